From an optimization exercise on the open Yosys and OpenROAD flow, aimed at small area and a short achievable clock period; shortcuts taken in it are not production practice.
RTL that was checked went through simulation tests only; none was proved equivalent to the original.
Runs are listed by start time; runs that overlapped did not see each other's results, and the first one shown may already differ from the original design.
Not every run is shown, and edits may drop behaviour that the tests do not exercise.
Function not checked in runs 2 and 3: the RTL went through the layout flow alone.
Power is estimated from default activity; no workload was simulated.

[flow/design.v]
module SPI (tx_valid,tx_data,rx_valid,rx_data,rst_n,clk,SS_n,MISO,MOSI);
parameter IDLE = 3'b000;
parameter CHK_CMD = 3'b001;
parameter READ_ADD = 3'b010;
parameter READ_DATA = 3'b011;
parameter WRITE = 3'b100;
input MOSI,SS_n,rst_n,clk,tx_valid;
input [7:0] tx_data;
output rx_valid,MISO;
output [9:0] rx_data;
reg rx_valid_tmp,MISO_tmp;
reg [9:0] rx_data_tmp;
reg [2:0] cs,ns;
reg [3:0] shift_counter;
reg read_state;
reg state;
always @(posedge clk or negedge rst_n) begin
    if(!rst_n) begin
        cs<=IDLE;
    end
    else begin
        cs<=ns;
    end
end 
always @(cs or MOSI or SS_n or tx_valid or tx_data or state or read_state) begin
    case (cs)
    IDLE:begin
        if(!SS_n) begin
            ns=CHK_CMD;
        end
        else begin
            ns=IDLE;
        end
    end
     CHK_CMD:begin
        if(SS_n) begin
            ns=IDLE;
        end
        else begin
            if(!({SS_n,MOSI}))begin
                ns=WRITE;
            end
            else if((!(SS_n))&&(MOSI)&&(!(state))) begin
                ns=READ_ADD;
            end
            else begin
                ns=READ_DATA;
            end
        end
     end
     READ_ADD:begin
        if(~SS_n) begin
            ns=READ_ADD;
        end
        else begin
            ns=IDLE;
        end
     end   
     READ_DATA:begin
           if(~SS_n) begin
            ns=READ_DATA;
        end
        else begin
            ns=IDLE;
        end
     end
     WRITE:begin
           if(~SS_n) begin
            ns=WRITE;
        end
        else begin
            ns=IDLE;
        end
     end
     default:begin
        ns=IDLE;
     end
    endcase
end
always @(posedge clk ) begin
case(cs)
IDLE:begin
    shift_counter<=10;  
    MISO_tmp<=0;
    rx_data_tmp<=0;
    rx_valid_tmp<=0;
    end
READ_ADD:begin
      if(shift_counter==0) begin
        rx_valid_tmp<=1;
        shift_counter<=10;
    end
    else begin
        rx_data_tmp<={MOSI,rx_data_tmp[9:1]};
        shift_counter<=shift_counter-1;
    end
end
READ_DATA:begin
    if((shift_counter==0)&&(!(read_state))) begin
        shift_counter<=8;
        rx_valid_tmp<=1;
    end
    else if ((shift_counter>0)&&(!(read_state))) begin
         rx_data_tmp<={MOSI,rx_data_tmp[9:1]};
         shift_counter<=shift_counter-1;  rx_valid_tmp<=0;
    end
    else if ((shift_counter==0)&&(read_state)) begin
        shift_counter<=10;
        rx_valid_tmp<=0;
    end
    else if (tx_valid) begin
        MISO_tmp<=tx_data[shift_counter-1];
        shift_counter<=shift_counter-1; rx_valid_tmp<=0;
    end
    end
WRITE:begin
    if(shift_counter==0) begin
        rx_valid_tmp<=1;
    end
    else begin
        rx_data_tmp<={MOSI,rx_data_tmp[9:1]};
        shift_counter<=shift_counter-1;
    end
end
endcase    
end
always @(posedge clk or negedge rst_n) begin
  if(~rst_n) begin
        state<=0;
        read_state<=0;
    end
    else begin
        case (cs)
        IDLE:begin
            read_state<=0;
        end
            READ_ADD:begin
                if(shift_counter==0) begin
                    state<=1;
                end
            end
           READ_DATA:begin
             if((shift_counter==0)&&(!(read_state))) begin
                read_state<=1;
             end
             else if ((shift_counter==0)&&(read_state)) begin
                read_state<=0;
                state<=0;
             end
           end
        endcase
    end   
end
assign MISO=MISO_tmp;
assign rx_data=rx_data_tmp;
assign rx_valid=rx_valid_tmp;
endmodule 
module rram (din,clk,rst_n,rx_valid,dout,tx_valid);
parameter MEM_DEPTH=256;
parameter ADDR_SIZE = 8;
input [9:0] din;
input clk,rst_n,rx_valid;
output [7:0] dout;
output tx_valid;
reg [7:0] dout_tmp;
reg tx_valid_tmp;
reg [ADDR_SIZE-1:0] address_holder;
reg [7:0] mem [MEM_DEPTH-1:0];
always @(posedge clk or negedge rst_n) begin
    if(!rst_n) begin
        dout_tmp<=0;
        tx_valid_tmp<=0;
    end
    else begin if(rx_valid) begin case (din[9:8])
        2'b11:begin
            dout_tmp<=mem[address_holder];
            tx_valid_tmp<=1;
        end
        default:begin
        end
    endcase
    end
end  
end
always @(posedge clk) begin
    if(rst_n && rx_valid) begin case (din[9:8])
        2'b00:begin
            address_holder<=din[7:0];
        end
        2'b01:begin
          mem [address_holder]<=din[7:0];  
        end
        2'b10:begin
            address_holder<=din [7:0];
        end
        default:begin
        end
    endcase
    end
end
assign dout=dout_tmp;
assign tx_valid=tx_valid_tmp;
endmodule 
module topmod (rst_n,clk,SS_n,MISO,MOSI);
input  MOSI,SS_n,rst_n,clk ;
output MISO;
wire rx_valid,tx_valid;
wire [9:0] rx_data;
wire [7:0] tx_data;
rram RAM_INTERFACE(.din(rx_data),.clk(clk),.rst_n(rst_n),.rx_valid(rx_valid),.dout(tx_data),.tx_valid(tx_valid));
SPI SPI_INTERFACE(.tx_valid(tx_valid),.tx_data(tx_data),.rx_valid(rx_valid),.rx_data(rx_data),.rst_n(rst_n),.clk(clk),.SS_n(SS_n),.MISO(MISO),.MOSI(MOSI));
endmodule 
[flow/run.sh]
#!/bin/bash
# synth_recipe.tcl (not shown) runs the flow's synth.tcl, then flattens the netlist and writes it again
# the make line also repeats each setting of config.mk as NAME=value (left out here)
make -C /OpenROAD-flow-scripts/flow DESIGN_CONFIG=/design/flow/config.mk WORK_HOME=/design/flow/orfs CLKGATE_MAP_FILE= SYNTH_SCRIPT=/design/flow/synth_recipe.tcl finish
[flow/config.mk]
export PLATFORM = sky130hd
export DESIGN_NAME = topmod
export DESIGN_NICKNAME = topmod
export VERILOG_FILES = /design/flow/design.v
export SDC_FILE = /design/flow/constraint.sdc
export NUM_CORES = 4
export LEC_CHECK = 0
export CAP_MARGIN = 20
export CORE_MARGIN = 2
export CORE_UTILIZATION = 40
export SLEW_MARGIN = 20
[flow/constraint.sdc]
create_clock -name core_clock -period 4.2 [get_ports {clk}]
set_input_delay 0.8400 -clock core_clock [delete_from_list [all_inputs] [get_ports {clk}]]
set_output_delay 0.8400 -clock core_clock [all_outputs]
set_load 0.01 [all_outputs]
==> out/results.txt, run 1 <==
Run status - timing/DRC/antenna clean
Root Driver - clkbuf_16
Met1 Track Usage GR - 28.7%
Share of flip-flops with an asynchronous set or reset - 0.671%
Number of warning messages in the yosys log - 2
Critical Path Sink Type - flop
Cell variety after synth - 70
Mapped Nets - 3,875
Final period util - 93.0%
DP Area - 87,000 µm²
Placed wire-length estimate - 128,000 µm
Measured slew at the worst slew-check pin - 1180 ps
Clock latency on the worst-skew pair - 860 ps
Final setup margin - 292 ps
GRT overflow - 0
DRC violation count after routing - 0
Final Util - 46.3%
Placeable Area - 202,000 µm²
Number of fill cells - 16,600
Fin area - 93,700 µm²
Commonest non-fill, non-tap cell in the layout - edfxtp_1
Hold Crit Class - in2async
Share of cells above drive strength 1 - 27.6%
Number of synthesized register bits - 2,086
Primary FF master, synth - edfxtp_1
Clock buffer depth - 3
H-tree depth - 4
Post-Route WL - 209,000 µm
CTS Buf Count - 208
Tot Pwr - 47.0 mW
Max_cap viols - 0
Worst slack, placed - 430 ps
CP Data Required Time - 5000 ps
Setup TNS - 0 ps
Post-Synthesis Cells - 3,870
Die Ht - 455 µm
Mapped cell area - 81,300 µm²
R2r setup slk - 290 ps
RSZ-0062 raised after global routing - no
Vias in the first global route - 40,800
Setup violations, final - 0
Final GP Congestion - 0.856
Peak supply drop - 0.342 mV
Hold WS - 397 ps
CTS resizes - 0
DR WL/cell - 29.4 µm
Initial Utilization - 40.2%
Largest net degree at the start of global routing - 187
Routed Antenna Nets - 0
Critical path arrival - 4710 ps
Count of final hold-check violations - 0
Mean post-synth cell area - 21.0 µm²
Initial antenna violation count - 4
Number of port buffers - 4
First-pass DRT Iterations - 5
CTS tree - built
Max-slew violations - 0
Met3 GRT Util - 3.81%
Nets@finish - 4,269
Fin crit period - 3910 ps
Area growth syn-to-layout - 15.2%
P_leak - 29.9 nW
Total I/O pin count - 5
Grt met2 use - 31.2%
GRT busiest layer - met2
Sequential fraction of the synthesis area - 76.9%
Footprint of the multi-input gates - 17,400 µm²
Critical path class - reg2reg
CP startpoint kind - flop
Vias per cell - 5.75
DR vias - 40,900
Pwr/cell area - 502 nW/µm²
CP max FO - 15
First-pass GRT wire length - 301,000 µm
Post-synth EDFFs - 2,072
Std-Cell Rows - 165
Peak Freq - 256 MHz
Iteration-0 DRC Markers - 4,962
GR Util All Layers - 20.2%
Post-CTS Setup Inserts - 0
Sequential cell area - 62,600 µm²
Clk sinks - 2,086
Most frequent cells in the layout - edfxtp_1 (2,072), mux4_2 (494), buf_4 (374)
Layout Cells excl Fill - 7,116
Die W - 455 µm
Die Footprint - 207,000 µm²
Hold buffers post-CTS - 0
Cells after DPL - 6,726
Clock Skew - 55.7 ps
Reg clk slew, reported paths - 70 ps
Slew margin rel. - 21.6%
## worst paths after layout
check	from	end	cells past startpoint
worst min register to register	RAM_INTERFACE.tx_valid_tmp$_DFFE_PN0P_	RAM_INTERFACE.tx_valid_tmp$_DFFE_PN0P_	1
min in group core_clock	RAM_INTERFACE.tx_valid_tmp$_DFFE_PN0P_	RAM_INTERFACE.tx_valid_tmp$_DFFE_PN0P_	1
worst max-delay path	RAM_INTERFACE.address_holder[5]$_DFFE_PP_	RAM_INTERFACE.dout_tmp[6]$_DFFE_PN0P_	9
max in group asynchronous	rst_n	RAM_INTERFACE.dout_tmp[7]$_DFFE_PN0P_	2
worst max register to register	RAM_INTERFACE.address_holder[5]$_DFFE_PP_	RAM_INTERFACE.dout_tmp[6]$_DFFE_PN0P_	9
worst min-delay path	rst_n	RAM_INTERFACE.dout_tmp[6]$_DFFE_PN0P_	2
## routing by layer
layer  share of wire [%]  up-vias
met2                  47     1787
li1                    -    16900
met1                  42    21900
met5              0.0053        -
met4                 3.4        2
met3                 7.8      340
## state kept, by name, indices dropped and copies added, names as in the netlist
signal / flops
SPI_INTERFACE.read_state: 1
RAM_INTERFACE.tx_valid_tmp: 1
SPI_INTERFACE.cs: 3
RAM_INTERFACE.address_holder: 8
SPI_INTERFACE.MISO_tmp: 1
SPI_INTERFACE.state: 1
SPI_INTERFACE.shift_counter: 4
SPI_INTERFACE.rx_data_tmp: 10
RAM_INTERFACE.mem: 2048
SPI_INTERFACE.rx_valid_tmp: 1
RAM_INTERFACE.dout_tmp: 8
## report_power, final
part | switching (mW) | internal, mW | total (mW)
clock | 7.97 | 10.3 | 18.2
sequential | 0.121 | 23.9 | 24.1
combinational | 3.23 | 1.49 | 4.72
## layout make-up
cell class / count / area share [%]
diodes: 4 / 0.0107
repair buffers: 417 / 3.87
clock buffers: 247 / 5.78
clock inverters: 139 / 1.36
well taps: 2672 / 3.57
multi-input cells: 1543 / 18.6
inverters: 8 / 0.0374
flip-flops and latches: 2086 / 66.8
## synth_stat cells, drive strengths merged (9+ instances only)
master,number,area [µm²]
a211oi,13,97.6
a21oi,24,120
a22oi,47,353
a31oi,12,75.1
a32oi,14,123
buf,159,1120
clkbuf,74,278
dfrtp,14,350
edfxtp,2072,62200
mux2i,143,1430
mux4,495,11200
nand2,156,586
nand2b,12,75.1
nand3,60,300
nand4,14,87.6
nor2,296,1110
nor2b,26,163
nor3,23,115
nor4,10,62.6
o211ai,9,67.6
o21ai,22,110
o22ai,57,357
## worst max-delay path, cell delays in order (launching register included)
cell	delay (ps)
edfxtp_1	800
buf_4	390
nand2b_1	680
buf_4	420
nor4_1	400
a22oi_1	180
a21oi_1	180
nor4_1	70
a31oi_1	570
a21o_1	140
## logic make-up (layout without fill, tap and decap cells)
family          count (synthesis)  after routing  share of synthesized area (%)
fa+ha+maj                       1              1                         0.0154
flops                        2086           2086                           76.9
xor+xnor                        2              2                         0.0215
buf+inv                       241            811                           1.76
other cells                     0              4                              0
simple gates                  621            621                           3.28
mux                           645            645                           15.6
compound gates                274            274                           2.42
==> run 2, diff against run 1 <==
--- a/flow/design.v
+++ b/flow/design.v
@@ -160,2 +160,4 @@
 parameter ADDR_SIZE = 8;
+localparam GROUP = 32;
+localparam NGRP = MEM_DEPTH/GROUP;
 input [9:0] din;
@@ -167,33 +169,62 @@
 reg [ADDR_SIZE-1:0] address_holder;
-reg [7:0] mem [MEM_DEPTH-1:0];
+reg [8*MEM_DEPTH-1:0] cells;
+reg phase, phase_d;
+reg wr_prev, rd_prev;
+reg [7:0] wdata;
+reg [8*NGRP-1:0] grp;
+wire wr_now = rx_valid & ~din[9] & din[8];
+wire rd_now = rx_valid & din[9] & din[8];
+wire [7:0] col = wr_prev ? (wdata ^ {8{phase}}) :
+                 (wr_now & rst_n) ? (din[7:0] ^ {8{phase}}) : 8'd0;
+reg [MEM_DEPTH-1:0] sel;
+integer i;
+always @* begin
+    for (i = 0; i < MEM_DEPTH; i = i + 1)
+        sel[i] = (address_holder == i);
+end
+genvar w, g, b;
+generate
+for (w = 0; w < MEM_DEPTH; w = w + 1) begin : row
+    always @(posedge clk)
+        cells[w*8 +: 8] <= ~(({8{sel[w]}} & col) | cells[w*8 +: 8]);
+end
+for (g = 0; g < NGRP; g = g + 1) begin : stage1
+    reg [7:0] acc;
+    integer k;
+    always @* begin
+        acc = 8'd0;
+        for (k = 0; k < GROUP; k = k + 1)
+            acc = acc | ({8{sel[g*GROUP+k]}} & cells[(g*GROUP+k)*8 +: 8]);
+    end
+    always @(posedge clk)
+        grp[g*8 +: 8] <= acc;
+end
+endgenerate
+reg [7:0] rdv;
+integer j;
+always @* begin
+    rdv = 8'd0;
+    for (j = 0; j < NGRP; j = j + 1)
+        rdv = rdv | grp[j*8 +: 8];
+    rdv = rdv ^ {8{phase_d}};
+end
+always @(posedge clk) begin
+    phase <= ~phase;
+    phase_d <= phase;
+    wr_prev <= wr_now & rst_n;
+    wdata <= din[7:0];
+    if (rst_n && rx_valid && !din[8])
+        address_holder <= din[7:0];
+end
 always @(posedge clk or negedge rst_n) begin
-    if(!rst_n) begin
-        dout_tmp<=0;
-        tx_valid_tmp<=0;
-    end
-    else begin if(rx_valid) begin case (din[9:8])
-        2'b11:begin
-            dout_tmp<=mem[address_holder];
-            tx_valid_tmp<=1;
-        end
-        default:begin
-        end
-    endcase
-    end
-end  
-end
-always @(posedge clk) begin
-    if(rst_n && rx_valid) begin case (din[9:8])
-        2'b00:begin
-            address_holder<=din[7:0];
-        end
-        2'b01:begin
-          mem [address_holder]<=din[7:0];  
-        end
-        2'b10:begin
-            address_holder<=din [7:0];
-        end
-        default:begin
-        end
-    endcase
+    if (!rst_n) begin
+        dout_tmp <= 0;
+        tx_valid_tmp <= 0;
+        rd_prev <= 0;
+    end else begin
+        rd_prev <= rd_now;
+        if (rd_now | rd_prev)
+            dout_tmp <= rdv;
+        if (rd_now)
+            tx_valid_tmp <= 1;
     end
@@ -202,3 +233,3 @@
 assign tx_valid=tx_valid_tmp;
-endmodule 
+endmodule
 module topmod (rst_n,clk,SS_n,MISO,MOSI);
==> run 2 against run 1 <==
  * Largest cell class unchanged
  * Routed wire length up 9.7%
  * Worst setup slack better by 370 ps
  * Largest power group unchanged
  * Critical path depth down 2
  * Clock-buffer cell count up 50
  * Critical endpoint is now RAM_INTERFACE.grp[30]$_DFF_P_
  * Critical path type unchanged
  * Utilization down 0.77 points
  * Clock power up 5%
  * Highest routed layer unchanged
  * Final area down 12%
==> out/results.txt, run 2 <==
CTS Buf Count - 211
Die W - 430 µm
Critical Path Sink Type - flop
Pwr/cell area - 520 nW/µm²
Synth top area share - 58.5%
Footprint of the multi-input gates - 26,600 µm²
Peak Freq - 283 MHz
Count of final hold-check violations - 0
Die Ht - 430 µm
Measured slew at the worst slew-check pin - 1190 ps
Clock buffer depth - 3
Vias in the first global route - 52,700
Slew margin rel. - 20.5%
CP max FO - 30
Area growth syn-to-layout - 13.3%
Die Footprint - 185,000 µm²
Clk sinks - 2,162
Std-Cell Rows - 156
Crit Reg-Reg Startpoint - RAM_INTERFACE.address_holder[1]$_DFFE_PP_
Run status - timing/DRC/antenna clean
Setup violations, final - 0
Largest net degree at the start of global routing - 104
Critical path arrival - 4310 ps
Post-CTS Setup Inserts - 0
Final period util - 84.1%
Number of warning messages in the yosys log - 2
Max-slew violations - 0
Worst-path cell chain - buf_4 -> and4b_4 -> buf_4 -> buf_4 -> a22oi_1 -> a31oi_1 -> a2111o_1
H-tree depth - 4
Placed wire-length estimate - 145,000 µm
Cell taking the most area after synthesis - dfxtp_1
R2R depth - 7
Post-Route WL - 229,000 µm
Number of port buffers - 4
Biggest regs - RAM_INTERFACE.cells x2048, RAM_INTERFACE.grp x64, SPI_INTERFACE.rx_data_tmp x10
DR vias - 55,800
Hold buffers post-CTS - 0
Most frequent cells in the layout - dfxtp_1 (2,123), a21oi_1 (2,120), mux2i_1 (449)
First-pass GRT wire length - 342,000 µm
Post-synth EDFFs - 24
Hold Crit Class - in2async
Initial antenna violation count - 7
Cell variety after synth - 67
DR WL/cell - 24.6 µm
Number of flip-flops under the largest register name - 2,048
R2r setup slk - 670 ps
Reg clk slew, reported paths - 60 ps
CP startpoint kind - flop
Final setup margin - 666 ps
Sequential fraction of the synthesis area - 60.1%
Vias per cell - 5.98
Max_cap viols - 0
Primary FF master, synth - dfxtp_1
Most flop-heavy register - RAM_INTERFACE.cells
GRT overflow - 0
CTS resizes - 0
Nets@finish - 6,802
Critical path class - reg2reg
Peak supply drop - 0.428 mV
Most common cell in the netlist - a21oi_1
Root Driver - clkbuf_16
Fin crit period - 3530 ps
Share of cells above drive strength 1 - 9.08%
Area contributors post-synth - dfxtp_1 (59%), a21oi_1 (15%), mux2i_1 (6.2%), a22oi_1 (3.6%), buf_2 (2.3%)
Total I/O pin count - 5
DRC violation count after routing - 0
Sequential cell area - 43,600 µm²
Critical path's slowest cell - edfxtp_1
Mapped cell area - 72,600 µm²
Initial Utilization - 40.2%
Most common cell on crit path - buf_4
Placeable Area - 181,000 µm²
Post-synth top cells - a21oi_1 (2,128), dfxtp_1 (2,123), mux2i_1 (449)
Setup TNS - 0 ps
Number of fill cells - 16,400
Worst slack, placed - 759 ps
P_leak - 29.6 nW
CP Data Required Time - 4980 ps
Iteration-0 DRC Markers - 6,543
Clock latency on the worst-skew pair - 860 ps
Mean post-synth cell area - 10.5 µm²
Mapped Nets - 6,946
Worst Setup EP - RAM_INTERFACE.grp[30]$_DFF_P_
Commonest non-fill, non-tap cell in the layout - dfxtp_1
CP peak stage delay - 870 ps
GR Util All Layers - 23.9%
RR Endpoint - RAM_INTERFACE.grp[30]$_DFF_P_
Final GP Congestion - 0.889
Post-Synthesis Cells - 6,941
Share of flip-flops with an asynchronous set or reset - 0.694%
Clock Skew - 72.3 ps
First-pass DRT Iterations - 7
CTS tree - built
Routed Antenna Nets - 0
RSZ-0062 raised after global routing - no
Number of synthesized register bits - 2,162
Crit path from - RAM_INTERFACE.address_holder[1]$_DFFE_PP_
-- run 2: cell count changes after synthesis, sizes merged, moves of 49 or more --
cell    before   now
a222oi       0    80
buf        159   394
nor2       296   376
mux4       495     2
edfxtp    2072    24
clkbuf      74   154
nand2      156    72
dfxtp        0  2123
a22oi       47   352
a21oi       24  2128
o22ai       57   177
a22o         7    56
mux2i      143   449
-- run 2: area by class of cell --
class	count	share of cell area (%)
diodes	2	0.00608
clock buffers	297	7.36
clock inverters	83	1.21
inverters	13	0.0593
multi-input cells	4218	32.3
flip-flops and latches	2162	53.0
well taps	2370	3.60
repair buffers	191	2.49
-- run 2: worst min path at each step --
stage	cells past startpoint	to	from	slack, ps
floorplan	0	RAM_INTERFACE.phase_d$_DFF_P_	RAM_INTERFACE.phase$_DFF_P_	330
global placement	1	RAM_INTERFACE.cells[1530]$_DFF_P_	RAM_INTERFACE.cells[1530]$_DFF_P_	390
detailed placement	1	RAM_INTERFACE.cells[1534]$_DFF_P_	RAM_INTERFACE.cells[1534]$_DFF_P_	390
CTS	2	SPI_INTERFACE.read_state$_DFFE_PN0P_	rst_n	380
global route	1	RAM_INTERFACE.cells[1018]$_DFF_P_	RAM_INTERFACE.cells[1018]$_DFF_P_	410
finish	2	RAM_INTERFACE.dout_tmp[1]$_DFFE_PN0P_	rst_n	400
-- run 2: routing by layer --
metal  up-vias  routed length [µm]  GRT usage (%)
met5         -                  52              0
met4         8                7390           8.19
met3       437               17300           4.16
met2      2256              102000           36.6
met1     27600              103000           33.9
li1      25500                   -              -
-- run 2: critical path: cells and delay by family (launching register included) --
family	cells	cell delay, ps
AO/OA/AOI/OAI	3	780
buffers and inverters	3	1000
flip-flops	1	870
AND/OR/NAND/NOR	1	760
-- run 2: cells by family after synthesis --
kind of cell | Yosys count | synth area share, %
xor+xnor | 11 | 0.133
fa+ha+maj | 2 | 0.0310
compound gates | 3111 | 25.4
simple gates | 595 | 3.71
flops | 2162 | 60.1
buf+inv | 561 | 3.71
mux | 499 | 7.00
-- run 2: metrics by stage --
step | utilization, % | hold slack (ps) | total power [mW] | cell area, µm² | std cells
2_1_floorplan | - | 329 | 22.9 | 72600 | 6941
3_3_place_gp | 41.7 | 392 | 23.9 | 75200 | 8953
3_5_place_dp | 41.7 | 393 | 23.9 | 75200 | 8953
4_1_cts | 45.6 | 378 | 42.9 | 82300 | 9333
5_1_grt | 45.6 | 410 | 43.9 | 82300 | 9334
6_report | 45.6 | 399 | 42.8 | 82300 | 9336
-- run 2: power breakdown --
| part | internal (mW) | total (mW) | switching (mW) |
|---|---|---|---|
| clock network | 11.0 | 19.2 | 8.22 |
| registers | 20.8 | 21.1 | 0.304 |
| logic | 0.677 | 2.42 | 1.75 |
==> run 3, diff against run 2 <==
--- a/flow/config.mk
+++ b/flow/config.mk
@@ -9,3 +9,4 @@
 export CORE_MARGIN = 2
-export CORE_UTILIZATION = 40
+export CORE_UTILIZATION = 55
+export SETUP_SLACK_MARGIN = 1.8
 export SLEW_MARGIN = 20
==> run 3 against run 2 <==
  * Die area is 27% lower
  * Clock power fell by 3%
  * Sequential cell count is the same
  * Clock-buffer cell count rose by 26
  * Sequential share of layout area is 3.9 points lower
  * Combinational power rose by 56%
  * Critical path type unchanged
==> out/results.txt, run 3 <==
Run status - timing/DRC/antenna clean
CP max FO - 28
Post-Synthesis Cells - 6,941
Vias in the first global route - 54,500
CTS tree - built
GRT overflow - 0
Final period util - 66.8%
Critical path's slowest cell - a222oi_1
WP buf/inv - 4
DR WL/cell - 29.6 µm
DRC violation count after routing - 0
Commonest non-fill, non-tap cell in the layout - dfxtp_1
Post-Route WL - 266,000 µm
Hold endpoint - RAM_INTERFACE.cells[1015]$_DFF_P_
Critical Path Sink Type - flop
Number of fill cells - 9,821
Clock buffer depth - 3
CTS Buf Count - 210
Compound-Gate Fraction of Synth Area - 25.4%
Primary FF master, synth - dfxtp_1
Setup violations, final - 0
Reg clk slew, reported paths - 60 ps
Crit Reg-Reg Startpoint - RAM_INTERFACE.address_holder[0]$_DFFE_PP_
Max-slew violations - 0
Worst-path cell chain - buf_6 -> buf_12 -> buf_4 -> nor4_4 -> buf_12 -> a222oi_1 -> a21oi_1 -> a2111o_1
Largest family of logic cells by synthesized area - compound AO/OA/AOI/OAI gates
Slew margin rel. - 14.8%
CP startpoint kind - flop
Std-Cell Rows - 133
Biggest regs - RAM_INTERFACE.cells x2048, RAM_INTERFACE.grp x64, SPI_INTERFACE.rx_data_tmp x10
Mapped Nets - 6,946
Post-synth EDFFs - 24
Xor/xnor share of the synthesized area - 0.133%
Most common cell on crit path - buf_12
Hold path depth - 1
Largest net degree at the start of global routing - 113
Cell taking the most area after synthesis - dfxtp_1
GR Util All Layers - 35.5%
Peak supply drop - 0.417 mV
Nets@finish - 7,079
Most flop-heavy register - RAM_INTERFACE.cells
Worst hold start - RAM_INTERFACE.cells[1015]$_DFF_P_
R2r setup slk - 1400 ps
Number of port buffers - 4
First-pass DRT Iterations - 9
Peak Freq - 357 MHz
Adder-cell share of the synthesized area - 0.0310%
Area contributors post-synth - dfxtp_1 (59%), a21oi_1 (15%), mux2i_1 (6.2%), a22oi_1 (3.6%), buf_2 (2.3%)
CP top delay family - compound AO/OA/AOI/OAI gates
Initial antenna violation count - 6
Mapped cell area - 72,600 µm²
Number of flip-flops under the largest register name - 2,048
Sequential fraction of the synthesis area - 60.1%
RR Endpoint - RAM_INTERFACE.grp[35]$_DFF_P_
Area growth syn-to-layout - 22.4%
Clock Skew - 30.4 ps
Mean post-synth cell area - 10.5 µm²
CP Data Required Time - 4930 ps
Die W - 367 µm
Placed wire-length estimate - 144,000 µm
Synth top area share - 58.5%
Post-synthesis simple-gate area fraction - 3.71%
H-tree depth - 4
CP peak stage delay - 940 ps
DR vias - 59,200
Number of synthesized register bits - 2,162
Hold Crit Class - reg2reg
Most frequent cells in the layout - dfxtp_1 (2,121), a21oi_1 (2,085), mux2i_1 (436)
Root Driver - clkbuf_16
Final GP Congestion - 0.870
Initial Utilization - 55.3%
Hold buffers post-CTS - 0
Measured slew at the worst slew-check pin - 1270 ps
Count of final hold-check violations - 0
Final Util - 67.7%
Post-synth top cells - a21oi_1 (2,128), dfxtp_1 (2,123), mux2i_1 (449)
Share of flip-flops with an asynchronous set or reset - 0.694%
Setup TNS - 0 ps
Clock latency on the worst-skew pair - 840 ps
Critical path arrival - 3530 ps
Max_cap viols - 0
Pwr/cell area - 491 nW/µm²
Routed Antenna Nets - 0
Die Footprint - 135,000 µm²
Cell variety after synth - 67
Number of warning messages in the yosys log - 2
Placeable Area - 131,000 µm²
Share of cells above drive strength 1 - 19.1%
Fin crit period - 2800 ps
Die Ht - 367 µm
First-pass GRT wire length - 362,000 µm
Most common cell in the netlist - a21oi_1
Vias per cell - 6.58
Iteration-0 DRC Markers - 7,324
RSZ-0062 raised after global routing - yes
R2R depth - 8
Mux share of post-synthesis cell area - 7.00%
P_leak - 32.1 nW
Total I/O pin count - 5
Clk sinks - 2,162
Critical path class - reg2reg
-- run 3: cell types whose count changed in the layout (fill, tap and decap cells not counted), moves of 58 or more --
cell and delta:
a22oi_2 +87, buf_6 +58, buf_4 +63, a22oi_1 -87, nor2_2 +131, nor2_4 +103, nor2_1 -234
-- run 3: timing repair --
item	CTS	global route
endpoints found under the setup margin	2069	1551
resized for setup	461	440
gates cloned	42	50
hold endpoints to repair	0	0
buffers inserted	96	76
pin swaps	65	150
-- run 3: final cells by class --
class                      count  area [µm²]  area share [%]
antenna                        3        7.51         0.00845
clock buffer                 323        6270            7.05
clock inverter                53         523           0.589
inverter                      13        48.8          0.0549
multi-input combinational   4226       29500            33.2
sequential                  2162       43600            49.1
tap                         1755        2200            2.47
timing repair buffer         461        6750            7.59
-- run 3: cells by family (layout without fill, tap and decap cells) --
family / Yosys count / in the layout
DFF: 2162 / 2162
and+or+nand+nor: 595 / 603
muxes: 499 / 499
other: 0 / 3
buffers and inverters: 561 / 850
AOI/OAI and AO/OA: 3111 / 3111
adders and majority gates: 2 / 2
xor gates and xnor gates: 11 / 11
-- run 3: power breakdown --
part           internal, mW  switching, mW
Clock                  10.7           7.98
Sequential             20.8          0.284
Combinational          1.29           2.48
Total                  32.8           10.8
-- run 3: worst max-delay path by stage --
stage / startpoint / end / slack (ps) / depth (start not counted)
after floorplan: rst_n / RAM_INTERFACE.cells[135]$_DFF_P_ / 1910 / 8
after global placement: RAM_INTERFACE.address_holder[1]$_DFFE_PP_ / RAM_INTERFACE.grp[29]$_DFF_P_ / 740 / 7
after detailed placement: RAM_INTERFACE.address_holder[1]$_DFFE_PP_ / RAM_INTERFACE.grp[29]$_DFF_P_ / 710 / 7
after CTS: RAM_INTERFACE.address_holder[3]$_DFFE_PP_ / RAM_INTERFACE.grp[35]$_DFF_P_ / 1610 / 7
final: RAM_INTERFACE.address_holder[0]$_DFFE_PP_ / RAM_INTERFACE.grp[35]$_DFF_P_ / 1400 / 8
after global routing: RAM_INTERFACE.address_holder[0]$_DFFE_PP_ / RAM_INTERFACE.grp[38]$_DFF_P_ / 1510 / 8
-- run 3: stage by stage --
| stage | hold WS [ps] | area (µm²) | power (mW) | worst slack [ps] | cells |
|---|---|---|---|---|---|
| 3_3_place_gp | 392 | 74600 | 24.0 | 740 | 8353 |
| 2_1_floorplan | 329 | 72600 | 22.9 | 1910 | 6941 |
| 3_5_place_dp | 393 | 74600 | 24.0 | 715 | 8353 |
| 5_1_grt | 413 | 88800 | 44.6 | 1510 | 8993 |
| 4_1_cts | 390 | 85100 | 43.0 | 1610 | 8867 |
| 6_report | 401 | 88800 | 43.6 | 1400 | 8996 |
-- run 3: metal layers --
layer / global-route usage, % / routed length, µm / part of all wire [%] / vias to the layer above
li1: - / - / - / 26100
met1: 49.3 / 107000 / 40 / 29200
met2: 53.7 / 117000 / 44 / 3106
met3: 6.34 / 26800 / 10 / 709
met4: 16.4 / 15900 / 6.0 / 2
met5: 0 / 15 / 0.0056 / -
==> run 4, diff against run 3 <==
--- a/flow/design.v
+++ b/flow/design.v
@@ -168,3 +168,3 @@
 reg tx_valid_tmp;
-reg [ADDR_SIZE-1:0] address_holder;
+reg [15:0] addr_hi_n, addr_lo_n;
 reg [8*MEM_DEPTH-1:0] cells;
@@ -182,3 +182,3 @@
     for (i = 0; i < MEM_DEPTH; i = i + 1)
-        sel[i] = (address_holder == i);
+        sel[i] = ~(addr_hi_n[i/16] | addr_lo_n[i%16]);
 end
@@ -215,4 +215,8 @@
     wdata <= din[7:0];
-    if (rst_n && rx_valid && !din[8])
-        address_holder <= din[7:0];
+    if (rst_n && rx_valid && !din[8]) begin
+        for (i = 0; i < 16; i = i + 1) begin
+            addr_hi_n[i] <= (din[7:4] != i);
+            addr_lo_n[i] <= (din[3:0] != i);
+        end
+    end
 end
==> run 4 against run 3 <==
  * Critical endpoint is now RAM_INTERFACE.grp[61]$_DFF_P_
  * Global-route usage fell by 2.1 points
  * Die area is 2.4% lower
  * Final area decreased by 6.9%
  * Clock-buffer cell count is 2 lower
  * Non-clock buffer count is 217 lower
  * First-iteration DRC count decreased by 12%
  * Utilization is 2.9 points lower
  * Power grew 0.76%
==> out/results.txt, run 4 <==
Clock buffer depth - 3
CTS tree - built
Cell taking the most area after synthesis - dfxtp_1
Grt met2 use - 50.9%
Measured slew at the worst slew-check pin - 1110 ps
Routed Antenna Nets - 0
Reg clk slew, reported paths - 70 ps
Placed wire-length estimate - 124,000 µm
Area growth syn-to-layout - 16.9%
Worst slack, placed - 428 ps
Final period util - 60.2%
DP Area - 72,000 µm²
Hold buffers post-CTS - 0
Number of warning messages in the yosys log - 2
CP max FO - 52
Setup TNS - 0 ps
Root Driver - clkbuf_16
Iteration-0 DRC Markers - 6,460
Clk sinks - 2,186
Switch share - 23.6%
Synth top area share - 60.0%
Die W - 363 µm
Critical path arrival - 3220 ps
Die Footprint - 132,000 µm²
DRC violation count after routing - 0
Cell variety after synth - 46
Total I/O pin count - 5
Run status - timing/DRC/antenna clean
Number of port buffers - 4
Most common cell in the netlist - dfxtp_1
Number of synthesized register bits - 2,186
Final setup margin - 1670 ps
Met1 Track Usage GR - 48.1%
DR vias - 56,200
Count of final hold-check violations - 0
GRT busiest layer - met2
Hold Crit Class - reg2reg
Most frequent cells in the layout - dfxtp_1 (2,121), a21oi_1 (2,057), nor2_1 (266)
GRT overflow - 0
Nets@finish - 6,674
Mapped Nets - 6,752
Share of flip-flops with an asynchronous set or reset - 0.686%
Int Pwr - 33.6 mW
Fin area - 82,700 µm²
CP Data Required Time - 4890 ps
Vias per cell - 6.60
Clock latency on the worst-skew pair - 840 ps
Peak Freq - 395 MHz
Most flop-heavy register - RAM_INTERFACE.cells
H-tree depth - 4
Mean post-synth cell area - 10.5 µm²
Placeable Area - 128,000 µm²
Power share of the combinational group - 6.2%
Slew margin rel. - 25.7%
Fin crit period - 2530 ps
Clock Skew - 31.6 ps
CTS Buf Count - 210
GR Util All Layers - 33.3%
Number of fill cells - 10,100
Pwr/cell area - 531 nW/µm²
Biggest regs - RAM_INTERFACE.cells x2048, RAM_INTERFACE.grp x64
Std-Cell Rows - 131
Commonest non-fill, non-tap cell in the layout - dfxtp_1
Initial antenna violation count - 7
Number of flip-flops under the largest register name - 2,048
Final GP Congestion - 0.807
Largest net degree at the start of global routing - 117
Setup violations, final - 0
P_leak - 30.0 nW
Vias in the first global route - 52,100
Max_cap viols - 0
Mapped cell area - 70,800 µm²
Switching power - 10.4 mW
Post-Synthesis Cells - 6,747
CP startpoint kind - flop
DR WL/cell - 28.4 µm
Initial Utilization - 55.4%
Post-synth top cells - dfxtp_1 (2,123), a21oi_1 (2,058), a221oi_1 (316)
Die Ht - 363 µm
Max-slew violations - 0
Peak supply drop - 0.447 mV
RSZ-0062 raised after global routing - yes
Post-synth EDFFs - 48
Met3 GRT Util - 5.44%
Critical Path Sink Type - flop
Flop pwr share - 50.7%
Sequential fraction of the synthesis area - 62.6%
First-pass GRT wire length - 336,000 µm
Final Util - 64.8%
Tot Pwr - 43.9 mW
Area contributors post-synth - dfxtp_1 (60%), a21oi_1 (15%), a221oi_1 (3.9%), a22o_1 (3.1%), edfxtp_1 (2.0%)
Clock power share - 43.2%
Critical path class - reg2reg
Primary FF master, synth - dfxtp_1
Share of cells above drive strength 1 - 11.9%
First-pass DRT Iterations - 8
Post-Route WL - 241,000 µm
## run 4: changes by cell type after synthesis, sizes merged, moves of 113 or more
cell,delta
nor2b,+205
a22oi,-167
a22o,+193
mux2i,-449
o22ai,-113
a221oi,+319
## run 4: logic make-up after synthesis
| family | count (synthesis) | share of synthesized area (%) |
|---|---|---|
| compound gates | 3242 | 28.3 |
| xor+xnor | 10 | 0.124 |
| fa+ha+maj | 1 | 0.0177 |
| buf+inv | 587 | 3.77 |
| flops | 2186 | 62.6 |
| mux | 2 | 0.0636 |
| simple gates | 719 | 5.14 |
## run 4: critical path, stage by stage, from the launching register on
cell      delay (ps)
edfxtp_1         370
bufinv_8         280
buf_6            330
a222oi_1         490
a31oi_4          200
or4_4            560
## run 4: metrics by stage
stage                     hold slack (ps)  instances
final                                 397       8503
after global routing                  404       8503
after CTS                             399       8421
after detailed placement              391       7983
after global placement                389       7982
after floorplan                       329       6747
## run 4: worst paths after layout
| kind | slack, ps | cells past startpoint | endpoint | start |
|---|---|---|---|---|
| max in group asynchronous | 3480 | 2 | RAM_INTERFACE.dout_tmp[5]$_DFFE_PN0P_ | rst_n |
| hold / removal | 400 | 1 | RAM_INTERFACE.cells[669]$_DFF_P_ | RAM_INTERFACE.cells[669]$_DFF_P_ |
| setup reg to reg | 1670 | 5 | RAM_INTERFACE.grp[61]$_DFF_P_ | RAM_INTERFACE.addr_lo_n[11]$_DFFE_PP_ |
| setup / recovery | 1670 | 5 | RAM_INTERFACE.grp[61]$_DFF_P_ | RAM_INTERFACE.addr_lo_n[11]$_DFFE_PP_ |
| hold reg to reg | 400 | 1 | RAM_INTERFACE.cells[669]$_DFF_P_ | RAM_INTERFACE.cells[669]$_DFF_P_ |
| min in group asynchronous | 530 | 2 | SPI_INTERFACE.cs[1]$_DFF_PN0_ | rst_n |
## run 4: area by class of cell
cell class / instances / area [µm²] / area share [%]
repair inverters: 17 / 133 / 0.160
clock inverters: 62 / 598 / 0.723
flip-flops and latches: 2186 / 44300 / 53.6
well taps: 1662 / 2080 / 2.51
multi-input cells: 3974 / 25100 / 30.4
repair buffers: 244 / 3790 / 4.59
diodes: 1 / 2.50 / 0.00302
inverters: 36 / 384 / 0.464
clock buffers: 321 / 6300 / 7.61
## run 4: metal layers
metal	routed length, µm	up-vias
met3	21400	444
met2	106000	2621
met4	9010	4
met5	24	-
li1	-	25200
met1	105000	27900
## run 4: power by group through the flow
| stage | Combinational, mW | Clock (mW) | Sequential [mW] |
|---|---|---|---|
| floorplan | 1.42 | 0 | 22.5 |
| global placement | 2.11 | 0 | 22.7 |
| detailed placement | 2.15 | 0 | 22.7 |
| CTS | 2.37 | 19.0 | 22.2 |
| global route | 2.82 | 19.9 | 22.3 |
| finish | 2.70 | 19.0 | 22.3 |
## run 4: what timing repair did
item / CTS / global route
gates cloned: 21 / 43
setup buffers: 34 / 38
resized for setup: 156 / 213
endpoints found under the setup margin: 2124 / 1639
pin swaps: 5 / 21
hold endpoints to repair: 0 / 0
==> run 5, diff against run 4 <==
--- a/flow/config.mk
+++ b/flow/config.mk
@@ -9,4 +9,4 @@
 export CORE_MARGIN = 2
-export CORE_UTILIZATION = 55
-export SETUP_SLACK_MARGIN = 1.8
+export CORE_UTILIZATION = 65
+export SETUP_SLACK_MARGIN = 2.2
 export SLEW_MARGIN = 20
==> run 5 against run 4 <==
  * The run now fails in global routing
  * Area after synthesis is the same
  * Synthesized cell count is the same
==> out/results.txt, run 5 <==
Post-Synthesis Cells - 6,747
Cell variety after synth - 46
Number of port buffers - 4
Area contributors post-synth - dfxtp_1 (60%), a21oi_1 (15%), a221oi_1 (3.9%), a22o_1 (3.1%), edfxtp_1 (2.0%)
Post-synth top cells - dfxtp_1 (2,123), a21oi_1 (2,058), a221oi_1 (316)
Run Error - [ERROR DPL-0038] Utilization greater than 100%, impossible to legalize
Share of flip-flops with an asynchronous set or reset - 0.686%
Root Driver - clkbuf_16
Cell taking the most area after synthesis - dfxtp_1
CTS Buf Count - 202
Total I/O pin count - 5
Number of warning messages in the yosys log - 2
Initial Utilization - 65.3%
Post-synth EDFFs - 48
Number of synthesized register bits - 2,186
Last stage - global routing
Placed wire-length estimate - 120,000 µm
Synth top area share - 60.0%
Clk sinks - 2,186
Std-Cell Rows - 121
Sequential fraction of the synthesis area - 62.6%
Worst_ep kind - register input
Primary FF master, synth - dfxtp_1
Largest net degree at the start of global routing - 81
Cells after DPL - 7,737
Die W - 334 µm
Clock buffer depth - 3
Final GP Congestion - 0.845
Mapped cell area - 70,800 µm²
Most common cell in the netlist - dfxtp_1
Crit. endpoint post-GRT repair - RAM_INTERFACE.cells[158]$_DFF_P_/D
Die Ht - 334 µm
Mean post-synth cell area - 10.5 µm²
Run status - stopped before the end
Mapped Nets - 6,752
H-tree depth - 4
==> run 5: what timing repair did <==
action                     4_1_cts
setup buffers                  362
gates resized for setup       2059
setup endpoints to repair     2141
hold buffers                     0
gates cloned                   331
pin swaps                      223
==> run 5: cells by family after synthesis <==
kind of cell | synth area share, %
AOI/OAI and AO/OA | 28.3
xor gates and xnor gates | 0.124
adders and majority gates | 0.0177
buffers and inverters | 3.77
DFF | 62.6
muxes | 0.0636
and+or+nand+nor | 5.14
==> run 5: worst max path at each step <==
stage                     slack [ps]                           endpoint                                       start  cells after the start
after floorplan                 1950   RAM_INTERFACE.cells[247]$_DFF_P_                                       rst_n                      7
after global placement           420  RAM_INTERFACE.cells[1649]$_DFF_P_                                       rst_n                      8
after detailed placement         270  RAM_INTERFACE.cells[1481]$_DFF_P_                                       rst_n                      8
after CTS                       1740  RAM_INTERFACE.cells[2017]$_DFF_P_  SPI_INTERFACE.rx_data_tmp[9]$_SDFFCE_PN0P_                     14
==> run 5: through the flow <==
step	total power, mW	util (%)	setup WS [ps]	instance area (µm²)
floorplan	23.9	-	1950	70800
global placement	24.7	66.2	419	71700
detailed placement	24.8	66.2	267	71700
CTS	45.0	91.2	1740	98800
==> run 5: power by group through the flow <==
stage	Combinational (mW)	Clock, mW	Sequential (mW)
floorplan	1.42	0	22.5
global placement	2.06	0	22.7
detailed placement	2.12	0	22.7
CTS	4.20	18.4	22.3
==> run 6, diff against run 5 <==
--- a/flow/config.mk
+++ b/flow/config.mk
@@ -9,4 +9,6 @@
 export CORE_MARGIN = 2
-export CORE_UTILIZATION = 65
-export SETUP_SLACK_MARGIN = 2.2
+export CORE_UTILIZATION = 55
+export CTS_CLUSTER_DIAMETER = 80
+export CTS_CLUSTER_SIZE = 30
+export SETUP_SLACK_MARGIN = 1.8
 export SLEW_MARGIN = 20
==> run 6 against run 5 <==
  * Now clean on timing, DRC and antenna
  * Synthesized cell count unchanged
  * Area after synthesis unchanged
==> out/results.txt, run 6 <==
Max-slew violations - 0
Total I/O pin count - 5
Post-synth top cells - dfxtp_1 (2,123), a21oi_1 (2,058), a221oi_1 (316)
Primary FF master, synth - dfxtp_1
Nets@finish - 6,537
CP startpoint kind - flop
Clock Skew - 38.9 ps
Sequential fraction of the synthesis area - 62.6%
CTS Buf Count - 89
First-pass DRT Iterations - 8
Slew margin rel. - 21.3%
Die Footprint - 132,000 µm²
Run status - timing/DRC/antenna clean
Cell variety after synth - 46
Critical Path Sink Type - flop
Post-Synthesis Cells - 6,747
Vias in the first global route - 50,500
Biggest regs - RAM_INTERFACE.cells x2048, RAM_INTERFACE.grp x64
Placeable Area - 128,000 µm²
R2R depth - 8
Die W - 363 µm
Footprint of the multi-input gates - 25,300 µm²
Std-Cell Rows - 131
Commonest non-fill, non-tap cell in the layout - dfxtp_1
Most flop-heavy register - RAM_INTERFACE.cells
Cells after DPL - 7,983
CP Data Required Time - 4810 ps
DR vias - 54,900
Cell taking the most area after synthesis - dfxtp_1
Critical path arrival - 3100 ps
Fin crit period - 2490 ps
Mapped Nets - 6,752
RSZ-0062 raised after global routing - yes
Vias per cell - 6.67
Area contributors post-synth - dfxtp_1 (60%), a21oi_1 (15%), a221oi_1 (3.9%), a22o_1 (3.1%), edfxtp_1 (2.0%)
Initial antenna violation count - 9
Reg clk slew, reported paths - 120 ps
Iteration-0 DRC Markers - 6,692
Final GP Congestion - 0.807
Root Driver - clkbuf_16
Setup violations, final - 0
GR Util All Layers - 32.8%
Clk sinks - 2,186
Most frequent cells in the layout - dfxtp_1 (2,121), a21oi_1 (2,056), nor2_1 (266)
Clock buffer depth - 3
Peak supply drop - 0.338 mV
DRC violation count after routing - 0
CTS tree - built
DR WL/cell - 28.7 µm
Area growth syn-to-layout - 11.0%
H-tree depth - 3
Max_cap viols - 0
P_leak - 27.8 nW
Hold buffers post-CTS - 0
GRT overflow - 0
Worst slack, placed - 428 ps
Hold WS - 289 ps
Final period util - 59.3%
Number of port buffers - 4
Final setup margin - 1710 ps
Peak Freq - 401 MHz
Tot Pwr - 36.0 mW
Number of synthesized register bits - 2,186
Clock latency on the worst-skew pair - 770 ps
Most common cell in the netlist - dfxtp_1
Placed wire-length estimate - 124,000 µm
Mean post-synth cell area - 10.5 µm²
Count of final hold-check violations - 0
Initial Utilization - 55.4%
Largest net degree at the start of global routing - 117
Mapped cell area - 70,800 µm²
Critical path class - reg2reg
Setup TNS - 0 ps
Measured slew at the worst slew-check pin - 1170 ps
Number of flip-flops under the largest register name - 2,048
Number of fill cells - 10,500
First-pass GRT wire length - 330,000 µm
Post-Route WL - 236,000 µm
Share of cells above drive strength 1 - 9.54%
Hold Crit Class - in2async
Routed Antenna Nets - 0
Sequential cell area - 44,300 µm²
Die Ht - 363 µm
CP max FO - 6
Synth top area share - 60.0%
Post-synth EDFFs - 48
Share of flip-flops with an asynchronous set or reset - 0.686%
Layout Cells excl Fill - 8,242
Number of warning messages in the yosys log - 2
Pwr/cell area - 458 nW/µm²
## run 6: cell counts after synthesis
No cell type changed its count.
## run 6: kinds of logic after synthesis
| logic type | Yosys count | share of synthesized area (%) |
|---|---|---|
| AOI/OAI and AO/OA | 3242 | 28.3 |
| buffers and inverters | 587 | 3.77 |
| DFF | 2186 | 62.6 |
| adders and majority gates | 1 | 0.0177 |
| xor gates and xnor gates | 10 | 0.124 |
| and+or+nand+nor | 719 | 5.14 |
| muxes | 2 | 0.0636 |
## run 6: power breakdown
group          leakage, nW  switching (mW)  internal (mW)
Clock                 1.35            6.71           4.37
Combinational         6.54            1.79          0.927
Sequential            20.0           0.548           21.7
## run 6: area by class of cell
| type | instances | share of cell area, % |
|---|---|---|
| sequential | 2186 | 56.4 |
| clock buffer | 105 | 3.00 |
| clock inverter | 29 | 0.519 |
| tap | 1662 | 2.65 |
| antenna | 5 | 0.0159 |
| multi-input combinational | 3974 | 32.2 |
| timing repair inverter | 16 | 0.162 |
| inverter | 36 | 0.497 |
| timing repair buffer | 229 | 4.54 |
## run 6: worst max-delay path: stages, from the launching register on
cell      delay, ps
edfxtp_1        370
buf_4           120
buf_12          170
buf_16          190
nor2b_1          70
a2111o_1        400
a221oi_1        330
a31oi_1         160
or4_4           490
## run 6: path summary, 6_finish.rpt
kind,from,to,slack [ps]
min in group core_clock,RAM_INTERFACE.cells[669]$_DFF_P_,RAM_INTERFACE.cells[669]$_DFF_P_,400
hold reg to reg,RAM_INTERFACE.cells[669]$_DFF_P_,RAM_INTERFACE.cells[669]$_DFF_P_,400
setup reg to reg,RAM_INTERFACE.addr_lo_n[0]$_DFFE_PP_,RAM_INTERFACE.grp[31]$_DFF_P_,1710
setup / recovery,RAM_INTERFACE.addr_lo_n[0]$_DFFE_PP_,RAM_INTERFACE.grp[31]$_DFF_P_,1710
max in group asynchronous,rst_n,SPI_INTERFACE.state$_DFFE_PN0P_,3710
hold / removal,rst_n,RAM_INTERFACE.rd_prev$_DFF_PN0_,290
## run 6: per-layer routing
| metal | track usage [%] | wire length, µm |
|---|---|---|
| met4 | 10.4 | 7870 |
| met3 | 4.80 | 19900 |
| met1 | 48.0 | 104000 |
| met2 | 50.0 | 104000 |
| met5 | 0 | 13 |
## run 6: timing repair
action | CTS | global route
cloned | 27 | 30
resized for setup | 192 | 214
endpoints found under the setup margin | 2127 | 1608
pin swaps | 7 | 26
setup buffers | 33 | 30
## run 6: through the flow
step | cell area [µm²] | utilization, %
6_report | 78600 | 61.6
3_3_place_gp | 72000 | 56.4
3_5_place_dp | 72000 | 56.4
4_1_cts | 76600 | 60.0
5_1_grt | 78600 | 61.6
2_1_floorplan | 70800 | -
==> run 7, diff against run 6 <==
--- a/flow/design.v
+++ b/flow/design.v
@@ -171,9 +171,9 @@
 reg phase, phase_d;
-reg wr_prev, rd_prev;
-reg [7:0] wdata;
-reg [8*NGRP-1:0] grp;
-wire wr_now = rx_valid & ~din[9] & din[8];
+reg [7:0] din_d, din_dd;
+reg aset_d, wr_d, wr_dd;
+reg rd_d, rd_dd;
+reg [8*NGRP-1:0] grp_n;
 wire rd_now = rx_valid & din[9] & din[8];
-wire [7:0] col = wr_prev ? (wdata ^ {8{phase}}) :
-                 (wr_now & rst_n) ? (din[7:0] ^ {8{phase}}) : 8'd0;
+wire [7:0] col = wr_dd ? (din_dd ^ {8{phase}}) :
+                 wr_d ? (din_d ^ {8{phase}}) : 8'd0;
 reg [MEM_DEPTH-1:0] sel;
@@ -184,3 +184,3 @@
 end
-genvar w, g, b;
+genvar w, g;
 generate
@@ -199,3 +199,3 @@
     always @(posedge clk)
-        grp[g*8 +: 8] <= acc;
+        grp_n[g*8 +: 8] <= ~acc;
 end
@@ -205,6 +205,6 @@
 always @* begin
-    rdv = 8'd0;
+    rdv = 8'hff;
     for (j = 0; j < NGRP; j = j + 1)
-        rdv = rdv | grp[j*8 +: 8];
-    rdv = rdv ^ {8{phase_d}};
+        rdv = rdv & grp_n[j*8 +: 8];
+    rdv = ~rdv ^ {8{phase_d}};
 end
@@ -213,8 +213,11 @@
     phase_d <= phase;
-    wr_prev <= wr_now & rst_n;
-    wdata <= din[7:0];
-    if (rst_n && rx_valid && !din[8]) begin
+    din_d <= din[7:0];
+    din_dd <= din_d;
+    aset_d <= rst_n & rx_valid & ~din[8];
+    wr_d <= rst_n & rx_valid & ~din[9] & din[8];
+    wr_dd <= wr_d;
+    if (aset_d) begin
         for (i = 0; i < 16; i = i + 1) begin
-            addr_hi_n[i] <= (din[7:4] != i);
-            addr_lo_n[i] <= (din[3:0] != i);
+            addr_hi_n[i] <= (din_d[7:4] != i);
+            addr_lo_n[i] <= (din_d[3:0] != i);
         end
@@ -226,6 +229,8 @@
         tx_valid_tmp <= 0;
-        rd_prev <= 0;
+        rd_d <= 0;
+        rd_dd <= 0;
     end else begin
-        rd_prev <= rd_now;
-        if (rd_now | rd_prev)
+        rd_d <= rd_now;
+        rd_dd <= rd_d;
+        if (rd_now | rd_d | rd_dd)
             dout_tmp <= rdv;
==> run 7 against run 6 <==
  * Routed wire length shrank 9.7%
  * Global-route usage shrank 1.7 points
  * Worst hold slack gained 61 ps
  * Via count shrank 4.7%
  * First-iteration DRC count shrank 22%
  * Utilization shrank 2.7 points
  * Final area shrank 4.3%
==> out/results.txt, run 7 <==
Primary FF master, synth - dfxtp_1
Run status - timing/DRC/antenna clean
Setup TNS - 0 ps
Peak supply drop - 0.351 mV
Critical path arrival - 3040 ps
First-pass GRT wire length - 315,000 µm
RSZ-0062 raised after global routing - no
Largest net degree at the start of global routing - 137
Placeable Area - 128,000 µm²
Mapped cell area - 70,900 µm²
Critical path class - reg2reg
Final period util - 57.5%
Adder-cell share of the synthesized area - 0.0176%
GR Util All Layers - 31.2%
Post-synthesis simple-gate area fraction - 5.35%
Mux share of post-synthesis cell area - 0.0635%
Critical Path Sink Type - flop
Hold buffers post-CTS - 0
CP startpoint kind - flop
Initial Utilization - 55.5%
Worst-path cell chain - buf_4 -> nor2b_1 -> a2111oi_0 -> a31oi_1 -> nor3_1
First-pass DRT Iterations - 8
Biggest regs - RAM_INTERFACE.cells x2048, RAM_INTERFACE.grp_n x64
Die W - 363 µm
Compound-Gate Fraction of Synth Area - 28.1%
Slew margin rel. - 24.0%
Total I/O pin count - 5
Nets@finish - 6,425
CTS Buf Count - 90
Commonest non-fill, non-tap cell in the layout - dfxtp_1
Hold Crit Class - reg2reg
Number of flip-flops under the largest register name - 2,048
P_leak - 31.5 nW
Post-synth top cells - dfxtp_1 (2,133), a21oi_1 (2,074), a22o_1 (386)
H-tree depth - 3
DR vias - 52,400
Share of flip-flops with an asynchronous set or reset - 0.728%
CP max FO - 17
Cell taking the most area after synthesis - dfxtp_1
GRT overflow - 0
Area contributors post-synth - dfxtp_1 (60%), a21oi_1 (15%), a22o_1 (4.8%), a221oi_1 (3.8%), nor2b_1 (2.3%)
Most common cell in the netlist - dfxtp_1
DRC violation count after routing - 0
Clock latency on the worst-skew pair - 740 ps
Max_cap viols - 0
Critical path's slowest cell - buf_4
Peak Freq - 414 MHz
Placed wire-length estimate - 123,000 µm
Most frequent cells in the layout - dfxtp_1 (2,130), a21oi_1 (2,066), a22o_1 (386)
CTS tree - built
Clock Skew - 31.3 ps
Routed Antenna Nets - 0
Post-Synthesis Cells - 6,733
Fin crit period - 2410 ps
Clock buffer depth - 3
Iteration-0 DRC Markers - 5,187
Cells after DPL - 7,973
Post-synth EDFFs - 48
Std-Cell Rows - 131
Number of warning messages in the yosys log - 2
Number of port buffers - 4
Largest family of logic cells by synthesized area - compound AO/OA/AOI/OAI gates
Reg clk slew, reported paths - 110 ps
Number of fill cells - 10,900
Vias in the first global route - 49,100
Measured slew at the worst slew-check pin - 1140 ps
Count of final hold-check violations - 0
Max-slew violations - 0
CP Data Required Time - 4820 ps
Die Ht - 363 µm
Vias per cell - 6.44
Final GP Congestion - 0.837
Die Footprint - 132,000 µm²
Layout Cells excl Fill - 8,125
Mean post-synth cell area - 10.5 µm²
DR WL/cell - 26.3 µm
Most flop-heavy register - RAM_INTERFACE.cells
Synth top area share - 60.2%
CP peak stage delay - 630 ps
Cell variety after synth - 44
Share of cells above drive strength 1 - 5.12%
Number of synthesized register bits - 2,197
Setup violations, final - 0
Root Driver - clkbuf_16
Post-Route WL - 213,000 µm
Area growth syn-to-layout - 6.03%
Xor/xnor share of the synthesized area - 0.123%
Clk sinks - 2,197
Sequential fraction of the synthesis area - 62.8%
Initial antenna violation count - 8
Mapped Nets - 6,738
Pwr/cell area - 481 nW/µm²
run 7: changes by cell type after synthesis, sizes merged, moves of 16 or more:
cell	previous run	this run
a22o	249	386
a2111oi	1	66
nor3	6	71
a222oi	64	0
o22ai	64	1
a22oi	185	129
o21ai	69	13
or4	56	0
nor2b	230	259
a2111o	80	63
a21oi	2058	2074
nand4	2	18
nor4	16	0
run 7: worst max-delay path, delay by kind of cell, from the launching register on:
kind / cells / cell delay (ps)
buffers and inverters: 1 / 630
flip-flops: 1 / 460
AND/OR/NAND/NOR: 2 / 360
AO/OA/AOI/OAI: 2 / 850
run 7: final timing paths:
check | endpoint | start | slack [ps] | cells after the start
max | RAM_INTERFACE.grp_n[63]$_DFF_P_ | RAM_INTERFACE.addr_lo_n[5]$_DFFE_PP_ | 1790 | 5
min | RAM_INTERFACE.din_d[0]$_DFF_P_ | SPI_INTERFACE.rx_data_tmp[0]$_SDFFCE_PN0P_ | 350 | 0
max reg2reg | RAM_INTERFACE.grp_n[63]$_DFF_P_ | RAM_INTERFACE.addr_lo_n[5]$_DFFE_PP_ | 1790 | 5
min reg2reg | RAM_INTERFACE.din_d[0]$_DFF_P_ | SPI_INTERFACE.rx_data_tmp[0]$_SDFFCE_PN0P_ | 350 | 0
max in group asynchronous | RAM_INTERFACE.dout_tmp[0]$_DFFE_PN0P_ | rst_n | 3550 | 2
min in group asynchronous | SPI_INTERFACE.cs[0]$_DFF_PN0_ | rst_n | 440 | 2
run 7: final cells by class:
type                            count  area (µm²)  area share, %
Sequential cell                  2197       44500           59.2
Multi-Input combinational cell   3974       24100           32.0
Clock buffer                      104        2430           3.23
Tap cell                         1662        2080           2.76
Timing Repair Buffer              126        1510           2.00
Clock inverter                     27         352          0.467
Inverter                           31         210          0.279
Antenna cell                        4        10.0         0.0133
run 7: where the power goes:
| group | total (mW) | switching [mW] | leakage (nW) | internal, mW |
|---|---|---|---|---|
| sequential | 22.4 | 0.585 | 18.6 | 21.8 |
| combinational | 2.75 | 1.75 | 11.6 | 1.01 |
| clock | 11.1 | 6.64 | 1.36 | 4.42 |
run 7: cell families (layout without fill, tap and decap cells):
family,after synthesis,in the layout
and+or+nand+nor,766,766
muxes,2,2
AOI/OAI and AO/OA,3195,3195
xor gates and xnor gates,10,10
other,0,4
adders and majority gates,1,1
buffers and inverters,562,288
DFF,2197,2197
run 7: timing repair:
item,CTS,global route
gates cloned,2,3
setup endpoints to repair,1275,1175
pin swaps,1,0
setup buffers,8,3
resized for setup,33,41
run 7: stage by stage:
stage	utilization, %	setup WS [ps]	hold slack, ps	area [µm²]	power [mW]
finish	58.8	1790	350	75200	36.2
global route	58.8	1800	373	75200	37.3
CTS	58.7	1700	359	75000	36.3
detailed placement	56.3	1500	329	72000	25.5
global placement	56.3	1610	327	72000	25.5
floorplan	-	2010	323	70900	24.4
run 7: per-layer routing:
metal / vias up / global-route usage (%) / part of all wire, %
met4: 4 / 8.06 / 2.8
li1: 24400 / - / -
met3: 287 / 4.18 / 6.7
met1: 26000 / 45.6 / 46
met2: 1682 / 48.5 / 45
met5: - / 0 / 0.013
==> run 8, diff against run 7 <==
--- a/flow/config.mk
+++ b/flow/config.mk
@@ -12,3 +12,3 @@
 export CTS_CLUSTER_SIZE = 30
-export SETUP_SLACK_MARGIN = 1.8
+export SETUP_SLACK_MARGIN = 2.0
 export SLEW_MARGIN = 20
==> run 8 against run 7 <==
  * Still clean
  * Combinational power grew 8.0%
  * Worst hold slack gained 9.0 ps
  * Sequential share of layout area shrank 0.96 points
  * Power up 0.76%
  * Critical path depth is 4 lower
  * Maximum frequency grew 5.1%
  * Cell count increased by 0.54%
  * Critical path type is now reg2out
  * Critical endpoint is now MISO
  * Largest cell class unchanged
==> out/results.txt, run 8 <==
Most common cell in the netlist - dfxtp_1
Slew margin rel. - 29.6%
Number of warning messages in the yosys log - 2
CTS tree - built
Post-synth EDFFs - 48
CP startpoint kind - flop
Measured slew at the worst slew-check pin - 1060 ps
Area contributors post-synth - dfxtp_1 (60%), a21oi_1 (15%), a22o_1 (4.8%), a221oi_1 (3.8%), nor2b_1 (2.3%)
Crit Reg-Reg Startpoint - RAM_INTERFACE.addr_lo_n[13]$_DFFE_PP_
First-pass GRT wire length - 322,000 µm
Max-slew violations - 0
WP buf/inv - 1
Hold endpoint - RAM_INTERFACE.din_d[0]$_DFF_P_
Cell taking the most area after synthesis - dfxtp_1
Vias per cell - 6.55
Peak supply drop - 0.350 mV
CP Data Required Time - 3360 ps
RSZ-0062 raised after global routing - yes
Hold Crit Class - reg2reg
Biggest regs - RAM_INTERFACE.cells x2048, RAM_INTERFACE.grp_n x64
Initial Utilization - 55.5%
Final period util - 54.7%
Largest net degree at the start of global routing - 137
Final GP Congestion - 0.837
Mapped Nets - 6,738
Placeable Area - 128,000 µm²
Total I/O pin count - 5
CP top delay family - flip-flops
Fin crit period - 2300 ps
Vias in the first global route - 49,300
Clock latency on the worst-skew pair - 740 ps
Iteration-0 DRC Markers - 5,982
DRC violation count after routing - 0
Layout Cells excl Fill - 8,169
Worst hold start - SPI_INTERFACE.rx_data_tmp[0]$_SDFFCE_PN0P_
Critical path arrival - 1460 ps
Cell variety after synth - 44
Std-Cell Rows - 131
Setup violations, final - 0
CP peak stage delay - 520 ps
Most flop-heavy register - RAM_INTERFACE.cells
Sequential fraction of the synthesis area - 62.8%
Worst-path cell chain - buf_2
Number of flip-flops under the largest register name - 2,048
Count of final hold-check violations - 0
R2r setup slk - 1960 ps
Nets@finish - 6,463
H-tree depth - 3
CP max FO - 1
Number of synthesized register bits - 2,197
CTS Buf Count - 90
Post-synthesis simple-gate area fraction - 5.35%
Mux share of post-synthesis cell area - 0.0635%
Initial antenna violation count - 12
RR Endpoint - RAM_INTERFACE.grp_n[30]$_DFF_P_
Mean post-synth cell area - 10.5 µm²
Critical path's slowest cell - edfxtp_1
Clock buffer depth - 3
Share of flip-flops with an asynchronous set or reset - 0.728%
Hold path depth - 0
Share of cells above drive strength 1 - 7.02%
Adder-cell share of the synthesized area - 0.0176%
Most frequent cells in the layout - dfxtp_1 (2,130), a21oi_1 (2,066), a22o_1 (386)
Die Ht - 363 µm
Compound-Gate Fraction of Synth Area - 28.1%
Die W - 363 µm
Critical Path Sink Type - output port
Post-Synthesis Cells - 6,733
Placed wire-length estimate - 123,000 µm
Footprint of the multi-input gates - 24,600 µm²
Post-Route WL - 228,000 µm
R2R depth - 7
Pwr/cell area - 477 nW/µm²
DR WL/cell - 27.9 µm
Xor/xnor share of the synthesized area - 0.123%
Peak Freq - 435 MHz
Largest family of logic cells by synthesized area - compound AO/OA/AOI/OAI gates
Reg clk slew, reported paths - 110 ps
Primary FF master, synth - dfxtp_1
Number of port buffers - 4
Number of fill cells - 10,800
Commonest non-fill, non-tap cell in the layout - dfxtp_1
GR Util All Layers - 32.0%
Clock Skew - 29.4 ps
Setup TNS - 0 ps
DR vias - 53,500
Cells after DPL - 7,973
Hold buffers post-CTS - 0
Sequential cell area - 44,500 µm²
Critical path class - reg2out
Max_cap viols - 0
Die Footprint - 132,000 µm²
Root Driver - clkbuf_16
Mapped cell area - 70,900 µm²
Synth top area share - 60.2%
Run status - timing/DRC/antenna clean
First-pass DRT Iterations - 6
GRT overflow - 0
P_leak - 31.9 nW
Routed Antenna Nets - 0
Clk sinks - 2,197
Post-synth top cells - dfxtp_1 (2,133), a21oi_1 (2,074), a22o_1 (386)
Area growth syn-to-layout - 7.79%
## run 8: cell count changes in the layout (fill, tap and decap cells not counted), sizes merged
cell / change
inv: +1
clkbuf: +7
diode: +6
bufinv: +2
buf: +28
## run 8: final cells by class
type                       count  area share (%)
timing repair buffer         161            2.76
sequential                  2197            58.3
timing repair inverter         3          0.0344
multi-input combinational   3974            32.2
clock buffer                 104            3.18
clock inverter                27           0.460
inverter                      31           0.381
tap                         1662            2.72
antenna                       10          0.0327
## run 8: what timing repair did
| item | 4_1_cts | 5_1_grt |
|---|---|---|
| buffers inserted | 19 | 14 |
| gates cloned | 8 | 14 |
| gates resized for setup | 130 | 127 |
| pin swaps | 1 | 12 |
| endpoints found under the setup margin | 2062 | 1328 |
## run 8: cells by family after synthesis
group,count (synthesis)
XOR/XNOR,10
flip-flops,2197
adder cells (fa/ha/maj),1
multiplexers,2
buffers and inverters,562
AO/OA/AOI/OAI,3195
AND/OR/NAND/NOR,766
## run 8: how the worst max path moves through the flow
stage	slack, ps	cells after the start	startpoint	end
5_1_grt	1880	7	RAM_INTERFACE.addr_lo_n[13]$_DFFE_PP_	RAM_INTERFACE.grp_n[30]$_DFF_P_
4_1_cts	1870	1	SPI_INTERFACE.MISO_tmp$_DFFE_PP_	MISO
3_3_place_gp	1610	5	RAM_INTERFACE.wr_dd$_DFF_P_	RAM_INTERFACE.cells[1748]$_DFF_P_
3_5_place_dp	1500	5	RAM_INTERFACE.wr_dd$_DFF_P_	RAM_INTERFACE.cells[458]$_DFF_P_
6_report	1900	1	SPI_INTERFACE.MISO_tmp$_DFFE_PP_	MISO
2_1_floorplan	2010	5	SPI_INTERFACE.shift_counter[0]$_DFFE_PP_	SPI_INTERFACE.rx_data_tmp[0]$_SDFFCE_PN0P_
## run 8: where the power goes
part	internal [mW]	switching, mW	total [mW]	leakage [nW]
Clock	4.42	6.69	11.1	1.36
Combinational	1.09	1.88	2.97	12.0
Sequential	21.8	0.592	22.4	18.6
Total	27.3	9.16	36.5	31.9
## run 8: per-layer routing
metal	part of all wire [%]	wire length [µm]	track usage, %
met1	44	101000	46.6
met3	8.1	18400	4.83
met2	44	101000	49.7
met5	0.0057	13	0
met4	3.4	7720	8.75
## run 8: per-stage QoR
step	hold WS, ps	util (%)	total power [mW]	setup WS (ps)	cell area, µm²
3_3_place_gp	327	56.3	25.5	1610	72000
6_report	359	59.8	36.5	1900	76500
3_5_place_dp	329	56.3	25.5	1500	72000
5_1_grt	373	59.8	37.5	1880	76400
2_1_floorplan	323	-	24.4	2010	70900
4_1_cts	359	59.1	36.4	1870	75600
==> run 9, diff against run 8 <==
==> flow/flow/run.sh (new file) <==
#!/bin/bash
# The standard layout (standard.sh, unchanged synthesis), except that
# the port buffers that global placement inserts are buf_4 cells instead of
# the default pick. The make output goes to flow_make.log here; ORFS keeps
# each step's own log under orfs/logs/.
set -euo pipefail
bash standard.sh "BUFFER_PORTS_ARGS=-buffer_cell sky130_fd_sc_hd__buf_4" finish > flow_make.log 2>&1
==> flow/standard.sh (new file) <==
#!/bin/bash
# synth_recipe.tcl (not shown) runs the flow's synth.tcl, then flattens the netlist and writes it again
# the make line also repeats each setting of config.mk as NAME=value (left out here)
make -C /OpenROAD-flow-scripts/flow DESIGN_CONFIG=/design/flow/config.mk WORK_HOME=/design/flow/orfs CLKGATE_MAP_FILE= SYNTH_SCRIPT=/design/flow/synth_recipe.tcl "${@:-finish}"
removed: flow/run.sh
==> run 9 against run 8 <==
  * Still clean on timing, DRC and antenna
  * Sequential cell count unchanged
  * Cell count grew 0.21%
  * Utilization up 0.12 points
  * Maximum frequency decreased by 1.9%
  * Worst setup slack got worse by 44 ps
  * Critical path depth grew 6
  * Combinational power hardly changed
  * Die area did not move
  * Global-route usage shrank 0.084 points
  * Non-clock buffer count is 13 higher
  * Synthesized cell count did not move
  * Power grew 0.66%
  * Critical endpoint is now RAM_INTERFACE.grp_n[1]$_DFF_P_
  * Highest routed layer unchanged
==> out/results.txt, run 9 <==
Run status - timing/DRC/antenna clean
CTS Buf Count - 93
GRT overflow - 0
Peak supply drop - 0.362 mV
Critical path class - reg2reg
CTS tree - built
Commonest non-fill, non-tap cell in the layout - dfxtp_1
Critical path arrival - 3010 ps
Biggest regs - RAM_INTERFACE.cells x2048, RAM_INTERFACE.grp_n x64
CP Data Required Time - 4870 ps
Die Ht - 363 µm
Post-synth top cells - dfxtp_1 (2,133), a21oi_1 (2,074), a22o_1 (386)
Vias per cell - 6.53
GR Util All Layers - 32.0%
Number of warning messages in the yosys log - 2
Cell variety after synth - 44
Mapped Nets - 6,738
Setup violations, final - 0
CP max FO - 24
Pwr/cell area - 479 nW/µm²
Clk sinks - 2,197
Root Driver - clkbuf_16
Critical path's slowest cell - edfxtp_1
Initial antenna violation count - 8
RSZ-0062 raised after global routing - yes
Vias in the first global route - 49,400
DR vias - 53,400
P_leak - 32.0 nW
Mapped cell area - 70,900 µm²
Primary FF master, synth - dfxtp_1
Share of cells above drive strength 1 - 6.92%
Post-Route WL - 225,000 µm
Number of port buffers - 4
DRC violation count after routing - 0
Placeable Area - 128,000 µm²
Hold Crit Class - in2reg
Total I/O pin count - 5
Initial Utilization - 55.5%
CP peak stage delay - 460 ps
Placed wire-length estimate - 126,000 µm
Mean post-synth cell area - 10.5 µm²
Number of synthesized register bits - 2,197
DR WL/cell - 27.4 µm
Nets@finish - 6,477
Hold WS - 273 ps
First-pass DRT Iterations - 5
Share of flip-flops with an asynchronous set or reset - 0.728%
Cell taking the most area after synthesis - dfxtp_1
Std-Cell Rows - 131
Post-synth EDFFs - 48
Sequential fraction of the synthesis area - 62.8%
Measured slew at the worst slew-check pin - 989 ps
Worst-path cell chain - buf_12 -> buf_16 -> nor2b_1 -> a2111o_1 -> a221oi_1 -> a31oi_1 -> nor3_2
Count of final hold-check violations - 0
Fin crit period - 2340 ps
Clock Skew - 32.1 ps
Most common cell in the netlist - dfxtp_1
Largest net degree at the start of global routing - 137
Post-Synthesis Cells - 6,733
Max-slew violations - 0
Number of fill cells - 10,700
Most frequent cells in the layout - dfxtp_1 (2,130), a21oi_1 (2,064), a22o_1 (386)
Clock buffer depth - 3
Critical Path Sink Type - flop
Most flop-heavy register - RAM_INTERFACE.cells
H-tree depth - 3
Die W - 363 µm
Reg clk slew, reported paths - 120 ps
Slew margin rel. - 34.1%
Routed Antenna Nets - 0
First-pass GRT wire length - 322,000 µm
Area contributors post-synth - dfxtp_1 (60%), a21oi_1 (15%), a22o_1 (4.8%), a221oi_1 (3.8%), nor2b_1 (2.3%)
Max_cap viols - 0
Final period util - 55.7%
Area growth syn-to-layout - 8.00%
Iteration-0 DRC Markers - 5,923
Clock latency on the worst-skew pair - 760 ps
Final GP Congestion - 0.813
Number of flip-flops under the largest register name - 2,048
Setup TNS - 0 ps
Synth top area share - 60.2%
Die Footprint - 132,000 µm²
Peak Freq - 427 MHz
CP startpoint kind - flop
run 9: kinds of logic (layout without fill, tap and decap cells):
logic type / after synthesis / after routing / share of synthesized area (%)
fa+ha+maj: 1 / 1 / 0.0176
mux: 2 / 2 / 0.0635
compound gates: 3195 / 3195 / 28.1
xor+xnor: 10 / 10 / 0.123
flops: 2197 / 2197 / 62.8
simple gates: 766 / 766 / 5.35
other cells: 0 / 5 / 0
buf+inv: 562 / 348 / 3.55
run 9: layout make-up:
| class | count | area (µm²) | area share (%) |
|---|---|---|---|
| diodes | 5 | 12.5 | 0.0163 |
| clock buffers | 110 | 2500 | 3.26 |
| clock inverters | 32 | 395 | 0.516 |
| inverters | 31 | 337 | 0.439 |
| multi-input cells | 3974 | 24500 | 32.0 |
| flip-flops and latches | 2197 | 44500 | 58.1 |
| well taps | 1662 | 2080 | 2.71 |
| repair buffers | 174 | 2200 | 2.88 |
| repair inverters | 1 | 8.76 | 0.0114 |
run 9: final timing paths:
kind | startpoint | endpoint | slack, ps | cells past startpoint
worst min-delay path | SS_n | SPI_INTERFACE.cs[1]$_DFF_PN0_ | 270 | 2
worst max-delay path | RAM_INTERFACE.addr_lo_n[4]$_DFFE_PP_ | RAM_INTERFACE.grp_n[1]$_DFF_P_ | 1860 | 7
max in group asynchronous | rst_n | SPI_INTERFACE.read_state$_DFFE_PN0P_ | 3430 | 2
worst min register to register | SPI_INTERFACE.rx_data_tmp[0]$_SDFFCE_PN0P_ | RAM_INTERFACE.din_d[0]$_DFF_P_ | 360 | 0
min in group asynchronous | rst_n | RAM_INTERFACE.tx_valid_tmp$_DFFE_PN0P_ | 550 | 2
worst max register to register | RAM_INTERFACE.addr_lo_n[4]$_DFFE_PP_ | RAM_INTERFACE.grp_n[1]$_DFF_P_ | 1860 | 7
run 9: stage by stage:
step	util (%)	setup WS (ps)	std cells	total power, mW	cell area (µm²)
after floorplan	-	2010	6733	24.4	70900
after global placement	56.4	1390	7994	25.5	72000
after detailed placement	56.4	1420	7995	25.5	72100
after CTS	59.2	1830	8158	36.6	75700
after global routing	59.9	1870	8181	37.8	76600
final	59.9	1860	8186	36.7	76600
run 9: layer usage:
| layer | wire length [µm] | global-route usage (%) | vias up |
|---|---|---|---|
| met5 | 13 | 0 | - |
| met3 | 16600 | 4.43 | 316 |
| met2 | 101000 | 49.8 | 2015 |
| met1 | 100000 | 46.2 | 26600 |
| met4 | 6720 | 9.54 | 2 |
| li1 | - | - | 24500 |
run 9: power breakdown:
group | total (mW) | internal [mW] | switching, mW | leakage [nW]
sequential | 22.4 | 21.8 | 0.592 | 18.6
clock | 11.3 | 4.46 | 6.88 | 1.40
combinational | 2.97 | 1.10 | 1.87 | 12.1
run 9: critical path: cells and delay by family, from the launching register on:
family / cells / cell delay (ps)
AOI/OAI and AO/OA: 3 / 1040
buffers and inverters: 2 / 380
DFF: 1 / 460
and+or+nand+nor: 2 / 350
run 9: timing repair:
item,4_1_cts,5_1_grt
endpoints found under the setup margin,2105,1385
cloned,5,11
hold buffers,1,0
pin swaps,1,12
gates resized for setup,129,138
setup buffers,15,12
hold endpoints to repair,16,0
==> run 10, diff against run 9 <==
--- a/flow/design.v
+++ b/flow/design.v
@@ -83,3 +83,2 @@
     shift_counter<=10;  
-    MISO_tmp<=0;
     rx_data_tmp<=0;
@@ -111,3 +110,2 @@
     else if (tx_valid) begin
-        MISO_tmp<=tx_data[shift_counter-1];
         shift_counter<=shift_counter-1; rx_valid_tmp<=0;
@@ -153,2 +151,7 @@
 end
+wire miso_clr = (cs == IDLE);
+wire miso_load = (cs == READ_DATA) && read_state && (shift_counter != 0) && tx_valid;
+wire miso_bit = tx_data[shift_counter-1];
+always @(posedge clk)
+    MISO_tmp <= (~miso_clr & miso_load & miso_bit) | (~miso_clr & ~miso_load & MISO_tmp);
 assign MISO=MISO_tmp;
@@ -218,7 +221,5 @@
     wr_dd <= wr_d;
-    if (aset_d) begin
-        for (i = 0; i < 16; i = i + 1) begin
-            addr_hi_n[i] <= (din_d[7:4] != i);
-            addr_lo_n[i] <= (din_d[3:0] != i);
-        end
+    for (i = 0; i < 16; i = i + 1) begin
+        addr_hi_n[i] <= (aset_d & (din_d[7:4] != i)) | (~aset_d & addr_hi_n[i]);
+        addr_lo_n[i] <= (aset_d & (din_d[3:0] != i)) | (~aset_d & addr_lo_n[i]);
     end
==> flow/run.sh (new file) <==
#!/bin/bash
# synth_recipe.tcl (not shown) runs the flow's synth.tcl, then flattens the netlist and writes it again
# the make line also repeats each setting of config.mk as NAME=value (left out here)
make -C /OpenROAD-flow-scripts/flow DESIGN_CONFIG=/design/flow/config.mk WORK_HOME=/design/flow/orfs CLKGATE_MAP_FILE= SYNTH_SCRIPT=/design/flow/synth_recipe.tcl finish
removed: flow/flow/run.sh
removed: flow/standard.sh
==> run 10 against run 9 <==
  * Sequential power hardly changed
  * First-iteration DRC count is 33% higher
  * Die area shrank 0.35%
  * Largest power group unchanged
  * Routed wire length increased by 19%
  * Cell count up 2.2%
  * Final area rose by 2.8%
  * Power increased by 1.8%
  * Utilization is 1.8 points higher
  * Critical path type unchanged
  * Critical path depth down 1
  * Sequential share of layout area shrank 1.6 points
  * Still clean
  * Clock power about the same
  * Global-route usage increased by 5.9 points
==> out/results.txt, run 10 <==
Die Ht - 363 µm
CTS tree - built
Critical Path Sink Type - flop
Placeable Area - 128,000 µm²
DR vias - 57,000
Number of port buffers - 4
Final period util - 56.7%
Clock latency on the worst-skew pair - 770 ps
RSZ-0062 raised after global routing - yes
Vias in the first global route - 52,300
R2r setup slk - 1820 ps
Mapped Nets - 6,729
Most common cell in the netlist - dfxtp_1
H-tree depth - 3
Clock Skew - 35.9 ps
Count of final hold-check violations - 0
Final GP Congestion - 0.863
Total I/O pin count - 5
Setup violations, final - 0
Critical path class - reg2reg
CP peak stage delay - 840 ps
First-pass DRT Iterations - 8
Reg clk slew, reported paths - 120 ps
Clk sinks - 2,197
Iteration-0 DRC Markers - 7,871
DRC violation count after routing - 0
Post-Synthesis Cells - 6,724
Root Driver - clkbuf_16
Worst hold start - SPI_INTERFACE.rx_data_tmp[0]$_SDFFCE_PN0P_
Sequential fraction of the synthesis area - 63.0%
Number of flip-flops under the largest register name - 2,048
Synth top area share - 60.4%
Post-synth top cells - dfxtp_1 (2,134), a21oi_1 (2,072), a22oi_1 (346)
Hold path depth - 0
CP startpoint kind - flop
Pwr/cell area - 475 nW/µm²
Std-Cell Rows - 131
Nets@finish - 6,653
Post-Route WL - 267,000 µm
Share of flip-flops with an asynchronous set or reset - 0.728%
Number of fill cells - 10,400
Most frequent cells in the layout - dfxtp_1 (2,130), a21oi_1 (2,063), a22oi_1 (340)
RR Endpoint - RAM_INTERFACE.grp_n[22]$_DFF_P_
Commonest non-fill, non-tap cell in the layout - dfxtp_1
Placed wire-length estimate - 150,000 µm
Vias per cell - 6.81
Measured slew at the worst slew-check pin - 1160 ps
Cell variety after synth - 60
Area growth syn-to-layout - 11.4%
Cell taking the most area after synthesis - dfxtp_1
Die Footprint - 131,000 µm²
DR WL/cell - 31.9 µm
Routed Antenna Nets - 0
Mean post-synth cell area - 10.5 µm²
Hold endpoint - RAM_INTERFACE.din_d[0]$_DFF_P_
Max_cap viols - 0
Worst-path cell chain - buf_4 -> clkbuf_16 -> nor2_1 -> a22oi_1 -> nand2_1 -> nor3_1
Largest net degree at the start of global routing - 147
Number of synthesized register bits - 2,197
Share of cells above drive strength 1 - 10.0%
Critical path arrival - 3040 ps
Die W - 363 µm
GRT overflow - 0
Number of warning messages in the yosys log - 2
GR Util All Layers - 37.9%
Mapped cell area - 70,700 µm²
Slew margin rel. - 22.5%
Setup TNS - 0 ps
P_leak - 33.0 nW
Peak Freq - 420 MHz
Post-synth EDFFs - 47
Run status - timing/DRC/antenna clean
Biggest regs - RAM_INTERFACE.cells x2048, RAM_INTERFACE.grp_n x64, SPI_INTERFACE.rx_data_tmp x10
R2R depth - 6
Initial Utilization - 55.4%
First-pass GRT wire length - 370,000 µm
CP max FO - 13
Hold Crit Class - reg2reg
CTS Buf Count - 94
Peak supply drop - 0.368 mV
Most flop-heavy register - RAM_INTERFACE.cells
Clock buffer depth - 3
Critical path's slowest cell - nor2_1
CP Data Required Time - 4860 ps
Max-slew violations - 0
Initial antenna violation count - 8
Area contributors post-synth - dfxtp_1 (60%), a21oi_1 (15%), a22oi_1 (3.7%), a221oi_1 (3.3%), a22o_1 (2.7%)
Final setup margin - 1820 ps
Worst slack, placed - 1310 ps
Fin crit period - 2380 ps
Final Util - 61.7%
Primary FF master, synth - dfxtp_1
-- run 10: cell types whose count changed after synthesis, moves of 17 or more --
cell,change
a41oi_1,+25
nor2b_1,-58
nor3_1,-20
buf_1,+18
nand2_1,-33
a2111oi_0,-62
a22o_1,-165
o21ai_0,+17
a22oi_1,+217
o22ai_1,+20
a31oi_1,-32
clkbuf_1,-22
a221oi_1,-44
a222oi_1,+50
-- run 10: where the power goes --
part / total, mW / switching, mW / internal [mW]
combinational: 3.42 / 2.22 / 1.20
sequential: 22.4 / 0.601 / 21.8
clock: 11.6 / 7.03 / 4.54
total: 37.4 / 9.85 / 27.5
-- run 10: area by class of cell --
| type | instances | area [µm²] | share of cell area (%) |
|---|---|---|---|
| diodes | 1 | 2.50 | 0.00318 |
| clock buffers | 112 | 2490 | 3.17 |
| clock inverters | 42 | 500 | 0.636 |
| inverters | 45 | 462 | 0.586 |
| multi-input cells | 3963 | 24500 | 31.1 |
| flip-flops and latches | 2197 | 44500 | 56.6 |
| well taps | 1662 | 2080 | 2.64 |
| repair buffers | 340 | 4090 | 5.20 |
| repair inverters | 7 | 61.3 | 0.0779 |
-- run 10: worst max-delay path, delay by kind of cell (launching register included) --
kind,cells,cell delay (ps)
compound gates,1,210
buf+inv,2,440
flops,1,500
simple gates,3,1120
-- run 10: stage by stage --
step                      std cells  total power [mW]  hold WS (ps)  area (µm²)
after floorplan                6724              24.4           323       70700
after global placement         8075              25.7           326       72600
after CTS                      8304              37.0           360       77300
final                          8369              37.4           359       78700
after detailed placement       8076              25.8           334       72600
after global routing           8368              38.3           366       78700
-- run 10: what timing repair did --
action,4_1_cts,5_1_grt
gates resized for setup,179,160
buffers inserted,65,46
endpoints found under the setup margin,2112,562
pin swaps,22,37
cloned,9,18
hold buffers,0,0
-- run 10: metal layers --
metal / up-vias / part of all wire [%] / track usage [%]
met5: - / 0.032 / 0
met4: 14 / 4.6 / 14.0
met2: 3242 / 43 / 57.4
met1: 28100 / 41 / 54.2
li1: 25000 / - / -
met3: 602 / 11 / 6.69
-- run 10: cells by family after synthesis --
logic type / Yosys count / share of synthesized area, %
adders and majority gates: 2 / 0.0319
and+or+nand+nor: 717 / 5.02
xor gates and xnor gates: 9 / 0.112
AOI/OAI and AO/OA: 3231 / 28.2
muxes: 4 / 0.0920
DFF: 2197 / 63.0
buffers and inverters: 564 / 3.54
-- run 10: worst max-delay path by stage --
| stage | cells after the start | slack [ps] | from | end |
|---|---|---|---|---|
| 5_1_grt | 6 | 1790 | flop | RAM_INTERFACE.grp_n[22]$_DFF_P_ |
| 6_report | 6 | 1820 | flop | RAM_INTERFACE.grp_n[22]$_DFF_P_ |
| 4_1_cts | 5 | 1600 | flop | RAM_INTERFACE.grp_n[58]$_DFF_P_ |
| 3_3_place_gp | 5 | 1250 | flop | RAM_INTERFACE.grp_n[55]$_DFF_P_ |
| 3_5_place_dp | 3 | 1310 | rst_n | RAM_INTERFACE.wr_d$_DFF_P_ |
| 2_1_floorplan | 6 | 2180 | SPI_INTERFACE.shift_counter[0]$_DFFE_PP_ | SPI_INTERFACE.rx_data_tmp[0]$_SDFFCE_PN0P_ |
==> run 11, diff against run 10 <==
--- a/flow/design.v
+++ b/flow/design.v
@@ -179,4 +179,4 @@
 wire rd_now = rx_valid & din[9] & din[8];
-wire [7:0] col = wr_dd ? (din_dd ^ {8{phase}}) :
-                 wr_d ? (din_d ^ {8{phase}}) : 8'd0;
+reg [7:0] col;
+wire wr_now = rst_n & rx_valid & ~din[9] & din[8];
 reg [MEM_DEPTH-1:0] sel;
@@ -219,3 +219,5 @@
     aset_d <= rst_n & rx_valid & ~din[8];
-    wr_d <= rst_n & rx_valid & ~din[9] & din[8];
+    wr_d <= wr_now;
+    col <= wr_d ? (din_d ^ {8{~phase}}) :
+           wr_now ? (din[7:0] ^ {8{~phase}}) : 8'd0;
     wr_dd <= wr_d;
==> run 11 against run 10 <==
  * Still clean
  * Routed wire length shrank 0.25%
  * Area after synthesis shrank 0.19%
  * Combinational power grew 32%
  * Power grew 7.7%
  * Sequential share of layout area grew 0.81 points
  * Final area shrank 1.4%
  * Clock skew shrank 4.0 ps
  * Sequential power grew 8.9%
  * Largest power group unchanged
==> out/results.txt, run 11 <==
Post-synthesis simple-gate area fraction - 5.44%
Final period util - 55.1%
Commonest non-fill, non-tap cell in the layout - dfxtp_1
Std-Cell Rows - 131
Die Footprint - 131,000 µm²
Worst slack, placed - 1460 ps
Final Util - 61.0%
Cell taking the most area after synthesis - dfxtp_1
Biggest regs - RAM_INTERFACE.cells x2048, RAM_INTERFACE.grp_n x64, SPI_INTERFACE.rx_data_tmp x10
Grt met2 use - 58.7%
Root Driver - clkbuf_16
Most common cell in the netlist - dfxtp_1
Iteration-0 DRC Markers - 7,635
Met3 GRT Util - 7.80%
Clock buffer depth - 3
Sequential fraction of the synthesis area - 63.1%
Primary FF master, synth - dfxtp_1
Routed Antenna Nets - 0
Xor/xnor share of the synthesized area - 0.124%
Total I/O pin count - 5
Post-synth EDFFs - 47
Mapped cell area - 70,600 µm²
Worst hold start - RAM_INTERFACE.rd_d$_DFF_PN0_
Critical Path Sink Type - flop
Footprint of the multi-input gates - 24,200 µm²
Post-Route WL - 266,000 µm
GRT overflow - 0
ANT cells - 0
Peak supply drop - 0.369 mV
Most frequent cells in the layout - dfxtp_1 (2,123), a21oi_1 (2,059), a221oi_1 (291)
First-pass GRT wire length - 376,000 µm
Final GP Congestion - 0.855
Synth top area share - 60.5%
Count of final hold-check violations - 0
Cell variety after synth - 59
Share of flip-flops with an asynchronous set or reset - 0.729%
Hold path depth - 0
Clock Skew - 32.0 ps
Number of warning messages in the yosys log - 2
GR Util All Layers - 38.8%
Largest family of logic cells by synthesized area - compound AO/OA/AOI/OAI gates
Number of synthesized register bits - 2,196
Run status - timing/DRC/antenna clean
Hold buffers post-CTS - 0
Max-slew violations - 0
CP startpoint kind - flop
Final setup margin - 1890 ps
First-pass DRT Iterations - 6
Placeable Area - 127,000 µm²
DR WL/cell - 32.0 µm
Fin crit period - 2310 ps
Mux share of post-synthesis cell area - 0.0638%
Die Ht - 362 µm
P_leak - 32.5 nW
CTS Buf Count - 92
CTS tree - built
Slew margin rel. - 22.4%
Nets@finish - 6,610
Met1 Track Usage GR - 54.1%
Mean post-synth cell area - 10.5 µm²
Die W - 362 µm
Largest net degree at the start of global routing - 109
Setup violations, final - 0
Peak Freq - 432 MHz
Number of fill cells - 10,500
Share of cells above drive strength 1 - 8.63%
R2R depth - 6
Most flop-heavy register - RAM_INTERFACE.cells
RSZ-0062 raised after global routing - yes
Clk sinks - 2,196
Mapped Nets - 6,721
Number of port buffers - 4
Sequential cell area - 44,500 µm²
Compound-Gate Fraction of Synth Area - 28.0%
GRT busiest layer - met2
Vias in the first global route - 52,800
Worst Setup EP - RAM_INTERFACE.grp_n[7]$_DFF_P_
CP max FO - 18
Initial antenna violation count - 7
DRC violation count after routing - 0
Post-synth top cells - dfxtp_1 (2,133), a21oi_1 (2,060), clkbuf_1 (350)
H-tree depth - 3
CP Data Required Time - 4820 ps
RR Endpoint - RAM_INTERFACE.grp_n[7]$_DFF_P_
Setup TNS - 0 ps
Adder-cell share of the synthesized area - 0.0319%
DR vias - 56,800
Initial Utilization - 55.4%
Hold Crit Class - reg2reg
Fin area - 77,600 µm²
DP Area - 72,600 µm²
Max_cap viols - 0
Measured slew at the worst slew-check pin - 1160 ps
Area growth syn-to-layout - 10.0%
Clock latency on the worst-skew pair - 760 ps
Reg clk slew, reported paths - 100 ps
Critical path arrival - 2940 ps
Post-Synthesis Cells - 6,716
R2r setup slk - 1890 ps
Pwr/cell area - 519 nW/µm²
Number of flip-flops under the largest register name - 2,048
Placed wire-length estimate - 152,000 µm
Vias per cell - 6.83
Critical path class - reg2reg
Area contributors post-synth - dfxtp_1 (61%), a21oi_1 (15%), a221oi_1 (4.1%), a22o_1 (3.2%), nor2b_1 (2.3%)
-- run 11: per-stage QoR --
| stage | instances | power (mW) | hold slack [ps] |
|---|---|---|---|
| final | 8312 | 40.3 | 387 |
| after global routing | 8312 | 41.4 | 411 |
| after CTS | 8259 | 39.9 | 391 |
| after detailed placement | 8078 | 28.8 | 367 |
| after global placement | 8078 | 28.7 | 363 |
| after floorplan | 6716 | 26.9 | 329 |
-- run 11: cell type report --
cell class              count  share of cell area (%)
flip-flops and latches   2196                    57.4
multi-input cells        3961                    31.2
repair buffers            306                    4.48
clock buffers             106                    3.16
well taps                1662                    2.68
inverters                  45                   0.540
clock inverters            33                   0.490
repair inverters            3                  0.0371
-- run 11: worst min path at each step --
stage | to
floorplan | RAM_INTERFACE.phase_d$_DFF_P_
global placement | RAM_INTERFACE.rd_dd$_DFF_PN0_
detailed placement | RAM_INTERFACE.rd_dd$_DFF_PN0_
CTS | RAM_INTERFACE.rd_dd$_DFF_PN0_
global route | SPI_INTERFACE.cs[2]$_DFF_PN0_
finish | RAM_INTERFACE.rd_dd$_DFF_PN0_
-- run 11: kinds of logic after synthesis --
| group | Yosys count |
|---|---|
| buffers and inverters | 559 |
| multiplexers | 2 |
| flip-flops | 2196 |
| AND/OR/NAND/NOR | 763 |
| XOR/XNOR | 10 |
| adder cells (fa/ha/maj) | 2 |
| AO/OA/AOI/OAI | 3184 |
-- run 11: routing by layer --
| layer | vias to the layer above | share of wire [%] |
|---|---|---|
| li1 | 24800 | - |
| met1 | 28300 | 41 |
| met2 | 3108 | 44 |
| met3 | 547 | 10 |
| met4 | 10 | 4.4 |
| met5 | - | 0.035 |
-- run 11: worst max-delay path: stages, from the launching register on --
cell	delay, ps
edfxtp_1	510
buf_4	220
buf_6	240
nor2_1	770
a22oi_1	180
nand3_1	190
nor3_1	70
-- run 11: repair_timing --
action                                  4_1_cts  5_1_grt
pin swaps                                     5        9
cloned                                       11        8
endpoints found under the setup margin       81       90
hold endpoints to repair                      0        0
gates resized for setup                     123       95
setup buffers                                31       45
-- run 11: where the power goes --
group          leakage [nW]  internal (mW)  switching (mW)
Clock                  1.39           4.44            6.94
Sequential             18.5           22.9            1.51
Combinational          12.6           1.72            2.80
==> run 12, diff against run 11 <==
--- a/flow/design.v
+++ b/flow/design.v
@@ -163,4 +163,2 @@
 parameter ADDR_SIZE = 8;
-localparam GROUP = 32;
-localparam NGRP = MEM_DEPTH/GROUP;
 input [9:0] din;
@@ -177,3 +175,3 @@
 reg rd_d, rd_dd;
-reg [8*NGRP-1:0] grp_n;
+reg [8*16-1:0] grp_n;
 wire rd_now = rx_valid & din[9] & din[8];
@@ -193,3 +191,3 @@
 end
-for (g = 0; g < NGRP; g = g + 1) begin : stage1
+for (g = 0; g < 16; g = g + 1) begin : stage1
     reg [7:0] acc;
@@ -198,4 +196,4 @@
         acc = 8'd0;
-        for (k = 0; k < GROUP; k = k + 1)
-            acc = acc | ({8{sel[g*GROUP+k]}} & cells[(g*GROUP+k)*8 +: 8]);
+        for (k = 0; k < 16; k = k + 1)
+            acc = acc | ({8{~addr_lo_n[k]}} & cells[(g*16+k)*8 +: 8]);
     end
@@ -205,2 +203,3 @@
 endgenerate
+reg [15:0] hi_d;
 reg [7:0] rdv;
@@ -208,6 +207,6 @@
 always @* begin
-    rdv = 8'hff;
-    for (j = 0; j < NGRP; j = j + 1)
-        rdv = rdv & grp_n[j*8 +: 8];
-    rdv = ~rdv ^ {8{phase_d}};
+    rdv = 8'd0;
+    for (j = 0; j < 16; j = j + 1)
+        rdv = rdv | ({8{hi_d[j]}} & ~grp_n[j*8 +: 8]);
+    rdv = rdv ^ {8{phase_d}};
 end
@@ -216,2 +215,3 @@
     phase_d <= phase;
+    hi_d <= ~addr_hi_n;
     din_d <= din[7:0];
==> run 12 against run 11 <==
  * Still clean on timing, DRC and antenna
  * First-iteration DRC count decreased by 14%
  * Sequential power increased by 5%
  * Clock power increased by 4%
  * Combinational power decreased by 9.5%
  * Sequential share of layout area increased by 3.0 points
  * Routed wire length decreased by 8.4%
  * Non-clock buffer count decreased by 207
  * Worst setup slack improved by 120 ps
  * Clock skew about the same
  * Register-to-register slack improved by 120 ps
  * Maximum frequency increased by 5.4%
  * Critical path depth decreased by 1
  * Critical endpoint is now RAM_INTERFACE.grp_n[99]$_DFF_P_
==> out/results.txt, run 12 <==
Pwr/cell area - 543 nW/µm²
Initial Utilization - 55.2%
Synth top area share - 61.1%
P_leak - 31.7 nW
Number of port buffers - 4
Share of flip-flops with an asynchronous set or reset - 0.703%
Critical Path Sink Type - flop
Cell taking the most area after synthesis - dfxtp_1
Initial antenna violation count - 7
Fin area - 76,400 µm²
Layout Cells excl Fill - 8,133
Number of fill cells - 11,300
Hold buffers post-CTS - 0
Vias per cell - 6.70
Iteration-0 DRC Markers - 6,586
Number of synthesized register bits - 2,276
Sequential fraction of the synthesis area - 63.7%
Mapped Nets - 6,668
Setup TNS - 0 ps
Run status - timing/DRC/antenna clean
ANT cells - 0
Hold WS - 400 ps
Cell variety after synth - 46
CP peak stage delay - 660 ps
Commonest non-fill, non-tap cell in the layout - dfxtp_1
Std-Cell Rows - 133
Biggest regs - RAM_INTERFACE.cells x2048, RAM_INTERFACE.grp_n x128, RAM_INTERFACE.hi_d x16
Final GP Congestion - 0.902
Placed wire-length estimate - 143,000 µm
GRT overflow - 0
Area growth syn-to-layout - 5.44%
Nets@finish - 6,333
Largest net degree at the start of global routing - 129
Peak Freq - 456 MHz
Switch share - 27.4%
Fin crit period - 2200 ps
H-tree depth - 3
Mapped cell area - 72,400 µm²
Final Util - 58.3%
Clk sinks - 2,276
CP Data Required Time - 4870 ps
CP startpoint kind - flop
Die Ht - 367 µm
DR vias - 54,500
Clock Skew - 31.6 ps
Measured slew at the worst slew-check pin - 1200 ps
Worst-path cell chain - inv_6 -> buf_4 -> a22o_1 -> a221oi_1 -> and4_1
Clock latency on the worst-skew pair - 770 ps
Critical path class - reg2reg
Mean post-synth cell area - 10.9 µm²
Die Footprint - 135,000 µm²
CTS tree - built
Final period util - 52.3%
Max-slew violations - 0
Die W - 367 µm
Tot Pwr - 41.5 mW
CP max FO - 65
Area contributors post-synth - dfxtp_1 (61%), a21oi_1 (14%), a221oi_1 (6.3%), a22o_1 (6.2%), edfxtp_1 (1.9%)
Share of cells above drive strength 1 - 4.41%
Post-Route WL - 244,000 µm
Int Pwr - 30.1 mW
GR Util All Layers - 35.1%
Vias in the first global route - 51,100
First-pass DRT Iterations - 6
Post-synth top cells - dfxtp_1 (2,213), a21oi_1 (2,053), a221oi_1 (519)
First-pass GRT wire length - 356,000 µm
CTS Buf Count - 97
DRC violation count after routing - 0
Worst slack, placed - 1640 ps
Routed Antenna Nets - 0
Most frequent cells in the layout - dfxtp_1 (2,203), a21oi_1 (2,052), a221oi_1 (514)
Count of final hold-check violations - 0
Primary FF master, synth - dfxtp_1
Hold Crit Class - reg2reg
Post-Synthesis Cells - 6,663
Clock power share - 28.7%
Slew margin rel. - 19.5%
Critical path arrival - 2870 ps
Power share of the combinational group - 9.9%
Flop pwr share - 61.4%
DP Area - 73,100 µm²
RSZ-0062 raised after global routing - yes
Max_cap viols - 0
Total I/O pin count - 5
Reg clk slew, reported paths - 110 ps
DR WL/cell - 30.0 µm
Most flop-heavy register - RAM_INTERFACE.cells
Critical path's slowest cell - inv_6
Setup violations, final - 0
Number of flip-flops under the largest register name - 2,048
Clock buffer depth - 3
Final setup margin - 2000 ps
Root Driver - clkbuf_16
Most common cell in the netlist - dfxtp_1
Number of warning messages in the yosys log - 2
Post-synth EDFFs - 47
Cells after DPL - 7,981
Placeable Area - 131,000 µm²
Switching power - 11.4 mW
Peak supply drop - 0.343 mV
[run 12: changes by cell type after synthesis, sizes merged, moves of 44 or more]
cell / change
a2111o: -80
a221oi: +186
a222oi: -44
a22o: +256
a22oi: -203
a31oi: -122
and4: +118
dfxtp: +80
nor2b: -146
nor3: -47
[run 12: layout make-up]
type                    count  area, µm²  area share, %
inverters                  75        423          0.554
clock inverters            38        468          0.613
well taps                1755       2200           2.87
flip-flops and latches   2276      46100           60.4
multi-input cells        3779      23400           30.6
clock buffers             111       2610           3.41
repair buffers             99       1160           1.52
[run 12: layer usage]
| layer | vias up | GRT usage (%) | share of wire (%) |
|---|---|---|---|
| met2 | 2501 | 53.5 | 44 |
| met5 | - | 0 | 0.016 |
| met1 | 27200 | 50.2 | 43 |
| li1 | 24300 | - | - |
| met3 | 461 | 6.58 | 9.1 |
| met4 | 2 | 11.6 | 3.6 |
[run 12: critical path: cells and delay by family, from the launching register on]
kind                   cells  cell delay [ps]
AOI/OAI and AO/OA          2              260
buffers and inverters      2             1100
DFF                        1              470
and+or+nand+nor            1              210
[run 12: cell families (layout without fill, tap and decap cells)]
family          count (synthesis)  after routing  synth area share, %
buf+inv                       608            323                 4.18
xor+xnor                        9              9                0.109
fa+ha+maj                       2              2               0.0311
compound gates               3153           3153                 27.4
mux                             3              3               0.0760
flops                        2276           2276                 63.7
simple gates                  612            612                 4.61
[run 12: worst paths after layout]
path	startpoint	endpoint	slack, ps	cells after the start
setup / recovery	flop	RAM_INTERFACE.grp_n[99]$_DFF_P_	2000	5
setup reg to reg	flop	RAM_INTERFACE.grp_n[99]$_DFF_P_	2000	5
hold / removal	RAM_INTERFACE.rd_d$_DFF_PN0_	RAM_INTERFACE.rd_dd$_DFF_PN0_	400	0
max in group asynchronous	rst_n	RAM_INTERFACE.dout_tmp[4]$_DFFE_PN0P_	3360	2
hold reg to reg	RAM_INTERFACE.rd_d$_DFF_PN0_	RAM_INTERFACE.rd_dd$_DFF_PN0_	400	0
min in group asynchronous	rst_n	SPI_INTERFACE.read_state$_DFFE_PN0P_	630	2
[run 12: what timing repair did]
item,CTS,global route
resized for setup,22,23
setup endpoints to repair,83,58
setup buffers,0,3
pin swaps,0,1
[run 12: power by group through the flow]
| stage | clock network, mW | logic (mW) | registers [mW] |
|---|---|---|---|
| after floorplan | 0 | 2.93 | 25.0 |
| after global placement | 0 | 3.87 | 25.9 |
| after detailed placement | 0 | 3.97 | 25.9 |
| after CTS | 12.0 | 3.98 | 25.4 |
| after global routing | 12.7 | 4.37 | 25.7 |
| final | 11.9 | 4.09 | 25.5 |
==> run 13, diff against run 12 <==
--- a/flow/design.v
+++ b/flow/design.v
@@ -79,2 +79,4 @@
 end
+reg cnt_zero;
+wire cnt_one = (shift_counter == 1);
 always @(posedge clk ) begin
@@ -83,3 +85,3 @@
     shift_counter<=10;  
-    rx_data_tmp<=0;
+    cnt_zero<=0;
     rx_valid_tmp<=0;
@@ -87,5 +89,6 @@
 READ_ADD:begin
-      if(shift_counter==0) begin
+      if(cnt_zero) begin
         rx_valid_tmp<=1;
         shift_counter<=10;
+        cnt_zero<=0;
     end
@@ -94,2 +97,3 @@
         shift_counter<=shift_counter-1;
+        cnt_zero<=cnt_one;
     end
@@ -97,12 +101,15 @@
 READ_DATA:begin
-    if((shift_counter==0)&&(!(read_state))) begin
+    if(cnt_zero&&(!(read_state))) begin
         shift_counter<=8;
+        cnt_zero<=0;
         rx_valid_tmp<=1;
     end
-    else if ((shift_counter>0)&&(!(read_state))) begin
+    else if ((!cnt_zero)&&(!(read_state))) begin
          rx_data_tmp<={MOSI,rx_data_tmp[9:1]};
          shift_counter<=shift_counter-1;  rx_valid_tmp<=0;
-    end
-    else if ((shift_counter==0)&&(read_state)) begin
+         cnt_zero<=cnt_one;
+    end
+    else if (cnt_zero&&(read_state)) begin
         shift_counter<=10;
+        cnt_zero<=0;
         rx_valid_tmp<=0;
@@ -111,2 +118,3 @@
         shift_counter<=shift_counter-1; rx_valid_tmp<=0;
+        cnt_zero<=cnt_one;
     end
@@ -114,3 +122,3 @@
 WRITE:begin
-    if(shift_counter==0) begin
+    if(cnt_zero) begin
         rx_valid_tmp<=1;
@@ -120,2 +128,3 @@
         shift_counter<=shift_counter-1;
+        cnt_zero<=cnt_one;
     end
@@ -135,3 +144,3 @@
             READ_ADD:begin
-                if(shift_counter==0) begin
+                if(cnt_zero) begin
                     state<=1;
@@ -140,6 +149,6 @@
            READ_DATA:begin
-             if((shift_counter==0)&&(!(read_state))) begin
+             if(cnt_zero&&(!(read_state))) begin
                 read_state<=1;
              end
-             else if ((shift_counter==0)&&(read_state)) begin
+             else if (cnt_zero&&(read_state)) begin
                 read_state<=0;
@@ -152,3 +161,3 @@
 wire miso_clr = (cs == IDLE);
-wire miso_load = (cs == READ_DATA) && read_state && (shift_counter != 0) && tx_valid;
+wire miso_load = (cs == READ_DATA) && read_state && !cnt_zero && tx_valid;
 wire miso_bit = tx_data[shift_counter-1];
==> run 13 against run 12 <==
  * Still clean on timing, DRC and antenna
  * Worst hold slack worse by 19 ps
  * Clock skew is 7.0 ps higher
  * Die area is 0.16% higher
  * Synthesized cell count is 0.11% higher
  * Worst setup slack worse by 85 ps
  * Via count hardly changed
  * Area after synthesis is 0.16% higher
  * Sequential share of layout area hardly changed
  * Critical path type unchanged
  * Highest routed layer unchanged
==> out/results.txt, run 13 <==
Critical path's slowest cell - a221oi_1
Mapped cell area - 72,600 µm²
Vias per cell - 6.68
Run status - timing/DRC/antenna clean
Number of port buffers - 4
Primary FF master, synth - dfxtp_1
Std-Cell Rows - 133
Footprint of the multi-input gates - 23,400 µm²
GRT overflow - 0
Area contributors post-synth - dfxtp_1 (61%), a21oi_1 (14%), a221oi_1 (6.3%), a22o_1 (6.2%), edfxtp_1 (2.0%)
Most frequent cells in the layout - dfxtp_1 (2,203), a21oi_1 (2,061), a22o_1 (513)
P_leak - 32.0 nW
Number of warning messages in the yosys log - 2
Mapped Nets - 6,679
First-pass GRT wire length - 352,000 µm
Measured slew at the worst slew-check pin - 1200 ps
Critical path arrival - 2970 ps
Hold endpoint - RAM_INTERFACE.rd_dd$_DFF_PN0_
Tot Pwr - 42.3 mW
Post-synth top cells - dfxtp_1 (2,213), a21oi_1 (2,062), a221oi_1 (519)
Routed Antenna Nets - 0
Area growth syn-to-layout - 5.36%
Reg clk slew, reported paths - 120 ps
CP peak stage delay - 630 ps
DR vias - 54,500
Final period util - 54.3%
Setup violations, final - 0
Biggest regs - RAM_INTERFACE.cells x2048, RAM_INTERFACE.grp_n x128, RAM_INTERFACE.hi_d x16
CTS Buf Count - 94
Iteration-0 DRC Markers - 6,185
GR Util All Layers - 34.9%
Cell variety after synth - 42
R2R depth - 4
Pwr/cell area - 554 nW/µm²
Layout Cells excl Fill - 8,159
Clock buffer depth - 3
Vias in the first global route - 50,500
RR Endpoint - RAM_INTERFACE.grp_n[26]$_DFF_P_
Initial antenna violation count - 3
Post-synth EDFFs - 48
Hold Crit Class - reg2reg
CTS tree - built
Initial Utilization - 55.3%
Count of final hold-check violations - 0
Max-slew violations - 0
Worst-path cell chain - inv_8 -> a22o_1 -> a221oi_1 -> and4_1
DR WL/cell - 29.8 µm
Most common cell in the netlist - dfxtp_1
Post-Synthesis Cells - 6,670
Sequential fraction of the synthesis area - 63.6%
RSZ-0062 raised after global routing - yes
Clock latency on the worst-skew pair - 780 ps
Cell taking the most area after synthesis - dfxtp_1
Root Driver - clkbuf_16
CP startpoint kind - flop
Peak supply drop - 0.364 mV
Nets@finish - 6,360
Hold buffers post-CTS - 0
H-tree depth - 3
Mean post-synth cell area - 10.9 µm²
DRC violation count after routing - 0
Die Footprint - 135,000 µm²
Worst slack, placed - 1490 ps
Critical Path Sink Type - flop
Sequential cell area - 46,200 µm²
Synth top area share - 61.1%
Number of flip-flops under the largest register name - 2,048
Max_cap viols - 0
Hold path depth - 0
CP Data Required Time - 4890 ps
Cells after DPL - 8,009
Largest net degree at the start of global routing - 177
Commonest non-fill, non-tap cell in the layout - dfxtp_1
Total I/O pin count - 5
Clock Skew - 38.5 ps
R2r setup slk - 1920 ps
Post-Route WL - 243,000 µm
CP max FO - 73
Number of fill cells - 11,200
Placeable Area - 131,000 µm²
Final setup margin - 1920 ps
Number of synthesized register bits - 2,277
Share of cells above drive strength 1 - 4.64%
Placed wire-length estimate - 143,000 µm
Fin crit period - 2280 ps
Critical path class - reg2reg
Peak Freq - 439 MHz
Setup TNS - 0 ps
Most flop-heavy register - RAM_INTERFACE.cells
Clk sinks - 2,277
Die Ht - 367 µm
Worst hold start - RAM_INTERFACE.rd_d$_DFF_PN0_
Final GP Congestion - 0.882
First-pass DRT Iterations - 6
Share of flip-flops with an asynchronous set or reset - 0.703%
Slew margin rel. - 20.1%
Die W - 367 µm
## run 13: cell count changes in the layout (fill, tap and decap cells not counted), moves of 4 or more
cell and change:
a2111oi_0 -5, nor2b_1 -9, clkinv_8 -7, a21oi_1 +9, buf_4 +27, ha_1 +4, bufinv_16 +5, o21ai_0 -4
buf_12 -5, clkbuf_16 -4
## run 13: cell type report
class,instances,area share [%]
clock buffers,108,3.27
inverters,78,0.641
clock inverters,39,0.583
diodes,2,0.00655
flip-flops and latches,2277,60.4
multi-input cells,3782,30.6
repair buffers,118,1.59
well taps,1755,2.87
## run 13: per-layer routing
metal / global-route usage [%] / routed length [µm] / up-vias / share of wire [%]
met5: 0 / 11 / - / 0.0045
met4: 12.1 / 9430 / 2 / 3.9
met3: 4.83 / 19800 / 450 / 8.1
met2: 52.9 / 106000 / 2425 / 44
met1: 51.0 / 108000 / 27300 / 44
li1: - / - / 24300 / -
## run 13: metrics by stage
step	hold slack (ps)	instance area, µm²	util (%)
after floorplan	329	72600	-
after global placement	360	73300	55.9
after detailed placement	364	73300	55.9
after CTS	372	76300	58.2
after global routing	409	76500	58.3
final	381	76500	58.3
## run 13: how the worst max path moves through the flow
stage	startpoint	end	slack [ps]	depth (start not counted)
finish	flop	RAM_INTERFACE.grp_n[26]$_DFF_P_	1920	4
floorplan	SPI_INTERFACE.cnt_zero$_DFFE_PP_	SPI_INTERFACE.shift_counter[0]$_DFFE_PP_	2280	7
global route	flop	RAM_INTERFACE.grp_n[113]$_DFF_P_	1990	5
CTS	SPI_INTERFACE.MISO_tmp$_DFF_P_	MISO	1930	1
detailed placement	rst_n	RAM_INTERFACE.col[6]$_DFF_P_	1490	8
global placement	RAM_INTERFACE.grp_n[100]$_DFF_P_	RAM_INTERFACE.dout_tmp[4]$_DFFE_PN0P_	1320	5
## run 13: logic make-up (layout without fill, tap and decap cells)
logic type      after synthesis  count (layout)  share of synthesized area [%]
mux                           4               4                          0.102
fa+ha+maj                     5               5                         0.0862
buf+inv                     611             343                           4.26
simple gates                610             610                           4.56
xor+xnor                     10              10                          0.121
flops                      2277            2277                           63.6
other cells                   0               2                              0
compound gates             3153            3153                           27.3
## run 13: power by group
part	internal (mW)	switching, mW	leakage (nW)
Sequential	24.6	2.11	19.2
Combinational	1.57	2.38	11.3
Clock	4.64	7.08	1.45
Total	30.8	11.6	32.0
## run 13: timing repair
action / in CTS / in global routing
endpoints found under the setup margin: 95 / 46
gates cloned: 0 / 0
setup buffers: 0 / 0
gates resized for setup: 22 / 24
## run 13: worst max-delay path, delay by kind of cell, from the launching register on
family / cells / cell delay (ps)
AOI/OAI and AO/OA: 2 / 950
buffers and inverters: 1 / 270
DFF: 1 / 470
and+or+nand+nor: 1 / 430
==> run 14, diff against run 13 <==
--- a/flow/design.v
+++ b/flow/design.v
@@ -79,4 +79,2 @@
 end
-reg cnt_zero;
-wire cnt_one = (shift_counter == 1);
 always @(posedge clk ) begin
@@ -85,3 +83,3 @@
     shift_counter<=10;  
-    cnt_zero<=0;
+    rx_data_tmp<=0;
     rx_valid_tmp<=0;
@@ -89,6 +87,5 @@
 READ_ADD:begin
-      if(cnt_zero) begin
+      if(shift_counter==0) begin
         rx_valid_tmp<=1;
         shift_counter<=10;
-        cnt_zero<=0;
     end
@@ -97,3 +94,2 @@
         shift_counter<=shift_counter-1;
-        cnt_zero<=cnt_one;
     end
@@ -101,15 +97,12 @@
 READ_DATA:begin
-    if(cnt_zero&&(!(read_state))) begin
+    if((shift_counter==0)&&(!(read_state))) begin
         shift_counter<=8;
-        cnt_zero<=0;
         rx_valid_tmp<=1;
     end
-    else if ((!cnt_zero)&&(!(read_state))) begin
+    else if ((shift_counter>0)&&(!(read_state))) begin
          rx_data_tmp<={MOSI,rx_data_tmp[9:1]};
          shift_counter<=shift_counter-1;  rx_valid_tmp<=0;
-         cnt_zero<=cnt_one;
-    end
-    else if (cnt_zero&&(read_state)) begin
+    end
+    else if ((shift_counter==0)&&(read_state)) begin
         shift_counter<=10;
-        cnt_zero<=0;
         rx_valid_tmp<=0;
@@ -118,3 +111,2 @@
         shift_counter<=shift_counter-1; rx_valid_tmp<=0;
-        cnt_zero<=cnt_one;
     end
@@ -122,3 +114,3 @@
 WRITE:begin
-    if(cnt_zero) begin
+    if(shift_counter==0) begin
         rx_valid_tmp<=1;
@@ -128,3 +120,2 @@
         shift_counter<=shift_counter-1;
-        cnt_zero<=cnt_one;
     end
@@ -144,3 +135,3 @@
             READ_ADD:begin
-                if(cnt_zero) begin
+                if(shift_counter==0) begin
                     state<=1;
@@ -149,6 +140,6 @@
            READ_DATA:begin
-             if(cnt_zero&&(!(read_state))) begin
+             if((shift_counter==0)&&(!(read_state))) begin
                 read_state<=1;
              end
-             else if (cnt_zero&&(read_state)) begin
+             else if ((shift_counter==0)&&(read_state)) begin
                 read_state<=0;
@@ -161,3 +152,3 @@
 wire miso_clr = (cs == IDLE);
-wire miso_load = (cs == READ_DATA) && read_state && !cnt_zero && tx_valid;
+wire miso_load = (cs == READ_DATA) && read_state && (shift_counter != 0) && tx_valid;
 wire miso_bit = tx_data[shift_counter-1];
--- a/flow/config.mk
+++ b/flow/config.mk
@@ -9,3 +9,3 @@
 export CORE_MARGIN = 2
-export CORE_UTILIZATION = 55
+export CORE_UTILIZATION = 62
 export CTS_CLUSTER_DIAMETER = 80
==> run 14 against run 13 <==
  * Clock-buffer cell count fell by 6
  * Sequential cell count fell by 1
  * Cell count is 3.7% lower
  * Via count is 0.69% higher
  * Global-route usage grew 3.4 points
  * Worst hold slack gained 28 ps
  * Die area fell by 11%
  * Synthesized cell count decreased by 0.10%
  * Register-to-register slack gained 40 ps
  * Still clean on timing, DRC and antenna
  * Final area decreased by 1.3%
  * Critical path depth increased by 2
==> out/results.txt, run 14 <==
Footprint of the multi-input gates - 23,400 µm²
Final GP Congestion - 0.941
Post-synth EDFFs - 47
DRC violation count after routing - 0
CTS Buf Count - 87
CTS tree - built
Area growth syn-to-layout - 4.17%
Most common cell in the netlist - dfxtp_1
Critical path class - reg2reg
Area contributors post-synth - dfxtp_1 (61%), a21oi_1 (14%), a221oi_1 (6.3%), a22o_1 (6.2%), edfxtp_1 (1.9%)
Placed wire-length estimate - 135,000 µm
Primary FF master, synth - dfxtp_1
Tot Pwr - 40.2 mW
Pwr/cell area - 533 nW/µm²
R2R depth - 6
Vias in the first global route - 51,500
Post-Route WL - 236,000 µm
DR vias - 54,900
Post-Synthesis Cells - 6,663
Run status - timing/DRC/antenna clean
Number of flip-flops under the largest register name - 2,048
Critical Path Sink Type - flop
Commonest non-fill, non-tap cell in the layout - dfxtp_1
Layout Cells excl Fill - 7,858
CP startpoint kind - flop
R2r setup slk - 1960 ps
Hold Crit Class - reg2reg
Most frequent cells in the layout - dfxtp_1 (2,204), a21oi_1 (2,052), a221oi_1 (516)
Hold endpoint - RAM_INTERFACE.din_d[0]$_DFF_P_
Clk sinks - 2,276
Mapped Nets - 6,668
Mean post-synth cell area - 10.9 µm²
Clock latency on the worst-skew pair - 750 ps
Die W - 346 µm
Placeable Area - 116,000 µm²
Cells after DPL - 7,737
Count of final hold-check violations - 0
DP Area - 72,800 µm²
Sequential fraction of the synthesis area - 63.7%
RR Endpoint - RAM_INTERFACE.grp_n[101]$_DFF_P_
Number of port buffers - 4
Sequential cell area - 46,100 µm²
H-tree depth - 3
Cell taking the most area after synthesis - dfxtp_1
Number of fill cells - 9,182
Vias per cell - 6.98
Final Util - 65.0%
Max-slew violations - 0
Std-Cell Rows - 125
Share of cells above drive strength 1 - 3.67%
Routed Antenna Nets - 0
Nets@finish - 6,311
Setup violations, final - 0
Number of synthesized register bits - 2,276
RSZ-0062 raised after global routing - yes
CP max FO - 63
Final period util - 53.3%
Fin crit period - 2240 ps
Share of flip-flops with an asynchronous set or reset - 0.703%
Initial antenna violation count - 7
Largest net degree at the start of global routing - 129
DR WL/cell - 30.1 µm
Cell variety after synth - 46
Measured slew at the worst slew-check pin - 1160 ps
Initial Utilization - 62.4%
First-pass DRT Iterations - 6
Clock buffer depth - 3
Critical path arrival - 2930 ps
Peak supply drop - 0.406 mV
Fin area - 75,500 µm²
Biggest regs - RAM_INTERFACE.cells x2048, RAM_INTERFACE.grp_n x128, RAM_INTERFACE.hi_d x16
Final setup margin - 1960 ps
Die Footprint - 120,000 µm²
P_leak - 31.3 nW
CP Data Required Time - 4890 ps
Root Driver - clkbuf_16
Slew margin rel. - 22.6%
Total I/O pin count - 5
Most flop-heavy register - RAM_INTERFACE.cells
Mapped cell area - 72,400 µm²
Peak Freq - 446 MHz
Hold path depth - 0
Synth top area share - 61.1%
GRT overflow - 0
Die Ht - 346 µm
Max_cap viols - 0
Setup TNS - 0 ps
Reg clk slew, reported paths - 120 ps
Iteration-0 DRC Markers - 6,822
Number of warning messages in the yosys log - 2
Clock Skew - 34.9 ps
Worst slack, placed - 1550 ps
Hold WS - 410 ps
First-pass GRT wire length - 346,000 µm
Post-synth top cells - dfxtp_1 (2,213), a21oi_1 (2,053), a221oi_1 (519)
Worst hold start - SPI_INTERFACE.rx_data_tmp[0]$_SDFFCE_PN0P_
GR Util All Layers - 38.2%
## run 14: cell count changes in the layout (fill, tap and decap cells not counted), moves of 6 or more
cell     change
buf_12       +6
a21oi_1      -9
inv_6        -8
nor2b_1      +9
buf_4       -40
## run 14: logic make-up after synthesis
| logic type | after synthesis | share of synthesized area, % |
|---|---|---|
| AO/OA/AOI/OAI | 3153 | 27.4 |
| flip-flops | 2276 | 63.7 |
| AND/OR/NAND/NOR | 612 | 4.61 |
| buffers and inverters | 608 | 4.18 |
| XOR/XNOR | 9 | 0.109 |
| multiplexers | 3 | 0.0760 |
| adder cells (fa/ha/maj) | 2 | 0.0311 |
## run 14: area by class of cell
type | count | area share, %
multi-input cells | 3779 | 31.0
diodes | 4 | 0.0133
well taps | 1524 | 2.53
clock inverters | 11 | 0.131
flip-flops and latches | 2276 | 61.1
clock buffers | 102 | 3.15
inverters | 75 | 0.590
repair buffers | 87 | 1.44
## run 14: power breakdown
| part | leakage [nW] | internal, mW | switching (mW) |
|---|---|---|---|
| logic | 10.9 | 1.62 | 2.44 |
| registers | 19.2 | 23.8 | 1.66 |
| clock network | 1.22 | 4.10 | 6.61 |
## run 14: worst max path at each step
| stage | cells past startpoint | slack [ps] | endpoint | startpoint |
|---|---|---|---|---|
| 6_report | 6 | 1960 | RAM_INTERFACE.grp_n[101]$_DFF_P_ | flop |
| 5_1_grt | 5 | 1990 | RAM_INTERFACE.dout_tmp[4]$_DFFE_PN0P_ | RAM_INTERFACE.grp_n[84]$_DFF_P_ |
| 4_1_cts | 1 | 1970 | MISO | SPI_INTERFACE.MISO_tmp$_DFF_P_ |
| 3_5_place_dp | 8 | 1550 | RAM_INTERFACE.col[6]$_DFF_P_ | rst_n |
| 3_3_place_gp | 8 | 1500 | RAM_INTERFACE.col[6]$_DFF_P_ | rst_n |
| 2_1_floorplan | 5 | 2170 | SPI_INTERFACE.rx_data_tmp[0]$_SDFFCE_PN0P_ | SPI_INTERFACE.shift_counter[0]$_DFFE_PP_ |
## run 14: worst max-delay path, cell delays in order (launching register included)
cell and delay [ps]:
edfxtp_1 380, buf_8 380, inv_16 190, buf_12 350, a22o_1 240, a221oi_1 270
and4_1 230
## run 14: layer usage
metal,wire (µm),up-vias,GRT usage (%)
li1,-,24200,-
met1,98100,27000,53.8
met2,102000,3006,56.8
met3,24800,628,8.44
met4,11400,10,16.4
met5,69,-,0
## run 14: repair_timing
action | in CTS | in global routing
pin swaps | 0 | 1
setup buffers | 0 | 4
cloned | 0 | 0
resized for setup | 28 | 26
endpoints found under the setup margin | 126 | 92
hold buffers | 0 | 0
==> run 15, diff against run 14 <==
--- a/flow/config.mk
+++ b/flow/config.mk
@@ -12,3 +12,3 @@
 export CTS_CLUSTER_SIZE = 30
-export SETUP_SLACK_MARGIN = 2.0
+export SETUP_SLACK_MARGIN = 2.15
 export SLEW_MARGIN = 20
==> run 15 against run 14 <==
  * Clock skew decreased by 3.0 ps
  * Cell count is 0.11% higher
  * Via count is 0.53% higher
  * First-iteration DRC count increased by 1.9%
  * Critical path depth decreased by 4
  * Synthesized cell count did not move
  * Non-clock buffer count increased by 8
  * Area after synthesis unchanged
  * Clock-buffer cell count did not move
  * Power increased by 0.28%
  * Worst setup slack better by 36 ps
  * Routed wire length increased by 1.1%
==> out/results.txt, run 15 <==
Run status - timing/DRC/antenna clean
CP Data Required Time - 4790 ps
Cell variety after synth - 46
RSZ-0062 raised after global routing - yes
Std-Cell Rows - 125
Slew margin rel. - 19.1%
Placeable Area - 116,000 µm²
Sequential fraction of the synthesis area - 63.7%
CTS tree - built
Die Footprint - 120,000 µm²
RR Endpoint - RAM_INTERFACE.cells[764]$_DFF_P_
H-tree depth - 3
Pwr/cell area - 531 nW/µm²
Area contributors post-synth - dfxtp_1 (61%), a21oi_1 (14%), a221oi_1 (6.3%), a22o_1 (6.2%), edfxtp_1 (1.9%)
Worst hold start - SPI_INTERFACE.rx_data_tmp[0]$_SDFFCE_PN0P_
Hold endpoint - RAM_INTERFACE.din_d[0]$_DFF_P_
Vias per cell - 7.01
Critical path class - reg2reg
Count of final hold-check violations - 0
Max-slew violations - 0
Cell taking the most area after synthesis - dfxtp_1
Die W - 346 µm
CTS Buf Count - 87
Clock buffer depth - 3
P_leak - 31.5 nW
Layout Cells excl Fill - 7,867
Mapped cell area - 72,400 µm²
CP max FO - 17
First-pass GRT wire length - 348,000 µm
Share of flip-flops with an asynchronous set or reset - 0.703%
Initial antenna violation count - 7
First-pass DRT Iterations - 6
R2r setup slk - 2000 ps
Fin crit period - 2200 ps
Most common cell in the netlist - dfxtp_1
Primary FF master, synth - dfxtp_1
Post-Route WL - 239,000 µm
Final GP Congestion - 0.941
GRT overflow - 0
Clock Skew - 31.9 ps
Largest net degree at the start of global routing - 129
Routed Antenna Nets - 0
Nets@finish - 6,320
Worst slack, placed - 1550 ps
Share of cells above drive strength 1 - 4.51%
Clk sinks - 2,276
Max_cap viols - 0
R2R depth - 2
Post-Synthesis Cells - 6,663
Number of warning messages in the yosys log - 2
Number of fill cells - 9,128
Critical path arrival - 2790 ps
CP startpoint kind - flop
Reg clk slew, reported paths - 120 ps
Cells after DPL - 7,737
Post-synth EDFFs - 47
Clock latency on the worst-skew pair - 740 ps
Final period util - 52.5%
Placed wire-length estimate - 135,000 µm
Vias in the first global route - 51,600
Die Ht - 346 µm
Peak supply drop - 0.406 mV
Post-synth top cells - dfxtp_1 (2,213), a21oi_1 (2,053), a221oi_1 (519)
Number of flip-flops under the largest register name - 2,048
Setup TNS - 0 ps
Peak Freq - 454 MHz
Critical Path Sink Type - flop
Final setup margin - 2000 ps
Number of synthesized register bits - 2,276
DR WL/cell - 30.4 µm
Number of port buffers - 4
Most flop-heavy register - RAM_INTERFACE.cells
Total I/O pin count - 5
Synth top area share - 61.1%
Initial Utilization - 62.4%
Area growth syn-to-layout - 4.91%
DR vias - 55,100
Hold buffers post-CTS - 0
DRC violation count after routing - 0
Hold Crit Class - reg2reg
Biggest regs - RAM_INTERFACE.cells x2048, RAM_INTERFACE.grp_n x128, RAM_INTERFACE.hi_d x16
Most frequent cells in the layout - dfxtp_1 (2,203), a21oi_1 (2,052), a22o_1 (513)
Mean post-synth cell area - 10.9 µm²
Setup violations, final - 0
Measured slew at the worst slew-check pin - 1210 ps
Tot Pwr - 40.3 mW
Commonest non-fill, non-tap cell in the layout - dfxtp_1
Iteration-0 DRC Markers - 6,954
GR Util All Layers - 38.6%
Final Util - 65.5%
Mapped Nets - 6,668
Hold path depth - 0
Root Driver - clkbuf_16
## run 15: cell counts after synthesis
Identical to the previous run, type by type.
## run 15: final cells by class
class | instances | area, µm² | area share (%)
flip-flops and latches | 2276 | 46100 | 60.7
multi-input cells | 3779 | 23600 | 31.1
clock buffers | 102 | 2380 | 3.13
well taps | 1524 | 1910 | 2.51
repair buffers | 95 | 1270 | 1.67
inverters | 75 | 558 | 0.734
clock inverters | 11 | 98.8 | 0.130
diodes | 4 | 10.0 | 0.0132
repair inverters | 1 | 8.76 | 0.0115
## run 15: worst max-delay path by stage
| stage | end | slack, ps |
|---|---|---|
| after global placement | RAM_INTERFACE.col[6]$_DFF_P_ | 1500 |
| after floorplan | SPI_INTERFACE.rx_data_tmp[0]$_SDFFCE_PN0P_ | 2170 |
| after CTS | MISO | 2070 |
| after global routing | RAM_INTERFACE.cells[764]$_DFF_P_ | 2050 |
| after detailed placement | RAM_INTERFACE.col[6]$_DFF_P_ | 1550 |
| final | RAM_INTERFACE.cells[764]$_DFF_P_ | 2000 |
## run 15: per-layer routing
metal | GRT usage, % | share of wire (%) | up-vias | routed length [µm]
met3 | 8.63 | 11 | 633 | 26400
met2 | 57.1 | 43 | 3172 | 103000
met5 | 0 | 0.033 | - | 78
li1 | - | - | 24200 | -
met1 | 54.4 | 41 | 27100 | 98300
met4 | 16.7 | 4.8 | 10 | 11500
## run 15: worst max-delay path: stages (launching register included)
cell,delay [ps]
edfxtp_1,870
nor2_1,950
a21oi_1,190
## run 15: through the flow
stage / hold WS [ps] / area [µm²]
after floorplan: 329 / 72500
after global placement: 361 / 72700
after detailed placement: 381 / 72800
after CTS: 407 / 75600
after global routing: 420 / 76000
final: 412 / 76000
## run 15: logic make-up (layout without fill, tap and decap cells)
kind of cell | Yosys count | count (layout) | share of synthesized area (%)
AOI/OAI and AO/OA | 3153 | 3153 | 27.4
xor gates and xnor gates | 9 | 9 | 0.109
adders and majority gates | 2 | 2 | 0.0311
buffers and inverters | 608 | 284 | 4.18
DFF | 2276 | 2276 | 63.7
muxes | 3 | 3 | 0.0760
other | 0 | 4 | 0
and+or+nand+nor | 612 | 612 | 4.61
## run 15: where the power goes
group | internal, mW | switching, mW
logic | 1.67 | 2.51
clock network | 4.10 | 6.61
registers | 23.8 | 1.65
total | 29.6 | 10.8
## run 15: what timing repair did
action / in CTS / in global routing
setup endpoints to repair: 148 / 260
gates resized for setup: 76 / 63
gates cloned: 2 / 1
buffers inserted: 3 / 7
endpoints found under the hold margin: 0 / 0
pin swaps: 1 / 0
==> run 16, diff against run 15 <==
--- a/flow/config.mk
+++ b/flow/config.mk
@@ -10,5 +10,5 @@
 export CORE_UTILIZATION = 62
-export CTS_CLUSTER_DIAMETER = 80
-export CTS_CLUSTER_SIZE = 30
-export SETUP_SLACK_MARGIN = 2.15
+export CTS_CLUSTER_DIAMETER = 60
+export CTS_CLUSTER_SIZE = 25
+export SETUP_SLACK_MARGIN = 2.0
 export SLEW_MARGIN = 20
==> run 16 against run 15 <==
  * Still clean on timing, DRC and antenna
  * Clock-buffer cell count rose by 75
  * Sequential power barely moved
  * Routed wire length fell by 0.41%
  * Area after synthesis did not move
  * Worst setup slack got worse by 60 ps
  * Power rose by 11%
  * Combinational power fell by 3%
  * Sequential cell count did not move
  * Non-clock buffer count fell by 7
  * Critical endpoint is now RAM_INTERFACE.dout_tmp[4]$_DFFE_PN0P_
  * Largest cell class unchanged
  * Largest power group unchanged
==> out/results.txt, run 16 <==
Run status - timing/DRC/antenna clean
Most common cell in the netlist - dfxtp_1
CTS tree - built
Initial Utilization - 62.4%
Max Used Layer - met5
R2r setup slk - 1940 ps
Met2 wire length - 103,000 µm
Number of port buffers - 4
Max-slew violations - 0
Xor/xnor share of the synthesized area - 0.109%
CP top delay family - compound AO/OA/AOI/OAI gates
Vias per cell - 6.93
GR Util All Layers - 38.7%
Reg clk slew, reported paths - 80 ps
Slew margin rel. - 23.0%
Clock Skew - 36.8 ps
Metal3 WL - 27,000 µm
Number of flip-flops under the largest register name - 2,048
Clock latency on the worst-skew pair - 780 ps
DR vias - 55,400
Peak supply drop - 0.494 mV
R2R depth - 5
Crit path from - RAM_INTERFACE.hi_d[6]$_DFF_P_
Iteration-0 DRC Markers - 6,735
Cell taking the most area after synthesis - dfxtp_1
Cell variety after synth - 46
Final Util - 67.0%
WP buf/inv - 0
Critical path's slowest cell - a2111oi_0
Most flop-heavy register - RAM_INTERFACE.cells
CP Data Required Time - 4830 ps
Final period util - 53.9%
Mean post-synth cell area - 10.9 µm²
Worst slack, placed - 1550 ps
DR WL/cell - 29.8 µm
Most frequent cells in the layout - dfxtp_1 (2,204), a21oi_1 (2,052), a221oi_1 (517)
Post-synthesis simple-gate area fraction - 4.61%
Crit Reg-Reg Startpoint - RAM_INTERFACE.hi_d[6]$_DFF_P_
Routed Antenna Nets - 0
Mapped cell area - 72,400 µm²
Largest net degree at the start of global routing - 129
Peak Freq - 442 MHz
Compound-Gate Fraction of Synth Area - 27.4%
Mux share of post-synthesis cell area - 0.0760%
Number of synthesized register bits - 2,276
Pwr/cell area - 576 nW/µm²
CTS Buf Count - 142
Sequential fraction of the synthesis area - 63.7%
Setup violations, final - 0
Measured slew at the worst slew-check pin - 1150 ps
First-pass GRT wire length - 349,000 µm
Hold buffers post-CTS - 0
DRC violation count after routing - 0
RSZ-0062 raised after global routing - yes
Placeable Area - 116,000 µm²
CP max FO - 8
CP peak stage delay - 920 ps
Adder-cell share of the synthesized area - 0.0311%
Setup TNS - 0 ps
Max_cap viols - 0
Hold Crit Class - reg2reg
Met1 Wirelength - 96,800 µm
Std-Cell Rows - 125
Post-synth EDFFs - 47
Share of cells above drive strength 1 - 5.47%
RR Endpoint - RAM_INTERFACE.dout_tmp[4]$_DFFE_PN0P_
Synth top area share - 61.1%
Die Footprint - 120,000 µm²
Critical path class - reg2reg
Clk sinks - 2,276
Fin crit period - 2260 ps
Critical path arrival - 2890 ps
Area contributors post-synth - dfxtp_1 (61%), a21oi_1 (14%), a221oi_1 (6.3%), a22o_1 (6.2%), edfxtp_1 (1.9%)
Count of final hold-check violations - 0
Worst-path cell chain - nor2b_1 -> a2111oi_0 -> nand4_1 -> xnor2_1 -> o21ai_0
Number of warning messages in the yosys log - 2
H-tree depth - 4
Clock buffer depth - 3
Largest family of logic cells by synthesized area - compound AO/OA/AOI/OAI gates
Share of flip-flops with an asynchronous set or reset - 0.703%
Post-Synthesis Cells - 6,663
Root Driver - clkbuf_16
Mapped Nets - 6,668
Critical Path Sink Type - flop
Commonest non-fill, non-tap cell in the layout - dfxtp_1
Critical path depth - 5
CP startpoint kind - flop
First-pass DRT Iterations - 8
Biggest regs - RAM_INTERFACE.cells x2048, RAM_INTERFACE.grp_n x128, RAM_INTERFACE.hi_d x16
Primary FF master, synth - dfxtp_1
Total I/O pin count - 5
GRT overflow - 0
Area growth syn-to-layout - 7.38%
P_leak - 32.5 nW
Nets@finish - 6,367
Final setup margin - 1940 ps
Initial antenna violation count - 7
Worst Setup EP - RAM_INTERFACE.dout_tmp[4]$_DFFE_PN0P_
Die Ht - 346 µm
Placed wire-length estimate - 135,000 µm
Post-Route WL - 238,000 µm
Final GP Congestion - 0.941
Post-synth top cells - dfxtp_1 (2,213), a21oi_1 (2,053), a221oi_1 (519)
Die W - 346 µm
Vias in the first global route - 52,300
## run 16: cell count changes in the layout (fill, tap and decap cells not counted), sizes merged
cell	change
inv	+15
buf	-7
bufbuf	-1
diode	-1
bufinv	+13
clkinvlp	+6
clkbuf	+76
clkinv	+27
## run 16: worst min path at each step
stage                                                from                        endpoint  slack (ps)  depth (start not counted)
6_report       SPI_INTERFACE.rx_data_tmp[0]$_SDFFCE_PN0P_  RAM_INTERFACE.din_d[0]$_DFF_P_         390                          0
5_1_grt                      RAM_INTERFACE.rd_d$_DFF_PN0_   RAM_INTERFACE.rd_dd$_DFF_PN0_         390                          0
4_1_cts                      RAM_INTERFACE.rd_d$_DFF_PN0_   RAM_INTERFACE.rd_dd$_DFF_PN0_         390                          0
3_5_place_dp                 RAM_INTERFACE.rd_d$_DFF_PN0_   RAM_INTERFACE.rd_dd$_DFF_PN0_         380                          0
3_3_place_gp                 RAM_INTERFACE.rd_d$_DFF_PN0_   RAM_INTERFACE.rd_dd$_DFF_PN0_         360                          0
2_1_floorplan                 RAM_INTERFACE.phase$_DFF_P_   RAM_INTERFACE.phase_d$_DFF_P_         330                          0
## run 16: routing by layer
metal / GRT usage, % / vias up
met5: 0 / -
met2: 57.5 / 3213
li1: - / 24400
met1: 53.7 / 27100
met4: 17.2 / 10
met3: 9.21 / 650
## run 16: timing repair
item / CTS / global route
pin swaps: 0 / 1
endpoints found under the setup margin: 125 / 80
resized for setup: 30 / 21
buffers inserted: 0 / 4
## run 16: worst reg2reg max path, delay by kind of cell, from the launching register on
| kind | cells | cell delay (ps) |
|---|---|---|
| xor+xnor | 1 | 240 |
| flops | 1 | 390 |
| compound gates | 2 | 1020 |
| simple gates | 2 | 480 |
## run 16: per-stage QoR
step           hold slack [ps]  cells  power (mW)  instance area [µm²]
2_1_floorplan              329   6663        28.0                72500
3_3_place_gp               361   7736        29.6                72700
3_5_place_dp               381   7737        29.8                72800
4_1_cts                    390   7987        44.6                77700
5_1_grt                    394   7992        46.1                77800
6_report                   393   7995        44.8                77800
## run 16: kinds of logic (layout without fill, tap and decap cells)
logic type,count (synthesis),in the layout
compound gates,3153,3153
xor+xnor,9,9
fa+ha+maj,2,2
buf+inv,608,413
flops,2276,2276
mux,3,3
other cells,0,3
simple gates,612,612
## run 16: report_power, final
group          switching (mW)  total, mW  internal [mW]  leakage, nW
registers                1.66       25.5           23.8         19.2
logic                    2.45       4.07           1.62         10.9
clock network            7.56       15.3           7.70         2.33
## run 16: area by class of cell
class | count | area (µm²)
diodes | 3 | 7.51
clock inverters | 73 | 956
well taps | 1524 | 1910
multi-input cells | 3779 | 23400
fillers | 8968 | 38200
repair buffers | 88 | 1100
flip-flops and latches | 2276 | 46100
inverters | 75 | 443
clock buffers | 177 | 3840
==> run 17, diff against run 16 <==
--- a/flow/design.v
+++ b/flow/design.v
@@ -213,3 +213,6 @@
 always @(posedge clk) begin
-    phase <= ~phase;
+    if (phase)
+        phase <= 1'b0;
+    else
+        phase <= 1'b1;
     phase_d <= phase;
--- a/flow/config.mk
+++ b/flow/config.mk
@@ -10,4 +10,4 @@
 export CORE_UTILIZATION = 62
-export CTS_CLUSTER_DIAMETER = 60
-export CTS_CLUSTER_SIZE = 25
+export CTS_CLUSTER_DIAMETER = 80
+export CTS_CLUSTER_SIZE = 30
 export SETUP_SLACK_MARGIN = 2.0
==> run 17 against run 16 <==
  * Still clean
  * First-iteration DRC count increased by 1.3%
  * Power fell by 10%
  * Synthesized cell count unchanged
  * Maximum frequency rose by 1.1%
  * Final area is 3.0% lower
  * Worst setup slack better by 24 ps
  * Critical path depth is 1 higher
  * Cell count is 1.7% lower
  * Die area unchanged
  * Critical endpoint is now RAM_INTERFACE.grp_n[101]$_DFF_P_
==> out/results.txt, run 17 <==
Run status - timing/DRC/antenna clean
Nets@finish - 6,311
Placed wire-length estimate - 135,000 µm
CTS tree - built
DP Area - 72,800 µm²
CP Data Required Time - 4890 ps
Primary FF master, synth - dfxtp_1
Clock latency on the worst-skew pair - 750 ps
Critical Path Sink Type - flop
Final GP Congestion - 0.941
Max_cap viols - 0
Post-Synthesis Cells - 6,663
Root Driver - clkbuf_16
Number of warning messages in the yosys log - 2
Post-Route WL - 236,000 µm
Share of flip-flops with an asynchronous set or reset - 0.703%
P_leak - 31.3 nW
Measured slew at the worst slew-check pin - 1160 ps
Mean post-synth cell area - 10.9 µm²
Most flop-heavy register - RAM_INTERFACE.cells
Cell variety after synth - 46
Initial antenna violation count - 7
DR vias - 54,900
Switching power - 10.7 mW
Post-synth EDFFs - 47
Clock buffer depth - 3
Post-synth top cells - dfxtp_1 (2,213), a21oi_1 (2,053), a221oi_1 (519)
Sequential fraction of the synthesis area - 63.7%
Iteration-0 DRC Markers - 6,822
CTS Buf Count - 87
Reg clk slew, reported paths - 120 ps
Switch share - 26.6%
Routed Antenna Nets - 0
Number of port buffers - 4
Mapped cell area - 72,400 µm²
Power share of the combinational group - 10.1%
Synth top area share - 61.1%
Peak Freq - 446 MHz
RSZ-0062 raised after global routing - yes
Std-Cell Rows - 125
Commonest non-fill, non-tap cell in the layout - dfxtp_1
Pwr/cell area - 533 nW/µm²
Most frequent cells in the layout - dfxtp_1 (2,204), a21oi_1 (2,052), a221oi_1 (516)
GRT overflow - 0
Most common cell in the netlist - dfxtp_1
Total I/O pin count - 5
Die W - 346 µm
GR Util All Layers - 38.2%
CP startpoint kind - flop
Fin crit period - 2240 ps
Placeable Area - 116,000 µm²
First-pass DRT Iterations - 6
Hold buffers post-CTS - 0
Largest net degree at the start of global routing - 129
DR WL/cell - 30.1 µm
Critical path arrival - 2930 ps
Cell taking the most area after synthesis - dfxtp_1
Setup TNS - 0 ps
Max-slew violations - 0
Tot Pwr - 40.2 mW
Die Footprint - 120,000 µm²
DRC violation count after routing - 0
Count of final hold-check violations - 0
Clk sinks - 2,276
Vias in the first global route - 51,500
CP max FO - 63
Area growth syn-to-layout - 4.17%
Hold Crit Class - reg2reg
Initial Utilization - 62.4%
Final period util - 53.3%
H-tree depth - 3
Area contributors post-synth - dfxtp_1 (61%), a21oi_1 (14%), a221oi_1 (6.3%), a22o_1 (6.2%), edfxtp_1 (1.9%)
Biggest regs - RAM_INTERFACE.cells x2048, RAM_INTERFACE.grp_n x128, RAM_INTERFACE.hi_d x16
Clock Skew - 34.9 ps
Number of flip-flops under the largest register name - 2,048
Peak supply drop - 0.406 mV
Fin area - 75,500 µm²
Setup violations, final - 0
Vias per cell - 6.98
Critical path class - reg2reg
Number of fill cells - 9,182
Flop pwr share - 63.3%
Slew margin rel. - 22.6%
Die Ht - 346 µm
Int Pwr - 29.5 mW
First-pass GRT wire length - 346,000 µm
Mapped Nets - 6,668
Clock power share - 26.6%
Share of cells above drive strength 1 - 3.67%
Number of synthesized register bits - 2,276
## run 17: cell types whose count changed in the layout (fill, tap and decap cells not counted), moves of 6 or more
| cell | before | now |
|---|---|---|
| bufinv_16 | 18 | 1 |
| clkbuf_1 | 24 | 7 |
| clkbuf_16 | 146 | 93 |
| clkinv_2 | 15 | 3 |
| clkinv_4 | 15 | 1 |
| clkinvlp_4 | 7 | 1 |
| inv_6 | 19 | 6 |
## run 17: what timing repair did
action                                  in CTS  in global routing
pin swaps                                    0                  1
setup buffers                                0                  4
gates resized for setup                     28                 26
endpoints found under the setup margin     126                 92
## run 17: worst max-delay path: stages, from the launching register on
cell	delay (ps)
edfxtp_1	380
buf_8	380
inv_16	190
buf_12	350
a22o_1	240
a221oi_1	270
and4_1	230
## run 17: final timing paths
path / start / endpoint / slack [ps] / cells past startpoint
max: flop / RAM_INTERFACE.grp_n[101]$_DFF_P_ / 1960 / 6
min: SPI_INTERFACE.rx_data_tmp[0]$_SDFFCE_PN0P_ / RAM_INTERFACE.din_d[0]$_DFF_P_ / 410 / 0
max reg2reg: flop / RAM_INTERFACE.grp_n[101]$_DFF_P_ / 1960 / 6
min reg2reg: SPI_INTERFACE.rx_data_tmp[0]$_SDFFCE_PN0P_ / RAM_INTERFACE.din_d[0]$_DFF_P_ / 410 / 0
max in group asynchronous: rst_n / RAM_INTERFACE.dout_tmp[3]$_DFFE_PN0P_ / 3530 / 2
min in group asynchronous: rst_n / SPI_INTERFACE.cs[2]$_DFF_PN0_ / 430 / 2
## run 17: final cells by class
class | count | area [µm²] | share of cell area [%]
flip-flops and latches | 2276 | 46100 | 61.1
multi-input cells | 3779 | 23400 | 31.0
clock buffers | 102 | 2380 | 3.15
well taps | 1524 | 1910 | 2.53
repair buffers | 87 | 1080 | 1.44
inverters | 75 | 445 | 0.590
clock inverters | 11 | 98.8 | 0.131
diodes | 4 | 10.0 | 0.0133
## run 17: logic make-up (layout without fill, tap and decap cells)
group / count (synthesis) / count (layout) / synth area share, %
xor gates and xnor gates: 9 / 9 / 0.109
adders and majority gates: 2 / 2 / 0.0311
other: 0 / 4 / 0
DFF: 2276 / 2276 / 63.7
muxes: 3 / 3 / 0.0760
AOI/OAI and AO/OA: 3153 / 3153 / 27.4
buffers and inverters: 608 / 275 / 4.18
and+or+nand+nor: 612 / 612 / 4.61
## run 17: metrics by stage
stage	setup slack [ps]	hold slack (ps)	util (%)	instances
after floorplan	2170	329	-	6663
after global placement	1500	361	62.7	7736
after detailed placement	1550	381	62.7	7737
after CTS	1970	407	64.9	7850
after global routing	1990	420	65.0	7854
final	1960	410	65.0	7858
## run 17: routing by layer
layer | routed length, µm | part of all wire (%) | GRT usage [%]
met5 | 69 | 0.029 | 0
met4 | 11400 | 4.8 | 16.4
met3 | 24800 | 11 | 8.44
met2 | 102000 | 43 | 56.8
met1 | 98100 | 41 | 53.8
## run 17: power groups by stage
stage	combinational [mW]	clock, mW	sequential, mW
after floorplan	2.93	0	25.0
after global placement	3.79	0	25.9
after detailed placement	3.92	0	25.9
after CTS	3.92	10.7	25.4
after global routing	4.32	11.4	25.7
final	4.06	10.7	25.5
==> run 18, diff against run 17 <==
--- a/flow/config.mk
+++ b/flow/config.mk
@@ -9,3 +9,3 @@
 export CORE_MARGIN = 2
-export CORE_UTILIZATION = 62
+export CORE_UTILIZATION = 70
 export CTS_CLUSTER_DIAMETER = 80
==> run 18 against run 17 <==
  * Still clean
  * Final area shrank 0.56%
  * First-iteration DRC count grew 18%
  * Clock skew shrank 8.0 ps
  * Critical path depth shrank 1
  * Worst hold slack lost 13 ps
  * Highest routed layer unchanged
==> out/results.txt, run 18 <==
Most common cell in the netlist - dfxtp_1
DRC violation count after routing - 0
Met1 Wirelength - 90,900 µm
RSZ-0062 raised after global routing - yes
Total I/O pin count - 5
Number of synthesized register bits - 2,276
Biggest regs - RAM_INTERFACE.cells x2048, RAM_INTERFACE.grp_n x128, RAM_INTERFACE.hi_d x16
Root Driver - clkbuf_16
Sequential fraction of the synthesis area - 63.7%
Post-synth top cells - dfxtp_1 (2,213), a21oi_1 (2,053), a221oi_1 (519)
Cells after DPL - 7,597
Share of cells above drive strength 1 - 3.45%
Mean post-synth cell area - 10.9 µm²
ANT cells - 0
Critical path arrival - 2860 ps
Slew margin rel. - 19.4%
Commonest non-fill, non-tap cell in the layout - dfxtp_1
First-pass GRT wire length - 339,000 µm
Primary FF master, synth - dfxtp_1
Run status - timing/DRC/antenna clean
Std-Cell Rows - 118
Cell variety after synth - 46
Mapped cell area - 72,400 µm²
Hold Crit Class - reg2reg
Pwr/cell area - 531 nW/µm²
Final GP Congestion - 0.921
Most frequent cells in the layout - dfxtp_1 (2,203), a21oi_1 (2,052), a221oi_1 (519)
Initial antenna violation count - 2
Metal3 WL - 29,000 µm
Count of final hold-check violations - 0
H-tree depth - 3
Area contributors post-synth - dfxtp_1 (61%), a21oi_1 (14%), a221oi_1 (6.3%), a22o_1 (6.2%), edfxtp_1 (1.9%)
Peak supply drop - 0.511 mV
Clock buffer depth - 3
Measured slew at the worst slew-check pin - 1180 ps
CTS tree - built
GRT overflow - 0
Max Used Layer - met5
Number of warning messages in the yosys log - 2
Setup violations, final - 0
Clock Skew - 26.8 ps
Fin area - 75,000 µm²
First-pass DRT Iterations - 6
Hold buffers post-CTS - 0
Critical Path Sink Type - flop
Die Footprint - 106,000 µm²
Critical path's slowest cell - inv_6
Iteration-0 DRC Markers - 8,065
Layout Cells excl Fill - 7,703
Max-slew violations - 0
CP startpoint kind - flop
Cell taking the most area after synthesis - dfxtp_1
Post-Route WL - 232,000 µm
Area growth syn-to-layout - 3.59%
DP Area - 72,500 µm²
CTS Buf Count - 85
Synth top area share - 61.1%
CP top delay family - buffers and inverters
Routed Antenna Nets - 0
Fin crit period - 2240 ps
Post-Synthesis Cells - 6,663
Share of flip-flops with an asynchronous set or reset - 0.703%
DR vias - 55,900
Post-synth EDFFs - 47
CP Data Required Time - 4830 ps
Largest net degree at the start of global routing - 157
CP max FO - 61
Most flop-heavy register - RAM_INTERFACE.cells
Vias in the first global route - 52,000
Clk sinks - 2,276
Critical path class - reg2reg
CP peak stage delay - 620 ps
Worst slack, placed - 1450 ps
Met2 wire length - 99,600 µm
Setup TNS - 0 ps
P_leak - 31.2 nW
Max_cap viols - 0
Die Ht - 326 µm
Tot Pwr - 39.8 mW
Final setup margin - 1960 ps
Number of flip-flops under the largest register name - 2,048
Nets@finish - 6,316
Number of port buffers - 4
Initial Utilization - 70.3%
Mapped Nets - 6,668
Placeable Area - 103,000 µm²
DR WL/cell - 30.2 µm
Vias per cell - 7.26
Die W - 326 µm
Worst-path cell chain - inv_6 -> buf_12 -> a22o_1 -> a221oi_1 -> and4_1
Placed wire-length estimate - 130,000 µm
GR Util All Layers - 42.2%
Clock latency on the worst-skew pair - 740 ps
WP buf/inv - 2
Final period util - 53.2%
Reg clk slew, reported paths - 110 ps
Peak Freq - 447 MHz
-- run 18: cell count changes in the layout (fill, tap and decap cells not counted), sizes merged, moves of 3 or more --
cell | before | now
buf | 84 | 87
clkinv | 5 | 0
bufinv | 2 | 5
clkbuf | 102 | 99
inv | 78 | 73
diode | 4 | 0
-- run 18: final cells by class --
class / instances / area, µm²
Clock buffer: 97 / 2210
Clock inverter: 2 / 38.8
Fill cell: 7493 / 28000
Inverter: 75 / 479
Multi-Input combinational cell: 3779 / 23400
Sequential cell: 2276 / 46100
Tap cell: 1380 / 1730
Timing Repair Buffer: 93 / 1050
Timing Repair inverter: 1 / 8.76
-- run 18: per-stage QoR --
stage                     hold slack [ps]  util, %
after floorplan                       329        -
after global placement                359     70.4
after detailed placement              379     70.4
after CTS                             398     72.7
after global routing                  415     72.8
final                                 397     72.8
-- run 18: power breakdown --
part           internal [mW]  total [mW]  switching (mW)
sequential              23.8        25.4            1.63
combinational           1.63        4.11            2.48
clock                   3.85        10.3            6.44
-- run 18: cells by family (layout without fill, tap and decap cells) --
kind of cell	count (synthesis)	in the layout	synth area share, %
compound gates	3153	3153	27.4
flops	2276	2276	63.7
simple gates	612	612	4.61
buf+inv	608	268	4.18
xor+xnor	9	9	0.109
mux	3	3	0.0760
fa+ha+maj	2	2	0.0311
-- run 18: per-layer routing --
metal  track usage [%]  vias up
li1                  -    24200
met1              59.0    27400
met2              62.2     3636
met3              9.97      725
met4              20.1        4
met5                 0        -
-- run 18: what timing repair did --
action,in CTS,in global routing
endpoints found under the setup margin,119,74
gates cloned,1,1
pin swaps,0,1
resized for setup,25,21
buffers inserted,1,2
-- run 18: final timing paths --
check,from,to,slack [ps],cells past startpoint
setup / recovery,flop,RAM_INTERFACE.grp_n[7]$_DFF_P_,1960,5
hold reg to reg,RAM_INTERFACE.rd_d$_DFF_PN0_,RAM_INTERFACE.rd_dd$_DFF_PN0_,400,0
max in group asynchronous,rst_n,RAM_INTERFACE.dout_tmp[7]$_DFFE_PN0P_,3350,2
setup reg to reg,flop,RAM_INTERFACE.grp_n[7]$_DFF_P_,1960,5
min in group asynchronous,rst_n,SPI_INTERFACE.cs[0]$_DFF_PN0_,660,2
hold / removal,RAM_INTERFACE.rd_d$_DFF_PN0_,RAM_INTERFACE.rd_dd$_DFF_PN0_,400,0
==> run 19, diff against run 18 <==
--- a/flow/design.v
+++ b/flow/design.v
@@ -170,2 +170,3 @@
 reg [15:0] addr_hi_n, addr_lo_n;
+reg [15:0] addr_lo2_n;
 reg [8*MEM_DEPTH-1:0] cells;
@@ -174,3 +175,4 @@
 reg aset_d, wr_d, wr_dd;
-reg rd_d, rd_dd;
+reg rd_d, rd_dd, rd_ddd;
+reg [7:0] rdq;
 reg [8*16-1:0] grp_n;
@@ -197,3 +199,3 @@
         for (k = 0; k < 16; k = k + 1)
-            acc = acc | ({8{~addr_lo_n[k]}} & cells[(g*16+k)*8 +: 8]);
+            acc = acc | ({8{~(g < 8 ? addr_lo_n[k] : addr_lo2_n[k])}} & cells[(g*16+k)*8 +: 8]);
     end
@@ -218,2 +220,3 @@
     phase_d <= phase;
+    rdq <= rdv;
     hi_d <= ~addr_hi_n;
@@ -229,2 +232,3 @@
         addr_lo_n[i] <= (aset_d & (din_d[3:0] != i)) | (~aset_d & addr_lo_n[i]);
+        addr_lo2_n[i] <= (aset_d & (din_d[3:0] != i)) | (~aset_d & addr_lo2_n[i]);
     end
@@ -237,2 +241,3 @@
         rd_dd <= 0;
+        rd_ddd <= 0;
     end else begin
@@ -240,4 +245,5 @@
         rd_dd <= rd_d;
-        if (rd_now | rd_d | rd_dd)
-            dout_tmp <= rdv;
+        rd_ddd <= rd_dd;
+        if (rd_now | rd_d | rd_dd | rd_ddd)
+            dout_tmp <= rdq;
         if (rd_now)
--- a/flow/config.mk
+++ b/flow/config.mk
@@ -9,3 +9,3 @@
 export CORE_MARGIN = 2
-export CORE_UTILIZATION = 70
+export CORE_UTILIZATION = 62
 export CTS_CLUSTER_DIAMETER = 80
==> run 19 against run 18 <==
  * Sequential cell count is 9 higher
  * Routed wire length is 3.5% higher
  * Global-route usage is 3.3 points lower
  * Critical endpoint is now RAM_INTERFACE.grp_n[78]$_DFF_P_
  * Area after synthesis is 0.19% higher
  * Sequential power hardly changed
  * Synthesized cell count is 0.32% lower
  * Non-clock buffer count is 3 higher
==> out/results.txt, run 19 <==
Iteration-0 DRC Markers - 7,507
Critical path's slowest cell - bufinv_8
Share of cells above drive strength 1 - 3.97%
Post-Route WL - 240,000 µm
Area contributors post-synth - dfxtp_1 (61%), a21oi_1 (14%), a221oi_1 (6.3%), a22o_1 (6.2%), edfxtp_1 (1.9%)
First-pass DRT Iterations - 8
CP peak stage delay - 670 ps
Switching power - 10.6 mW
Peak supply drop - 0.426 mV
CTS Buf Count - 89
Clock Skew - 35.7 ps
Initial Utilization - 62.5%
CP max FO - 70
Most frequent cells in the layout - dfxtp_1 (2,211), a21oi_1 (2,055), a221oi_1 (514)
Footprint of the multi-input gates - 23,400 µm²
Area growth syn-to-layout - 4.22%
Cell variety after synth - 51
Placed wire-length estimate - 139,000 µm
DP Area - 72,900 µm²
Power share of the combinational group - 9.9%
Number of warning messages in the yosys log - 2
GR Util All Layers - 39.0%
Mapped cell area - 72,600 µm²
Worst-path cell chain - bufinv_8 -> buf_4 -> a22o_1 -> a221oi_1 -> and4_1
Critical path class - reg2reg
Vias in the first global route - 51,400
GRT overflow - 0
Switch share - 26.4%
Final GP Congestion - 0.927
Total I/O pin count - 5
Pwr/cell area - 531 nW/µm²
DR vias - 55,000
Number of fill cells - 9,242
Setup violations, final - 0
Max-slew violations - 0
Flop pwr share - 62.9%
Clock buffer depth - 3
Number of synthesized register bits - 2,285
Critical Path Sink Type - flop
Max_cap viols - 0
Synth top area share - 61.3%
Hold buffers post-CTS - 0
Vias per cell - 7.01
Cell taking the most area after synthesis - dfxtp_1
Slew margin rel. - 18.8%
H-tree depth - 3
Primary FF master, synth - dfxtp_1
Post-Synthesis Cells - 6,642
RSZ-0062 raised after global routing - no
Root Driver - clkbuf_16
Hold Crit Class - reg2reg
Biggest regs - RAM_INTERFACE.cells x2048, RAM_INTERFACE.grp_n x128, RAM_INTERFACE.hi_d x16
DR WL/cell - 30.6 µm
CP startpoint kind - flop
Critical path arrival - 2910 ps
Routed Antenna Nets - 0
Die Footprint - 120,000 µm²
Final period util - 53.8%
Count of final hold-check violations - 0
Die Ht - 346 µm
Peak Freq - 443 MHz
Mean post-synth cell area - 10.9 µm²
CTS tree - built
Nets@finish - 6,300
Reg clk slew, reported paths - 110 ps
Fin area - 75,700 µm²
Commonest non-fill, non-tap cell in the layout - dfxtp_1
First-pass GRT wire length - 351,000 µm
CP Data Required Time - 4850 ps
Fin crit period - 2260 ps
Measured slew at the worst slew-check pin - 1210 ps
Most flop-heavy register - RAM_INTERFACE.cells
Die W - 346 µm
Setup TNS - 0 ps
Largest net degree at the start of global routing - 168
DRC violation count after routing - 0
Share of flip-flops with an asynchronous set or reset - 0.744%
Clk sinks - 2,285
Clock latency on the worst-skew pair - 750 ps
Std-Cell Rows - 125
Int Pwr - 29.6 mW
P_leak - 31.3 nW
Initial antenna violation count - 6
Clock power share - 27.2%
Mapped Nets - 6,647
Placeable Area - 116,000 µm²
Run status - timing/DRC/antenna clean
Number of flip-flops under the largest register name - 2,048
Sequential cell area - 46,300 µm²
Sequential fraction of the synthesis area - 63.8%
Post-synth top cells - dfxtp_1 (2,221), a21oi_1 (2,056), a221oi_1 (518)
Most common cell in the netlist - dfxtp_1
Number of port buffers - 4
Post-synth EDFFs - 47
==> run 19: cell count changes after synthesis, moves of 9 or more <==
cell and change:
nand2b_1 +96, nor2b_1 -94, a2111oi_0 -32, o2111ai_1 +32
inv_1 -24, o21ai_0 -9
==> run 19: final cells by class <==
type                            count  share of cell area, %
Antenna cell                        2                0.00662
Clock buffer                      102                   3.15
Clock inverter                     15                  0.251
Inverter                           51                  0.493
Multi-Input combinational cell   3772                   31.0
Sequential cell                  2285                   61.2
Tap cell                         1524                   2.52
Timing Repair Buffer               96                   1.38
==> run 19: worst max-delay path: cells and delay by family (launching register included) <==
| family | cells | cell delay, ps |
|---|---|---|
| buf+inv | 2 | 1060 |
| flops | 1 | 400 |
| simple gates | 1 | 270 |
| compound gates | 2 | 250 |
==> run 19: through the flow <==
stage                     std cells  power (mW)  util (%)  hold WS [ps]  setup WS [ps]
after global routing           7845        41.3      65.1           412           2000
after CTS                      7843        40.0      65.0           399           2000
after global placement         7726        29.4      62.7           367           1450
final                          7847        40.2      65.1           394           1940
after floorplan                6642        27.8         -           355           2000
after detailed placement       7726        29.5      62.7           369           1450
==> run 19: repair_timing <==
action / 4_1_cts / 5_1_grt
pin swaps: 0 / 0
endpoints found under the setup margin: 131 / 85
gates resized for setup: 27 / 20
gates cloned: 0 / 0
buffers inserted: 0 / 1
==> run 19: routing by layer <==
metal / vias up / global-route usage (%) / wire length [µm]
li1: 24200 / - / -
met3: 622 / 8.55 / 26400
met1: 27100 / 55.1 / 99300
met2: 3095 / 57.8 / 103000
met4: 4 / 16.5 / 11500
met5: - / 0 / 65
==> run 19: power by group through the flow <==
stage / Combinational (mW) / Sequential, mW / Clock (mW)
floorplan: 2.89 / 24.9 / 0
global placement: 3.72 / 25.7 / 0
detailed placement: 3.82 / 25.7 / 0
CTS: 3.83 / 25.2 / 10.9
global route: 4.20 / 25.5 / 11.7
finish: 3.97 / 25.3 / 10.9
==> run 19: kinds of logic after synthesis <==
family | Yosys count | synth area share, %
flip-flops | 2285 | 63.8
multiplexers | 11 | 0.246
adder cells (fa/ha/maj) | 2 | 0.0310
XOR/XNOR | 9 | 0.109
AO/OA/AOI/OAI | 3147 | 27.3
AND/OR/NAND/NOR | 603 | 4.56
buffers and inverters | 585 | 4.00
==> run 19: path summary, 6_finish.rpt <==
check | slack [ps] | startpoint | end | cells past startpoint
setup / recovery | 1940 | flop | RAM_INTERFACE.grp_n[78]$_DFF_P_ | 5
hold / removal | 390 | RAM_INTERFACE.rd_d$_DFF_PN0_ | RAM_INTERFACE.rd_dd$_DFF_PN0_ | 0
setup reg to reg | 1940 | flop | RAM_INTERFACE.grp_n[78]$_DFF_P_ | 5
hold reg to reg | 390 | RAM_INTERFACE.rd_d$_DFF_PN0_ | RAM_INTERFACE.rd_dd$_DFF_PN0_ | 0
max in group asynchronous | 3550 | rst_n | RAM_INTERFACE.dout_tmp[1]$_DFFE_PN0P_ | 2
min in group asynchronous | 420 | rst_n | RAM_INTERFACE.dout_tmp[3]$_DFFE_PN0P_ | 2

==> re-timing with driven ports <==
Ports are ideal in the flow. The routed layouts listed here were re-timed in OpenROAD.
Step 1: set_driving_cell puts a clkbuf_16 on clk and a buf_2 on each other input, an assumption about the parent block.
Step 2, shift: input delay + t, output delay - t, t = (earliest + latest rising clock arrival at the registers) / 2. This alone moves slack from input paths to output paths.
a / b / c = ideal / step 1 / step 2; a / b = the first two.
| run | t, ns | slack for setup (ns) | clock arrival spread, ns | worst data-port slew with drivers (ns) |
|---|---|---|---|---|
| run 1 | 0.920 | 0.292 / 0.292 / 0.292 | 0.061 / 0.061 | 0.03 |
| run 2 | 0.906 | 0.666 / 0.666 / 0.666 | 0.074 / 0.074 | 0.03 |
| run 3 | 0.908 | 1.396 / 1.396 / 0.988 | 0.034 / 0.034 | 0.03 |
| run 4 | 0.899 | 1.671 / 1.671 / 0.874 | 0.034 / 0.034 | 0.04 |
| run 6 | 0.825 | 1.708 / 1.708 / 1.202 | 0.043 / 0.043 | 0.03 |
| run 7 | 0.802 | 1.785 / 1.785 / 1.785 | 0.038 / 0.038 | 0.07 |
| run 8 | 0.807 | 1.903 / 1.827 / 1.956 | 0.034 / 0.034 | 0.07 |
| run 9 | 0.823 | 1.859 / 1.859 / 1.859 | 0.040 / 0.040 | 0.06 |
| run 10 | 0.840 | 1.818 / 1.818 / 1.344 | 0.036 / 0.036 | 0.03 |
| run 11 | 0.835 | 1.885 / 1.885 / 1.553 | 0.036 / 0.036 | 0.04 |
| run 12 | 0.837 | 2.005 / 2.001 / 1.591 | 0.032 / 0.032 | 0.05 |
| run 13 | 0.848 | 1.920 / 1.920 / 1.471 | 0.042 / 0.042 | 0.04 |
| run 14 | 0.808 | 1.960 / 1.960 / 1.487 | 0.042 / 0.041 | 0.03 |
| run 15 | 0.805 | 1.996 / 1.996 / 1.480 | 0.039 / 0.039 | 0.03 |
| run 16 | 0.836 | 1.936 / 1.936 / 1.435 | 0.037 / 0.038 | 0.03 |
| run 17 | 0.808 | 1.960 / 1.960 / 1.487 | 0.042 / 0.041 | 0.03 |
| run 18 | 0.801 | 1.965 / 1.965 / 1.310 | 0.031 / 0.031 | 0.03 |
| run 19 | 0.806 | 1.940 / 1.940 / 1.429 | 0.039 / 0.039 | 0.04 |
After both steps every run listed still meets setup and hold. For run 4, which loses most, drivers alone change the setup slack by 0.000 ns; drivers and shift together by -0.797 ns.
